From an optimization exercise on the open Yosys and OpenROAD flow, aimed at small area, a short achievable clock period and few clock cycles per item; shortcuts taken in it are not production practice.
Where RTL was checked, it was by simulation tests only, not by an equivalence proof against the original.
The runs stand in the order in which they began. Some may have run side by side, so a run need not build on the results above it, and the first need not be the original design.
Some runs may be left out. An edit can pass the tests and still lose a function that they never use.
Only the layout flow was run in runs 3, 4, 6, 7, 13, 17 to 20 and 23; the RTL was not checked for function there.

===== flow/run.sh =====
#!/bin/bash
# synth_recipe.tcl (not shown) runs the flow's synth.tcl, then flattens the netlist and writes it again
# the make line also repeats each setting of config.mk as NAME=value (left out here)
make -C /OpenROAD-flow-scripts/flow DESIGN_CONFIG=/design/flow/config.mk WORK_HOME=/design/flow/orfs CLKGATE_MAP_FILE= SYNTH_SCRIPT=/design/flow/synth_recipe.tcl finish

===== flow/design.v =====
module Rsa256Core (
	input          i_clk,
	input          i_rst,
	input          i_start,
	input  [255:0] i_a,  
	input  [255:0] i_d,  
	input  [255:0] i_n,
	output [255:0] o_a_pow_d,  
	output         o_finished
);
localparam S_IDLE = 2'd0;
localparam S_PREP = 2'd1;
localparam S_MONT = 2'd2;
localparam S_CALC = 2'd3;
logic i_prep_flag;
logic i_mont_flag;
logic o_mont1_flag;
logic o_mont2_flag;
logic o_prep_flag;
logic [255:0] o_mont1;
logic [255:0] o_mont2;
logic [255:0] o_prep;
logic [1:0] state;
logic [1:0] state_nxt;
logic [7:0] counter;
logic [7:0] counter_nxt;
logic [255:0] t,t_nxt,m,m_nxt;
logic [255:0] s_a, s_a_nxt;
logic [255:0] c_d, c_d_nxt;
logic finish, finish_nxt;
RsaMont rsa_mont1(.i_clk(i_clk), .i_rst(i_rst), .i_start(i_mont_flag), .i_a(m), .i_b(t), .i_n(i_n), .o_ab(o_mont1), .o_finished(o_mont1_flag));
RsaMont rsa_mont2(.i_clk(i_clk), .i_rst(i_rst), .i_start(i_mont_flag), .i_a(t), .i_b(t), .i_n(i_n), .o_ab(o_mont2), .o_finished(o_mont2_flag));
PreMult pre_mult(.i_clk(i_clk), .i_rst(i_rst),  .i_start(i_prep_flag), .i_a(s_a), .i_n(i_n), .o_aMul256(o_prep), .o_finished(o_prep_flag));
assign o_a_pow_d = m;
assign o_finished = finish;
always_comb begin
	case(state)
	S_IDLE: begin
		if(i_start) begin
			state_nxt = S_PREP;
			s_a_nxt = i_a;
		end
		else begin
			state_nxt = state;
			s_a_nxt = s_a;
		end
		counter_nxt = 8'd0;
		i_prep_flag = 1'd0;
		i_mont_flag = 1'd0;
		t_nxt = 256'd0;
		m_nxt = 256'd1;
		finish_nxt = 1'd0;
		c_d_nxt = i_d;
	end
	S_PREP: begin
		if(o_prep_flag) begin
			state_nxt = S_MONT;
			i_prep_flag = 1'd0;
			t_nxt = o_prep;
		end
		else begin
			state_nxt = state;
			i_prep_flag = 1'd1;
			t_nxt = t;
		end
		counter_nxt = 8'd0;
		i_mont_flag = 1'd0;
		m_nxt = m;
		finish_nxt = 1'd0;
		s_a_nxt = s_a;
		c_d_nxt = i_d;
	end
	S_MONT: begin
		if(o_mont1_flag&o_mont2_flag) begin
			state_nxt = S_CALC;
			i_mont_flag = 1'd0;
			t_nxt = o_mont2;
			m_nxt = (c_d[0])? o_mont1 : m;
		end
		else begin
			state_nxt = state;
			i_mont_flag = 1'd1;
			t_nxt = t;
			m_nxt = m;
		end
		counter_nxt = counter;
		i_prep_flag = 1'd0;
		finish_nxt = 1'd0;
		s_a_nxt = s_a;
		c_d_nxt = c_d;
	end
	S_CALC: begin
		if(counter == 8'd255) begin
			state_nxt = S_IDLE;
			counter_nxt = 8'd0;
			finish_nxt = 1'd1;
		end
		else begin
			state_nxt = S_MONT;
			counter_nxt = counter + 8'd1;
			finish_nxt = 1'd0;
		end
		i_prep_flag = 1'd0;
		i_mont_flag = 1'd0;
		t_nxt = t;
		m_nxt = m;
		s_a_nxt = s_a;
		c_d_nxt = c_d >> 1;
	end
	endcase
end
always_ff @(posedge i_clk) begin
	if(i_rst) begin
		state <= S_IDLE;
		counter <= 8'd0;
		t <= 256'd0;
		m <= 256'd1;
		finish <= 1'd0;
		c_d <= i_d;
	end 
	else begin
		state <= state_nxt;
		counter <= counter_nxt;
		t <= t_nxt;
		m <= m_nxt;
		finish <= finish_nxt;
		c_d <= c_d_nxt;
	end
	s_a <= s_a_nxt;
end
endmodule
module RsaMont (
	input          i_clk,
	input          i_rst,
	input 		   reset_flag,
	input          i_start,
	input  [255:0] i_a, 
	input  [255:0] i_b, 
	input  [255:0] i_n,
	output [255:0] o_ab, 
	output         o_finished
);
localparam S_IDLE = 1'b0;
localparam S_PROC = 1'b1;
logic [257:0] m1,m2,m3;  
logic state;
logic state_nxt;
logic [7:0] counter;
logic [7:0] counter_nxt;
logic [257:0] data;  
logic [257:0] data_nxt;  
logic [255:0] c_a;
logic [255:0] c_a_next;
logic finish, finish_nxt;
assign o_finished = finish;
assign o_ab = data[255:0];
always_comb begin 
	if(c_a[0]) begin
		m1 = data + {2'b0,i_b};
	end
	else begin
		m1 = data;
	end
	if(m1[0]) begin
		m2 = m1 + {2'b0,i_n};
	end
	else begin
		m2 = m1;
	end
	m3 = m2 >> 1;
end
always_comb begin
	case(state)
	S_IDLE: begin
		if(i_start) begin
			state_nxt = S_PROC;
		end
		else begin
			state_nxt = state;
		end
		counter_nxt = 8'd0;
		data_nxt = 257'd0;
		c_a_next = i_a;
		finish_nxt =1'd0;
	end
	S_PROC: begin
		if(counter == 8'd255) begin
			state_nxt = S_IDLE;
			counter_nxt = 8'd0;
			data_nxt = (m3 >= {2'b0,i_n})? m3 - {2'b0,i_n} : m3;
			finish_nxt = 1'd1;
		end
		else begin
			state_nxt = state;
			counter_nxt = counter + 8'd1;
			data_nxt = m3;
			finish_nxt =1'd0;
		end
		c_a_next = c_a >> 1;
	end
	endcase
end
always_ff @(posedge i_clk) begin
	if(i_rst) begin
		state <= S_IDLE;
		counter <= 8'd0;
		data <= 257'd0;
		c_a <= i_a;
		finish <= 1'd0;
	end 
	else begin
		state <= state_nxt;
		counter <= counter_nxt;
		data <= data_nxt;
		c_a <= c_a_next;
		finish <= finish_nxt;
	end
end
endmodule
module PreMult (
	input          i_clk,
	input          i_rst,
	input 		   reset_flag,
	input          i_start,
	input  [255:0] i_a, 
	input  [255:0] i_n,
	output [255:0] o_aMul256,
	output         o_finished
);
localparam S_IDLE = 1'b0;
localparam S_PROC = 1'b1;
logic [256:0] tempt1,tempt2;
logic state;
logic state_nxt;
logic [7:0] counter;
logic [7:0] counter_nxt;
logic [256:0] data;
logic [256:0] data_nxt;
logic finish, finish_nxt;
assign o_finished = finish;
assign o_aMul256 = data[255:0];
always_comb begin 
	tempt1 = data << 1;
	tempt2 = (tempt1 > i_n)? tempt1 - i_n : tempt1; 
end
always_comb begin
	case(state)
	S_IDLE: begin
		if(i_start) begin
			state_nxt = S_PROC;
			data_nxt = {1'b0,i_a};
		end
		else begin
			state_nxt = state;
			data_nxt = 257'd0;
		end
		counter_nxt = 8'd0;
		finish_nxt =1'd0;
	end
	S_PROC: begin
		if(counter == 8'd255) begin
			state_nxt = S_IDLE;
			counter_nxt = 8'd0;
			finish_nxt =1'd1;
		end
		else begin
			state_nxt = state;
			counter_nxt = counter + 8'd1;
			finish_nxt =1'd0;
		end
		data_nxt = tempt2;
	end
	endcase
end
always_ff @(posedge i_clk) begin
	if(i_rst) begin
		state <= S_IDLE;
		counter <= 8'd0;
		data <= 257'd0;
		finish <= 1'd0;
	end 
	else begin
		state <= state_nxt;
		counter <= counter_nxt;
		data <= data_nxt;
		finish <= finish_nxt;
	end
end
endmodule

===== flow/config.mk =====
export PLATFORM = sky130hd
export DESIGN_NAME = Rsa256Core
export DESIGN_NICKNAME = Rsa256Core
export VERILOG_FILES = /design/flow/design.v
export SDC_FILE = /design/flow/constraint.sdc
export NUM_CORES = 4
export LEC_CHECK = 0
export CAP_MARGIN = 30
export CORE_MARGIN = 2
export CORE_UTILIZATION = 35
export SETUP_SLACK_MARGIN = 0.6
export SLEW_MARGIN = 20

===== flow/constraint.sdc =====
create_clock -name core_clock -period 14.0 [get_ports {i_clk}]
set_input_delay 2.8000 -clock core_clock [delete_from_list [all_inputs] [get_ports {i_clk}]]
set_output_delay 2.8000 -clock core_clock [all_outputs]
set_load 0.01 [all_outputs]

==> results of run 1 <==
[critical path, delay by kind of cell (launching register included)]
kind	cells	cell delay, ns
muxes	1	0.36
buffers and inverters	16	3.00
and+or+nand+nor	13	2.30
DFF	1	0.54
xor gates and xnor gates	2	0.67
adders and majority gates	3	1.09
AOI/OAI and AO/OA	24	5.22
[cells in the final DEF (no fill, tap or decap), types with 163 or more instances in the layout]
master / Yosys / final
xor2_1: 677 / 672
dfxtp_1: 1837 / 1827
nand3_1: 798 / 794
a22o_1: 294 / 294
nor2b_1: 169 / 163
a21oi_1: 4384 / 4343
edfxtp_1: 512 / 512
diode_2: 0 / 214
nor3_1: 480 / 461
nor2_1: 2617 / 2602
ha_1: 1798 / 1784
a31oi_1: 201 / 190
o21a_1: 280 / 279
buf_4: 20 / 5668
o21ai_0: 2294 / 2234
clkbuf_16: 0 / 301
o21ai_1: 129 / 170
nand4_1: 1029 / 1029
a21o_1: 767 / 766
inv_1: 998 / 995
xnor2_1: 1087 / 1080
nand2_1: 5209 / 5203
mux2_2: 731 / 731
clkdlybuf4s50_1: 0 / 1026
o21bai_1: 641 / 635
[state kept, by name (all words and copies together), names as in the netlist]
register           flops
state                  2
finish                 1
pre_mult.data        256
s_a                  256
pre_mult.state         1
rsa_mont1.counter      8
rsa_mont2.c_a        256
rsa_mont1.finish       1
counter                8
rsa_mont2.state        1
rsa_mont2.data       258
pre_mult.counter       8
rsa_mont1.data       258
c_d                  256
rsa_mont1.c_a        256
rsa_mont2.finish       1
rsa_mont1.state        1
rsa_mont2.counter      8
pre_mult.finish        1
t                    256
m                    256
[logic make-up after synthesis]
logic type / after synthesis
AND/OR/NAND/NOR: 11200
flip-flops: 2349
multiplexers: 855
buffers and inverters: 2898
AO/OA/AOI/OAI: 10300
XOR/XNOR: 1766
adder cells (fa/ha/maj): 1805
[repair_timing]
action / in CTS / in global routing
pin swaps: 7 / 41
gates cloned: 0 / 5
resized for setup: 47 / 231
setup buffers: 7 / 21
endpoints found under the setup margin: 506 / 515
[routing by layer]
metal | wire (µm) | global-route usage | vias up
li1 | - | - | 123000
met1 | 704000 | 0.671 | 137000
met2 | 514000 | 0.523 | 19900
met3 | 324000 | 0.333 | 2220
met4 | 66300 | 0.163 | 154
met5 | 4170 | 0.0377 | -
[stage by stage]
stage               cell area, µm²  setup WS, ns
floorplan                   222000          3.30
global placement            280000        -0.806
detailed placement          280000        -0.627
CTS                         290000         0.613
global route                292000         0.536
finish                      292000         0.474
[how the worst max path moves through the flow]
stage / depth (start not counted) / endpoint / startpoint / slack (ns)
4_1_cts: 62 / rsa_mont2.data[6]$_SDFF_PP0_ / t[0]$_SDFFE_PP0P_ / 0.61
6_report: 59 / rsa_mont2.data[23]$_SDFF_PP0_ / rsa_mont2.data[35]$_SDFF_PP0_ / 0.47
3_3_place_gp: 36 / rsa_mont1.data[253]$_SDFF_PP0_ / i_n[1] / -0.81
3_5_place_dp: 63 / rsa_mont2.data[68]$_SDFF_PP0_ / t[0]$_SDFFE_PP0P_ / -0.63
5_1_grt: 68 / rsa_mont1.data[56]$_SDFF_PP0_ / t[0]$_SDFFE_PP0P_ / 0.54
2_1_floorplan: 52 / rsa_mont1.data[253]$_SDFF_PP0_ / t[0]$_SDFFE_PP0P_ / 3.30
[layout make-up]
class,instances,area share
multi-input combinational,25900,0.547
timing repair buffer,6843,0.190
sequential,2349,0.178
tap,8379,0.0359
clock buffer,394,0.0279
inverter,1000,0.0129
clock inverter,128,0.00562
antenna,214,0.00183
==> impl_metrics.tcl, run 1 <==
set metrics [dict create \
    period_needed_ns 13.53 \
    grt_max_degree 154 \
    die_y_um 800 \
    synth_top_family_by_area "compound AO/OA/AOI/OAI gates" \
    run_status "finished clean" \
    crit_path_frequent_cell "buf_4" \
    cp_max_fo 18 \
    ant_nets 0 \
    min_path_type "register to register" \
    r2r_cells 59 \
    drt_iter0_markers 46000 \
    grt_pass1_vias 252000 \
    fmax_mhz 73.9 \
    portBuffers 1027 \
    synth_edf_count 512 \
    r2r_slack_ns 0.47 \
    synth_warnings 3 \
    cts_buffer_depth 4 \
    crit_path_top_delay_cell "dfxtp_1" \
    yosys-top-cells-count "5,209 x nand2_1, 4,384 x a21oi_1, 2,617 x nor2_1" \
    r2r-end "rsa_mont2.data[23]$_SDFF_PP0_" \
    rows 292 \
    h-tree-depth 5 \
    worstPathArrival_ns 14.41 \
    synth.mux.area_fraction 0.0427 \
    drt-vias-per-instance 6.23 \
    clock-skew-final_ns 0.106 \
    ff_latch_area_mm2 0.0522 \
    fp.coreArea_mm2 0.632 \
    syn_to_final_growth_pct 31.7 \
    synthesis.area_mm2 0.222 \
    final_hold_viol_count 0 \
    ys_ff_latch 2349 \
    grt_pass1_wl_um 2120000 \
    cts_tree "built" \
    dieArea_mm2 0.641 \
    clock_sinks 2349 \
    nFillCells 64500 \
    rsz0062_at_grt "true" \
    ctsHoldBuffers 0 \
    whs_endpoint "rsa_mont2.c_a[81]$_DFF_P_" \
    maxCapViolCount 0 \
    syn_avg_cell_area_um2 7.12 \
    finalCritPeriodShare 0.966 \
    crit_required_ns 14.88 \
    nets 39000 \
    wl_um 1610000 \
    seq_area_frac_synth 0.235 \
    tns_ns 0 \
    place_inst 44400 \
    end_kind "register" \
    start_kind "register" \
    synth_top_cell_area_share 0.166 \
    cts-buffers-inserted 286 \
    yosys.area_share.xor_xnor 0.0698 \
    synthSimpleGateAreaFrac 0.221 \
    yosysMostFrequentCell "nand2_1" \
    stdcell_count 45200 \
    drc_errors 0 \
    clock_latency_ns 1.09 \
    overflow 0 \
    synthAdderAreaFrac 0.102 \
    async_flop_share 0 \
    ys_types 118 \
    r2r-start "rsa_mont2.data[35]$_SDFF_PP0_" \
    multiInputGateArea_mm2 0.160 \
    cts.clk_slew.worst_paths_ns 0.06 \
    vias 282000 \
    yosys.area.top_type "dfxtp_1" \
    gp_congestion 1.21 \
    fin_hold_ws_ns 0.381 \
    grt_usage 0.472 \
    tightest_slew_ns 1.26 \
    setup_violations 0 \
    wire_per_inst_um 35.6 \
    synth_compound_area_frac 0.279 \
    min_from "rsa_mont2.c_a[82]$_DFF_P_" \
    synth_ff_type "dfxtp_1" \
    antenna_found_initial 343 \
    start_util 0.351 \
    critPathKind "register to register" \
    slew_violations 0 \
    relSlewSlack 0.157 \
    dp_hpwl_um 1390000 \
    final_core_util 0.463 \
    die_w_um 800 \
    root_buffer "clkbuf_16" \
    postSynthCellCount 31200 \
    drive_above_1_share 0.205 \
    synthTopCellsByArea "dfxtp_1 17%, ha_1 10%, a21oi_1 9.9%" \
    boundaryPins 1028 \
    min_path_cells 2 \
    max_stage_delay_ns 0.54 \
    dr.pass1.iters 8 \
]
Testbench counts, summed over its fixed seeds: cycles 1,597,512, items 24.
Power of run 1 is not shown: the default activity estimate is doubtful for this run.
==> run 2, diff against run 1 <==
==> flow/design.v (replaced) <==
module Rsa256Core (
	input          i_clk,
	input          i_rst,
	input          i_start,
	input  [255:0] i_a,  
	input  [255:0] i_d,  
	input  [255:0] i_n,
	output [255:0] o_a_pow_d,  
	output         o_finished
);
localparam int W  = 260;    
localparam int NI = 129;    
localparam int J  = 4;      
localparam int RT = W / 2;  
localparam logic [2:0] P_PRE  = 3'd0;
localparam logic [2:0] P_FIX  = 3'd1;
localparam logic [2:0] P_ONE  = 3'd2;
localparam logic [2:0] P_ZERO = 3'd3;
localparam logic [2:0] P_SQ   = 3'd4;
localparam logic [2:0] P_MUL  = 3'd5;
localparam logic [2:0] P_FIN  = 3'd6;
localparam logic [1:0] S_IDLE = 2'd0;
localparam logic [1:0] S_ACT  = 2'd1;  
localparam logic [1:0] S_CONV = 2'd2;  
localparam logic [1:0] S_WAIT = 2'd3;  
logic [255:0] Nr;        
logic [127:0] Dr;        
logic [256:0] A;         
logic [W-1:0] M;         
logic [W-1:0] S, C;      
logic [1:0] st;
logic [2:0] pk;          
logic [7:0] cnt;         
logic [7:0] rc;          
logic [8:0] k;           
logic [7:0] e;           
logic       found, dzero, dvalid;
logic       neg;         
logic       allq;
logic       finish;
logic       clr, mult, x1M, x1A, x2M, x2A, nNeg, one, q1f, q2f;
assign o_a_pow_d  = M[255:0];
assign o_finished = finish;
logic [W-1:0] Nw, Sg, Cg, y1, y2, n1, n2;
logic [W-1:0] aS, aCr, aC, bS, bCr, bC, rS, rC;
logic [W-1:0] cS, cCr, cC, dS, dCr, dC;
logic         q1, q2;
always_comb begin
	Nw = {{(W-256){1'b0}}, Nr};
	Sg = clr ? '0 : S;
	Cg = clr ? '0 : C;
	y1 = ({W{x1M}} & M) | ({W{x1A}} & {{(W-257){1'b0}}, A}) | ({W{nNeg}} & ~Nw)
	   | {{(W-1){1'b0}}, one};
	y2 = ({W{x2M}} & M) | ({W{x2A}} & {{(W-257){1'b0}}, A});
	q1  = (mult & (Sg[0] ^ Cg[0] ^ y1[0])) | q1f;
	n1  = {W{q1}} & Nw;
	aS  = Sg ^ Cg ^ y1;
	aCr = (Sg & Cg) | (Sg & y1) | (Cg & y1);
	aC  = {aCr[W-2:0], aCr[W-1]};
	bS  = aS ^ aC ^ n1;
	bCr = (aS & aC) | (aS & n1) | (aC & n1);
	bC  = {bCr[W-2:0], bCr[W-1]};
	rS  = {bS[0], bS[W-1:1]};
	rC  = {bC[0], bC[W-1:1]};
	q2  = (mult & ((Sg[1] ^ Cg[1] ^ y1[1]) ^ ((Sg[0] & Cg[0]) | (Sg[0] & y1[0]) | (Cg[0] & y1[0]))
	              ^ (q1 & Nr[1]) ^ q1 ^ y2[0])) | q2f;
	n2  = {W{q2}} & Nw;
	cS  = rS ^ rC ^ y2;
	cCr = (rS & rC) | (rS & y2) | (rC & y2);
	cC  = {cCr[W-2:0], cCr[W-1]};
	dS  = cS ^ cC ^ n2;
	dCr = (cS & cC) | (cS & n2) | (cC & n2);
	dC  = {dCr[W-2:0], dCr[W-1]};
end
always_ff @(posedge i_clk) begin
	S <= {dS[0], dS[W-1:1]};
	C <= {dC[0], dC[W-1:1]};
end
logic [W-1:0] Srot;
assign Srot = {S[W-1-2*J:0], S[W-1:W-2*J]};
logic Czero, cap;
assign Czero = ~|C;
assign cap   = (st == S_CONV) && (rc == J) && Czero;
logic Dbit;
assign Dbit = Dr[e[7:1]];
always_ff @(posedge i_clk) begin
	for (int j = 0; j < 128; j++) Dr[j] <= e[0] ? i_d[2*j+1] : i_d[2*j];
	Nr <= i_n;
end
always_ff @(posedge i_clk) begin
	if (cap) M <= Srot;
	if (st == S_IDLE) A <= {1'b0, i_a};
	else if (cap && (pk == P_PRE || pk == P_FIX)) A <= Srot[256:0];
end
logic [2:0] nxt_after_pre;
always_comb begin
	if (dzero)        nxt_after_pre = P_ONE;
	else if (e == 0)  nxt_after_pre = P_FIN;
	else              nxt_after_pre = P_SQ;
end
logic [7:0] ni;
logic [1:0] xnext;
assign ni = cnt + 8'd1;
always_comb begin
	if (st == S_ACT) xnext = {M[{ni, 1'b1}], M[{ni, 1'b0}]};
	else if (cap)    xnext = Srot[1:0];
	else             xnext = M[1:0];
end
logic       go;      
logic [2:0] gok;     
logic       gneg;    
always_comb begin
	go = 1'b0; gok = P_PRE; gneg = neg;
	if (st == S_IDLE) begin
		go = i_start; gok = P_PRE; gneg = 1'b0;
	end else if (st == S_WAIT) begin
		go = found; gok = nxt_after_pre;
	end else if (cap) begin
		gneg = Srot[W-1];
		go = 1'b1;
		case (pk)
		P_PRE: begin
			if (k != 9'd257)   gok = P_PRE;
			else if (Srot[W-1]) gok = P_FIX;
			else begin go = found; gok = nxt_after_pre; end
		end
		P_FIX: begin go = found; gok = nxt_after_pre; end
		P_SQ: begin
			if (Dbit)         gok = P_MUL;
			else if (e == 0)  gok = P_FIN;
			else              gok = P_SQ;
		end
		P_MUL: gok = (e == 0) ? P_FIN : P_SQ;
		P_FIN: begin go = allq; gok = P_ZERO; end
		default: go = 1'b0;  
		endcase
	end
end
always_ff @(posedge i_clk) begin
	clr <= 1'b0; mult <= 1'b0; x1M <= 1'b0; x1A <= 1'b0; x2M <= 1'b0; x2A <= 1'b0;
	nNeg <= 1'b0; one <= 1'b0; q1f <= 1'b0; q2f <= 1'b0;
	finish <= 1'b0;
	if (st != S_IDLE && !found) begin
		if (dvalid) begin
			if (Dbit) found <= 1'b1;
			else if (e == 0) begin found <= 1'b1; dzero <= 1'b1; end
			else begin e <= e - 8'd1; dvalid <= 1'b0; end
		end else dvalid <= 1'b1;
	end
	case (st)
	S_ACT: begin
		if (cnt == NI - 1) begin
			st <= S_CONV; rc <= 8'd0;
		end else begin
			cnt  <= cnt + 8'd1;
			mult <= 1'b1;
			if (pk != P_FIN) begin
				x1M <= xnext[0] & (pk != P_MUL);
				x1A <= xnext[0] & (pk == P_MUL);
				x2M <= xnext[1] & (pk != P_MUL);
				x2A <= xnext[1] & (pk == P_MUL);
			end
		end
		if (pk == P_FIN) allq <= allq & q1 & q2;
	end
	S_CONV: begin
		rc <= (rc == RT - 1) ? 8'd0 : rc + 8'd1;
		if (cap) begin
			neg <= Srot[W-1];
			if (pk == P_PRE) k <= k + 9'd1;
			if (!go) begin
				st <= (pk == P_PRE || pk == P_FIX) ? S_WAIT : S_IDLE;
				finish <= !(pk == P_PRE || pk == P_FIX);
			end
		end
	end
	default: ;
	endcase
	if (go) begin
		pk  <= gok;
		clr <= 1'b1;
		if (gok == P_SQ || gok == P_MUL || gok == P_FIN) begin
			st   <= S_ACT;
			cnt  <= 8'd0;
			mult <= 1'b1;
			allq <= 1'b1;
			if (gok == P_FIN) x1M <= 1'b1;
			else begin
				x1M <= xnext[0] & (gok == P_SQ);
				x1A <= xnext[0] & (gok == P_MUL);
				x2M <= xnext[1] & (gok == P_SQ);
				x2A <= xnext[1] & (gok == P_MUL);
			end
			if (gok == P_SQ) e <= e - 8'd1;
		end else begin
			st <= S_CONV;
			rc <= 8'd0;
			case (gok)
			P_PRE: begin
				if (st == S_IDLE) x2A <= 1'b1; else x2M <= 1'b1;
				if (gneg) q1f <= 1'b1; else nNeg <= 1'b1;
			end
			P_FIX: begin x1M <= 1'b1; q2f <= 1'b1; end
			P_ONE: one <= 1'b1;
			default: ;
			endcase
		end
	end
	if (st == S_IDLE && i_start) begin
		k <= 9'd0; e <= 8'd255; found <= 1'b0; dzero <= 1'b0; dvalid <= 1'b0; neg <= 1'b0;
	end
	if (i_rst) begin
		st <= S_IDLE;
		finish <= 1'b0;
		clr <= 1'b0; mult <= 1'b0; x1M <= 1'b0; x1A <= 1'b0; x2M <= 1'b0; x2A <= 1'b0;
		nNeg <= 1'b0; one <= 1'b0; q1f <= 1'b0; q2f <= 1'b0;
	end
end
endmodule
==> run 2 against run 1 <==
Final cell count is 76% lower. Clock-buffer cell count is 164 lower. Global-route usage is 21 points lower. Routed wire length is 80% lower. Clock skew is 0.047 ns lower. Highest routed layer unchanged. Sequential share of layout area is 16 points higher.
==> impl_metrics.tcl, run 2 <==
set metrics [dict create \
    top_regs "C x260, M x260, S x260" \
    multiInputGateArea_mm2 0.0419 \
    clock_sinks 1475 \
    ys_ff_latch 1475 \
    stdcell_count 11000 \
    final_hold_viol_count 0 \
    seq_area_frac_synth 0.414 \
    layout_common_cells "1,063 x inv_1, 1,032 x fa_1, 1,027 x clkdlybuf4s50_1" \
    postCtsSetupRepairBufs 0 \
    start_util 0.352 \
    synth_warnings 1 \
    grt_pass1_wl_um 455000 \
    synthesis.area_mm2 0.0839 \
    relSlewSlack 0.285 \
    start_kind "register" \
    tightest_slew_ns 1.07 \
    grt_usage 0.264 \
    rows 179 \
    ys_types 83 \
    clock_latency_ns 0.84 \
    place_inst 10600 \
    ff_latch_area_mm2 0.0348 \
    vias 56800 \
    yosys.area.top_type "fa_1" \
    postSynthCellCount 6949 \
    syn_avg_cell_area_um2 12.1 \
    yosysMostFrequentCell "inv_1" \
    crit_path_frequent_cell "fa_1" \
    drt_iter0_markers 5074 \
    ctsHoldBuffers 0 \
    crit_required_ns 14.69 \
    synth_top_cell_area_share 0.246 \
    ant_nets 0 \
    end_kind "register" \
    run_status "finished clean" \
    fp.coreArea_mm2 0.238 \
    root_buffer "clkbuf_16" \
    dr.pass1.iters 5 \
    grt_pass1_vias 60600 \
    syn_to_final_growth_pct 21.2 \
    layout_commonest_cell "inv_1" \
    fmax_mhz 160 \
    clock-skew-final_ns 0.0596 \
    synth_ff_type "dfxtp_1" \
    min_path_type "register to register" \
    cts_tree "built" \
    post_cts_resized 0 \
    die_y_um 494 \
    gp_congestion 0.941 \
    overflow 0 \
    nets 9444 \
    drive_above_1_share 0.113 \
    async_flop_share 0 \
    portBuffers 1027 \
    drt-vias-per-instance 5.17 \
    cts.clk_slew.worst_paths_ns 0.06 \
    finalCritPeriodShare 0.446 \
    die_w_um 494 \
    boundaryPins 1028 \
    max_stage_delay_ns 0.91 \
    synth_edf_count 519 \
    slew_violations 0 \
    placed_area_mm2 0.0955 \
    drc_errors 0 \
    wire_per_inst_um 29.7 \
    worstPathArrival_ns 6.94 \
    tns_ns 0 \
    grt_max_degree 153 \
    cp_max_fo 105 \
    fin_area_mm2 0.102 \
    dp_hpwl_um 248000 \
    wl_um 326000 \
    antenna_found_initial 109 \
    cts-buffers-inserted 175 \
    path_cells "inv_8, o21ai_0, a211oi_1, fa_1, inv_1, a21o_4, nand2_1, fa_1, xnor2_1, a21oi_4, buf_4, buf_4, nor2b_1, fa_1" \
    nFillCells 22000 \
    critPathKind "register to register" \
    rsz0062_at_grt "false" \
    h-tree-depth 4 \
    maxCapViolCount 0 \
    setup_violations 0 \
    synthTopCellsByArea "fa_1 25%, dfxtp_1 23%, edfxtp_1 19%" \
    dieArea_mm2 0.244 \
    period_needed_ns 6.25 \
    crit_path_top_delay_cell "buf_4" \
    yosys-top-cells-count "1,065 x inv_1, 1,032 x fa_1, 956 x dfxtp_1" \
    cts_buffer_depth 3 \
    final_core_util 0.427 \
]
-- run 2: critical path: cells and delay by family (launching register included) --
family	cells	cell delay [ns]
flops	1	0.39
buf+inv	4	2.17
xor+xnor	1	0.20
fa+ha+maj	3	1.53
simple gates	2	0.35
compound gates	4	1.24
-- run 2: cells by family (layout without fill, tap and decap cells) --
group / count (synthesis) / count (layout) / synth area share
fa+ha+maj: 1052 / 1052 / 0.249
mux: 531 / 531 / 0.0840
xor+xnor: 18 / 18 / 0.00197
flops: 1475 / 1475 / 0.414
other cells: 0 / 39 / 0
buf+inv: 1666 / 2491 / 0.0869
compound gates: 893 / 893 / 0.0759
simple gates: 1314 / 1314 / 0.0879
-- run 2: worst paths after layout --
kind / end / slack, ns / depth (start not counted) / startpoint
worst max-delay path: S[179]$_DFF_P_ / 7.75 / 14 / nNeg$_SDFF_PP0_
worst min-delay path: M[146]$_DFFE_PN_ / 0.44 / 0 / S[138]$_DFF_P_
worst min register to register: M[146]$_DFFE_PN_ / 0.44 / 0 / S[138]$_DFF_P_
worst max register to register: S[179]$_DFF_P_ / 7.75 / 14 / nNeg$_SDFF_PP0_
-- run 2: layout make-up --
type                    count  area share
multi-input cells        3808       0.413
flip-flops and latches   1475       0.342
repair buffers           1095       0.108
clock buffers             230      0.0474
inverters                1066      0.0395
well taps                3167      0.0390
clock inverters           100      0.0107
diodes                     39    0.000960
-- run 2: routing by layer --
metal / track usage / up-vias / share of wire / routed length, µm
li1: - / 23900 / - / -
met1: 0.323 / 29500 / 0.38 / 123000
met2: 0.431 / 2716 / 0.48 / 156000
met3: 0.0695 / 594 / 0.089 / 28900
met4: 0.134 / 84 / 0.053 / 17200
met5: 0 / - / 0.0016 / 516
-- run 2: stage by stage --
| step | hold slack (ns) | setup slack, ns |
|---|---|---|
| after floorplan | 0.401 | 5.52 |
| after global placement | 0.423 | 7.15 |
| after detailed placement | 0.427 | 7.51 |
| after CTS | 0.438 | 7.48 |
| after global routing | 0.453 | 7.42 |
| final | 0.436 | 7.75 |
Testbench counts for the RTL of run 2, summed over its fixed seeds: cycles 1,266,033, items 24.
Power of run 2 is not shown: the default activity estimate is doubtful for this run.
==> run 3, diff against run 2 <==
--- a/flow/design.v
+++ b/flow/design.v
@@ -14,2 +14,3 @@
 localparam int RT = W / 2;  
+localparam int CL = 132;    
 localparam logic [2:0] P_PRE  = 3'd0;
@@ -21,8 +22,9 @@
 localparam logic [2:0] P_FIN  = 3'd6;
-localparam logic [1:0] S_IDLE = 2'd0;
-localparam logic [1:0] S_ACT  = 2'd1;  
-localparam logic [1:0] S_CONV = 2'd2;  
-localparam logic [1:0] S_WAIT = 2'd3;  
+localparam logic [2:0] S_IDLE  = 3'd0;
+localparam logic [2:0] S_ACT   = 3'd1;  
+localparam logic [2:0] S_CONV  = 3'd2;  
+localparam logic [2:0] S_WAIT  = 3'd3;  
+localparam logic [2:0] S_CLEAN = 3'd4;  
 logic [255:0] Nr;        
-logic [127:0] Dr;        
+logic [15:0]  Dr;        
 logic [256:0] A;         
@@ -30,3 +32,3 @@
 logic [W-1:0] S, C;      
-logic [1:0] st;
+logic [2:0] st;
 logic [2:0] pk;          
@@ -36,2 +38,3 @@
 logic [7:0] e;           
+logic [7:0] cl;          
 logic       found, dzero, dvalid;
@@ -41,8 +44,9 @@
 logic       clr, mult, x1M, x1A, x2M, x2A, nNeg, one, q1f, q2f;
+logic       mq, y10, y11, y20;
 assign o_a_pow_d  = M[255:0];
 assign o_finished = finish;
-logic [W-1:0] Nw, Sg, Cg, y1, y2, n1, n2;
+logic [W-1:0] Nw, Sg, y1, y2, n1, n2;
 logic [W-1:0] aS, aCr, aC, bS, bCr, bC, rS, rC;
 logic [W-1:0] cS, cCr, cC, dS, dCr, dC;
-logic         q1, q2;
+logic         q1, q1m, q2;
 always_comb begin
@@ -50,3 +54,2 @@
 	Sg = clr ? '0 : S;
-	Cg = clr ? '0 : C;
 	y1 = ({W{x1M}} & M) | ({W{x1A}} & {{(W-257){1'b0}}, A}) | ({W{nNeg}} & ~Nw)
@@ -54,9 +57,9 @@
 	y2 = ({W{x2M}} & M) | ({W{x2A}} & {{(W-257){1'b0}}, A});
-	q1  = (mult & (Sg[0] ^ Cg[0] ^ y1[0])) | q1f;
+	q1m = (mq & (S[0] ^ C[0])) ^ y10;
+	q1  = q1m | q1f;
+	q2  = ((mq & (S[1] ^ C[1])) ^ y11 ^ ((mq & S[0] & C[0]) | (mq & (S[0] | C[0]) & y10))
+	      ^ (q1m & ~Nr[1]) ^ y20) | q2f;
 	n1  = {W{q1}} & Nw;
-	aS  = Sg ^ Cg ^ y1;
-	aCr = (Sg & Cg) | (Sg & y1) | (Cg & y1);
+	n2  = {W{q2}} & Nw;
 	aC  = {aCr[W-2:0], aCr[W-1]};
-	bS  = aS ^ aC ^ n1;
-	bCr = (aS & aC) | (aS & n1) | (aC & n1);
 	bC  = {bCr[W-2:0], bCr[W-1]};
@@ -64,11 +67,10 @@
 	rC  = {bC[0], bC[W-1:1]};
-	q2  = (mult & ((Sg[1] ^ Cg[1] ^ y1[1]) ^ ((Sg[0] & Cg[0]) | (Sg[0] & y1[0]) | (Cg[0] & y1[0]))
-	              ^ (q1 & Nr[1]) ^ q1 ^ y2[0])) | q2f;
-	n2  = {W{q2}} & Nw;
-	cS  = rS ^ rC ^ y2;
-	cCr = (rS & rC) | (rS & y2) | (rC & y2);
 	cC  = {cCr[W-2:0], cCr[W-1]};
-	dS  = cS ^ cC ^ n2;
-	dCr = (cS & cC) | (cS & n2) | (cC & n2);
 	dC  = {dCr[W-2:0], dCr[W-1]};
+end
+for (genvar i = 0; i < W; i++) begin : g_csa
+	RsaFa fa_a (.a(Sg[i]), .b(C[i]),  .c(y1[i]), .s(aS[i]), .co(aCr[i]));
+	RsaFa fa_b (.a(aS[i]), .b(aC[i]), .c(n1[i]), .s(bS[i]), .co(bCr[i]));
+	RsaFa fa_c (.a(rS[i]), .b(rC[i]), .c(y2[i]), .s(cS[i]), .co(cCr[i]));
+	RsaFa fa_d (.a(cS[i]), .b(cC[i]), .c(n2[i]), .s(dS[i]), .co(dCr[i]));
 end
@@ -84,7 +86,9 @@
 logic Dbit;
-assign Dbit = Dr[e[7:1]];
-always_ff @(posedge i_clk) begin
-	for (int j = 0; j < 128; j++) Dr[j] <= e[0] ? i_d[2*j+1] : i_d[2*j];
+assign Dbit = Dr[e[7:4]];
+always_ff @(posedge i_clk) begin
+	for (int j = 0; j < 16; j++) Dr[j] <= i_d[16*j + e[3:0]];
 	Nr <= i_n;
 end
+logic ldA;
+assign ldA = cap && (pk == P_PRE || pk == P_FIX);
 always_ff @(posedge i_clk) begin
@@ -92,3 +96,3 @@
 	if (st == S_IDLE) A <= {1'b0, i_a};
-	else if (cap && (pk == P_PRE || pk == P_FIX)) A <= Srot[256:0];
+	else if (ldA) A <= Srot[256:0];
 end
@@ -101,3 +105,3 @@
 logic [7:0] ni;
-logic [1:0] xnext;
+logic [1:0] xnext, mn, an;
 assign ni = cnt + 8'd1;
@@ -107,2 +111,4 @@
 	else             xnext = M[1:0];
+	mn = cap ? Srot[1:0] : M[1:0];
+	an = ldA ? Srot[1:0] : A[1:0];
 end
@@ -114,3 +120,5 @@
 	if (st == S_IDLE) begin
-		go = i_start; gok = P_PRE; gneg = 1'b0;
+		go = i_start && cl == CL; gok = P_PRE; gneg = 1'b0;
+	end else if (st == S_CLEAN) begin
+		go = cl == CL; gok = P_PRE; gneg = 1'b0;
 	end else if (st == S_WAIT) begin
@@ -138,6 +146,38 @@
 end
-always_ff @(posedge i_clk) begin
-	clr <= 1'b0; mult <= 1'b0; x1M <= 1'b0; x1A <= 1'b0; x2M <= 1'b0; x2A <= 1'b0;
-	nNeg <= 1'b0; one <= 1'b0; q1f <= 1'b0; q2f <= 1'b0;
+logic       n_mult, n_x1M, n_x1A, n_x2M, n_x2A;
+logic       n_yM;    
+always_comb begin
+	n_mult = 1'b0; n_x1M = 1'b0; n_x1A = 1'b0; n_x2M = 1'b0; n_x2A = 1'b0;
+	n_yM = 1'b1;
+	if (go && (gok == P_SQ || gok == P_MUL || gok == P_FIN)) begin
+		n_mult = 1'b1;
+		n_yM = gok != P_MUL;
+		if (gok == P_FIN) n_x1M = 1'b1;
+		else begin
+			n_x1M = xnext[0] & n_yM;
+			n_x1A = xnext[0] & !n_yM;
+			n_x2M = xnext[1] & n_yM;
+			n_x2A = xnext[1] & !n_yM;
+		end
+	end else if (st == S_ACT && cnt != NI - 1) begin
+		n_mult = 1'b1;
+		n_yM = pk != P_MUL;
+		if (pk != P_FIN) begin
+			n_x1M = xnext[0] & n_yM;
+			n_x1A = xnext[0] & !n_yM;
+			n_x2M = xnext[1] & n_yM;
+			n_x2A = xnext[1] & !n_yM;
+		end
+	end
+end
+always_ff @(posedge i_clk) begin
+	clr <= 1'b0; nNeg <= 1'b0; one <= 1'b0; q1f <= 1'b0; q2f <= 1'b0; x1M <= 1'b0; x2M <= 1'b0;
 	finish <= 1'b0;
+	mult <= n_mult; x1A <= n_x1A; x2A <= n_x2A;
+	if (n_mult) begin x1M <= n_x1M; x2M <= n_x2M; end
+	mq  <= n_mult & !go;
+	y10 <= (n_x1M & mn[0]) | (n_x1A & an[0]);
+	y11 <= (n_x1M & mn[1]) | (n_x1A & an[1]);
+	y20 <= (n_x2M & mn[0]) | (n_x2A & an[0]);
+	if (cl != CL) cl <= cl + 8'd1;
 	if (st != S_IDLE && !found) begin
@@ -154,10 +194,3 @@
 		end else begin
-			cnt  <= cnt + 8'd1;
-			mult <= 1'b1;
-			if (pk != P_FIN) begin
-				x1M <= xnext[0] & (pk != P_MUL);
-				x1A <= xnext[0] & (pk == P_MUL);
-				x2M <= xnext[1] & (pk != P_MUL);
-				x2A <= xnext[1] & (pk == P_MUL);
-			end
+			cnt <= cnt + 8'd1;
 		end
@@ -184,11 +217,3 @@
 			cnt  <= 8'd0;
-			mult <= 1'b1;
 			allq <= 1'b1;
-			if (gok == P_FIN) x1M <= 1'b1;
-			else begin
-				x1M <= xnext[0] & (gok == P_SQ);
-				x1A <= xnext[0] & (gok == P_MUL);
-				x2M <= xnext[1] & (gok == P_SQ);
-				x2A <= xnext[1] & (gok == P_MUL);
-			end
 			if (gok == P_SQ) e <= e - 8'd1;
@@ -199,3 +224,3 @@
 			P_PRE: begin
-				if (st == S_IDLE) x2A <= 1'b1; else x2M <= 1'b1;
+				if (st == S_IDLE || st == S_CLEAN) x2A <= 1'b1; else x2M <= 1'b1;
 				if (gneg) q1f <= 1'b1; else nNeg <= 1'b1;
@@ -210,2 +235,3 @@
 		k <= 9'd0; e <= 8'd255; found <= 1'b0; dzero <= 1'b0; dvalid <= 1'b0; neg <= 1'b0;
+		if (cl != CL) st <= S_CLEAN;
 	end
@@ -214,4 +240,6 @@
 		finish <= 1'b0;
+		cl <= 8'd0;
 		clr <= 1'b0; mult <= 1'b0; x1M <= 1'b0; x1A <= 1'b0; x2M <= 1'b0; x2A <= 1'b0;
 		nNeg <= 1'b0; one <= 1'b0; q1f <= 1'b0; q2f <= 1'b0;
+		mq <= 1'b0; y10 <= 1'b0; y11 <= 1'b0; y20 <= 1'b0;
 	end
@@ -219 +247,11 @@
 endmodule
+module RsaFa (
+	input  a,
+	input  b,
+	input  c,
+	output s,
+	output co
+);
+assign s  = a ^ b ^ c;
+assign co = (a & b) | (a & c) | (b & c);
+endmodule
==> flow/flow/run.sh (new file) <==
#!/bin/bash
# Standard synthesis, then the standard layout steps with timing repair aimed
# at a period of about 14 - SETUP_SLACK_MARGIN ns (the constraints stay those
# of the design) and smaller port buffers.
set -euo pipefail
MARGIN=${MARGIN:-9.8}
bash standard.sh synth > synth.log 2>&1
bash standard.sh SETUP_SLACK_MARGIN=$MARGIN "BUFFER_PORTS_ARGS=-buffer_cell sky130_fd_sc_hd__buf_2" finish > layout.log 2>&1
==> flow/standard.sh (new file) <==
#!/bin/bash
# synth_recipe.tcl (not shown) runs the flow's synth.tcl, then flattens the netlist and writes it again
# the make line also repeats each setting of config.mk as NAME=value (left out here)
make -C /OpenROAD-flow-scripts/flow DESIGN_CONFIG=/design/flow/config.mk WORK_HOME=/design/flow/orfs CLKGATE_MAP_FILE= SYNTH_SCRIPT=/design/flow/synth_recipe.tcl "${@:-finish}"
--- a/flow/config.mk
+++ b/flow/config.mk
@@ -7,2 +7,3 @@
 export LEC_CHECK = 0
+export ABC_CLOCK_PERIOD_IN_PS = 3500
 export CAP_MARGIN = 30
@@ -12 +13,2 @@
 export SLEW_MARGIN = 20
+export SYNTH_HIERARCHICAL = 1
removed: flow/run.sh
==> run 3 against run 2 <==
Register-to-register slack better by 2.0 ns. Sequential share of layout area increased by 0.93 points. Global-route usage increased by 1.9 points. Utilization is 0.15 points lower. Die area fell by 8.0%. Fmax rose by 43%. Highest routed layer unchanged.
==> impl_metrics.tcl, run 3 <==
set metrics [dict create \
    vias 55200 \
    drive_above_1_share 0.268 \
    drt-vias-per-instance 5.48 \
    min_path_type "register to register" \
    cp_max_fo 2 \
    top_regs "C x260, M x260, S x260" \
    end_kind "output pin" \
    fp.coreArea_mm2 0.219 \
    maxCapViolCount 0 \
    syn_avg_cell_area_um2 12.7 \
    die_w_um 473 \
    critPathKind "register to output pin" \
    rows 172 \
    yosysMostFrequentCell "fa_1" \
    portBuffers 1027 \
    min_from "S[250]$_DFF_P_" \
    r2r-start "cnt[0]$_DFF_P_" \
    wl_met3_um 32900 \
    period_needed_ns 4.38 \
    overflow 0 \
    met2WireLength_um 143000 \
    drt_iter0_markers 5655 \
    cts_buffer_depth 3 \
    clock_sinks 1375 \
    wl_met1_um 131000 \
    finalCritPeriodShare 0.313 \
    layout_common_cells "1,040 x fa_1, 880 x buf_2, 844 x dfxtp_1" \
    dr.pass1.iters 6 \
    die_y_um 473 \
    ant_nets 0 \
    relSlewSlack 0.111 \
    drc_errors 0 \
    setup_violations 0 \
    grt_pass1_wl_um 447000 \
    path_buf_inv 1 \
    seq_area_frac_synth 0.424 \
    grt_pass1_vias 58000 \
    ys_ff_latch 1375 \
    synth_top_cell_area_share 0.270 \
    cts_tree "built" \
    synthTopCellsByArea "fa_1 27%, dfxtp_1 22%, edfxtp_1 20%" \
    postSynthCellCount 6051 \
    nFillCells 20200 \
    crit_path_top_delay_cell "edfxtp_1" \
    path_cells "buf_2" \
    wl_um 322000 \
    synth_edf_count 519 \
    rsz0062_at_grt "true" \
    grt_usage 0.284 \
    boundaryPins 1028 \
    yosys-top-cells-count "1,040 x fa_1, 856 x dfxtp_1, 814 x nand2_1" \
    ctsHoldBuffers 0 \
    cts-buffers-inserted 162 \
    wire_per_inst_um 31.9 \
    tightest_slew_ns 1.33 \
    grt_max_degree 160 \
    tns_ns 0 \
    yosys.area.top_type "fa_1" \
    fmax_mhz 229 \
    highest_layer "met5" \
    dp_hpwl_um 230000 \
    synth_ff_type "dfxtp_1" \
    gp_congestion 0.954 \
    crit_family "flip-flops" \
    crit_required_ns 11.20 \
    root_buffer "clkbuf_16" \
    layout_commonest_cell "fa_1" \
    clock_latency_ns 0.85 \
    antenna_found_initial 42 \
    nets 8880 \
    dieArea_mm2 0.224 \
    ys_types 81 \
    start_util 0.352 \
    crit_start "M[31]$_DFFE_PN_" \
    start_kind "register" \
    syn_to_final_growth_pct 20.9 \
    async_flop_share 0 \
    synth_warnings 7 \
    synthesis.area_mm2 0.0771 \
    final_hold_viol_count 0 \
    cts.clk_slew.worst_paths_ns 0.06 \
    layout_setup_ws_ns 9.62 \
    multiInputGateArea_mm2 0.0413 \
    max_stage_delay_ns 0.53 \
    ff_latch_area_mm2 0.0328 \
    post-place-ws_ns 8.56 \
    h-tree-depth 4 \
    slew_violations 0 \
    worstPathArrival_ns 1.58 \
    clock-skew-final_ns 0.0504 \
    run_status "finished clean" \
]
## run 3: cell count changes after synthesis, moves of 12 or more
cell / before / now
nor2_1: 57 / 69
mux2_2: 409 / 4
inv_1: 1065 / 23
nand2_1: 293 / 814
nor4_1: 66 / 92
mux4_2: 89 / 155
dfxtp_1: 956 / 856
## run 3: through the flow
step,area (µm²),hold WS (ns),util,cells
after floorplan,77200,0.401,-,6058
after global placement,83300,0.431,0.380,9409
after detailed placement,83500,0.432,0.381,9417
after CTS,92400,0.437,0.421,9995
after global routing,93200,0.441,0.425,10100
final,93300,0.435,0.425,10100
## run 3: area by class of cell
type,instances,share of cell area
sequential,1375,0.351
multi-input combinational,4059,0.443
clock buffer,221,0.0489
antenna,18,0.000483
inverter,25,0.00129
timing repair inverter,3,0.000282
clock inverter,84,0.0113
timing repair buffer,1432,0.105
tap,2871,0.0385
## run 3: final timing paths
path                                          to  slack [ns]  depth (start not counted)
worst max register to register    x1M$_SDFF_PP0_        9.73                         12
worst min register to register  M[258]$_DFFE_PN_        0.43                          0
worst max-delay path               o_a_pow_d[31]        9.62                          1
worst min-delay path            M[258]$_DFFE_PN_        0.43                          0
## run 3: kinds of logic (layout without fill, tap and decap cells)
family / count (synthesis) / count (layout) / synth area share
AND/OR/NAND/NOR: 1893 / 1895 / 0.125
flip-flops: 1375 / 1375 / 0.424
adder cells (fa/ha/maj): 1051 / 1051 / 0.272
AO/OA/AOI/OAI: 886 / 886 / 0.0813
buffers and inverters: 626 / 1765 / 0.0437
multiplexers: 186 / 186 / 0.0495
XOR/XNOR: 33 / 33 / 0.00399
other: 1 / 26 / 0.0000486
## run 3: repair_timing
action / 4_1_cts / 5_1_grt
pin swaps: 4 / 1
setup endpoints to repair: 1127 / 499
gates cloned: 10 / 3
resized for setup: 304 / 34
buffers inserted: 263 / 70
## run 3: Yosys stat by module, one instance, submodules excluded
module / area [µm²] / cells inside
RsaFa: 20.0 / 1
Rsa256Core: 56300 / 5011
## run 3: layer usage
metal / GRT usage / up-vias
li1: - / 22700
met1: 0.384 / 28800
met2: 0.431 / 3215
met3: 0.0783 / 539
met4: 0.112 / 14
met5: 0 / -
Power of run 3 is not shown: the default activity estimate is doubtful for this run.
==> run 4, diff against run 3 <==
--- a/flow/design.v
+++ b/flow/design.v
@@ -45,3 +45,2 @@
 logic       mq, y10, y11, y20;
-assign o_a_pow_d  = M[255:0];
 assign o_finished = finish;
@@ -85,2 +84,5 @@
 assign cap   = (st == S_CONV) && (rc == J) && Czero;
+logic [W-1:0] Sout;
+assign Sout = {S[W-3-2*J:0], S[W-1:W-2-2*J]};
+assign o_a_pow_d = Sout[255:0];
 logic Dbit;
==> run 4 against run 3 <==
Synthesized area unchanged. Flip-flop and latch count unchanged. Synthesized cell count unchanged. Fmax increased by 2.9%. Register-to-register slack improved by 0.02 ns. Largest cell class unchanged. Highest routed layer unchanged. Global-route usage increased by 0.40 points.
==> impl_metrics.tcl, run 4 <==
set metrics [dict create \
    run_status "finished clean" \
    grt_pass1_wl_um 452000 \
    yosysMostFrequentCell "fa_1" \
    top_regs "C x260, M x260, S x260" \
    layout_setup_ws_ns 9.75 \
    die_w_um 473 \
    cts_buffer_depth 3 \
    async_flop_share 0 \
    use_met1 0.384 \
    tns_ns 0 \
    met2_usage 0.423 \
    syn_avg_cell_area_um2 12.7 \
    final_core_util 0.425 \
    wl_um 325000 \
    die_y_um 473 \
    layout_common_cells "1,040 x fa_1, 859 x buf_2, 811 x nand2_1" \
    root_buffer "clkbuf_16" \
    crit_family "buffers and inverters" \
    fin_hold_ws_ns 0.438 \
    drt-vias-per-instance 5.54 \
    slew_violations 0 \
    start_util 0.352 \
    clock-skew-final_ns 0.0542 \
    start_kind "register" \
    wire_per_inst_um 32.7 \
    synthTopCellsByArea "fa_1 27%, dfxtp_1 22%, edfxtp_1 20%" \
    ctsHoldBuffers 0 \
    antenna_found_initial 53 \
    crit_path_top_delay_cell "dfxtp_4" \
    seq_area_frac_synth 0.424 \
    final_hold_viol_count 0 \
    synth_warnings 7 \
    portBuffers 1027 \
    ys_types 81 \
    layout_commonest_cell "fa_1" \
    ant_nets 0 \
    end_kind "register" \
    clock_latency_ns 0.85 \
    dr.pass1.iters 8 \
    fp.coreArea_mm2 0.219 \
    gp_congestion 0.937 \
    grt_usage 0.288 \
    critPathKind "register to register" \
    nets 8756 \
    finalCritPeriodShare 0.304 \
    boundaryPins 1028 \
    tightest_slew_ns 1.11 \
    path_buf_inv 3 \
    syn_to_final_growth_pct 20.9 \
    synth_ff_type "dfxtp_1" \
    dp_hpwl_um 231000 \
    vias 55200 \
    yosys.area.top_type "fa_1" \
    cp_max_fo 63 \
    dieArea_mm2 0.224 \
    maxCapViolCount 0 \
    synth_edf_count 519 \
    min_path_type "register to register" \
    rows 172 \
    max_stage_delay_ns 1.00 \
    path_cells "buf_4, buf_16, buf_4, a22o_1, fa_1, fa_1" \
    top_usage_layer "met2" \
    cts.clk_slew.worst_paths_ns 0.06 \
    setup_violations 0 \
    use_met3 0.0935 \
    cts-buffers-inserted 163 \
    grt_pass1_vias 58200 \
    yosys-top-cells-count "1,040 x fa_1, 856 x dfxtp_1, 814 x nand2_1" \
    drive_above_1_share 0.291 \
    postSynthCellCount 6051 \
    post-place-ws_ns 7.74 \
    crit_required_ns 14.69 \
    drt_iter0_markers 6101 \
    worstPathArrival_ns 4.95 \
    grt_max_degree 140 \
    relSlewSlack 0.259 \
    cts_tree "built" \
    synthesis.area_mm2 0.0771 \
    ys_ff_latch 1375 \
    synth_top_cell_area_share 0.270 \
    fmax_mhz 235 \
    clock_sinks 1375 \
    h-tree-depth 4 \
    period_needed_ns 4.25 \
    overflow 0 \
    drc_errors 0 \
    rsz0062_at_grt "true" \
]
[run 4: cell counts after synthesis]
Identical to the previous run, type by type.
[run 4: per-stage QoR]
step,cell area [µm²],instances
5_1_grt,93200,9954
2_1_floorplan,77200,6058
4_1_cts,93100,9939
3_3_place_gp,83300,9411
3_5_place_dp,83500,9423
6_report,93300,9959
[run 4: what timing repair did]
item / in CTS / in global routing
resized for setup: 792 / 9
gates cloned: 9 / 1
buffers inserted: 203 / 3
pin swaps: 6 / 2
endpoints found under the setup margin: 1149 / 507
[run 4: worst register-to-register path, delay by kind of cell (launching register included)]
family / cells / cell delay, ns
AO/OA/AOI/OAI: 1 / 0.40
flip-flops: 1 / 1.00
buffers and inverters: 3 / 1.72
adder cells (fa/ha/maj): 2 / 0.99
[run 4: Yosys stat by module (local to each module, per instance)]
module	copies in the design	flops+latches	area (µm²)
Rsa256Core	1	1375	56300
RsaFa	1040	0	20.0
[run 4: cell families after synthesis]
family,count (synthesis),share of synthesized area
xor+xnor,33,0.00399
simple gates,1893,0.125
fa+ha+maj,1051,0.272
compound gates,886,0.0813
mux,186,0.0495
buf+inv,626,0.0437
flops,1375,0.424
other cells,1,0.0000486
[run 4: per-layer routing]
metal  part of all wire  vias up  wire length [µm]
li1                   -    22400                 -
met1               0.40    28800            129000
met5            0.00053        -               171
met3               0.12      640             37600
met2               0.43     3292            141000
met4              0.053       22             17200
[run 4: final cells by class]
type | count | area, µm²
repair inverters | 2 | 17.5
inverters | 25 | 120
repair buffers | 1307 | 8850
clock inverters | 84 | 1060
clock buffers | 220 | 4560
fillers | 20300 | 126000
multi-input cells | 4060 | 41300
diodes | 15 | 37.5
well taps | 2871 | 3590
flip-flops and latches | 1375 | 33700
[run 4: path summary, 6_finish.rpt]
path / from / endpoint / slack, ns / depth (start not counted)
setup / recovery: x2A$_SDFF_PP0_ / S[59]$_DFF_P_ / 9.75 / 6
setup reg to reg: x2A$_SDFF_PP0_ / S[59]$_DFF_P_ / 9.75 / 6
hold reg to reg: S[249]$_DFF_P_ / M[257]$_DFFE_PN_ / 0.44 / 0
hold / removal: S[249]$_DFF_P_ / M[257]$_DFFE_PN_ / 0.44 / 0
Power of run 4 is not shown: the default activity estimate is doubtful for this run.
==> run 5, diff against run 4 <==
--- a/flow/design.v
+++ b/flow/design.v
@@ -27,3 +27,3 @@
 localparam logic [2:0] S_CLEAN = 3'd4;  
-logic [255:0] Nr;        
+logic         Nr1;       
 logic [15:0]  Dr;        
@@ -35,2 +35,3 @@
 logic [7:0] cnt;         
+logic [7:0] cnt1;        
 logic [7:0] rc;          
@@ -51,6 +52,5 @@
 always_comb begin
-	Nw = {{(W-256){1'b0}}, Nr};
+	Nw = {{(W-256){1'b0}}, i_n};
 	Sg = clr ? '0 : S;
-	y1 = ({W{x1M}} & M) | ({W{x1A}} & {{(W-257){1'b0}}, A}) | ({W{nNeg}} & ~Nw)
-	   | {{(W-1){1'b0}}, one};
+	y1 = ({W{x1M}} & M) | ({W{x1A}} & {{(W-257){1'b0}}, A}) | {{(W-1){1'b0}}, one};
 	y2 = ({W{x2M}} & M) | ({W{x2A}} & {{(W-257){1'b0}}, A});
@@ -59,4 +59,4 @@
 	q2  = ((mq & (S[1] ^ C[1])) ^ y11 ^ ((mq & S[0] & C[0]) | (mq & (S[0] | C[0]) & y10))
-	      ^ (q1m & ~Nr[1]) ^ y20) | q2f;
-	n1  = {W{q1}} & Nw;
+	      ^ (q1m & ~Nr1) ^ y20) | q2f;
+	n1  = ({W{q1}} & Nw) | ({W{nNeg}} & ~Nw);
 	n2  = {W{q2}} & Nw;
@@ -91,3 +91,3 @@
 	for (int j = 0; j < 16; j++) Dr[j] <= i_d[16*j + e[3:0]];
-	Nr <= i_n;
+	Nr1 <= i_n[1];
 end
@@ -106,7 +106,5 @@
 end
-logic [7:0] ni;
 logic [1:0] xnext, mn, an;
-assign ni = cnt + 8'd1;
-always_comb begin
-	if (st == S_ACT) xnext = {M[{ni, 1'b1}], M[{ni, 1'b0}]};
+always_comb begin
+	if (st == S_ACT) xnext = {M[{cnt1, 1'b1}], M[{cnt1, 1'b0}]};
 	else if (cap)    xnext = Srot[1:0];
@@ -197,2 +195,3 @@
 			cnt <= cnt + 8'd1;
+			cnt1 <= cnt1 + 8'd1;
 		end
@@ -219,2 +218,3 @@
 			cnt  <= 8'd0;
+			cnt1 <= 8'd1;
 			allq <= 1'b1;
==> flow/flow/run.sh (replaced) <==
#!/bin/bash
set -euo pipefail
PRE=${PRE:-8.5}
POST=${POST:-9.8}
BUF="BUFFER_PORTS_ARGS=-buffer_cell sky130_fd_sc_hd__buf_2"
bash standard.sh synth > synth.log 2>&1
bash standard.sh SETUP_SLACK_MARGIN=$PRE "$BUF" place > place.log 2>&1
bash standard.sh SETUP_SLACK_MARGIN=$POST "$BUF" finish > finish.log 2>&1
--- a/flow/config.mk
+++ b/flow/config.mk
@@ -10,3 +10,3 @@
 export CORE_MARGIN = 2
-export CORE_UTILIZATION = 35
+export CORE_UTILIZATION = 50
 export SETUP_SLACK_MARGIN = 0.6
==> run 5 against run 4 <==
Synthesized area down 6.4%. Largest cell class unchanged. Critical path depth shrank 5. Clock skew down 0.021 ns. Global-route usage rose by 8.9 points. First-iteration DRC count decreased by 11%. Still clean on timing, DRC and antenna. Routed wire length is 15% lower. Utilization is 15 points higher. Register-to-register slack gained 0.08 ns. Via count shrank 5.3%.
==> impl_metrics.tcl, run 5 <==
set metrics [dict create \
    synthesis.area_mm2 0.0722 \
    layout_common_cells "1,040 x fa_1, 985 x buf_2, 817 x nand2_1" \
    r2r-end "S[113]$_DFF_P_" \
    finalCritPeriodShare 0.301 \
    antenna_found_initial 105 \
    drt_iter0_markers 5450 \
    seq_area_frac_synth 0.385 \
    crit_path_top_delay_cell "dfxtp_1" \
    r2r_cells 6 \
    use_met1 0.485 \
    end_kind "output pin" \
    gp_congestion 0.952 \
    critical_path.endpoint "o_finished" \
    async_flop_share 0 \
    grt_max_degree 160 \
    root_buffer "clkbuf_16" \
    yosys-top-cells-count "1,040 x fa_1, 819 x nand2_1, 609 x dfxtp_1" \
    cts_buffer_depth 3 \
    top_regs "C x260, M x260, S x260" \
    synth_top_cell_area_share 0.288 \
    crit_required_ns 11.20 \
    critPathKind "register to output pin" \
    cts-buffers-inserted 135 \
    drc_errors 0 \
    drt-vias-per-instance 6.06 \
    grt_pass1_vias 54700 \
    max_stage_delay_ns 0.45 \
    drive_above_1_share 0.265 \
    synthTopCellsByArea "fa_1 29%, edfxtp_1 22%, dfxtp_1 17%" \
    cts.clk_slew.worst_paths_ns 0.06 \
    die_y_um 384 \
    run_status "finished clean" \
    h-tree-depth 4 \
    yosys.area.top_type "fa_1" \
    fin_hold_ws_ns 0.464 \
    tns_ns 0 \
    period_needed_ns 4.21 \
    clock_sinks 1128 \
    slew_violations 0 \
    vias 52300 \
    clock-skew-final_ns 0.0335 \
    synth_warnings 7 \
    r2r_slack_ns 9.83 \
    fin_area_mm2 0.0832 \
    portBuffers 1027 \
    worstPathArrival_ns 1.41 \
    setup_violations 0 \
    wl_um 277000 \
    start_kind "register" \
    fp.coreArea_mm2 0.143 \
    wire_per_inst_um 32.1 \
    nets 8356 \
    top_usage_layer "met2" \
    min_path_type "register to register" \
    final_core_util 0.580 \
    rsz0062_at_grt "false" \
    ys_ff_latch 1128 \
    grt_usage 0.377 \
    r2r-start "clr$_SDFF_PP0_" \
    boundaryPins 1028 \
    syn_to_final_growth_pct 15.2 \
    maxCapViolCount 0 \
    synth_edf_count 519 \
    path_cells "buf_2" \
    use_met3 0.0720 \
    relSlewSlack 0.151 \
    cp.depth 1 \
    die_w_um 384 \
    placed_area_mm2 0.0772 \
    clock_latency_ns 0.80 \
    tightest_slew_ns 1.27 \
    cp_max_fo 1 \
    crit_start "finish$_SDFF_PP0_" \
    layout_commonest_cell "fa_1" \
    yosysMostFrequentCell "fa_1" \
    start_util 0.503 \
    ys_types 89 \
    final_hold_viol_count 0 \
    rows 139 \
    dieArea_mm2 0.147 \
    fmax_mhz 238 \
    cts_tree "built" \
    grt_pass1_wl_um 394000 \
    syn_avg_cell_area_um2 12.3 \
    postSynthCellCount 5874 \
    path_buf_inv 1 \
    dr.pass1.iters 5 \
    met2_usage 0.583 \
    synth_ff_type "dfxtp_1" \
    overflow 0 \
    crit_family "flip-flops" \
    min_from "k[8]$_SDFFE_PP0P_" \
    ant_nets 0 \
    dp_hpwl_um 201000 \
    ctsHoldBuffers 0 \
]
-- run 5: changes by cell type after synthesis, sizes merged, moves of 6 or more --
cell and change:
nor2 +270, a22o +264, nor2b -259, a22oi -256, o21ai -256, a21oi +250, dfxtp -247, nor4 +15
and3 +12, mux4 -12, nand2b -10, nand4b +8, nor3 +6
-- run 5: modules after synthesis (local to each module, per instance) --
module,copies in the design,flip-flops and latches
Rsa256Core,1,1128
RsaFa,1040,0
-- run 5: worst min-delay path by stage --
stage / cells past startpoint / end / slack (ns)
6_report: 1 / k[8]$_SDFFE_PP0P_ / 0.46
5_1_grt: 0 / M[143]$_DFFE_PN_ / 0.48
4_1_cts: 1 / allq$_DFF_P_ / 0.46
3_5_place_dp: 1 / allq$_DFF_P_ / 0.45
3_3_place_gp: 1 / allq$_DFF_P_ / 0.44
2_1_floorplan: 0 / M[257]$_DFFE_PN_ / 0.40
-- run 5: cell families after synthesis --
logic type,share of synthesized area
multiplexers,0.0498
other,0.0000519
XOR/XNOR,0.00412
buffers and inverters,0.0477
AO/OA/AOI/OAI,0.0930
AND/OR/NAND/NOR,0.130
flip-flops,0.385
adder cells (fa/ha/maj),0.290
-- run 5: timing repair --
item,4_1_cts,5_1_grt
setup buffers,19,9
setup endpoints to repair,1110,419
cloned,4,1
pin swaps,6,6
resized for setup,378,23
-- run 5: metal layers --
layer	wire length (µm)	up-vias
met5	44	-
met4	20900	8
met3	24400	674
met2	129000	3111
met1	103000	26900
li1	-	21600
-- run 5: area by class of cell --
type | instances | area (µm²)
clock buffer | 209 | 4100
antenna | 80 | 200
timing repair buffer | 1121 | 6460
fill | 12200 | 60300
inverter | 25 | 93.8
tap | 1903 | 2380
clock inverter | 41 | 364
sequential | 1128 | 28300
multi-input combinational | 4122 | 41300
-- run 5: per-stage QoR --
step | std cells | worst slack (ns)
after floorplan | 5877 | 7.54
after global placement | 8252 | 7.53
after detailed placement | 8264 | 7.73
after CTS | 8537 | 9.80
after global routing | 8623 | 9.80
final | 8629 | 9.79
Testbench counts for the RTL of run 5, summed over its fixed seeds: cycles 1,267,081, items 24.
Power of run 5 is not shown: the default activity estimate is doubtful for this run.
==> run 6, diff against run 5 <==
--- a/flow/design.v
+++ b/flow/design.v
@@ -15,2 +15,4 @@
 localparam int CL = 132;    
+localparam int NS = 4;      
+localparam int SW = W / NS;
 localparam logic [2:0] P_PRE  = 3'd0;
@@ -44,20 +46,29 @@
 logic       finish;
-logic       clr, mult, x1M, x1A, x2M, x2A, nNeg, one, q1f, q2f;
+logic       mult, one, q1f, q2f;
+logic [5:0] ctl [NS];    
+logic [5:0] ctl_n;
 logic       mq, y10, y11, y20;
 assign o_finished = finish;
-logic [W-1:0] Nw, Sg, y1, y2, n1, n2;
+logic [W-1:0] Nw, Aw, Sg, y1, y2, n1, n2;
 logic [W-1:0] aS, aCr, aC, bS, bCr, bC, rS, rC;
 logic [W-1:0] cS, cCr, cC, dS, dCr, dC;
-logic         q1, q1m, q2;
-always_comb begin
-	Nw = {{(W-256){1'b0}}, i_n};
-	Sg = clr ? '0 : S;
-	y1 = ({W{x1M}} & M) | ({W{x1A}} & {{(W-257){1'b0}}, A}) | {{(W-1){1'b0}}, one};
-	y2 = ({W{x2M}} & M) | ({W{x2A}} & {{(W-257){1'b0}}, A});
-	q1m = (mq & (S[0] ^ C[0])) ^ y10;
-	q1  = q1m | q1f;
-	q2  = ((mq & (S[1] ^ C[1])) ^ y11 ^ ((mq & S[0] & C[0]) | (mq & (S[0] | C[0]) & y10))
-	      ^ (q1m & ~Nr1) ^ y20) | q2f;
-	n1  = ({W{q1}} & Nw) | ({W{nNeg}} & ~Nw);
-	n2  = {W{q2}} & Nw;
+logic [NS-1:0] q1s, q2s;
+logic         q1, q2;
+for (genvar s = 0; s < NS; s++) begin : g_slice
+	RsaCtlReg u_ctl (.clk(i_clk), .d(ctl_n), .q(ctl[s]));
+	RsaQ u_q (.s0(S[0]), .s1(S[1]), .c0(C[0]), .c1(C[1]), .mq(mq), .y10(y10), .y11(y11),
+	          .y20(y20), .nn1(~Nr1), .q1f(q1f), .q2f(q2f), .q1(q1s[s]), .q2(q2s[s]));
+	for (genvar i = s * SW; i < (s + 1) * SW; i++) begin : g_bit
+		assign Sg[i] = S[i] & !ctl[s][5];
+		assign y1[i] = (ctl[s][4] & M[i]) | (ctl[s][3] & Aw[i]) | (i == 0 && one);
+		assign y2[i] = (ctl[s][2] & M[i]) | (ctl[s][1] & Aw[i]);
+		assign n1[i] = (q1s[s] & Nw[i]) | (ctl[s][0] & !Nw[i]);
+		assign n2[i] = q2s[s] & Nw[i];
+	end
+end
+assign q1 = q1s[0];
+assign q2 = q2s[0];
+always_comb begin
+	Nw  = {{(W-256){1'b0}}, i_n};
+	Aw  = {{(W-257){1'b0}}, A};
 	aC  = {aCr[W-2:0], aCr[W-1]};
@@ -172,7 +183,22 @@
 end
-always_ff @(posedge i_clk) begin
-	clr <= 1'b0; nNeg <= 1'b0; one <= 1'b0; q1f <= 1'b0; q2f <= 1'b0; x1M <= 1'b0; x2M <= 1'b0;
+logic n_pre, n_pre_a;
+always_comb begin
+	n_pre   = go && gok == P_PRE;
+	n_pre_a = n_pre && (st == S_IDLE || st == S_CLEAN);
+	ctl_n = '0;
+	if (!i_rst) begin
+		ctl_n[5] = go;                                               
+		ctl_n[4] = (n_mult & n_x1M) | (go && gok == P_FIX);          
+		ctl_n[3] = n_x1A;                                            
+		ctl_n[2] = (n_mult & n_x2M) | (n_pre & !n_pre_a);            
+		ctl_n[1] = n_x2A | n_pre_a;                                  
+		ctl_n[0] = n_pre & !gneg;                                    
+	end
+end
+always_ff @(posedge i_clk) begin
 	finish <= 1'b0;
-	mult <= n_mult; x1A <= n_x1A; x2A <= n_x2A;
-	if (n_mult) begin x1M <= n_x1M; x2M <= n_x2M; end
+	mult <= n_mult;
+	one  <= go && gok == P_ONE;
+	q1f  <= n_pre && gneg;
+	q2f  <= go && gok == P_FIX;
 	mq  <= n_mult & !go;
@@ -214,3 +240,2 @@
 		pk  <= gok;
-		clr <= 1'b1;
 		if (gok == P_SQ || gok == P_MUL || gok == P_FIN) begin
@@ -224,11 +249,2 @@
 			rc <= 8'd0;
-			case (gok)
-			P_PRE: begin
-				if (st == S_IDLE || st == S_CLEAN) x2A <= 1'b1; else x2M <= 1'b1;
-				if (gneg) q1f <= 1'b1; else nNeg <= 1'b1;
-			end
-			P_FIX: begin x1M <= 1'b1; q2f <= 1'b1; end
-			P_ONE: one <= 1'b1;
-			default: ;
-			endcase
 		end
@@ -243,4 +259,3 @@
 		cl <= 8'd0;
-		clr <= 1'b0; mult <= 1'b0; x1M <= 1'b0; x1A <= 1'b0; x2M <= 1'b0; x2A <= 1'b0;
-		nNeg <= 1'b0; one <= 1'b0; q1f <= 1'b0; q2f <= 1'b0;
+		mult <= 1'b0; one <= 1'b0; q1f <= 1'b0; q2f <= 1'b0;
 		mq <= 1'b0; y10 <= 1'b0; y11 <= 1'b0; y20 <= 1'b0;
@@ -248,2 +263,19 @@
 end
+endmodule
+module RsaCtlReg (
+	input              clk,
+	input        [5:0] d,
+	output logic [5:0] q
+);
+always_ff @(posedge clk) q <= d;
+endmodule
+module RsaQ (
+	input  s0, s1, c0, c1, mq, y10, y11, y20, nn1, q1f, q2f,
+	output q1, q2
+);
+logic q1m;
+assign q1m = (mq & (s0 ^ c0)) ^ y10;
+assign q1  = q1m | q1f;
+assign q2  = ((mq & (s1 ^ c1)) ^ y11 ^ ((mq & s0 & c0) | (mq & (s0 | c0) & y10))
+             ^ (q1m & nn1) ^ y20) | q2f;
 endmodule
==> run 6 against run 5 <==
Still clean on timing, DRC and antenna. Utilization down 0.16 points. Clock skew increased by 0.0065 ns. Sequential share of layout area increased by 0.10 points. Worst setup slack worse by 0.017 ns. Synthesized area is 1.4% higher. Clock-buffer cell count fell by 12. Register-to-register slack better by 0.10 ns. Die area rose by 1.4%. Global-route usage fell by 1.3 points. Flip-flop and latch count grew 18. Final cell count down 3.0%. Fmax fell by 0.40%.
==> impl_metrics.tcl, run 6 <==
set metrics [dict create \
    run_status "finished clean" \
    seq_area_frac_synth 0.384 \
    tns_ns 0 \
    grt_pass1_vias 53700 \
    clock_latency_ns 0.79 \
    synth_top_family_by_area "adder cells" \
    cts_buffer_depth 3 \
    grt_usage 0.364 \
    syn_avg_cell_area_um2 13.0 \
    grt_pass1_wl_um 390000 \
    postSynthCellCount 5638 \
    ys_ff_latch 1146 \
    rsz0062_at_grt "true" \
    top_regs "C x260, M x260, S x260" \
    synth_top_cell_area_share 0.284 \
    final_core_util 0.578 \
    finalCritPeriodShare 0.302 \
    setup_violations 0 \
    drc_errors 0 \
    synthesis.area_mm2 0.0733 \
    portBuffers 1027 \
    r2r_slack_ns 9.93 \
    synthSimpleGateAreaFrac 0.114 \
    ctsHoldBuffers 0 \
    tightest_slew_ns 1.08 \
    layout_commonest_cell "fa_1" \
    boundaryPins 1028 \
    ant_nets 0 \
    end_kind "register" \
    dp_hpwl_um 196000 \
    cts_tree "built" \
    fmax_mhz 237 \
    drt-vias-per-instance 6.08 \
    post-place-ws_ns 8.05 \
    layout_setup_ws_ns 9.77 \
    relSlewSlack 0.278 \
    synth_warnings 9 \
    period_needed_ns 4.23 \
    h-tree-depth 4 \
    synth.mux.area_fraction 0.0879 \
    rows 140 \
    critical_path.endpoint "S[54]$_DFF_P_" \
    yosys-top-cells-count "1,040 x fa_1, 809 x nand2_1, 627 x dfxtp_1" \
    crit_required_ns 14.65 \
    r2r_cells 11 \
    nFillCells 12000 \
    fp.coreArea_mm2 0.146 \
    crit_start "i_n[56]" \
    synth_edf_count 519 \
    synthTopCellsByArea "fa_1 28%, edfxtp_1 21%, dfxtp_1 17%" \
    r2r-start "rc[0]$_DFF_P_" \
    drive_above_1_share 0.321 \
    cp_max_fo 2 \
    grt_max_degree 83 \
    clock-skew-final_ns 0.0400 \
    wire_per_inst_um 32.4 \
    wl_um 271000 \
    min_path_type "register to register" \
    die_w_um 387 \
    vias 50900 \
    synth_compound_area_frac 0.0746 \
    antenna_found_initial 59 \
    syn_to_final_growth_pct 14.9 \
    gp_congestion 0.986 \
    synthAdderAreaFrac 0.287 \
    maxCapViolCount 0 \
    yosys.area.top_type "fa_1" \
    drt_iter0_markers 4896 \
    overflow 0 \
    yosys.area_share.xor_xnor 0.00579 \
    critPathKind "primary input to register" \
    ys_types 79 \
    layout_common_cells "1,040 x fa_1, 986 x buf_2, 808 x nand2_1" \
    async_flop_share 0 \
    dieArea_mm2 0.150 \
    synth_ff_type "dfxtp_1" \
    clock_sinks 1146 \
    slew_violations 0 \
    worstPathArrival_ns 4.88 \
    nets 8131 \
    start_util 0.503 \
    die_y_um 387 \
    dr.pass1.iters 5 \
    root_buffer "clkbuf_16" \
    yosysMostFrequentCell "fa_1" \
    r2r-end "A[38]$_DFFE_PP_" \
    cts.clk_slew.worst_paths_ns 0.06 \
    fin_hold_ws_ns 0.453 \
    final_hold_viol_count 0 \
    cts-buffers-inserted 138 \
    start_kind "primary input" \
]
-- run 6: cell types whose count changed in the layout (fill, tap and decap cells not counted), sizes merged, moves of 14 or more --
cell | previous run | this run
a21oi | 282 | 36
dfxtp | 609 | 627
diode | 80 | 34
a22oi | 2 | 17
mux2 | 7 | 264
nor2b | 525 | 266
and2 | 11 | 269
nor2 | 339 | 83
mux2i | 25 | 39
nor4 | 111 | 84
-- run 6: critical path: stages --
cell and delay (ns):
buf_2 0.17, mux2_2 0.36, fa_1 0.48, fa_1 0.56
fa_1 0.50
-- run 6: final cells by class --
type                    count  area (µm²)  area share
multi-input cells        3877       42100       0.501
flip-flops and latches   1146       28700       0.341
repair buffers           1112        6200      0.0737
clock buffers             197        3930      0.0467
well taps                1917        2400      0.0285
clock inverters            58         584     0.00694
inverters                  30         113     0.00134
diodes                     34        85.1     0.00101
-- run 6: per-stage QoR --
| step | area (µm²) | instances |
|---|---|---|
| 2_1_floorplan | 73300 | 5641 |
| 3_3_place_gp | 78200 | 8050 |
| 3_5_place_dp | 78300 | 8057 |
| 4_1_cts | 83900 | 8329 |
| 5_1_grt | 84100 | 8365 |
| 6_report | 84200 | 8371 |
-- run 6: worst min path at each step --
stage / start / end / slack (ns) / depth (start not counted)
floorplan: S[249]$_DFF_P_ / M[257]$_DFFE_PN_ / 0.40 / 0
global placement: S[246]$_DFF_P_ / M[254]$_DFFE_PN_ / 0.44 / 0
detailed placement: S[246]$_DFF_P_ / M[254]$_DFFE_PN_ / 0.44 / 0
CTS: S[246]$_DFF_P_ / M[254]$_DFFE_PN_ / 0.45 / 0
global route: S[66]$_DFF_P_ / M[74]$_DFFE_PN_ / 0.48 / 0
finish: S[246]$_DFF_P_ / M[254]$_DFFE_PN_ / 0.45 / 0
-- run 6: per-layer routing --
| metal | wire length (µm) | vias to the layer above | track usage |
|---|---|---|---|
| met3 | 26900 | 493 | 0.0934 |
| met4 | 12400 | 20 | 0.153 |
| met2 | 124000 | 2779 | 0.557 |
| li1 | - | 20800 | - |
| met1 | 108000 | 26800 | 0.495 |
| met5 | 115 | - | 0 |
-- run 6: Yosys stat by module, one instance, submodules excluded --
module	flip-flops and latches	times used	cells
RsaFa	0	1040	1
RsaQ	0	4	22
Rsa256Core	1122	1	4486
RsaCtlReg	6	4	6
-- run 6: kinds of logic (layout without fill, tap and decap cells) --
family                     after synthesis  count (layout)
AOI/OAI and AO/OA                      658             659
muxes                                  439             439
DFF                                   1146            1146
adders and majority gates             1055            1055
other                                    1              38
and+or+nand+nor                       1673            1675
buffers and inverters                  621            1397
xor gates and xnor gates                45              45
-- run 6: timing repair --
action / CTS / global route
gates resized for setup: 416 / 25
pin swaps: 5 / 6
buffers inserted: 14 / 5
cloned: 3 / 1
setup endpoints to repair: 747 / 393
Power of run 6 is not shown: the default activity estimate is doubtful for this run.
==> run 7, diff against run 6 <==
--- a/flow/design.v
+++ b/flow/design.v
@@ -15,4 +15,2 @@
 localparam int CL = 132;    
-localparam int NS = 4;      
-localparam int SW = W / NS;
 localparam logic [2:0] P_PRE  = 3'd0;
@@ -46,33 +44,27 @@
 logic       finish;
-logic       mult, one, q1f, q2f;
-logic [5:0] ctl [NS];    
-logic [5:0] ctl_n;
+logic       clr, mult, x1M, x1A, x2M, x2A, nNeg, one, q1f, q2f;
 logic       mq, y10, y11, y20;
+logic       cb;          
 assign o_finished = finish;
-logic [W-1:0] Nw, Aw, Sg, y1, y2, n1, n2;
-logic [W-1:0] aS, aCr, aC, bS, bCr, bC, rS, rC;
+logic [W-1:0] Nw, Sg, y1, y2, y2s, n1, n2, n2s;
+logic [W-1:0] aS, aCr, aC, bS, bCr, bC;
 logic [W-1:0] cS, cCr, cC, dS, dCr, dC;
-logic [NS-1:0] q1s, q2s;
-logic         q1, q2;
-for (genvar s = 0; s < NS; s++) begin : g_slice
-	RsaCtlReg u_ctl (.clk(i_clk), .d(ctl_n), .q(ctl[s]));
-	RsaQ u_q (.s0(S[0]), .s1(S[1]), .c0(C[0]), .c1(C[1]), .mq(mq), .y10(y10), .y11(y11),
-	          .y20(y20), .nn1(~Nr1), .q1f(q1f), .q2f(q2f), .q1(q1s[s]), .q2(q2s[s]));
-	for (genvar i = s * SW; i < (s + 1) * SW; i++) begin : g_bit
-		assign Sg[i] = S[i] & !ctl[s][5];
-		assign y1[i] = (ctl[s][4] & M[i]) | (ctl[s][3] & Aw[i]) | (i == 0 && one);
-		assign y2[i] = (ctl[s][2] & M[i]) | (ctl[s][1] & Aw[i]);
-		assign n1[i] = (q1s[s] & Nw[i]) | (ctl[s][0] & !Nw[i]);
-		assign n2[i] = q2s[s] & Nw[i];
-	end
-end
-assign q1 = q1s[0];
-assign q2 = q2s[0];
-always_comb begin
-	Nw  = {{(W-256){1'b0}}, i_n};
-	Aw  = {{(W-257){1'b0}}, A};
+logic         q1, q1m, q2, c0p;
+logic [2:0]   t0;
+always_comb begin
+	Nw = {{(W-256){1'b0}}, i_n};
+	Sg = clr ? '0 : S;
+	y1 = ({W{x1M}} & M) | ({W{x1A}} & {{(W-257){1'b0}}, A}) | {{(W-1){1'b0}}, one};
+	y2 = ({W{x2M}} & M) | ({W{x2A}} & {{(W-257){1'b0}}, A});
+	t0  = {2'b0, mq & S[0]} + {2'b0, mq & C[0]} + {2'b0, y10} + {2'b0, cb};
+	q1m = t0[0];
+	q1  = q1m | q1f;
+	c0p = (t0 == 3'd1) || (t0 == 3'd2);  
+	q2  = ((mq & (S[1] ^ C[1])) ^ y11 ^ y20 ^ (q1m & Nr1) ^ c0p) | q2f;
+	n1  = ({W{q1}} & Nw) | ({W{nNeg}} & ~Nw);
+	n2  = {W{q2}} & Nw;
+	y2s = {y2[W-2:0], y2[W-1] | cb};
+	n2s = {n2[W-2:0], n2[W-1]};
 	aC  = {aCr[W-2:0], aCr[W-1]};
 	bC  = {bCr[W-2:0], bCr[W-1]};
-	rS  = {bS[0], bS[W-1:1]};
-	rC  = {bC[0], bC[W-1:1]};
 	cC  = {cCr[W-2:0], cCr[W-1]};
@@ -81,10 +73,11 @@
 for (genvar i = 0; i < W; i++) begin : g_csa
-	RsaFa fa_a (.a(Sg[i]), .b(C[i]),  .c(y1[i]), .s(aS[i]), .co(aCr[i]));
-	RsaFa fa_b (.a(aS[i]), .b(aC[i]), .c(n1[i]), .s(bS[i]), .co(bCr[i]));
-	RsaFa fa_c (.a(rS[i]), .b(rC[i]), .c(y2[i]), .s(cS[i]), .co(cCr[i]));
-	RsaFa fa_d (.a(cS[i]), .b(cC[i]), .c(n2[i]), .s(dS[i]), .co(dCr[i]));
-end
-always_ff @(posedge i_clk) begin
-	S <= {dS[0], dS[W-1:1]};
-	C <= {dC[0], dC[W-1:1]};
+	RsaFa fa_a (.a(Sg[i]), .b(C[i]),  .c(y1[i]),  .s(aS[i]), .co(aCr[i]));
+	RsaFa fa_b (.a(aS[i]), .b(aC[i]), .c(y2s[i]), .s(bS[i]), .co(bCr[i]));
+	RsaFa fa_c (.a(bS[i]), .b(bC[i]), .c(n1[i]),  .s(cS[i]), .co(cCr[i]));
+	RsaFa fa_d (.a(cS[i]), .b(cC[i]), .c(n2s[i]), .s(dS[i]), .co(dCr[i]));
+end
+always_ff @(posedge i_clk) begin
+	S  <= {dS[1:0] & {2{!mult}}, dS[W-1:2]};
+	C  <= {dC[1:0] & {2{!mult}}, dC[W-1:2]};
+	cb <= mult & dS[1];
 end
@@ -183,22 +176,7 @@
 end
-logic n_pre, n_pre_a;
-always_comb begin
-	n_pre   = go && gok == P_PRE;
-	n_pre_a = n_pre && (st == S_IDLE || st == S_CLEAN);
-	ctl_n = '0;
-	if (!i_rst) begin
-		ctl_n[5] = go;                                               
-		ctl_n[4] = (n_mult & n_x1M) | (go && gok == P_FIX);          
-		ctl_n[3] = n_x1A;                                            
-		ctl_n[2] = (n_mult & n_x2M) | (n_pre & !n_pre_a);            
-		ctl_n[1] = n_x2A | n_pre_a;                                  
-		ctl_n[0] = n_pre & !gneg;                                    
-	end
-end
-always_ff @(posedge i_clk) begin
+always_ff @(posedge i_clk) begin
+	clr <= 1'b0; nNeg <= 1'b0; one <= 1'b0; q1f <= 1'b0; q2f <= 1'b0; x1M <= 1'b0; x2M <= 1'b0;
 	finish <= 1'b0;
-	mult <= n_mult;
-	one  <= go && gok == P_ONE;
-	q1f  <= n_pre && gneg;
-	q2f  <= go && gok == P_FIX;
+	mult <= n_mult; x1A <= n_x1A; x2A <= n_x2A;
+	if (n_mult) begin x1M <= n_x1M; x2M <= n_x2M; end
 	mq  <= n_mult & !go;
@@ -240,2 +218,3 @@
 		pk  <= gok;
+		clr <= 1'b1;
 		if (gok == P_SQ || gok == P_MUL || gok == P_FIN) begin
@@ -249,2 +228,11 @@
 			rc <= 8'd0;
+			case (gok)
+			P_PRE: begin
+				if (st == S_IDLE || st == S_CLEAN) x2A <= 1'b1; else x2M <= 1'b1;
+				if (gneg) q1f <= 1'b1; else nNeg <= 1'b1;
+			end
+			P_FIX: begin x1M <= 1'b1; q2f <= 1'b1; end
+			P_ONE: one <= 1'b1;
+			default: ;
+			endcase
 		end
@@ -259,3 +247,4 @@
 		cl <= 8'd0;
-		mult <= 1'b0; one <= 1'b0; q1f <= 1'b0; q2f <= 1'b0;
+		clr <= 1'b0; mult <= 1'b0; x1M <= 1'b0; x1A <= 1'b0; x2M <= 1'b0; x2A <= 1'b0;
+		nNeg <= 1'b0; one <= 1'b0; q1f <= 1'b0; q2f <= 1'b0;
 		mq <= 1'b0; y10 <= 1'b0; y11 <= 1'b0; y20 <= 1'b0;
@@ -263,19 +252,2 @@
 end
-endmodule
-module RsaCtlReg (
-	input              clk,
-	input        [5:0] d,
-	output logic [5:0] q
-);
-always_ff @(posedge clk) q <= d;
-endmodule
-module RsaQ (
-	input  s0, s1, c0, c1, mq, y10, y11, y20, nn1, q1f, q2f,
-	output q1, q2
-);
-logic q1m;
-assign q1m = (mq & (s0 ^ c0)) ^ y10;
-assign q1  = q1m | q1f;
-assign q2  = ((mq & (s1 ^ c1)) ^ y11 ^ ((mq & s0 & c0) | (mq & (s0 | c0) & y10))
-             ^ (q1m & nn1) ^ y20) | q2f;
 endmodule
==> run 7 against run 6 <==
The layout now fails its checks (max-slew violations). Flip-flop and latch count decreased by 16. Non-clock buffer count increased by 8. Register-to-register slack got worse by 0.06 ns. Critical endpoint is now o_a_pow_d[92].
==> impl_metrics.tcl, run 7 <==
set metrics [dict create \
    synth_warnings 7 \
    synthesis.area_mm2 0.0721 \
    min_from "S[249]$_DFF_P_" \
    yosys.area.top_type "fa_1" \
    fp.coreArea_mm2 0.143 \
    overflow 0 \
    relSlewSlack -0.0610 \
    yosysMostFrequentCell "fa_1" \
    nFillCells 11900 \
    die_y_um 384 \
    period_needed_ns 4.17 \
    cts-buffers-inserted 135 \
    grt_pass1_wl_um 372000 \
    syn_to_final_growth_pct 14.8 \
    rows 139 \
    grt_usage 0.358 \
    drt_iter0_markers 4351 \
    gp_congestion 0.940 \
    finalCritPeriodShare 0.298 \
    slew_violations 55 \
    dp_hpwl_um 193000 \
    grt_max_degree 167 \
    cp_max_fo 4 \
    crit_path_top_delay_cell "dfxtp_4" \
    start_util 0.503 \
    dr.pass1.iters 5 \
    setup_violations 0 \
    synthTopCellsByArea "fa_1 29%, edfxtp_1 22%, dfxtp_1 17%" \
    drive_above_1_share 0.312 \
    ff_latch_area_mm2 0.0283 \
    die_w_um 384 \
    r2r-start "x1M$_SDFF_PP0_" \
    postSynthCellCount 5448 \
    vias 49900 \
    synth_edf_count 519 \
    rsz0062_at_grt "false" \
    nets 7956 \
    ys_types 79 \
    cts_tree "built" \
    maxCapViolCount 0 \
    layout_commonest_cell "fa_1" \
    ant_nets 0 \
    end_kind "output pin" \
    tns_ns 0 \
    async_flop_share 0 \
    start_kind "register" \
    portBuffers 1027 \
    tightest_slew_ns 1.59 \
    synth_ff_type "dfxtp_1" \
    root_buffer "clkbuf_16" \
    path_cells "buf_2" \
    so_faults "max-slew violations" \
    antenna_found_initial 106 \
    final_hold_viol_count 0 \
    cts.clk_slew.worst_paths_ns 0.06 \
    run_status "complete, but fails checks" \
    ys_ff_latch 1130 \
    multiInputGateArea_mm2 0.0412 \
    top_regs "C x260, M x260, S x260" \
    path_buf_inv 1 \
    clock_sinks 1130 \
    yosys-top-cells-count "1,041 x fa_1, 611 x dfxtp_1, 528 x nor2b_1" \
    drc_errors 0 \
    crit_family "flip-flops" \
    wl_um 264000 \
    fmax_mhz 240 \
    cts_buffer_depth 3 \
    critPathKind "register to output pin" \
    seq_area_frac_synth 0.386 \
    clock_latency_ns 0.77 \
    crit_start "S[82]$_DFF_P_" \
    max_stage_delay_ns 0.44 \
    grt_pass1_vias 51700 \
    clock-skew-final_ns 0.0334 \
    worstPathArrival_ns 1.37 \
    drt-vias-per-instance 6.07 \
    ctsHoldBuffers 0 \
    dieArea_mm2 0.147 \
    boundaryPins 1028 \
    min_path_type "register to register" \
    syn_avg_cell_area_um2 13.2 \
    layout_common_cells "1,041 x fa_1, 1,018 x buf_2, 528 x nor2b_1" \
    wire_per_inst_um 32.1 \
    final_core_util 0.577 \
    crit_required_ns 11.20 \
    synth_top_cell_area_share 0.289 \
    h-tree-depth 4 \
]
==> run 7: changes by cell type after synthesis, moves of 12 or more <==
cell and delta:
nand2_1 -738, nor2_1 +277, a21oi_1 +265, nor2b_1 +262, and2_1 -254, mux2i_1 +78, mux4_2 -48, a221oi_1 +16
dfxtp_1 -16, o21ai_0 +15, xnor2_1 -14, nor4_1 +12
==> run 7: final cells by class <==
type / instances / area share
Multi-Input combinational cell: 3723 / 0.498
Sequential cell: 1130 / 0.341
Timing Repair Buffer: 1120 / 0.0761
Clock buffer: 204 / 0.0488
Tap cell: 1903 / 0.0288
Clock inverter: 43 / 0.00367
Antenna cell: 77 / 0.00233
Inverter: 21 / 0.000952
==> run 7: path summary, 6_finish.rpt <==
path                            to  slack, ns  depth (start not counted)
setup / recovery     o_a_pow_d[92]       9.83                          1
hold / removal    M[257]$_DFFE_PN_       0.44                          0
hold reg to reg   M[257]$_DFFE_PN_       0.44                          0
setup reg to reg     S[39]$_DFF_P_       9.87                          7
==> run 7: per-layer routing <==
layer	vias up	routed length, µm	track usage
met5	-	230	0
met2	2772	124000	0.555
met3	583	23700	0.0892
met1	25900	98000	0.447
met4	38	18000	0.233
li1	20700	-	-
==> run 7: through the flow <==
step	instance area (µm²)	hold WS (ns)	worst slack (ns)	cells
6_report	82800	0.442	9.83	8221
5_1_grt	82800	0.455	9.80	8207
4_1_cts	82400	0.449	9.79	8135
3_5_place_dp	77200	0.423	8.12	7862
3_3_place_gp	77100	0.408	8.16	7855
2_1_floorplan	72200	0.401	3.04	5451
==> run 7: per-module statistics from Yosys (local to each module, per instance) <==
module      cells inside  cell area, µm²  flops+latches
Rsa256Core          4408           51300           1130
RsaFa                  1            20.0              0
==> run 7: what timing repair did <==
action / in CTS / in global routing
cloned: 4 / 1
resized for setup: 322 / 17
setup buffers: 22 / 4
setup endpoints to repair: 1100 / 342
pin swaps: 5 / 1
==> run 7: kinds of logic after synthesis <==
kind of cell | after synthesis | synth area share
AO/OA/AOI/OAI | 963 | 0.0984
XOR/XNOR | 31 | 0.00376
adder cells (fa/ha/maj) | 1054 | 0.291
buffers and inverters | 601 | 0.0450
flip-flops | 1130 | 0.386
multiplexers | 469 | 0.0849
other | 1 | 0.0000520
AND/OR/NAND/NOR | 1199 | 0.0911
Power of run 7 is not shown: the default activity estimate is doubtful for this run.
==> run 8, diff against run 7 <==
--- a/flow/design.v
+++ b/flow/design.v
@@ -15,2 +15,4 @@
 localparam int CL = 132;    
+localparam int NS = 4;      
+localparam int SW = W / NS;
 localparam logic [2:0] P_PRE  = 3'd0;
@@ -44,3 +46,5 @@
 logic       finish;
-logic       clr, mult, x1M, x1A, x2M, x2A, nNeg, one, q1f, q2f;
+logic       mult, one, q1f, q2f;
+logic [5:0] ctl [NS];    
+logic [5:0] ctl_n;
 logic       mq, y10, y11, y20;
@@ -48,19 +52,24 @@
 assign o_finished = finish;
-logic [W-1:0] Nw, Sg, y1, y2, y2s, n1, n2, n2s;
+logic [W-1:0] Nw, Aw, Sg, y1, y2, y2s, n1, n2, n2s;
 logic [W-1:0] aS, aCr, aC, bS, bCr, bC;
 logic [W-1:0] cS, cCr, cC, dS, dCr, dC;
-logic         q1, q1m, q2, c0p;
-logic [2:0]   t0;
-always_comb begin
-	Nw = {{(W-256){1'b0}}, i_n};
-	Sg = clr ? '0 : S;
-	y1 = ({W{x1M}} & M) | ({W{x1A}} & {{(W-257){1'b0}}, A}) | {{(W-1){1'b0}}, one};
-	y2 = ({W{x2M}} & M) | ({W{x2A}} & {{(W-257){1'b0}}, A});
-	t0  = {2'b0, mq & S[0]} + {2'b0, mq & C[0]} + {2'b0, y10} + {2'b0, cb};
-	q1m = t0[0];
-	q1  = q1m | q1f;
-	c0p = (t0 == 3'd1) || (t0 == 3'd2);  
-	q2  = ((mq & (S[1] ^ C[1])) ^ y11 ^ y20 ^ (q1m & Nr1) ^ c0p) | q2f;
-	n1  = ({W{q1}} & Nw) | ({W{nNeg}} & ~Nw);
-	n2  = {W{q2}} & Nw;
+logic [NS-1:0] q1s, q2s;
+logic         q1, q2;
+for (genvar s = 0; s < NS; s++) begin : g_slice
+	RsaCtlReg u_ctl (.clk(i_clk), .d(ctl_n), .q(ctl[s]));
+	RsaQ u_q (.s0(S[0]), .s1(S[1]), .c0(C[0]), .c1(C[1]), .cb(cb), .mq(mq), .y10(y10),
+	          .y11(y11), .y20(y20), .n1(Nr1), .q1f(q1f), .q2f(q2f), .q1(q1s[s]), .q2(q2s[s]));
+	for (genvar i = s * SW; i < (s + 1) * SW; i++) begin : g_bit
+		assign Sg[i] = S[i] & !ctl[s][5];
+		assign y1[i] = (ctl[s][4] & M[i]) | (ctl[s][3] & Aw[i]) | (i == 0 && one);
+		assign y2[i] = (ctl[s][2] & M[i]) | (ctl[s][1] & Aw[i]);
+		assign n1[i] = (q1s[s] & Nw[i]) | (ctl[s][0] & !Nw[i]);
+		assign n2[i] = q2s[s] & Nw[i];
+	end
+end
+assign q1 = q1s[0];
+assign q2 = q2s[0];
+always_comb begin
+	Nw  = {{(W-256){1'b0}}, i_n};
+	Aw  = {{(W-257){1'b0}}, A};
 	y2s = {y2[W-2:0], y2[W-1] | cb};
@@ -176,7 +185,22 @@
 end
-always_ff @(posedge i_clk) begin
-	clr <= 1'b0; nNeg <= 1'b0; one <= 1'b0; q1f <= 1'b0; q2f <= 1'b0; x1M <= 1'b0; x2M <= 1'b0;
+logic n_pre, n_pre_a;
+always_comb begin
+	n_pre   = go && gok == P_PRE;
+	n_pre_a = n_pre && (st == S_IDLE || st == S_CLEAN);
+	ctl_n = '0;
+	if (!i_rst) begin
+		ctl_n[5] = go;                                               
+		ctl_n[4] = (n_mult & n_x1M) | (go && gok == P_FIX);          
+		ctl_n[3] = n_x1A;                                            
+		ctl_n[2] = (n_mult & n_x2M) | (n_pre & !n_pre_a);            
+		ctl_n[1] = n_x2A | n_pre_a;                                  
+		ctl_n[0] = n_pre & !gneg;                                    
+	end
+end
+always_ff @(posedge i_clk) begin
 	finish <= 1'b0;
-	mult <= n_mult; x1A <= n_x1A; x2A <= n_x2A;
-	if (n_mult) begin x1M <= n_x1M; x2M <= n_x2M; end
+	mult <= n_mult;
+	one  <= go && gok == P_ONE;
+	q1f  <= n_pre && gneg;
+	q2f  <= go && gok == P_FIX;
 	mq  <= n_mult & !go;
@@ -218,3 +242,2 @@
 		pk  <= gok;
-		clr <= 1'b1;
 		if (gok == P_SQ || gok == P_MUL || gok == P_FIN) begin
@@ -228,11 +251,2 @@
 			rc <= 8'd0;
-			case (gok)
-			P_PRE: begin
-				if (st == S_IDLE || st == S_CLEAN) x2A <= 1'b1; else x2M <= 1'b1;
-				if (gneg) q1f <= 1'b1; else nNeg <= 1'b1;
-			end
-			P_FIX: begin x1M <= 1'b1; q2f <= 1'b1; end
-			P_ONE: one <= 1'b1;
-			default: ;
-			endcase
 		end
@@ -247,4 +261,3 @@
 		cl <= 8'd0;
-		clr <= 1'b0; mult <= 1'b0; x1M <= 1'b0; x1A <= 1'b0; x2M <= 1'b0; x2A <= 1'b0;
-		nNeg <= 1'b0; one <= 1'b0; q1f <= 1'b0; q2f <= 1'b0;
+		mult <= 1'b0; one <= 1'b0; q1f <= 1'b0; q2f <= 1'b0;
 		mq <= 1'b0; y10 <= 1'b0; y11 <= 1'b0; y20 <= 1'b0;
@@ -252,2 +265,21 @@
 end
+endmodule
+module RsaCtlReg (
+	input              clk,
+	input        [5:0] d,
+	output logic [5:0] q
+);
+always_ff @(posedge clk) q <= d;
+endmodule
+module RsaQ (
+	input  s0, s1, c0, c1, cb, mq, y10, y11, y20, n1, q1f, q2f,
+	output q1, q2
+);
+logic [2:0] t0;   
+logic       q1m, c0p;
+assign t0  = {2'b0, mq & s0} + {2'b0, mq & c0} + {2'b0, y10} + {2'b0, cb};
+assign q1m = t0[0];
+assign q1  = q1m | q1f;
+assign c0p = (t0 == 3'd1) || (t0 == 3'd2);  
+assign q2  = ((mq & (s1 ^ c1)) ^ y11 ^ y20 ^ (q1m & n1) ^ c0p) | q2f;
 endmodule
--- a/flow/config.mk
+++ b/flow/config.mk
@@ -10,3 +10,3 @@
 export CORE_MARGIN = 2
-export CORE_UTILIZATION = 50
+export CORE_UTILIZATION = 55
 export SETUP_SLACK_MARGIN = 0.6
==> run 8 against run 7 <==
Now clean on timing, DRC and antenna. Die area fell by 7.3%. Clock-buffer cell count fell by 21. Flip-flop and latch count grew 18. Highest routed layer unchanged.
==> impl_metrics.tcl, run 8 <==
set metrics [dict create \
    r2r_slack_ns 9.92 \
    min_path_cells 0 \
    layout_commonest_cell "fa_1" \
    root_buffer "clkbuf_16" \
    yosys.area.top_type "fa_1" \
    cts_tree "built" \
    tns_ns 0 \
    clock_sinks 1148 \
    path_buf_inv 1 \
    drc_errors 0 \
    whs_endpoint "M[257]$_DFFE_PN_" \
    dieArea_mm2 0.137 \
    tightest_slew_ns 1.09 \
    critPathKind "register to output pin" \
    crit_path_top_delay_cell "dfxtp_4" \
    period_needed_ns 4.18 \
    path_cells "buf_6" \
    portBuffers 1027 \
    nets 8136 \
    ant_nets 0 \
    grt_pass1_vias 52800 \
    max_stage_delay_ns 0.45 \
    start_util 0.553 \
    cts.clk_slew.worst_paths_ns 0.06 \
    crit_required_ns 11.20 \
    syn_to_final_growth_pct 13.9 \
    dr.pass1.iters 6 \
    slew_violations 0 \
    wire_per_inst_um 31.7 \
    synth_edf_count 519 \
    finalCritPeriodShare 0.299 \
    vias 50500 \
    synth_warnings 9 \
    maxCapViolCount 0 \
    rsz0062_at_grt "true" \
    die_w_um 370 \
    die_y_um 370 \
    top_regs "C x260, M x260, S x260" \
    r2r-start "C[163]$_DFF_P_" \
    wl_um 260000 \
    run_status "finished clean" \
    end_kind "output pin" \
    seq_area_frac_synth 0.383 \
    synthTopCellsByArea "fa_1 28%, edfxtp_1 21%, dfxtp_1 17%" \
    synthesis.area_mm2 0.0735 \
    dp_hpwl_um 189000 \
    cts_buffer_depth 3 \
    clock_latency_ns 0.79 \
    synth_ff_type "dfxtp_1" \
    fp.coreArea_mm2 0.133 \
    drt-vias-per-instance 6.16 \
    syn_avg_cell_area_um2 13.0 \
    grt_usage 0.386 \
    min_path_type "register to register" \
    antenna_found_initial 42 \
    drive_above_1_share 0.320 \
    synth_top_cell_area_share 0.284 \
    fmax_mhz 239 \
    async_flop_share 0 \
    clock-skew-final_ns 0.0297 \
    drt_iter0_markers 4558 \
    min_from "S[249]$_DFF_P_" \
    postSynthCellCount 5649 \
    layout_common_cells "1,044 x fa_1, 985 x buf_2, 822 x nand2_1" \
    grt_pass1_wl_um 375000 \
    yosysMostFrequentCell "fa_1" \
    start_kind "register" \
    ctsHoldBuffers 0 \
    h-tree-depth 4 \
    relSlewSlack 0.273 \
    grt_max_degree 152 \
    yosys-top-cells-count "1,044 x fa_1, 824 x nand2_1, 629 x dfxtp_1" \
    ys_types 86 \
    worstPathArrival_ns 1.38 \
    rows 134 \
    gp_congestion 0.933 \
    r2r_cells 7 \
    final_hold_viol_count 0 \
    cp_max_fo 4 \
    r2r-end "M[153]$_DFFE_PN_" \
    setup_violations 0 \
    crit_family "flip-flops" \
    overflow 0 \
    cts-buffers-inserted 135 \
    boundaryPins 1028 \
    ys_ff_latch 1148 \
]
## run 8: changes by cell type after synthesis, sizes merged, moves of 18 or more
cell,delta
mux2i,-88
nor2,-270
nand2,+754
a21oi,-278
buf,+19
mux4,+54
nor2b,-258
a22oi,-20
and2,+258
dfxtp,+18
## run 8: final cells by class
class	instances	area, µm²
Multi-Input combinational cell	3878	42100
Antenna cell	15	37.5
Clock buffer	183	3870
Tap cell	1768	2210
Timing Repair Buffer	1101	5990
Sequential cell	1148	28700
Inverter	38	143
Clock inverter	66	649
Fill cell	10500	49200
## run 8: stage by stage
step	setup WS (ns)	std cells	hold slack, ns	utilization	area, µm²
2_1_floorplan	5.15	5652	0.401	-	73500
3_3_place_gp	7.88	7910	0.415	0.588	78100
3_5_place_dp	8.49	7911	0.414	0.588	78200
4_1_cts	9.79	8178	0.422	0.628	83600
5_1_grt	9.79	8190	0.448	0.629	83700
6_report	9.82	8197	0.420	0.630	83700
## run 8: worst max path at each step
stage | depth (start not counted) | slack (ns) | endpoint | startpoint
2_1_floorplan | 8 | 5.15 | st[1]$_SDFF_PP0_ | C[103]$_DFF_P_
3_3_place_gp | 9 | 7.88 | A[110]$_DFFE_PP_ | C[30]$_DFF_P_
3_5_place_dp | 11 | 8.49 | A[109]$_DFFE_PP_ | rc[0]$_DFF_P_
4_1_cts | 1 | 9.79 | o_a_pow_d[199] | S[189]$_DFF_P_
5_1_grt | 1 | 9.79 | o_a_pow_d[199] | S[189]$_DFF_P_
6_report | 1 | 9.82 | o_a_pow_d[199] | S[189]$_DFF_P_
## run 8: repair_timing
action | CTS | global route
pin swaps | 1 | 1
resized for setup | 373 | 16
setup buffers | 15 | 2
endpoints found under the setup margin | 566 | 355
cloned | 3 | 1
## run 8: per-module statistics from Yosys (local to each module, per instance)
| module | flip-flops and latches | area [µm²] | cells |
|---|---|---|---|
| RsaCtlReg | 6 | 120 | 6 |
| RsaQ | 0 | 178 | 21 |
| Rsa256Core | 1124 | 51500 | 4501 |
| RsaFa | 0 | 20.0 | 1 |
## run 8: cells by family (layout without fill, tap and decap cells)
group | Yosys count | count (layout) | share of synthesized area
simple gates | 1678 | 1681 | 0.114
flops | 1148 | 1148 | 0.383
compound gates | 658 | 658 | 0.0757
buf+inv | 629 | 1388 | 0.0467
xor+xnor | 43 | 43 | 0.00587
mux | 429 | 429 | 0.0870
fa+ha+maj | 1063 | 1063 | 0.288
other cells | 1 | 19 | 0.0000510
## run 8: layer usage
| layer | track usage | wire (µm) | vias to the layer above |
|---|---|---|---|
| li1 | - | - | 20800 |
| met1 | 0.522 | 102000 | 26500 |
| met2 | 0.593 | 118000 | 2661 |
| met3 | 0.0963 | 24700 | 519 |
| met4 | 0.171 | 13900 | 34 |
| met5 | 0 | 241 | - |
Testbench counts for the RTL of run 8, summed over its fixed seeds: cycles 1,267,081, items 24.
Power of run 8 is not shown: the default activity estimate is doubtful for this run.
==> run 9, diff against run 8 <==
--- a/flow/flow/run.sh
+++ b/flow/flow/run.sh
@@ -3,3 +3,3 @@
 PRE=${PRE:-8.5}
-POST=${POST:-9.8}
+POST=${POST:-10.3}
 BUF="BUFFER_PORTS_ARGS=-buffer_cell sky130_fd_sc_hd__buf_2"
==> run 9 against run 8 <==
Still clean on timing, DRC and antenna. Fmax about the same. Clock-buffer cell count did not move. Register-to-register slack improved by 0.36 ns. Worst setup slack got worse by 0.0012 ns. Via count grew 3.2%. Global-route usage grew 1.8 points. Worst hold slack better by 0.0019 ns. Clock skew decreased by 0.0013 ns. Final cell count up 2.9%. Synthesized area is the same. Final area increased by 5.0%. Critical endpoint unchanged.
==> impl_metrics.tcl, run 9 <==
set metrics [dict create \
    die_w_um 370 \
    layout_common_cells "1,043 x fa_1, 822 x nand2_1, 768 x buf_2" \
    grt_max_degree 152 \
    portBuffers 1027 \
    fp.coreArea_mm2 0.133 \
    setup_violations 0 \
    whs_endpoint "M[257]$_DFFE_PN_" \
    top_regs "C x260, M x260, S x260" \
    worstPathArrival_ns 1.38 \
    cp_max_fo 4 \
    r2r_cells 10 \
    seq_area_frac_synth 0.383 \
    ys_ff_latch 1148 \
    tns_ns 0 \
    relSlewSlack 0.273 \
    r2r-end "g_slice[1].u_ctl.q[4]$_DFF_P_" \
    path_cells "buf_6" \
    ff_latch_area_mm2 0.0292 \
    ant_nets 0 \
    stdcell_count 8433 \
    min_path_type "register to register" \
    synth_edf_count 519 \
    nets 8371 \
    finalCritPeriodShare 0.299 \
    wire_per_inst_um 32.4 \
    grt_pass1_vias 54900 \
    cts.clk_slew.worst_paths_ns 0.06 \
    cts-buffers-inserted 135 \
    min_from "S[249]$_DFF_P_" \
    clock_latency_ns 0.79 \
    ys_types 86 \
    syn_to_final_growth_pct 19.6 \
    synth_ff_type "dfxtp_1" \
    drc_errors 0 \
    min_path_cells 0 \
    r2r-start "cnt1[1]$_DFF_P_" \
    cts_tree "built" \
    dp_hpwl_um 189000 \
    overflow 0 \
    fmax_mhz 239 \
    synth_warnings 9 \
    tightest_slew_ns 1.09 \
    start_util 0.553 \
    dr.pass1.iters 6 \
    synth_top_cell_area_share 0.284 \
    nFillCells 10000 \
    root_buffer "clkbuf_16" \
    maxCapViolCount 0 \
    run_status "finished clean" \
    clock_sinks 1148 \
    boundaryPins 1028 \
    yosysMostFrequentCell "fa_1" \
    vias 52100 \
    max_stage_delay_ns 0.45 \
    crit_required_ns 11.20 \
    start_kind "register" \
    final_hold_viol_count 0 \
    rows 134 \
    cts_buffer_depth 3 \
    drt_iter0_markers 4946 \
    layout_commonest_cell "fa_1" \
    place_inst 7911 \
    h-tree-depth 4 \
    yosys-top-cells-count "1,044 x fa_1, 824 x nand2_1, 629 x dfxtp_1" \
    grt_usage 0.403 \
    synthesis.area_mm2 0.0735 \
    syn_avg_cell_area_um2 13.0 \
    async_flop_share 0 \
    dieArea_mm2 0.137 \
    r2r_slack_ns 10.28 \
    gp_congestion 0.933 \
    yosys.area.top_type "fa_1" \
    end_kind "output pin" \
    crit_family "flip-flops" \
    slew_violations 0 \
    period_needed_ns 4.18 \
    crit_path_top_delay_cell "dfxtp_4" \
    die_y_um 370 \
    synthTopCellsByArea "fa_1 28%, edfxtp_1 21%, dfxtp_1 17%" \
    postSynthCellCount 5649 \
    critPathKind "register to output pin" \
    wl_um 273000 \
    clock-skew-final_ns 0.0284 \
    drt-vias-per-instance 6.18 \
    drive_above_1_share 0.350 \
    multiInputGateArea_mm2 0.0423 \
    path_buf_inv 1 \
    antenna_found_initial 45 \
    rsz0062_at_grt "true" \
    grt_pass1_wl_um 390000 \
]
## run 9: per-module statistics from Yosys (local to each module, per instance)
module | cells | copies in the design | cell area, µm² | flip-flops and latches
RsaCtlReg | 6 | 4 | 120 | 6
RsaFa | 1 | 1040 | 20.0 | 0
RsaQ | 21 | 4 | 178 | 0
Rsa256Core | 4501 | 1 | 51500 | 1124
## run 9: worst max path at each step
stage,endpoint,slack (ns),start,depth (start not counted)
after global routing,o_a_pow_d[199],9.80,S[189]$_DFF_P_,1
after global placement,A[110]$_DFFE_PP_,7.88,C[30]$_DFF_P_,9
after detailed placement,A[109]$_DFFE_PP_,8.49,rc[0]$_DFF_P_,11
after floorplan,st[1]$_SDFF_PP0_,5.15,C[103]$_DFF_P_,8
final,o_a_pow_d[199],9.82,S[189]$_DFF_P_,1
after CTS,o_a_pow_d[199],9.79,S[189]$_DFF_P_,1
## run 9: cells by family (layout without fill, tap and decap cells)
logic type                 Yosys count  after routing  synth area share
AOI/OAI and AO/OA                  658            658            0.0757
muxes                              429            429            0.0870
buffers and inverters              629           1620            0.0467
and+or+nand+nor                   1678           1684             0.114
DFF                               1148           1148             0.383
xor gates and xnor gates            43             43           0.00587
other                                1             20         0.0000510
adders and majority gates         1063           1063             0.288
## run 9: layout make-up
type	instances	area share
flip-flops and latches	1148	0.332
multi-input cells	3881	0.482
well taps	1768	0.0252
clock inverters	66	0.00739
diodes	16	0.000456
inverters	38	0.00162
repair buffers	1333	0.107
clock buffers	183	0.0440
## run 9: layer usage
metal	part of all wire	routed length, µm	GRT usage
met5	0.00075	206	0
met2	0.46	125000	0.620
met4	0.059	16100	0.201
met1	0.38	104000	0.531
met3	0.10	28200	0.107
## run 9: per-stage QoR
| stage | utilization | setup slack [ns] | hold WS [ns] | cell area (µm²) |
|---|---|---|---|---|
| 6_report | 0.661 | 9.82 | 0.422 | 87900 |
| 5_1_grt | 0.661 | 9.80 | 0.448 | 87800 |
| 4_1_cts | 0.658 | 9.79 | 0.422 | 87500 |
| 3_5_place_dp | 0.588 | 8.49 | 0.414 | 78200 |
| 3_3_place_gp | 0.588 | 7.88 | 0.415 | 78100 |
| 2_1_floorplan | - | 5.15 | 0.401 | 73500 |
## run 9: repair_timing
action | in CTS | in global routing
hold buffers | 0 | 0
pin swaps | 2 | 10
cloned | 10 | 2
gates resized for setup | 877 | 42
setup buffers | 237 | 7
endpoints found under the setup margin | 1280 | 731
Power of run 9 is not shown: the default activity estimate is doubtful for this run.
==> run 10, diff against run 9 <==
--- a/flow/config.mk
+++ b/flow/config.mk
@@ -11,2 +11,4 @@
 export CORE_UTILIZATION = 55
+export CTS_CLUSTER_DIAMETER = 100
+export CTS_CLUSTER_SIZE = 20
 export SETUP_SLACK_MARGIN = 0.6
==> run 10 against run 9 <==
Still clean on timing, DRC and antenna. Clock-buffer cell count shrank 70. Highest routed layer unchanged. First-iteration DRC count grew 4.1%. Worst setup slack gained 0.089 ns. Synthesized area is the same. Synthesized cell count is the same. Worst hold slack gained 0.017 ns.
==> impl_metrics.tcl, run 10 <==
set metrics [dict create \
    run_status "finished clean" \
    maxCapViolCount 0 \
    crit_path_top_delay_cell "dfxtp_2" \
    dieArea_mm2 0.137 \
    clock_latency_ns 0.68 \
    synth.mux.area_fraction 0.0870 \
    ctsHoldBuffers 0 \
    min_path_type "register to register" \
    synthesis.area_mm2 0.0735 \
    ys_ff_latch 1148 \
    yosys.area_share.xor_xnor 0.00587 \
    slew_violations 0 \
    h-tree-depth 3 \
    synth_top_family_by_area "adder cells" \
    die_w_um 370 \
    syn_to_final_growth_pct 16.7 \
    synth_top_cell_area_share 0.284 \
    yosysMostFrequentCell "fa_1" \
    clock-skew-final_ns 0.0366 \
    grt_max_degree 152 \
    ys_types 86 \
    fmax_mhz 244 \
    root_buffer "clkbuf_16" \
    rsz0062_at_grt "true" \
    post-place-ws_ns 8.49 \
    stdcell_count 8306 \
    drive_above_1_share 0.338 \
    tightest_slew_ns 1.07 \
    critPathKind "register to output pin" \
    wl_um 270000 \
    synth_warnings 9 \
    cp_max_fo 2 \
    start_kind "register" \
    use_met1 0.531 \
    synthAdderAreaFrac 0.288 \
    seq_area_frac_synth 0.383 \
    crit_required_ns 11.20 \
    period_needed_ns 4.09 \
    rows 134 \
    yosys.area.top_type "fa_1" \
    grt_pass1_wl_um 386000 \
    final_hold_viol_count 0 \
    dp_hpwl_um 189000 \
    overflow 0 \
    wire_per_inst_um 32.5 \
    clock_sinks 1148 \
    layout_commonest_cell "fa_1" \
    path_cells "buf_6, buf_6" \
    postSynthCellCount 5649 \
    synth_ff_type "dfxtp_1" \
    cts_tree "built" \
    cts-buffers-inserted 67 \
    top_regs "C x260, M x260, S x260" \
    setup_violations 0 \
    drt-vias-per-instance 6.19 \
    drc_errors 0 \
    crit_path_frequent_cell "buf_6" \
    ff_latch_area_mm2 0.0292 \
    max_stage_delay_ns 0.33 \
    dr.pass1.iters 6 \
    yosys-top-cells-count "1,044 x fa_1, 824 x nand2_1, 629 x dfxtp_1" \
    fp.coreArea_mm2 0.133 \
    finalCritPeriodShare 0.292 \
    relSlewSlack 0.285 \
    async_flop_share 0 \
    top_usage_layer "met2" \
    nets 8305 \
    antenna_found_initial 47 \
    layout_common_cells "1,030 x fa_1, 822 x nand2_1, 712 x buf_2" \
    tns_ns 0 \
    r2r_slack_ns 10.28 \
    synthTopCellsByArea "fa_1 28%, edfxtp_1 21%, dfxtp_1 17%" \
    boundaryPins 1028 \
    grt_usage 0.398 \
    layout_setup_ws_ns 9.91 \
    cts.clk_slew.worst_paths_ns 0.08 \
    vias 51400 \
    drt_iter0_markers 5148 \
    grt_pass1_vias 53900 \
    portBuffers 1027 \
    gp_congestion 0.933 \
    place_inst 7911 \
    synth_edf_count 519 \
    worstPathArrival_ns 1.29 \
    met2_usage 0.612 \
    synth_compound_area_frac 0.0757 \
    start_util 0.553 \
    synthSimpleGateAreaFrac 0.114 \
    use_met3 0.0981 \
    syn_avg_cell_area_um2 13.0 \
    die_y_um 370 \
    multiInputGateArea_mm2 0.0426 \
    cts_buffer_depth 3 \
    ant_nets 0 \
    end_kind "output pin" \
    nFillCells 10300 \
]
-- run 10: modules after synthesis, one instance, submodules excluded --
module | flops+latches | area (µm²) | times used
Rsa256Core | 1124 | 51500 | 1
RsaCtlReg | 6 | 120 | 4
RsaFa | 0 | 20.0 | 1040
RsaQ | 0 | 178 | 4
-- run 10: final timing paths --
kind                                      from          endpoint  cells past startpoint
worst min register to register  S[249]$_DFF_P_  M[257]$_DFFE_PN_                      0
worst min-delay path            S[249]$_DFF_P_  M[257]$_DFFE_PN_                      0
worst max register to register   C[67]$_DFF_P_   A[37]$_DFFE_PP_                     10
worst max-delay path            S[252]$_DFF_P_      o_a_pow_d[2]                      2
-- run 10: timing repair --
action	CTS	global route
setup endpoints to repair	1315	800
gates resized for setup	895	172
setup buffers	242	7
pin swaps	11	125
cloned	9	0
-- run 10: final cells by class --
| cell class | count | share of cell area |
|---|---|---|
| multi-input cells | 3881 | 0.497 |
| diodes | 18 | 0.000525 |
| clock inverters | 5 | 0.000963 |
| well taps | 1768 | 0.0258 |
| clock buffers | 113 | 0.0221 |
| flip-flops and latches | 1148 | 0.341 |
| repair buffers | 1335 | 0.112 |
| inverters | 38 | 0.00166 |
-- run 10: per-stage QoR --
| stage | util | hold WS (ns) | area (µm²) |
|---|---|---|---|
| 6_report | 0.645 | 0.439 | 85700 |
| 5_1_grt | 0.645 | 0.456 | 85700 |
| 4_1_cts | 0.640 | 0.437 | 85100 |
| 3_5_place_dp | 0.588 | 0.414 | 78200 |
| 3_3_place_gp | 0.588 | 0.415 | 78100 |
| 2_1_floorplan | - | 0.401 | 73500 |
-- run 10: cells by family after synthesis --
logic type | after synthesis
AOI/OAI and AO/OA | 658
buffers and inverters | 629
muxes | 429
other | 1
adders and majority gates | 1063
xor gates and xnor gates | 43
and+or+nand+nor | 1678
DFF | 1148
-- run 10: per-layer routing --
layer	share of wire	up-vias
met1	0.39	26900
met2	0.46	2914
met5	0.00087	-
met4	0.057	34
li1	-	21100
met3	0.099	527
-- run 10: worst max-delay path, delay by kind of cell, from the launching register on --
kind	cells	cell delay, ns
flip-flops	1	0.33
buffers and inverters	2	0.29
Power of run 10 is not shown: the default activity estimate is doubtful for this run.
==> run 11, diff against run 10 <==
--- a/flow/flow/run.sh
+++ b/flow/flow/run.sh
@@ -3,4 +3,4 @@
 PRE=${PRE:-8.5}
-POST=${POST:-10.3}
-BUF="BUFFER_PORTS_ARGS=-buffer_cell sky130_fd_sc_hd__buf_2"
+POST=${POST:-9.8}
+BUF="BUFFER_PORTS_ARGS=-buffer_cell sky130_fd_sc_hd__buf_1"
 bash standard.sh synth > synth.log 2>&1
--- a/flow/config.mk
+++ b/flow/config.mk
@@ -8,5 +8,5 @@
 export ABC_CLOCK_PERIOD_IN_PS = 3500
-export CAP_MARGIN = 30
+export CAP_MARGIN = 15
 export CORE_MARGIN = 2
-export CORE_UTILIZATION = 55
+export CORE_UTILIZATION = 65
 export CTS_CLUSTER_DIAMETER = 100
==> run 11 against run 10 <==
Still clean on timing, DRC and antenna. Final area shrank 7.9%. Utilization increased by 5.8 points. Synthesized cell count unchanged. Global-route usage increased by 4.6 points. First-iteration DRC count grew 9.2%. Critical path depth is 1 lower. Sequential share of layout area up 1.9 points. Non-clock buffer count shrank 259. Clock-buffer cell count grew 3. Die area fell by 15%. Fmax down 2.6%. Critical path type unchanged. Critical endpoint is now o_a_pow_d[202]. Highest routed layer unchanged.
==> impl_metrics.tcl, run 11 <==
set metrics [dict create \
    clock_latency_ns 0.69 \
    async_flop_share 0 \
    start_util 0.654 \
    synthesis.area_mm2 0.0735 \
    ys_ff_latch 1148 \
    clock_sinks 1148 \
    worstPathArrival_ns 1.40 \
    setup_violations 0 \
    path_cells "buf_2" \
    maxCapViolCount 0 \
    cts_buffer_depth 3 \
    nets 8042 \
    grt_usage 0.444 \
    drive_above_1_share 0.122 \
    cp_max_fo 4 \
    crit_path_top_delay_cell "dfxtp_1" \
    start_kind "register" \
    synthSimpleGateAreaFrac 0.114 \
    dr.pass1.iters 7 \
    min_path_type "register to register" \
    synth_edf_count 519 \
    cts_tree "built" \
    die_w_um 340 \
    layout_setup_ws_ns 9.80 \
    layout_common_cells "1,044 x fa_1, 961 x buf_1, 822 x nand2_1" \
    top_regs "C x260, M x260, S x260" \
    boundaryPins 1028 \
    overflow 0 \
    synth_top_family_by_area "adder cells" \
    yosys.area_share.xor_xnor 0.00587 \
    nFillCells 8086 \
    root_buffer "clkbuf_16" \
    dp_hpwl_um 188000 \
    slew_violations 0 \
    portBuffers 1027 \
    drt_iter0_markers 5620 \
    rows 123 \
    yosysMostFrequentCell "fa_1" \
    syn_to_final_growth_pct 7.41 \
    synth_compound_area_frac 0.0757 \
    yosys.area.top_type "fa_1" \
    fp.coreArea_mm2 0.112 \
    die_y_um 340 \
    synth_ff_type "dfxtp_1" \
    wl_um 254000 \
    tns_ns 0 \
    final_hold_viol_count 0 \
    gp_congestion 0.977 \
    synthTopCellsByArea "fa_1 28%, edfxtp_1 21%, dfxtp_1 17%" \
    seq_area_frac_synth 0.383 \
    tightest_slew_ns 1.09 \
    vias 51000 \
    synth.mux.area_fraction 0.0870 \
    cts-buffers-inserted 67 \
    wire_per_inst_um 32.6 \
    layout_commonest_cell "fa_1" \
    synthAdderAreaFrac 0.288 \
    grt_pass1_vias 52900 \
    grt_max_degree 82 \
    finalCritPeriodShare 0.300 \
    end_kind "output pin" \
    post-place-ws_ns 8.23 \
    fmax_mhz 238 \
    max_stage_delay_ns 0.49 \
    critPathKind "register to output pin" \
    crit_required_ns 11.20 \
    ys_types 86 \
    yosys-top-cells-count "1,044 x fa_1, 824 x nand2_1, 629 x dfxtp_1" \
    antenna_found_initial 50 \
    final_core_util 0.703 \
    ant_nets 0 \
    synth_warnings 9 \
    fin_hold_ws_ns 0.449 \
    run_status "finished clean" \
    cts.clk_slew.worst_paths_ns 0.09 \
    clock-skew-final_ns 0.0342 \
    dieArea_mm2 0.116 \
    crit_family "flip-flops" \
    postSynthCellCount 5649 \
    rsz0062_at_grt "false" \
    period_needed_ns 4.20 \
    grt_pass1_wl_um 367000 \
    synth_top_cell_area_share 0.284 \
    relSlewSlack 0.269 \
    drc_errors 0 \
    h-tree-depth 3 \
    drt-vias-per-instance 6.54 \
    syn_avg_cell_area_um2 13.0 \
    path_buf_inv 1 \
]
## run 11: cell counts after synthesis
Identical to the previous run, type by type.
## run 11: layer usage
metal | track usage | wire, µm | up-vias
met4 | 0.281 | 19600 | 28
met5 | 0 | 166 | -
met3 | 0.123 | 30400 | 692
met1 | 0.583 | 89900 | 26100
li1 | - | - | 20500
met2 | 0.660 | 114000 | 3572
## run 11: final timing paths
path | startpoint | end | slack (ns) | cells past startpoint
worst max-delay path | S[192]$_DFF_P_ | o_a_pow_d[202] | 9.80 | 1
worst min-delay path | S[249]$_DFF_P_ | M[257]$_DFFE_PN_ | 0.45 | 0
worst max register to register | C[87]$_DFF_P_ | A[155]$_DFFE_PP_ | 9.81 | 9
worst min register to register | S[249]$_DFF_P_ | M[257]$_DFFE_PN_ | 0.45 | 0
## run 11: metrics by stage
step                cell area, µm²  cells
floorplan                    73500   5652
global placement             76400   7633
detailed placement           76400   7633
CTS                          78700   7756
global route                 78900   7785
finish                       78900   7790
## run 11: Yosys stat by module (local to each module, per instance)
| module | cells | cell area (µm²) | flops+latches | times used |
|---|---|---|---|---|
| RsaCtlReg | 6 | 120 | 6 | 4 |
| Rsa256Core | 4501 | 51500 | 1124 | 1 |
| RsaQ | 21 | 178 | 0 | 4 |
| RsaFa | 1 | 20.0 | 0 | 1040 |
## run 11: layout make-up
type | instances | area (µm²) | share of cell area
diodes | 31 | 77.6 | 0.000983
inverters | 38 | 143 | 0.00181
flip-flops and latches | 1148 | 28400 | 0.360
clock buffers | 116 | 1900 | 0.0241
clock inverters | 4 | 33.8 | 0.000428
well taps | 1500 | 1880 | 0.0238
repair buffers | 1076 | 4450 | 0.0563
multi-input cells | 3877 | 42100 | 0.533
## run 11: repair_timing
item	4_1_cts	5_1_grt
endpoints found under the setup margin	430	293
setup buffers	0	3
gates cloned	3	0
pin swaps	1	0
hold buffers	0	0
gates resized for setup	167	40
## run 11: cells by family (layout without fill, tap and decap cells)
logic type / Yosys count / in the layout
xor+xnor: 43 / 43
buf+inv: 629 / 1234
flops: 1148 / 1148
other cells: 1 / 35
simple gates: 1678 / 1680
fa+ha+maj: 1063 / 1063
compound gates: 658 / 658
mux: 429 / 429
Power of run 11 is not shown: the default activity estimate is doubtful for this run.
==> run 12, diff against run 11 <==
--- a/flow/flow/run.sh
+++ b/flow/flow/run.sh
@@ -4,3 +4,3 @@
 POST=${POST:-9.8}
-BUF="BUFFER_PORTS_ARGS=-buffer_cell sky130_fd_sc_hd__buf_1"
+BUF="BUFFER_PORTS_ARGS=-buffer_cell sky130_fd_sc_hd__buf_2"
 bash standard.sh synth > synth.log 2>&1
--- a/flow/config.mk
+++ b/flow/config.mk
@@ -8,3 +8,3 @@
 export ABC_CLOCK_PERIOD_IN_PS = 3500
-export CAP_MARGIN = 15
+export CAP_MARGIN = 30
 export CORE_MARGIN = 2
==> run 12 against run 11 <==
Still clean. Critical endpoint is now o_a_pow_d[250]. Critical path depth did not move. Synthesized area did not move. Worst hold slack got worse by 0.0014 ns. Clock skew rose by 0.0043 ns. Sequential share of layout area fell by 0.64 points. Final cell count barely moved.
==> impl_metrics.tcl, run 12 <==
set metrics [dict create \
    run_status "finished clean" \
    dr.pass1.iters 6 \
    synthSimpleGateAreaFrac 0.114 \
    grt_max_degree 185 \
    critPathKind "register to output pin" \
    relSlewSlack 0.258 \
    root_buffer "clkbuf_16" \
    wl_um 253000 \
    synth_top_cell_area_share 0.284 \
    synthAdderAreaFrac 0.288 \
    drc_errors 0 \
    post-place-ws_ns 9.02 \
    layout_commonest_cell "fa_1" \
    gp_congestion 0.974 \
    fin_area_mm2 0.0803 \
    syn_to_final_growth_pct 9.34 \
    async_flop_share 0 \
    path_buf_inv 1 \
    final_hold_viol_count 0 \
    path_cells "buf_2" \
    start_kind "register" \
    h-tree-depth 3 \
    layout_common_cells "1,044 x fa_1, 1,009 x buf_2, 822 x nand2_1" \
    slew_violations 0 \
    synthesis.area_mm2 0.0735 \
    portBuffers 1027 \
    synth_ff_type "dfxtp_1" \
    vias 50700 \
    layout_setup_ws_ns 9.79 \
    rsz0062_at_grt "false" \
    cts_buffer_depth 3 \
    placed_area_mm2 0.0778 \
    synthTopCellsByArea "fa_1 28%, edfxtp_1 21%, dfxtp_1 17%" \
    fp.coreArea_mm2 0.112 \
    ant_nets 0 \
    cp_max_fo 4 \
    r2r_slack_ns 9.80 \
    postSynthCellCount 5649 \
    final_core_util 0.715 \
    finalCritPeriodShare 0.301 \
    top_regs "C x260, M x260, S x260" \
    yosysMostFrequentCell "fa_1" \
    period_needed_ns 4.21 \
    synth_top_family_by_area "adder cells" \
    grt_pass1_vias 52500 \
    dieArea_mm2 0.116 \
    clock_sinks 1148 \
    ctsHoldBuffers 0 \
    boundaryPins 1028 \
    overflow 0 \
    drive_above_1_share 0.277 \
    yosys.area_share.xor_xnor 0.00587 \
    ys_ff_latch 1148 \
    maxCapViolCount 0 \
    wire_per_inst_um 32.4 \
    ys_types 86 \
    cts-buffers-inserted 67 \
    synth.mux.area_fraction 0.0870 \
    cts_tree "built" \
    yosys-top-cells-count "1,044 x fa_1, 824 x nand2_1, 629 x dfxtp_1" \
    min_path_type "register to register" \
    crit_path_top_delay_cell "dfxtp_1" \
    tightest_slew_ns 1.11 \
    rows 123 \
    start_util 0.654 \
    synth_compound_area_frac 0.0757 \
    synth_edf_count 519 \
    clock-skew-final_ns 0.0385 \
    crit_family "flip-flops" \
    dp_hpwl_um 186000 \
    yosys.area.top_type "fa_1" \
    worstPathArrival_ns 1.41 \
    drt-vias-per-instance 6.51 \
    setup_violations 0 \
    seq_area_frac_synth 0.383 \
    fmax_mhz 238 \
    drt_iter0_markers 5483 \
    cts.clk_slew.worst_paths_ns 0.09 \
    die_w_um 340 \
    max_stage_delay_ns 0.49 \
    grt_pass1_wl_um 364000 \
    syn_avg_cell_area_um2 13.0 \
    tns_ns 0 \
    crit_required_ns 11.20 \
    antenna_found_initial 40 \
    end_kind "output pin" \
    nFillCells 7952 \
    nets 8047 \
    grt_usage 0.441 \
    clock_latency_ns 0.69 \
    synth_warnings 9 \
    die_y_um 340 \
]
[run 12: cell type report]
type | count | area, µm² | share of cell area
tap | 1500 | 1880 | 0.0234
multi-input combinational | 3876 | 42100 | 0.524
antenna | 26 | 65.1 | 0.000810
sequential | 1148 | 28400 | 0.353
timing repair buffer | 1082 | 5820 | 0.0724
clock buffer | 119 | 1970 | 0.0245
inverter | 38 | 143 | 0.00178
clock inverter | 3 | 22.5 | 0.000280
[run 12: path summary, 6_finish.rpt]
check | startpoint | end | cells after the start
hold / removal | S[249]$_DFF_P_ | M[257]$_DFFE_PN_ | 0
setup reg to reg | rc[2]$_DFF_P_ | y11$_SDFF_PP0_ | 10
setup / recovery | S[240]$_DFF_P_ | o_a_pow_d[250] | 1
hold reg to reg | S[249]$_DFF_P_ | M[257]$_DFFE_PN_ | 0
[run 12: modules after synthesis, one instance, submodules excluded]
module,area [µm²],times used,flip-flops and latches
RsaFa,20.0,1040,0
RsaQ,178,4,0
Rsa256Core,51500,1,1124
RsaCtlReg,120,4,6
[run 12: what timing repair did]
action	in CTS	in global routing
setup endpoints to repair	394	453
setup buffers	1	1
resized for setup	121	21
gates cloned	2	1
[run 12: metal layers]
metal	global-route usage	wire [µm]
met3	0.122	30300
met5	0	82
met1	0.578	89200
met2	0.651	112000
met4	0.294	20700
[run 12: stage by stage]
step / std cells / hold slack [ns]
6_report: 7792 / 0.448
5_1_grt: 7784 / 0.473
4_1_cts: 7761 / 0.445
3_5_place_dp: 7636 / 0.430
3_3_place_gp: 7633 / 0.426
2_1_floorplan: 5652 / 0.401
[run 12: cell families after synthesis]
| kind of cell | count (synthesis) |
|---|---|
| flops | 1148 |
| xor+xnor | 43 |
| mux | 429 |
| buf+inv | 629 |
| fa+ha+maj | 1063 |
| other cells | 1 |
| compound gates | 658 |
| simple gates | 1678 |
Power of run 12 is not shown: the default activity estimate is doubtful for this run.
==> run 13, diff against run 12 <==
--- a/flow/design.v
+++ b/flow/design.v
@@ -10,8 +10,8 @@
 );
-localparam int W  = 260;    
-localparam int NI = 129;    
-localparam int J  = 4;      
-localparam int RT = W / 2;  
-localparam int CL = 132;    
-localparam int NS = 4;      
+localparam int W  = 261;    
+localparam int NI = 86;     
+localparam int J  = 3;      
+localparam int RT = W / 3;  
+localparam int CL = 90;     
+localparam int NS = 3;      
 localparam int SW = W / NS;
@@ -29,3 +29,3 @@
 localparam logic [2:0] S_CLEAN = 3'd4;  
-logic         Nr1;       
+logic [2:1]   Nr;        
 logic [15:0]  Dr;        
@@ -47,22 +47,24 @@
 logic       mult, one, q1f, q2f;
-logic [5:0] ctl [NS];    
-logic [5:0] ctl_n;
-logic       mq, y10, y11, y20;
+logic [7:0] ctl [NS];    
+logic [7:0] ctl_n;
+logic       mq, y10, y11, y12, y20, y21, y30;
 logic       cb;          
 assign o_finished = finish;
-logic [W-1:0] Nw, Aw, Sg, y1, y2, y2s, n1, n2, n2s;
-logic [W-1:0] aS, aCr, aC, bS, bCr, bC;
-logic [W-1:0] cS, cCr, cC, dS, dCr, dC;
-logic [NS-1:0] q1s, q2s;
-logic         q1, q2;
+logic [W-1:0] Nw, Aw, Sg, y1, y2, y2s, y3, y3s, n1, n2, n2s, n3, n3s;
+logic [W-1:0] aS, aCr, aC, bS, bCr, bC, cS, cCr, cC;
+logic [W-1:0] dS, dCr, dC, eS, eCr, eC, fS, fCr, fC;
+logic [NS-1:0] q1s, q2s, q3s;
+logic         q1, q2, q3;
 for (genvar s = 0; s < NS; s++) begin : g_slice
 	RsaCtlReg u_ctl (.clk(i_clk), .d(ctl_n), .q(ctl[s]));
-	RsaQ u_q (.s0(S[0]), .s1(S[1]), .c0(C[0]), .c1(C[1]), .cb(cb), .mq(mq), .y10(y10),
-	          .y11(y11), .y20(y20), .n1(Nr1), .q1f(q1f), .q2f(q2f), .q1(q1s[s]), .q2(q2s[s]));
+	RsaQ u_q (.s(S[2:0]), .c(C[2:0]), .cb(cb), .mq(mq), .y1({y12, y11, y10}), .y2({y21, y20}),
+	          .y3(y30), .n(Nr), .q1f(q1f), .q2f(q2f), .q1(q1s[s]), .q2(q2s[s]), .q3(q3s[s]));
 	for (genvar i = s * SW; i < (s + 1) * SW; i++) begin : g_bit
-		assign Sg[i] = S[i] & !ctl[s][5];
-		assign y1[i] = (ctl[s][4] & M[i]) | (ctl[s][3] & Aw[i]) | (i == 0 && one);
-		assign y2[i] = (ctl[s][2] & M[i]) | (ctl[s][1] & Aw[i]);
+		assign Sg[i] = S[i] & !ctl[s][7];
+		assign y1[i] = (ctl[s][6] & M[i]) | (ctl[s][5] & Aw[i]) | (i == 0 && one);
+		assign y2[i] = (ctl[s][4] & M[i]) | (ctl[s][3] & Aw[i]);
+		assign y3[i] = (ctl[s][2] & M[i]) | (ctl[s][1] & Aw[i]);
 		assign n1[i] = (q1s[s] & Nw[i]) | (ctl[s][0] & !Nw[i]);
 		assign n2[i] = q2s[s] & Nw[i];
+		assign n3[i] = q3s[s] & Nw[i];
 	end
@@ -71,2 +73,3 @@
 assign q2 = q2s[0];
+assign q3 = q3s[0];
 always_comb begin
@@ -75,3 +78,5 @@
 	y2s = {y2[W-2:0], y2[W-1] | cb};
+	y3s = {y3[W-3:0], y3[W-1:W-2]};
 	n2s = {n2[W-2:0], n2[W-1]};
+	n3s = {n3[W-3:0], n3[W-1:W-2]};
 	aC  = {aCr[W-2:0], aCr[W-1]};
@@ -80,2 +85,4 @@
 	dC  = {dCr[W-2:0], dCr[W-1]};
+	eC  = {eCr[W-2:0], eCr[W-1]};
+	fC  = {fCr[W-2:0], fCr[W-1]};
 end
@@ -84,12 +91,16 @@
 	RsaFa fa_b (.a(aS[i]), .b(aC[i]), .c(y2s[i]), .s(bS[i]), .co(bCr[i]));
-	RsaFa fa_c (.a(bS[i]), .b(bC[i]), .c(n1[i]),  .s(cS[i]), .co(cCr[i]));
-	RsaFa fa_d (.a(cS[i]), .b(cC[i]), .c(n2s[i]), .s(dS[i]), .co(dCr[i]));
+	RsaFa fa_c (.a(bS[i]), .b(bC[i]), .c(y3s[i]), .s(cS[i]), .co(cCr[i]));
+	RsaFa fa_d (.a(cS[i]), .b(cC[i]), .c(n1[i]),  .s(dS[i]), .co(dCr[i]));
+	RsaFa fa_e (.a(dS[i]), .b(dC[i]), .c(n2s[i]), .s(eS[i]), .co(eCr[i]));
+	RsaFa fa_f (.a(eS[i]), .b(eC[i]), .c(n3s[i]), .s(fS[i]), .co(fCr[i]));
 end
+logic [3:0] low;
+assign low = {1'b0, fS[2:0]} + {1'b0, fC[2:0]};
 always_ff @(posedge i_clk) begin
-	S  <= {dS[1:0] & {2{!mult}}, dS[W-1:2]};
-	C  <= {dC[1:0] & {2{!mult}}, dC[W-1:2]};
-	cb <= mult & dS[1];
+	S  <= {fS[2:0] & {3{!mult}}, fS[W-1:3]};
+	C  <= {fC[2:0] & {3{!mult}}, fC[W-1:3]};
+	cb <= mult & low[3];
 end
 logic [W-1:0] Srot;
-assign Srot = {S[W-1-2*J:0], S[W-1:W-2*J]};
+assign Srot = {S[W-1-3*J:0], S[W-1:W-3*J]};
 logic Czero, cap;
@@ -98,3 +109,3 @@
 logic [W-1:0] Sout;
-assign Sout = {S[W-3-2*J:0], S[W-1:W-2-2*J]};
+assign Sout = {S[W-4-3*J:0], S[W-1:W-3-3*J]};
 assign o_a_pow_d = Sout[255:0];
@@ -104,3 +115,3 @@
 	for (int j = 0; j < 16; j++) Dr[j] <= i_d[16*j + e[3:0]];
-	Nr1 <= i_n[1];
+	Nr <= i_n[2:1];
 end
@@ -119,9 +130,11 @@
 end
-logic [1:0] xnext, mn, an;
+logic [2:0] xnext, mn, an;
+logic [8:0] xb;
+assign xb = {cnt1, 1'b0} + {1'b0, cnt1};    
 always_comb begin
-	if (st == S_ACT) xnext = {M[{cnt1, 1'b1}], M[{cnt1, 1'b0}]};
-	else if (cap)    xnext = Srot[1:0];
-	else             xnext = M[1:0];
-	mn = cap ? Srot[1:0] : M[1:0];
-	an = ldA ? Srot[1:0] : A[1:0];
+	if (st == S_ACT) xnext = M[xb +: 3];
+	else if (cap)    xnext = Srot[2:0];
+	else             xnext = M[2:0];
+	mn = cap ? Srot[2:0] : M[2:0];
+	an = ldA ? Srot[2:0] : A[2:0];
 end
@@ -159,3 +172,3 @@
 end
-logic       n_mult, n_x1M, n_x1A, n_x2M, n_x2A;
+logic       n_mult, n_x1M, n_x1A, n_x2M, n_x2A, n_x3M, n_x3A;
 logic       n_yM;    
@@ -163,2 +176,3 @@
 	n_mult = 1'b0; n_x1M = 1'b0; n_x1A = 1'b0; n_x2M = 1'b0; n_x2A = 1'b0;
+	n_x3M = 1'b0; n_x3A = 1'b0;
 	n_yM = 1'b1;
@@ -173,2 +187,4 @@
 			n_x2A = xnext[1] & !n_yM;
+			n_x3M = xnext[2] & n_yM;
+			n_x3A = xnext[2] & !n_yM;
 		end
@@ -182,2 +198,4 @@
 			n_x2A = xnext[1] & !n_yM;
+			n_x3M = xnext[2] & n_yM;
+			n_x3A = xnext[2] & !n_yM;
 		end
@@ -191,7 +209,9 @@
 	if (!i_rst) begin
-		ctl_n[5] = go;                                               
-		ctl_n[4] = (n_mult & n_x1M) | (go && gok == P_FIX);          
-		ctl_n[3] = n_x1A;                                            
-		ctl_n[2] = (n_mult & n_x2M) | (n_pre & !n_pre_a);            
-		ctl_n[1] = n_x2A | n_pre_a;                                  
+		ctl_n[7] = go;                                               
+		ctl_n[6] = (n_mult & n_x1M) | (go && gok == P_FIX);          
+		ctl_n[5] = n_x1A;                                            
+		ctl_n[4] = (n_mult & n_x2M) | (n_pre & !n_pre_a);            
+		ctl_n[3] = n_x2A | n_pre_a;                                  
+		ctl_n[2] = n_x3M;                                            
+		ctl_n[1] = n_x3A;                                            
 		ctl_n[0] = n_pre & !gneg;                                    
@@ -208,3 +228,6 @@
 	y11 <= (n_x1M & mn[1]) | (n_x1A & an[1]);
+	y12 <= (n_x1M & mn[2]) | (n_x1A & an[2]);
 	y20 <= (n_x2M & mn[0]) | (n_x2A & an[0]);
+	y21 <= (n_x2M & mn[1]) | (n_x2A & an[1]);
+	y30 <= (n_x3M & mn[0]) | (n_x3A & an[0]);
 	if (cl != CL) cl <= cl + 8'd1;
@@ -225,3 +248,3 @@
 		end
-		if (pk == P_FIN) allq <= allq & q1 & q2;
+		if (pk == P_FIN) allq <= allq & q1 & q2 & q3;
 	end
@@ -262,3 +285,3 @@
 		mult <= 1'b0; one <= 1'b0; q1f <= 1'b0; q2f <= 1'b0;
-		mq <= 1'b0; y10 <= 1'b0; y11 <= 1'b0; y20 <= 1'b0;
+		mq <= 1'b0; y10 <= 1'b0; y11 <= 1'b0; y12 <= 1'b0; y20 <= 1'b0; y21 <= 1'b0; y30 <= 1'b0;
 	end
@@ -268,4 +291,4 @@
 	input              clk,
-	input        [5:0] d,
-	output logic [5:0] q
+	input        [7:0] d,
+	output logic [7:0] q
 );
@@ -274,12 +297,16 @@
 module RsaQ (
-	input  s0, s1, c0, c1, cb, mq, y10, y11, y20, n1, q1f, q2f,
-	output q1, q2
+	input  [2:0] s, c, y1,
+	input  [1:0] y2,
+	input        y3, cb, mq,
+	input  [2:1] n,
+	input        q1f, q2f,
+	output       q1, q2, q3
 );
-logic [2:0] t0;   
-logic       q1m, c0p;
-assign t0  = {2'b0, mq & s0} + {2'b0, mq & c0} + {2'b0, y10} + {2'b0, cb};
-assign q1m = t0[0];
-assign q1  = q1m | q1f;
-assign c0p = (t0 == 3'd1) || (t0 == 3'd2);  
-assign q2  = ((mq & (s1 ^ c1)) ^ y11 ^ y20 ^ (q1m & n1) ^ c0p) | q2f;
+logic [2:0] t1, t2, t3;
+assign t1 = (s & {3{mq}}) + (c & {3{mq}}) + {2'b0, cb} + y1 + {y2, 1'b0} + {y3, 2'b0};
+assign t2 = t1 + ({n, 1'b1} & {3{t1[0]}});
+assign t3 = t2 + ({n[1], 2'b10} & {3{t2[1]}});
+assign q1 = t1[0] | q1f;
+assign q2 = t2[1] | q2f;
+assign q3 = t3[2];
 endmodule
--- a/flow/config.mk
+++ b/flow/config.mk
@@ -10,3 +10,3 @@
 export CORE_MARGIN = 2
-export CORE_UTILIZATION = 65
+export CORE_UTILIZATION = 55
 export CTS_CLUSTER_DIAMETER = 100
==> run 13 against run 12 <==
Still clean. Via count up 34%. Clock skew down 0.0015 ns. Fmax shrank 11%. Critical path depth is 8 higher. Global-route usage grew 0.37 points. Synthesized area rose by 27%. Register-to-register slack worse by 0.44 ns. First-iteration DRC count increased by 32%. Worst hold slack improved by 0.032 ns. Final cell count up 31%. Final area up 35%. Critical path type is now primary input to register. Largest cell class unchanged.
==> impl_metrics.tcl, run 13 <==
set metrics [dict create \
    h-tree-depth 3 \
    crit_path_top_delay_cell "fa_1" \
    clock_sinks 1155 \
    ctsHoldBuffers 0 \
    tightest_slew_ns 1.03 \
    ys_ff_latch 1155 \
    relSlewSlack 0.315 \
    path_cells "buf_6, mux2_4, fa_1, fa_1, fa_1, ha_1, a31o_2, a21oi_2, nor2b_1" \
    end_kind "register" \
    rsz0062_at_grt "true" \
    final_hold_viol_count 0 \
    maxCapViolCount 0 \
    max_stage_delay_ns 0.55 \
    synthesis.area_mm2 0.0931 \
    cts_tree "built" \
    overflow 0 \
    drc_errors 0 \
    crit_family "adder cells" \
    period_needed_ns 4.72 \
    clock-skew-final_ns 0.0371 \
    ys_types 90 \
    min_path_type "register to register" \
    fmax_mhz 212 \
    r2r_slack_ns 9.36 \
    syn_avg_cell_area_um2 13.1 \
    r2r_cells 11 \
    run_status "finished clean" \
    top_regs "C x261, M x261, S x261" \
    seq_area_frac_synth 0.304 \
    grt_max_degree 205 \
    drt_iter0_markers 7222 \
    dr.pass1.iters 5 \
    start_util 0.555 \
    finalCritPeriodShare 0.337 \
    layout_commonest_cell "fa_1" \
    grt_usage 0.445 \
    path_buf_inv 1 \
    crit_required_ns 14.60 \
    place_inst 9707 \
    fin_area_mm2 0.109 \
    min_from "allq$_DFF_P_" \
    cp_max_fo 4 \
    dieArea_mm2 0.172 \
    synth_top_cell_area_share 0.340 \
    boundaryPins 1028 \
    whs_endpoint "allq$_DFF_P_" \
    grt_pass1_vias 71100 \
    cts.clk_slew.worst_paths_ns 0.10 \
    fp.coreArea_mm2 0.168 \
    tns_ns 0 \
    portBuffers 1027 \
    rows 150 \
    wl_um 382000 \
    synth_ff_type "dfxtp_1" \
    postSynthCellCount 7119 \
    antenna_found_initial 79 \
    critPathKind "primary input to register" \
    vias 68200 \
    r2r-end "cb$_DFF_P_" \
    worstPathArrival_ns 5.33 \
    wire_per_inst_um 37.5 \
    root_buffer "clkbuf_16" \
    async_flop_share 0 \
    ant_nets 0 \
    yosys.area.top_type "fa_1" \
    dp_hpwl_um 249000 \
    die_y_um 415 \
    nets 10200 \
    min_path_cells 1 \
    die_w_um 415 \
    r2r-start "A[0]$_DFFE_PP_" \
    crit_path_frequent_cell "fa_1" \
    synth_warnings 9 \
    syn_to_final_growth_pct 16.8 \
    yosys-top-cells-count "1,579 x fa_1, 847 x nand2_1, 772 x a22o_1" \
    cts_buffer_depth 3 \
    layout_common_cells "1,261 x fa_1, 1,013 x buf_2, 846 x nand2_1" \
    cts-buffers-inserted 69 \
    placed_area_mm2 0.0980 \
    synthTopCellsByArea "fa_1 34%, edfxtp_1 17%, dfxtp_1 14%" \
    gp_congestion 0.985 \
    grt_pass1_wl_um 537000 \
    synth_edf_count 520 \
    setup_violations 0 \
    drive_above_1_share 0.389 \
    yosysMostFrequentCell "fa_1" \
    start_kind "primary input" \
    drt-vias-per-instance 6.69 \
    slew_violations 0 \
    stdcell_count 10200 \
    clock_latency_ns 0.72 \
]
==> run 13: how the worst max path moves through the flow <==
| stage | slack (ns) | start | cells after the start | to |
|---|---|---|---|---|
| global placement | 7.27 | C[128]$_DFF_P_ | 9 | A[105]$_DFFE_PP_ |
| floorplan | 8.34 | C[27]$_DFF_P_ | 6 | M[0]$_DFFE_PN_ |
| finish | 9.28 | i_n[1] | 9 | cb$_DFF_P_ |
| CTS | 9.30 | i_n[1] | 9 | cb$_DFF_P_ |
| global route | 9.21 | i_n[1] | 9 | cb$_DFF_P_ |
| detailed placement | 7.75 | C[87]$_DFF_P_ | 10 | A[104]$_DFFE_PP_ |
==> run 13: metal layers <==
metal,part of all wire,GRT usage
met2,0.45,0.669
met1,0.34,0.544
met3,0.10,0.100
met4,0.11,0.389
met5,0.00042,0
==> run 13: cell families after synthesis <==
group                      synth area share
other                             0.0000403
muxes                                 0.110
and+or+nand+nor                       0.109
adders and majority gates             0.343
buffers and inverters                0.0438
DFF                                   0.304
xor gates and xnor gates            0.00660
AOI/OAI and AO/OA                    0.0836
==> run 13: what timing repair did <==
action                     4_1_cts  5_1_grt
pin swaps                      376      279
buffers inserted               144       21
cloned                         108        5
resized for setup             1173      129
setup endpoints to repair     1274      700
==> run 13: stage by stage <==
| stage | hold WS, ns | setup slack [ns] | util |
|---|---|---|---|
| 2_1_floorplan | 0.401 | 8.34 | - |
| 3_3_place_gp | 0.446 | 7.27 | 0.584 |
| 3_5_place_dp | 0.450 | 7.75 | 0.585 |
| 4_1_cts | 0.471 | 9.30 | 0.642 |
| 5_1_grt | 0.499 | 9.21 | 0.648 |
| 6_report | 0.480 | 9.28 | 0.648 |
==> run 13: layout make-up <==
cell class / instances / area, µm²
sequential: 1155 / 28700
clock inverter: 13 / 125
fill: 12700 / 58900
inverter: 40 / 153
clock buffer: 113 / 1980
antenna: 70 / 175
timing repair buffer: 1383 / 11700
multi-input combinational: 5207 / 63000
tap: 2204 / 2760
==> run 13: per-module statistics from Yosys (local to each module, per instance) <==
module,area (µm²),flip-flops and latches
RsaFa,20.0,0
Rsa256Core,60400,1131
RsaQ,262,0
RsaCtlReg,160,8
Power of run 13 is not shown: the default activity estimate is doubtful for this run.
==> run 14, diff against run 13 <==
==> flow/design.v: back to that of run 8 <==
==> run 14 against run 13 <==
Utilization is 4.2 points lower. Clock-buffer cell count stayed put. Final area is 26% lower. Still clean. Final cell count is 21% lower. Critical path type is now register to output pin. Critical path depth is 8 lower. Clock skew is 0.0021 ns higher. Fmax is 12% higher. Sequential share of layout area is 8.7 points higher. Worst hold slack worse by 0.038 ns. Global-route usage is 6.5 points lower.
==> impl_metrics.tcl, run 14 <==
set metrics [dict create \
    run_status "finished clean" \
    cts-buffers-inserted 67 \
    synthTopCellsByArea "fa_1 28%, edfxtp_1 21%, dfxtp_1 17%" \
    ys_types 86 \
    drc_errors 0 \
    top_regs "C x260, M x260, S x260" \
    met2_usage 0.588 \
    grt_usage 0.379 \
    start_util 0.553 \
    use_met3 0.0858 \
    period_needed_ns 4.21 \
    clock_latency_ns 0.68 \
    r2r-end "A[105]$_DFFE_PP_" \
    portBuffers 1027 \
    die_w_um 370 \
    finalCritPeriodShare 0.300 \
    gp_congestion 0.933 \
    min_path_type "register to register" \
    cts_tree "built" \
    dieArea_mm2 0.137 \
    synth_ff_type "dfxtp_1" \
    ys_ff_latch 1148 \
    r2r_slack_ns 9.90 \
    dp_hpwl_um 189000 \
    rows 134 \
    critical_path.endpoint "o_a_pow_d[160]" \
    crit_family "flip-flops" \
    maxCapViolCount 0 \
    cts.clk_slew.worst_paths_ns 0.09 \
    synthesis.area_mm2 0.0735 \
    synth_top_cell_area_share 0.284 \
    layout_common_cells "1,044 x fa_1, 1,017 x buf_2, 822 x nand2_1" \
    grt_pass1_wl_um 370000 \
    cp_max_fo 4 \
    ctsHoldBuffers 0 \
    seq_area_frac_synth 0.383 \
    wire_per_inst_um 31.8 \
    fmax_mhz 238 \
    final_hold_viol_count 0 \
    postSynthCellCount 5649 \
    die_y_um 370 \
    tightest_slew_ns 1.05 \
    syn_to_final_growth_pct 9.69 \
    syn_avg_cell_area_um2 13.0 \
    nFillCells 10800 \
    worstPathArrival_ns 1.41 \
    drive_above_1_share 0.275 \
    r2r-start "C[67]$_DFF_P_" \
    top_usage_layer "met2" \
    critPathKind "register to output pin" \
    tns_ns 0 \
    synth_edf_count 519 \
    h-tree-depth 3 \
    rsz0062_at_grt "false" \
    path_buf_inv 1 \
    drt-vias-per-instance 6.13 \
    cp.depth 1 \
    async_flop_share 0 \
    crit_required_ns 11.20 \
    yosys-top-cells-count "1,044 x fa_1, 824 x nand2_1, 629 x dfxtp_1" \
    cts_buffer_depth 3 \
    clock_sinks 1148 \
    max_stage_delay_ns 0.53 \
    path_cells "buf_2" \
    fp.coreArea_mm2 0.133 \
    grt_pass1_vias 52000 \
    relSlewSlack 0.296 \
    ant_nets 0 \
    use_met1 0.518 \
    overflow 0 \
    start_kind "register" \
    boundaryPins 1028 \
    nets 8054 \
    slew_violations 0 \
    vias 49400 \
    dr.pass1.iters 6 \
    setup_violations 0 \
    drt_iter0_markers 4565 \
    antenna_found_initial 48 \
    wl_um 256000 \
    r2r_cells 10 \
    crit_start "S[150]$_DFF_P_" \
    clock-skew-final_ns 0.0392 \
    end_kind "output pin" \
    grt_max_degree 152 \
    root_buffer "clkbuf_16" \
    synth_warnings 9 \
    layout_commonest_cell "fa_1" \
    yosys.area.top_type "fa_1" \
    yosysMostFrequentCell "fa_1" \
    crit_path_top_delay_cell "dfxtp_1" \
]
[run 14: worst min-delay path by stage]
stage          cells after the start                to  slack [ns]           start
3_5_place_dp                       0  M[257]$_DFFE_PN_        0.41  S[249]$_DFF_P_
6_report                           0  M[257]$_DFFE_PN_        0.44  S[249]$_DFF_P_
4_1_cts                            0  M[257]$_DFFE_PN_        0.44  S[249]$_DFF_P_
2_1_floorplan                      0  M[257]$_DFFE_PN_        0.40  S[249]$_DFF_P_
5_1_grt                            0  M[257]$_DFFE_PN_        0.46  S[249]$_DFF_P_
3_3_place_gp                       0  M[257]$_DFFE_PN_        0.41  S[249]$_DFF_P_
[run 14: per-stage QoR]
| stage | util | cells | instance area, µm² | setup slack [ns] | hold WS [ns] |
|---|---|---|---|---|---|
| global placement | 0.588 | 7910 | 78100 | 7.88 | 0.415 |
| detailed placement | 0.588 | 7911 | 78200 | 8.49 | 0.414 |
| global route | 0.606 | 8048 | 80600 | 9.80 | 0.459 |
| finish | 0.606 | 8059 | 80600 | 9.79 | 0.441 |
| CTS | 0.605 | 8034 | 80500 | 9.80 | 0.437 |
| floorplan | - | 5652 | 73500 | 5.15 | 0.401 |
[run 14: routing by layer]
| metal | part of all wire | vias to the layer above | wire length [µm] |
|---|---|---|---|
| li1 | - | 20500 | - |
| met1 | 0.40 | 26000 | 101000 |
| met2 | 0.46 | 2426 | 117000 |
| met3 | 0.092 | 454 | 23500 |
| met4 | 0.052 | 40 | 13300 |
| met5 | 0.00099 | - | 253 |
[run 14: layout make-up]
| cell class | instances | area, µm² | area share |
|---|---|---|---|
| tap | 1768 | 2210 | 0.0274 |
| inverter | 38 | 143 | 0.00177 |
| clock inverter | 5 | 82.6 | 0.00102 |
| sequential | 1148 | 28400 | 0.352 |
| antenna | 22 | 55.1 | 0.000683 |
| timing repair buffer | 1087 | 5760 | 0.0715 |
| clock buffer | 113 | 1890 | 0.0235 |
| multi-input combinational | 3878 | 42100 | 0.522 |
[run 14: Yosys stat by module (local to each module, per instance)]
| module | copies in the design | flops+latches | area (µm²) | cells inside |
|---|---|---|---|---|
| RsaQ | 4 | 0 | 178 | 21 |
| Rsa256Core | 1 | 1124 | 51500 | 4501 |
| RsaCtlReg | 4 | 6 | 120 | 6 |
| RsaFa | 1040 | 0 | 20.0 | 1 |
[run 14: repair_timing]
item                       in CTS  in global routing
setup endpoints to repair     394                360
hold endpoints to repair        0                  0
buffers inserted                1                  2
gates resized for setup       108                 16
pin swaps                       1                  0
cloned                          4                  0
[run 14: cell families (layout without fill, tap and decap cells)]
logic type | count (synthesis) | after routing | share of synthesized area
fa+ha+maj | 1063 | 1063 | 0.288
compound gates | 658 | 658 | 0.0757
xor+xnor | 43 | 43 | 0.00587
other cells | 1 | 26 | 0.0000510
simple gates | 1678 | 1681 | 0.114
mux | 429 | 429 | 0.0870
buf+inv | 629 | 1243 | 0.0467
flops | 1148 | 1148 | 0.383
Testbench counts for the RTL of run 14, summed over its fixed seeds: cycles 1,267,081, items 24.
Power of run 14 is not shown: the default activity estimate is doubtful for this run.
==> run 15, diff against run 14 <==
--- a/flow/flow/run.sh
+++ b/flow/flow/run.sh
@@ -3,3 +3,3 @@
 PRE=${PRE:-8.5}
-POST=${POST:-9.8}
+POST=${POST:-10.0}
 BUF="BUFFER_PORTS_ARGS=-buffer_cell sky130_fd_sc_hd__buf_2"
==> run 15 against run 14 <==
Sequential share of layout area decreased by 0.48 points. Routed wire length up 4.1%. Clock-buffer cell count unchanged. Die area is the same. Synthesized area stayed put.
==> impl_metrics.tcl, run 15 <==
set metrics [dict create \
    rows 134 \
    r2r-end "st[1]$_SDFF_PP0_" \
    crit_required_ns 11.20 \
    min_from "S[249]$_DFF_P_" \
    run_status "finished clean" \
    placed_area_mm2 0.0782 \
    clock_latency_ns 0.68 \
    rsz0062_at_grt "true" \
    fin_area_mm2 0.0841 \
    wl_um 266000 \
    path_cells "buf_6" \
    maxCapViolCount 0 \
    syn_to_final_growth_pct 14.4 \
    die_w_um 370 \
    yosysMostFrequentCell "fa_1" \
    syn_avg_cell_area_um2 13.0 \
    tns_ns 0 \
    drt_iter0_markers 4709 \
    drt-vias-per-instance 6.16 \
    final_core_util 0.632 \
    min_path_cells 0 \
    dr.pass1.iters 6 \
    r2r_slack_ns 9.99 \
    crit_family "flip-flops" \
    layout_commonest_cell "fa_1" \
    fmax_mhz 244 \
    place_inst 7911 \
    critPathKind "register to output pin" \
    ys_ff_latch 1148 \
    dp_hpwl_um 189000 \
    start_kind "register" \
    slew_violations 0 \
    h-tree-depth 3 \
    ys_types 86 \
    cp_max_fo 4 \
    end_kind "output pin" \
    ant_nets 0 \
    fp.coreArea_mm2 0.133 \
    synthesis.area_mm2 0.0735 \
    die_y_um 370 \
    yosys.area.top_type "fa_1" \
    drc_errors 0 \
    final_hold_viol_count 0 \
    ctsHoldBuffers 0 \
    synthTopCellsByArea "fa_1 28%, edfxtp_1 21%, dfxtp_1 17%" \
    clock-skew-final_ns 0.0392 \
    vias 51000 \
    overflow 0 \
    drive_above_1_share 0.330 \
    top_regs "C x260, M x260, S x260" \
    min_path_type "register to register" \
    stdcell_count 8284 \
    postSynthCellCount 5649 \
    yosys-top-cells-count "1,044 x fa_1, 824 x nand2_1, 629 x dfxtp_1" \
    cts.clk_slew.worst_paths_ns 0.09 \
    path_buf_inv 1 \
    grt_pass1_vias 53400 \
    grt_max_degree 152 \
    setup_violations 0 \
    async_flop_share 0 \
    whs_endpoint "M[257]$_DFFE_PN_" \
    gp_congestion 0.933 \
    layout_common_cells "1,044 x fa_1, 886 x buf_2, 822 x nand2_1" \
    wire_per_inst_um 32.2 \
    grt_pass1_wl_um 381000 \
    crit_path_top_delay_cell "dfxtp_4" \
    seq_area_frac_synth 0.383 \
    max_stage_delay_ns 0.47 \
    root_buffer "clkbuf_16" \
    portBuffers 1027 \
    period_needed_ns 4.09 \
    clock_sinks 1148 \
    tightest_slew_ns 1.07 \
    synth_warnings 9 \
    synth_ff_type "dfxtp_1" \
    nets 8283 \
    cts-buffers-inserted 67 \
    dieArea_mm2 0.137 \
    worstPathArrival_ns 1.29 \
    cts_buffer_depth 3 \
    grt_usage 0.393 \
    antenna_found_initial 46 \
    cts_tree "built" \
    finalCritPeriodShare 0.292 \
    r2r-start "C[123]$_DFF_P_" \
    r2r_cells 10 \
    start_util 0.553 \
    synth_edf_count 519 \
    boundaryPins 1028 \
    synth_top_cell_area_share 0.284 \
    relSlewSlack 0.287 \
]
-- run 15: cell count changes in the layout (fill, tap and decap cells not counted), sizes merged --
cell | previous run | this run
bufbuf | 1 | 2
diode | 22 | 18
clkbuf | 115 | 113
buf | 1084 | 1313
nand2b | 14 | 15
-- run 15: cells by family (layout without fill, tap and decap cells) --
logic type,after synthesis,in the layout,synth area share
and+or+nand+nor,1678,1682,0.114
DFF,1148,1148,0.383
adders and majority gates,1063,1063,0.288
AOI/OAI and AO/OA,658,658,0.0757
buffers and inverters,629,1471,0.0467
muxes,429,429,0.0870
xor gates and xnor gates,43,43,0.00587
other,1,22,0.0000510
-- run 15: repair_timing --
item / CTS / global route
endpoints found under the setup margin: 880 / 240
cloned: 5 / 1
endpoints found under the hold margin: 0 / 0
buffers inserted: 228 / 2
pin swaps: 1 / 0
gates resized for setup: 726 / 21
-- run 15: Yosys stat by module (local to each module, per instance) --
module	cell area (µm²)	times used	cells
Rsa256Core	51500	1	4501
RsaQ	178	4	21
RsaFa	20.0	1040	1
RsaCtlReg	120	4	6
-- run 15: cell type report --
| cell class | instances | area, µm² |
|---|---|---|
| tap | 1768 | 2210 |
| sequential | 1148 | 29200 |
| antenna | 18 | 45.0 |
| fill | 10500 | 48900 |
| timing repair buffer | 1315 | 8380 |
| multi-input combinational | 3879 | 42200 |
| clock inverter | 5 | 82.6 |
| clock buffer | 113 | 1890 |
| inverter | 38 | 143 |
-- run 15: worst max path at each step --
stage                         from               end  slack [ns]  cells after the start
detailed placement   rc[0]$_DFF_P_  A[109]$_DFFE_PP_        8.49                     11
finish              S[189]$_DFF_P_    o_a_pow_d[199]        9.91                      1
global placement     C[30]$_DFF_P_  A[110]$_DFFE_PP_        7.88                      9
floorplan           C[103]$_DFF_P_  st[1]$_SDFF_PP0_        5.15                      8
global route        S[252]$_DFF_P_      o_a_pow_d[2]        9.89                      2
CTS                 S[252]$_DFF_P_      o_a_pow_d[2]        9.89                      2
-- run 15: metal layers --
layer / global-route usage / wire length, µm
met5: 0 / 242
met4: 0.181 / 14700
met1: 0.527 / 103000
met2: 0.609 / 122000
met3: 0.0923 / 25700
-- run 15: through the flow --
stage | hold WS (ns) | worst slack, ns
2_1_floorplan | 0.401 | 5.15
3_3_place_gp | 0.415 | 7.88
3_5_place_dp | 0.414 | 8.49
4_1_cts | 0.437 | 9.89
5_1_grt | 0.457 | 9.89
6_report | 0.438 | 9.91
Power of run 15 is not shown: the default activity estimate is doubtful for this run.
==> run 16, diff against run 15 <==
--- a/flow/flow/run.sh
+++ b/flow/flow/run.sh
@@ -3,3 +3,3 @@
 PRE=${PRE:-8.5}
-POST=${POST:-10.0}
+POST=${POST:-10.1}
 BUF="BUFFER_PORTS_ARGS=-buffer_cell sky130_fd_sc_hd__buf_2"
==> run 16 against run 15 <==
Utilization increased by 0.66 points. Register-to-register slack improved by 0.09 ns. Fmax about the same. Final area increased by 1.0%. Non-clock buffer count increased by 9. Synthesized area unchanged. Die area unchanged. First-iteration DRC count increased by 1.5%. Clock skew decreased by 0.0014 ns. Largest cell class unchanged. Still clean. Critical path depth increased by 1.
==> impl_metrics.tcl, run 16 <==
set metrics [dict create \
    dp_hpwl_um 189000 \
    crit_path_top_delay_cell "dfxtp_2" \
    cts.clk_slew.worst_paths_ns 0.08 \
    fp.coreArea_mm2 0.133 \
    synth_ff_type "dfxtp_1" \
    die_w_um 370 \
    end_kind "output pin" \
    wire_per_inst_um 32.3 \
    cts_buffer_depth 3 \
    yosysMostFrequentCell "fa_1" \
    grt_usage 0.394 \
    finalCritPeriodShare 0.292 \
    yosys.area.top_type "fa_1" \
    drt_iter0_markers 4779 \
    rsz0062_at_grt "true" \
    worstPathArrival_ns 1.29 \
    critPathKind "register to output pin" \
    synthAdderAreaFrac 0.288 \
    synth.mux.area_fraction 0.0870 \
    synth_compound_area_frac 0.0757 \
    yosys-top-cells-count "1,044 x fa_1, 824 x nand2_1, 629 x dfxtp_1" \
    path_buf_inv 2 \
    start_util 0.553 \
    run_status "finished clean" \
    cts-buffers-inserted 67 \
    start_kind "register" \
    syn_to_final_growth_pct 15.6 \
    root_buffer "clkbuf_16" \
    synth_top_family_by_area "adder cells" \
    maxCapViolCount 0 \
    fin_area_mm2 0.0850 \
    layout_common_cells "1,044 x fa_1, 822 x nand2_1, 770 x buf_2" \
    seq_area_frac_synth 0.383 \
    crit_family "flip-flops" \
    vias 51200 \
    drt-vias-per-instance 6.17 \
    rows 134 \
    async_flop_share 0 \
    synthesis.area_mm2 0.0735 \
    nFillCells 10300 \
    slew_violations 0 \
    top_regs "C x260, M x260, S x260" \
    die_y_um 370 \
    gp_congestion 0.933 \
    postSynthCellCount 5649 \
    grt_pass1_wl_um 383000 \
    clock_latency_ns 0.68 \
    tns_ns 0 \
    relSlewSlack 0.241 \
    overflow 0 \
    cts_tree "built" \
    clock_sinks 1148 \
    synth_warnings 9 \
    clock-skew-final_ns 0.0379 \
    path_cells "buf_6, buf_6" \
    nets 8293 \
    dieArea_mm2 0.137 \
    max_stage_delay_ns 0.33 \
    min_path_type "register to register" \
    tightest_slew_ns 1.14 \
    h-tree-depth 3 \
    wl_um 268000 \
    drive_above_1_share 0.332 \
    setup_violations 0 \
    syn_avg_cell_area_um2 13.0 \
    ys_types 86 \
    layout_commonest_cell "fa_1" \
    portBuffers 1027 \
    placed_area_mm2 0.0782 \
    antenna_found_initial 46 \
    final_hold_viol_count 0 \
    cp_max_fo 2 \
    synthTopCellsByArea "fa_1 28%, edfxtp_1 21%, dfxtp_1 17%" \
    crit_required_ns 11.20 \
    period_needed_ns 4.09 \
    dr.pass1.iters 5 \
    synth_top_cell_area_share 0.284 \
    ant_nets 0 \
    ys_ff_latch 1148 \
    drc_errors 0 \
    synthSimpleGateAreaFrac 0.114 \
    grt_max_degree 152 \
    grt_pass1_vias 53700 \
    boundaryPins 1028 \
    synth_edf_count 519 \
    crit_path_frequent_cell "buf_6" \
    fmax_mhz 244 \
    yosys.area_share.xor_xnor 0.00587 \
]
[run 16: path summary, 6_finish.rpt]
path,from,endpoint,slack (ns),cells past startpoint
min,S[249]$_DFF_P_,M[257]$_DFFE_PN_,0.44,0
min reg2reg,S[249]$_DFF_P_,M[257]$_DFFE_PN_,0.44,0
max reg2reg,mq$_SDFF_PP0_,S[168]$_DFF_P_,10.08,11
max,S[252]$_DFF_P_,o_a_pow_d[2],9.91,2
[run 16: area by class of cell]
class,instances,area [µm²],share of cell area
clock buffer,113,1890,0.0223
tap,1768,2210,0.0260
multi-input combinational,3880,42200,0.496
timing repair buffer,1324,9220,0.109
inverter,38,143,0.00168
sequential,1148,29200,0.343
clock inverter,5,82.6,0.000972
antenna,20,50.0,0.000589
[run 16: cells by family (layout without fill, tap and decap cells)]
family | after synthesis | in the layout
flops | 1148 | 1148
fa+ha+maj | 1063 | 1063
other cells | 1 | 24
mux | 429 | 429
compound gates | 658 | 658
xor+xnor | 43 | 43
simple gates | 1678 | 1683
buf+inv | 629 | 1480
[run 16: routing by layer]
metal	part of all wire	vias up	GRT usage
li1	-	21000	-
met1	0.39	26800	0.528
met2	0.46	2790	0.612
met3	0.096	514	0.0914
met4	0.055	36	0.182
met5	0.00089	-	0
[run 16: stage by stage]
step	worst slack [ns]	std cells	util	hold slack, ns
2_1_floorplan	5.15	5652	-	0.401
3_3_place_gp	7.88	7910	0.588	0.415
3_5_place_dp	8.49	7911	0.588	0.414
4_1_cts	9.89	8266	0.637	0.437
5_1_grt	9.89	8285	0.639	0.458
6_report	9.91	8296	0.639	0.441
[run 16: what timing repair did]
action                                  CTS  global route
hold buffers                              0             0
cloned                                    5             3
pin swaps                                 1             0
gates resized for setup                 858            22
endpoints found under the setup margin  893           617
buffers inserted                        232             6
[run 16: Yosys stat by module (local to each module, per instance)]
| module | copies in the design | cells | area, µm² |
|---|---|---|---|
| Rsa256Core | 1 | 4501 | 51500 |
| RsaFa | 1040 | 1 | 20.0 |
| RsaQ | 4 | 21 | 178 |
| RsaCtlReg | 4 | 6 | 120 |
Power of run 16 is not shown: the default activity estimate is doubtful for this run.
==> run 17, diff against run 16 <==
--- a/flow/design.v
+++ b/flow/design.v
@@ -10,8 +10,8 @@
 );
-localparam int W  = 260;    
-localparam int NI = 129;    
-localparam int J  = 4;      
-localparam int RT = W / 2;  
-localparam int CL = 132;    
-localparam int NS = 4;      
+localparam int W  = 261;    
+localparam int NI = 86;     
+localparam int J  = 3;      
+localparam int RT = W / 3;  
+localparam int CL = 90;     
+localparam int NS = 3;      
 localparam int SW = W / NS;
@@ -29,3 +29,3 @@
 localparam logic [2:0] S_CLEAN = 3'd4;  
-logic         Nr1;       
+logic [255:0] Nr;        
 logic [15:0]  Dr;        
@@ -47,22 +47,24 @@
 logic       mult, one, q1f, q2f;
-logic [5:0] ctl [NS];    
-logic [5:0] ctl_n;
-logic       mq, y10, y11, y20;
+logic [7:0] ctl [NS];    
+logic [7:0] ctl_n;
+logic       mq, y10, y11, y12, y20, y21, y30;
 logic       cb;          
 assign o_finished = finish;
-logic [W-1:0] Nw, Aw, Sg, y1, y2, y2s, n1, n2, n2s;
-logic [W-1:0] aS, aCr, aC, bS, bCr, bC;
-logic [W-1:0] cS, cCr, cC, dS, dCr, dC;
-logic [NS-1:0] q1s, q2s;
-logic         q1, q2;
+logic [W-1:0] Nw, Aw, Sg, y1, y2, y2s, y3, y3s, n1, n2, n2s, n3, n3s;
+logic [W-1:0] aS, aCr, aC, bS, bCr, bC, cS, cCr, cC;
+logic [W-1:0] dS, dCr, dC, eS, eCr, eC, fS, fCr, fC;
+logic [NS-1:0] q1s, q2s, q3s;
+logic         q1, q2, q3;
 for (genvar s = 0; s < NS; s++) begin : g_slice
 	RsaCtlReg u_ctl (.clk(i_clk), .d(ctl_n), .q(ctl[s]));
-	RsaQ u_q (.s0(S[0]), .s1(S[1]), .c0(C[0]), .c1(C[1]), .cb(cb), .mq(mq), .y10(y10),
-	          .y11(y11), .y20(y20), .n1(Nr1), .q1f(q1f), .q2f(q2f), .q1(q1s[s]), .q2(q2s[s]));
+	RsaQ u_q (.s(S[2:0]), .c(C[2:0]), .cb(cb), .mq(mq), .y1({y12, y11, y10}), .y2({y21, y20}),
+	          .y3(y30), .n(Nr[2:1]), .q1f(q1f), .q2f(q2f), .q1(q1s[s]), .q2(q2s[s]), .q3(q3s[s]));
 	for (genvar i = s * SW; i < (s + 1) * SW; i++) begin : g_bit
-		assign Sg[i] = S[i] & !ctl[s][5];
-		assign y1[i] = (ctl[s][4] & M[i]) | (ctl[s][3] & Aw[i]) | (i == 0 && one);
-		assign y2[i] = (ctl[s][2] & M[i]) | (ctl[s][1] & Aw[i]);
+		assign Sg[i] = S[i] & !ctl[s][7];
+		assign y1[i] = (ctl[s][6] & M[i]) | (ctl[s][5] & Aw[i]) | (i == 0 && one);
+		assign y2[i] = (ctl[s][4] & M[i]) | (ctl[s][3] & Aw[i]);
+		assign y3[i] = (ctl[s][2] & M[i]) | (ctl[s][1] & Aw[i]);
 		assign n1[i] = (q1s[s] & Nw[i]) | (ctl[s][0] & !Nw[i]);
 		assign n2[i] = q2s[s] & Nw[i];
+		assign n3[i] = q3s[s] & Nw[i];
 	end
@@ -71,7 +73,10 @@
 assign q2 = q2s[0];
+assign q3 = q3s[0];
 always_comb begin
-	Nw  = {{(W-256){1'b0}}, i_n};
+	Nw  = {{(W-256){1'b0}}, Nr};
 	Aw  = {{(W-257){1'b0}}, A};
 	y2s = {y2[W-2:0], y2[W-1] | cb};
+	y3s = {y3[W-3:0], y3[W-1:W-2]};
 	n2s = {n2[W-2:0], n2[W-1]};
+	n3s = {n3[W-3:0], n3[W-1:W-2]};
 	aC  = {aCr[W-2:0], aCr[W-1]};
@@ -80,2 +85,4 @@
 	dC  = {dCr[W-2:0], dCr[W-1]};
+	eC  = {eCr[W-2:0], eCr[W-1]};
+	fC  = {fCr[W-2:0], fCr[W-1]};
 end
@@ -84,12 +91,14 @@
 	RsaFa fa_b (.a(aS[i]), .b(aC[i]), .c(y2s[i]), .s(bS[i]), .co(bCr[i]));
-	RsaFa fa_c (.a(bS[i]), .b(bC[i]), .c(n1[i]),  .s(cS[i]), .co(cCr[i]));
-	RsaFa fa_d (.a(cS[i]), .b(cC[i]), .c(n2s[i]), .s(dS[i]), .co(dCr[i]));
+	RsaFa fa_c (.a(bS[i]), .b(bC[i]), .c(y3s[i]), .s(cS[i]), .co(cCr[i]));
+	RsaFa fa_d (.a(cS[i]), .b(cC[i]), .c(n1[i]),  .s(dS[i]), .co(dCr[i]));
+	RsaFa fa_e (.a(dS[i]), .b(dC[i]), .c(n2s[i]), .s(eS[i]), .co(eCr[i]));
+	RsaFa fa_f (.a(eS[i]), .b(eC[i]), .c(n3s[i]), .s(fS[i]), .co(fCr[i]));
 end
 always_ff @(posedge i_clk) begin
-	S  <= {dS[1:0] & {2{!mult}}, dS[W-1:2]};
-	C  <= {dC[1:0] & {2{!mult}}, dC[W-1:2]};
-	cb <= mult & dS[1];
+	S  <= {fS[2:0] & {3{!mult}}, fS[W-1:3]};
+	C  <= {fC[2:0] & {3{!mult}}, fC[W-1:3]};
+	cb <= mult & (fS[2] | fS[1] | fC[2] | fC[1]);
 end
 logic [W-1:0] Srot;
-assign Srot = {S[W-1-2*J:0], S[W-1:W-2*J]};
+assign Srot = {S[W-1-3*J:0], S[W-1:W-3*J]};
 logic Czero, cap;
@@ -98,3 +107,3 @@
 logic [W-1:0] Sout;
-assign Sout = {S[W-3-2*J:0], S[W-1:W-2-2*J]};
+assign Sout = {S[W-4-3*J:0], S[W-1:W-3-3*J]};
 assign o_a_pow_d = Sout[255:0];
@@ -104,3 +113,3 @@
 	for (int j = 0; j < 16; j++) Dr[j] <= i_d[16*j + e[3:0]];
-	Nr1 <= i_n[1];
+	Nr <= i_n;
 end
@@ -119,9 +128,11 @@
 end
-logic [1:0] xnext, mn, an;
+logic [2:0] xnext, mn, an;
+logic [8:0] xb;
+assign xb = {cnt1, 1'b0} + {1'b0, cnt1};    
 always_comb begin
-	if (st == S_ACT) xnext = {M[{cnt1, 1'b1}], M[{cnt1, 1'b0}]};
-	else if (cap)    xnext = Srot[1:0];
-	else             xnext = M[1:0];
-	mn = cap ? Srot[1:0] : M[1:0];
-	an = ldA ? Srot[1:0] : A[1:0];
+	if (st == S_ACT) xnext = M[xb +: 3];
+	else if (cap)    xnext = Srot[2:0];
+	else             xnext = M[2:0];
+	mn = cap ? Srot[2:0] : M[2:0];
+	an = ldA ? Srot[2:0] : A[2:0];
 end
@@ -159,3 +170,3 @@
 end
-logic       n_mult, n_x1M, n_x1A, n_x2M, n_x2A;
+logic       n_mult, n_x1M, n_x1A, n_x2M, n_x2A, n_x3M, n_x3A;
 logic       n_yM;    
@@ -163,2 +174,3 @@
 	n_mult = 1'b0; n_x1M = 1'b0; n_x1A = 1'b0; n_x2M = 1'b0; n_x2A = 1'b0;
+	n_x3M = 1'b0; n_x3A = 1'b0;
 	n_yM = 1'b1;
@@ -173,2 +185,4 @@
 			n_x2A = xnext[1] & !n_yM;
+			n_x3M = xnext[2] & n_yM;
+			n_x3A = xnext[2] & !n_yM;
 		end
@@ -182,2 +196,4 @@
 			n_x2A = xnext[1] & !n_yM;
+			n_x3M = xnext[2] & n_yM;
+			n_x3A = xnext[2] & !n_yM;
 		end
@@ -191,7 +207,9 @@
 	if (!i_rst) begin
-		ctl_n[5] = go;                                               
-		ctl_n[4] = (n_mult & n_x1M) | (go && gok == P_FIX);          
-		ctl_n[3] = n_x1A;                                            
-		ctl_n[2] = (n_mult & n_x2M) | (n_pre & !n_pre_a);            
-		ctl_n[1] = n_x2A | n_pre_a;                                  
+		ctl_n[7] = go;                                               
+		ctl_n[6] = (n_mult & n_x1M) | (go && gok == P_FIX);          
+		ctl_n[5] = n_x1A;                                            
+		ctl_n[4] = (n_mult & n_x2M) | (n_pre & !n_pre_a);            
+		ctl_n[3] = n_x2A | n_pre_a;                                  
+		ctl_n[2] = n_x3M;                                            
+		ctl_n[1] = n_x3A;                                            
 		ctl_n[0] = n_pre & !gneg;                                    
@@ -208,3 +226,6 @@
 	y11 <= (n_x1M & mn[1]) | (n_x1A & an[1]);
+	y12 <= (n_x1M & mn[2]) | (n_x1A & an[2]);
 	y20 <= (n_x2M & mn[0]) | (n_x2A & an[0]);
+	y21 <= (n_x2M & mn[1]) | (n_x2A & an[1]);
+	y30 <= (n_x3M & mn[0]) | (n_x3A & an[0]);
 	if (cl != CL) cl <= cl + 8'd1;
@@ -225,3 +246,3 @@
 		end
-		if (pk == P_FIN) allq <= allq & q1 & q2;
+		if (pk == P_FIN) allq <= allq & q1 & q2 & q3;
 	end
@@ -262,3 +283,3 @@
 		mult <= 1'b0; one <= 1'b0; q1f <= 1'b0; q2f <= 1'b0;
-		mq <= 1'b0; y10 <= 1'b0; y11 <= 1'b0; y20 <= 1'b0;
+		mq <= 1'b0; y10 <= 1'b0; y11 <= 1'b0; y12 <= 1'b0; y20 <= 1'b0; y21 <= 1'b0; y30 <= 1'b0;
 	end
@@ -268,4 +289,4 @@
 	input              clk,
-	input        [5:0] d,
-	output logic [5:0] q
+	input        [7:0] d,
+	output logic [7:0] q
 );
@@ -274,12 +295,16 @@
 module RsaQ (
-	input  s0, s1, c0, c1, cb, mq, y10, y11, y20, n1, q1f, q2f,
-	output q1, q2
+	input  [2:0] s, c, y1,
+	input  [1:0] y2,
+	input        y3, cb, mq,
+	input  [2:1] n,
+	input        q1f, q2f,
+	output       q1, q2, q3
 );
-logic [2:0] t0;   
-logic       q1m, c0p;
-assign t0  = {2'b0, mq & s0} + {2'b0, mq & c0} + {2'b0, y10} + {2'b0, cb};
-assign q1m = t0[0];
-assign q1  = q1m | q1f;
-assign c0p = (t0 == 3'd1) || (t0 == 3'd2);  
-assign q2  = ((mq & (s1 ^ c1)) ^ y11 ^ y20 ^ (q1m & n1) ^ c0p) | q2f;
+logic [2:0] t1, t2, t3;
+assign t1 = (s & {3{mq}}) + (c & {3{mq}}) + {2'b0, cb} + y1 + {y2, 1'b0} + {y3, 2'b0};
+assign t2 = t1 + ({n, 1'b1} & {3{t1[0]}});
+assign t3 = t2 + ({n[1], 2'b10} & {3{t2[1]}});
+assign q1 = t1[0] | q1f;
+assign q2 = t2[1] | q2f;
+assign q3 = t3[2];
 endmodule
--- a/flow/flow/run.sh
+++ b/flow/flow/run.sh
@@ -2,4 +2,4 @@
 set -euo pipefail
-PRE=${PRE:-8.5}
-POST=${POST:-10.1}
+PRE=${PRE:-8.3}
+POST=${POST:-9.6}
 BUF="BUFFER_PORTS_ARGS=-buffer_cell sky130_fd_sc_hd__buf_2"
==> run 17 against run 16 <==
Fmax decreased by 7.5%. Critical path depth increased by 13. Sequential share of layout area decreased by 3.5 points. First-iteration DRC count increased by 51%. Critical endpoint is now S[151]$_DFF_P_. Worst hold slack improved by 0.013 ns. Global-route usage decreased by 0.34 points. Die area increased by 33%. Non-clock buffer count decreased by 68. Largest cell class unchanged.
==> impl_metrics.tcl, run 17 <==
set metrics [dict create \
    run_status "finished clean" \
    synthAdderAreaFrac 0.326 \
    r2r-start "S[1]$_DFF_P_" \
    synthSimpleGateAreaFrac 0.0775 \
    tightest_slew_ns 1.16 \
    critPathKind "register to register" \
    grt_usage 0.390 \
    antenna_found_initial 46 \
    fp.coreArea_mm2 0.176 \
    layout_common_cells "1,568 x fa_1, 1,030 x buf_2, 830 x dfxtp_1" \
    fin_hold_ws_ns 0.453 \
    h-tree-depth 3 \
    rsz0062_at_grt "true" \
    yosys-top-cells-count "1,579 x fa_1, 889 x dfxtp_1, 773 x a22o_1" \
    r2r_slack_ns 9.58 \
    relSlewSlack 0.219 \
    layout_commonest_cell "fa_1" \
    async_flop_share 0 \
    cts_tree "built" \
    synthTopCellsByArea "fa_1 32%, dfxtp_1 18%, edfxtp_1 16%" \
    nets 9898 \
    min_path_type "register to register" \
    dr.pass1.iters 6 \
    cts.clk_slew.worst_paths_ns 0.09 \
    tns_ns 0 \
    ant_nets 0 \
    rows 154 \
    drt-vias-per-instance 6.55 \
    start_kind "register" \
    top_regs "C x261, M x261, S x261" \
    final_core_util 0.617 \
    synth_top_family_by_area "adder cells" \
    end_kind "register" \
    drt_iter0_markers 7227 \
    overflow 0 \
    grt_pass1_vias 67400 \
    crit_required_ns 14.73 \
    clock_sinks 1409 \
    fmax_mhz 226 \
    synth_warnings 9 \
    die_y_um 426 \
    vias 65100 \
    dp_hpwl_um 253000 \
    slew_violations 0 \
    place_inst 9633 \
    dieArea_mm2 0.181 \
    wire_per_inst_um 36.1 \
    yosys.area.top_type "fa_1" \
    die_w_um 426 \
    gp_congestion 0.963 \
    ctsHoldBuffers 0 \
    maxCapViolCount 0 \
    min_from "S[248]$_DFF_P_" \
    grt_max_degree 161 \
    setup_violations 0 \
    synth.mux.area_fraction 0.127 \
    final_hold_viol_count 0 \
    crit_start "S[1]$_DFF_P_" \
    worstPathArrival_ns 5.15 \
    synth_top_cell_area_share 0.323 \
    finalCritPeriodShare 0.316 \
    postSynthCellCount 6876 \
    synth_compound_area_frac 0.0813 \
    syn_to_final_growth_pct 11.2 \
    period_needed_ns 4.42 \
    boundaryPins 1028 \
    yosysMostFrequentCell "fa_1" \
    wl_um 359000 \
    seq_area_frac_synth 0.342 \
    yosys.area_share.xor_xnor 0.00589 \
    syn_avg_cell_area_um2 14.2 \
    cts_buffer_depth 3 \
    grt_pass1_wl_um 501000 \
    ys_ff_latch 1409 \
    synth_ff_type "dfxtp_1" \
    portBuffers 1027 \
    synthesis.area_mm2 0.0978 \
    clock_latency_ns 0.78 \
    root_buffer "clkbuf_16" \
    cts-buffers-inserted 81 \
    synth_edf_count 520 \
    cp_max_fo 9 \
    ys_types 89 \
    clock-skew-final_ns 0.0630 \
    drive_above_1_share 0.309 \
    stdcell_count 9942 \
    drc_errors 0 \
    start_util 0.555 \
]
[run 17: final cells by class]
| cell class | count | area (µm²) |
|---|---|---|
| fillers | 13700 | 67500 |
| multi-input cells | 4738 | 61100 |
| flip-flops and latches | 1409 | 33500 |
| repair buffers | 1256 | 8630 |
| well taps | 2340 | 2930 |
| clock buffers | 140 | 2340 |
| inverters | 40 | 150 |
| clock inverters | 6 | 56.3 |
| diodes | 13 | 32.5 |
[run 17: worst max-delay path, cell delays in order (launching register included)]
cell and delay (ns):
dfxtp_4 0.37, and2_4 0.14, fa_1 0.49, inv_1 0.05
fa_1 0.50, inv_2 0.05, ha_4 0.25, inv_2 0.03
fa_2 0.55, buf_6 0.12, nand2b_4 0.19, buf_12 0.21
buf_12 0.15, and2_1 0.15, fa_1 0.50, fa_2 0.58
[run 17: worst paths after layout]
kind / endpoint / depth (start not counted)
min reg2reg: M[257]$_DFFE_PN_ / 0
max: S[151]$_DFF_P_ / 15
min: M[257]$_DFFE_PN_ / 0
max reg2reg: S[151]$_DFF_P_ / 15
[run 17: logic make-up after synthesis]
family          Yosys count
compound gates          939
xor+xnor                 64
fa+ha+maj              1601
buf+inv                 742
flops                  1409
mux                     836
other cells               1
simple gates           1284
[run 17: routing by layer]
metal	track usage	share of wire	vias up
met1	0.523	0.38	34600
met4	0.199	0.065	16
met2	0.601	0.46	4077
li1	-	-	25600
met5	0	0.00026	-
met3	0.0879	0.098	804
[run 17: timing repair]
action | 4_1_cts | 5_1_grt
setup endpoints to repair | 870 | 778
pin swaps | 33 | 76
gates cloned | 22 | 28
buffers inserted | 53 | 41
resized for setup | 164 | 106
[run 17: per-module statistics from Yosys (local to each module, per instance)]
module      cell area, µm²  flip-flops and latches  times used  cells inside
Rsa256Core           65200                    1385           1          5193
RsaQ                   262                       0           3            31
RsaCtlReg              160                       8           3             8
RsaFa                 20.0                       0        1566             1
[run 17: stage by stage]
| step | cell area [µm²] | setup slack, ns |
|---|---|---|
| after floorplan | 97800 | 8.34 |
| after global placement | 103000 | 8.34 |
| after detailed placement | 103000 | 8.34 |
| after CTS | 107000 | 9.60 |
| after global routing | 109000 | 9.51 |
| final | 109000 | 9.58 |
Power of run 17 is not shown: the default activity estimate is doubtful for this run.
==> run 18, diff against run 17 <==
--- a/flow/flow/run.sh
+++ b/flow/flow/run.sh
@@ -2,4 +2,4 @@
 set -euo pipefail
-PRE=${PRE:-8.3}
-POST=${POST:-9.6}
+PRE=${PRE:-8.5}
+POST=${POST:-9.8}
 BUF="BUFFER_PORTS_ARGS=-buffer_cell sky130_fd_sc_hd__buf_2"
==> run 18 against run 17 <==
Synthesized cell count stayed put. Critical path type unchanged. Clock-buffer cell count is 3 higher. Worst hold slack better by 0.034 ns. Register-to-register slack better by 0.05 ns. Die area stayed put. Highest routed layer unchanged. Via count is 2.6% higher. Sequential share of layout area is 0.53 points lower. First-iteration DRC count is 5.5% lower.
==> impl_metrics.tcl, run 18 <==
set metrics [dict create \
    run_status "finished clean" \
    r2r-start "cnt1[0]$_DFF_P_" \
    wire_per_inst_um 37.1 \
    r2r_slack_ns 9.62 \
    crit_family "multiplexers" \
    syn_to_final_growth_pct 15.0 \
    min_path_cells 1 \
    dr.pass1.iters 6 \
    seq_area_frac_synth 0.342 \
    layout_commonest_cell "fa_1" \
    synth_edf_count 520 \
    crit_path_top_delay_cell "fa_4" \
    fmax_mhz 228 \
    synth_warnings 9 \
    boundaryPins 1028 \
    r2r-end "g_slice[1].u_ctl.q[6]$_DFF_P_" \
    layout_common_cells "1,428 x fa_1, 998 x buf_2, 773 x a22o_1" \
    cp.depth 13 \
    relSlewSlack 0.298 \
    highest_layer "met5" \
    cts-buffers-inserted 82 \
    die_w_um 426 \
    end_kind "register" \
    overflow 0 \
    grt_max_degree 122 \
    yosys-top-cells-count "1,579 x fa_1, 889 x dfxtp_1, 773 x a22o_1" \
    drt_iter0_markers 6830 \
    top_regs "C x261, M x261, S x261" \
    dieArea_mm2 0.181 \
    grt_usage 0.401 \
    rows 154 \
    nets 9998 \
    yosysMostFrequentCell "fa_1" \
    drt-vias-per-instance 6.64 \
    wl_met3_um 43700 \
    cts.clk_slew.worst_paths_ns 0.10 \
    clock_latency_ns 0.78 \
    async_flop_share 0 \
    root_buffer "clkbuf_16" \
    min_path_type "register to register" \
    portBuffers 1027 \
    worstPathArrival_ns 5.03 \
    max_stage_delay_ns 0.88 \
    ant_nets 0 \
    ys_ff_latch 1409 \
    clock-skew-final_ns 0.0490 \
    synthTopCellsByArea "fa_1 32%, dfxtp_1 18%, edfxtp_1 16%" \
    ys_types 89 \
    syn_avg_cell_area_um2 14.2 \
    fp.coreArea_mm2 0.176 \
    synth_top_cell_area_share 0.323 \
    start_kind "register" \
    rsz0062_at_grt "true" \
    antenna_found_initial 50 \
    postSynthCellCount 6876 \
    final_hold_viol_count 0 \
    slew_violations 0 \
    wl_met1_um 136000 \
    path_buf_inv 3 \
    maxCapViolCount 0 \
    ctsHoldBuffers 0 \
    grt_pass1_vias 69100 \
    grt_pass1_wl_um 513000 \
    cts_tree "built" \
    cp_max_fo 6 \
    met2WireLength_um 168000 \
    synthesis.area_mm2 0.0978 \
    min_from "allq$_DFF_P_" \
    cts_buffer_depth 3 \
    gp_congestion 0.972 \
    tns_ns 0 \
    critPathKind "register to register" \
    r2r_cells 13 \
    tightest_slew_ns 1.05 \
    synth_ff_type "dfxtp_1" \
    die_y_um 426 \
    drc_errors 0 \
    drive_above_1_share 0.394 \
    wl_um 373000 \
    dp_hpwl_um 251000 \
    path_cells "ha_4, fa_4, buf_6, buf_12, mux4_2, mux4_2, nand2_2, nand4_1, o2111a_2, a311oi_4, buf_6, o31ai_4, or2_1" \
    finalCritPeriodShare 0.313 \
    start_util 0.555 \
    vias 66800 \
    fin_hold_ws_ns 0.488 \
    h-tree-depth 3 \
    yosys.area.top_type "fa_1" \
    setup_violations 0 \
    crit_required_ns 14.65 \
    period_needed_ns 4.38 \
    clock_sinks 1409 \
    whs_endpoint "allq$_DFF_P_" \
]
-- run 18: per-stage QoR --
| step | instance area, µm² | cells | setup slack, ns | utilization |
|---|---|---|---|---|
| finish | 112000 | 10100 | 9.62 | 0.638 |
| global placement | 103000 | 9628 | 7.17 | 0.584 |
| detailed placement | 103000 | 9637 | 8.20 | 0.585 |
| CTS | 110000 | 9950 | 9.67 | 0.623 |
| floorplan | 97800 | 6885 | 8.34 | - |
| global route | 112000 | 10000 | 9.55 | 0.637 |
-- run 18: kinds of logic (layout without fill, tap and decap cells) --
logic type / count (synthesis) / count (layout) / share of synthesized area
and+or+nand+nor: 1284 / 1290 / 0.0775
adders and majority gates: 1601 / 1601 / 0.326
DFF: 1409 / 1409 / 0.342
buffers and inverters: 742 / 1544 / 0.0399
xor gates and xnor gates: 64 / 65 / 0.00589
muxes: 836 / 836 / 0.127
other: 1 / 31 / 0.0000384
AOI/OAI and AO/OA: 939 / 939 / 0.0813
-- run 18: cell type report --
class	instances	area, µm²
Fill cell	13400	63900
Multi-Input combinational cell	4741	62300
Sequential cell	1409	34100
Timing Repair Buffer	1352	10400
Tap cell	2340	2930
Clock buffer	143	2400
Inverter	40	153
Clock inverter	9	98.8
Antenna cell	21	52.6
-- run 18: worst max-delay path by stage --
stage                     from                            end  slack (ns)
2_1_floorplan   C[221]$_DFF_P_                 M[0]$_DFFE_PN_        8.34
5_1_grt          mq$_SDFF_PP0_                 S[142]$_DFF_P_        9.55
3_5_place_dp   cnt1[0]$_DFF_P_  g_slice[0].u_ctl.q[6]$_DFF_P_        8.20
4_1_cts          mq$_SDFF_PP0_                  S[54]$_DFF_P_        9.67
6_report       cnt1[0]$_DFF_P_  g_slice[1].u_ctl.q[6]$_DFF_P_        9.62
3_3_place_gp     C[37]$_DFF_P_                A[64]$_DFFE_PP_        7.17
-- run 18: routing by layer --
layer / vias to the layer above / track usage
met2: 4601 / 0.607
met4: 12 / 0.207
met5: - / 0
met3: 903 / 0.103
met1: 35400 / 0.538
li1: 25800 / -
-- run 18: modules after synthesis (local to each module, per instance) --
module / cells inside / flip-flops and latches / times used / cell area [µm²]
Rsa256Core: 5193 / 1385 / 1 / 65200
RsaCtlReg: 8 / 8 / 3 / 160
RsaFa: 1 / 0 / 1566 / 20.0
RsaQ: 31 / 0 / 3 / 262
-- run 18: repair_timing --
action / 4_1_cts / 5_1_grt
gates cloned: 43 / 43
setup endpoints to repair: 1259 / 620
resized for setup: 717 / 372
setup buffers: 118 / 39
pin swaps: 115 / 217
Power of run 18 is not shown: the default activity estimate is doubtful for this run.
==> run 19, diff against run 18 <==
--- a/flow/design.v
+++ b/flow/design.v
@@ -302,9 +302,18 @@
 );
-logic [2:0] t1, t2, t3;
-assign t1 = (s & {3{mq}}) + (c & {3{mq}}) + {2'b0, cb} + y1 + {y2, 1'b0} + {y3, 2'b0};
-assign t2 = t1 + ({n, 1'b1} & {3{t1[0]}});
-assign t3 = t2 + ({n[1], 2'b10} & {3{t2[1]}});
-assign q1 = t1[0] | q1f;
-assign q2 = t2[1] | q2f;
-assign q3 = t3[2];
+logic [2:0] sg, cg, z, zh;
+logic       q1m, q2m, q3m, b1, k0lo, k0hi, k1b;
+assign sg   = s & {3{mq}};
+assign cg   = c & {3{mq}};
+assign q1m  = sg[0] ^ cg[0] ^ cb ^ y1[0];
+assign k0hi = (sg[0] & cg[0] & (cb | y1[0])) | (cb & y1[0] & (sg[0] | cg[0]));
+assign k0lo = (sg[0] | cg[0] | cb | y1[0]) & !k0hi;
+assign b1   = q1m & n[1];
+assign q2m  = sg[1] ^ cg[1] ^ y1[1] ^ y2[0] ^ b1 ^ k0lo;
+assign z    = {2'b0, sg[1]} + {2'b0, cg[1]} + {2'b0, y1[1]} + {2'b0, y2[0]} + {2'b0, b1} + {2'b0, k0lo};
+assign zh   = (z + {2'b0, z[0]}) >> 1;
+assign k1b  = zh[0] ^ k0hi;
+assign q3m  = sg[2] ^ cg[2] ^ y1[2] ^ y2[1] ^ y3 ^ (q1m & n[2]) ^ (q2m & n[1]) ^ k1b;
+assign q1   = q1m | q1f;
+assign q2   = q2m | q2f;
+assign q3   = q3m;
 endmodule
--- a/flow/flow/run.sh
+++ b/flow/flow/run.sh
@@ -2,4 +2,4 @@
 set -euo pipefail
-PRE=${PRE:-8.5}
-POST=${POST:-9.8}
+PRE=${PRE:-8.3}
+POST=${POST:-9.6}
 BUF="BUFFER_PORTS_ARGS=-buffer_cell sky130_fd_sc_hd__buf_2"
==> run 19 against run 18 <==
Highest routed layer unchanged. Clock-buffer cell count is 2 lower. Clock skew down 0.0045 ns. Global-route usage shrank 0.85 points. Fmax fell by 0.67%. Worst setup slack worse by 0.029 ns. Synthesized cell count up 10%. Sequential share of layout area is 0.64 points higher. Non-clock buffer count is 124 lower. Final cell count increased by 5.4%.
==> impl_metrics.tcl, run 19 <==
set metrics [dict create \
    run_status "finished clean" \
    drt-vias-per-instance 6.43 \
    cp_max_fo 4 \
    synthesis.area_mm2 0.0985 \
    crit_start "S[98]$_DFF_P_" \
    layout_commonest_cell "fa_1" \
    dieArea_mm2 0.182 \
    postSynthCellCount 7585 \
    synth_ff_type "dfxtp_1" \
    synth_top_cell_area_share 0.320 \
    worstPathArrival_ns 1.61 \
    nets 10500 \
    top_regs "C x261, M x261, S x261" \
    slew_violations 0 \
    overflow 0 \
    seq_area_frac_synth 0.339 \
    r2r-start "g_slice[2].u_ctl.q[4]$_DFF_P_" \
    ys_types 90 \
    clock-skew-final_ns 0.0445 \
    crit_required_ns 11.20 \
    yosys.area.top_type "fa_1" \
    gp_congestion 0.957 \
    start_kind "register" \
    wl_um 360000 \
    antenna_found_initial 35 \
    ant_nets 0 \
    yosysMostFrequentCell "fa_1" \
    cts.clk_slew.worst_paths_ns 0.10 \
    path_buf_inv 1 \
    relSlewSlack 0.244 \
    wl_met3_um 35100 \
    synth_edf_count 520 \
    grt_pass1_wl_um 509000 \
    ys_ff_latch 1409 \
    wl_met1_um 140000 \
    synthTopCellsByArea "fa_1 32%, dfxtp_1 18%, edfxtp_1 16%" \
    tightest_slew_ns 1.13 \
    syn_to_final_growth_pct 10.1 \
    start_util 0.552 \
    end_kind "output pin" \
    h-tree-depth 3 \
    boundaryPins 1028 \
    crit_path_top_delay_cell "dfxtp_1" \
    max_stage_delay_ns 0.61 \
    grt_pass1_vias 70000 \
    path_cells "buf_2" \
    synth_warnings 9 \
    wire_per_inst_um 34.0 \
    fp.coreArea_mm2 0.178 \
    crit_family "flip-flops" \
    min_path_type "register to register" \
    final_hold_viol_count 0 \
    async_flop_share 0 \
    root_buffer "clkbuf_16" \
    syn_avg_cell_area_um2 13.0 \
    nFillCells 14200 \
    finalCritPeriodShare 0.315 \
    cts-buffers-inserted 81 \
    vias 68200 \
    grt_max_degree 173 \
    rows 155 \
    die_y_um 427 \
    fmax_mhz 227 \
    clock_latency_ns 0.78 \
    die_w_um 427 \
    rsz0062_at_grt "true" \
    highest_layer "met5" \
    met2WireLength_um 162000 \
    tns_ns 0 \
    layout_common_cells "1,567 x fa_1, 1,031 x buf_2, 921 x nand2_1" \
    period_needed_ns 4.41 \
    maxCapViolCount 0 \
    setup_violations 0 \
    cts_buffer_depth 3 \
    portBuffers 1027 \
    dp_hpwl_um 256000 \
    drive_above_1_share 0.242 \
    cts_tree "built" \
    min_from "S[248]$_DFF_P_" \
    dr.pass1.iters 6 \
    drc_errors 0 \
    yosys-top-cells-count "1,573 x fa_1, 926 x nand2_1, 889 x dfxtp_1" \
    clock_sinks 1409 \
    critPathKind "register to output pin" \
    grt_usage 0.393 \
    drt_iter0_markers 7209 \
]
==> run 19: cell count changes in the layout (fill, tap and decap cells not counted), sizes merged, moves of 15 or more <==
| cell | previous run | this run |
|---|---|---|
| a221oi | 0 | 18 |
| buf | 1316 | 1215 |
| clkbuf | 175 | 150 |
| mux2 | 526 | 261 |
| mux2i | 36 | 100 |
| mux4 | 274 | 237 |
| nand2 | 98 | 932 |
| nand2b | 20 | 5 |
| nand3 | 33 | 61 |
| nor2 | 107 | 89 |
| o21ai | 30 | 48 |
==> run 19: repair_timing <==
item | in CTS | in global routing
gates resized for setup | 136 | 61
gates cloned | 13 | 13
setup endpoints to repair | 975 | 451
pin swaps | 25 | 21
hold buffers | 0 | 0
setup buffers | 43 | 42
==> run 19: path summary, 6_finish.rpt <==
check                     endpoint  slack [ns]  depth (start not counted)
setup / recovery    o_a_pow_d[110]        9.59                          1
hold / removal    M[257]$_DFFE_PN_        0.46                          0
setup reg to reg        cb$_DFF_P_        9.60                          8
hold reg to reg   M[257]$_DFFE_PN_        0.46                          0
==> run 19: logic make-up (layout without fill, tap and decap cells) <==
family,count (synthesis),after routing,synth area share
simple gates,2117,2120,0.108
flops,1409,1409,0.339
fa+ha+maj,1598,1598,0.323
compound gates,997,997,0.0845
mux,598,598,0.0943
buf+inv,786,1416,0.0423
xor+xnor,79,79,0.00802
other cells,1,27,0.0000381
==> run 19: cell type report <==
| cell class | count | area [µm²] | share of cell area |
|---|---|---|---|
| clock buffers | 141 | 2360 | 0.0217 |
| diodes | 17 | 42.5 | 0.000392 |
| repair buffers | 1228 | 7910 | 0.0729 |
| inverters | 41 | 156 | 0.00144 |
| well taps | 2355 | 2950 | 0.0272 |
| flip-flops and latches | 1409 | 33600 | 0.310 |
| clock inverters | 6 | 68.8 | 0.000635 |
| multi-input cells | 5402 | 61400 | 0.566 |
==> run 19: modules after synthesis (local to each module, per instance) <==
module | flops+latches | copies in the design | cells inside
RsaCtlReg | 8 | 3 | 8
Rsa256Core | 1385 | 1 | 5869
RsaFa | 0 | 1566 | 1
RsaQ | 0 | 3 | 42
==> run 19: through the flow <==
| stage | instances | hold WS [ns] | cell area (µm²) | utilization | worst slack, ns |
|---|---|---|---|---|---|
| after CTS | 10500 | 0.448 | 108000 | 0.603 | 9.60 |
| after global placement | 10300 | 0.409 | 103000 | 0.580 | 7.53 |
| after detailed placement | 10300 | 0.426 | 104000 | 0.582 | 7.89 |
| final | 10600 | 0.456 | 108000 | 0.608 | 9.59 |
| after floorplan | 7594 | 0.401 | 98500 | - | 5.40 |
| after global routing | 10600 | 0.466 | 108000 | 0.608 | 9.50 |
==> run 19: per-layer routing <==
| metal | track usage | vias up |
|---|---|---|
| met3 | 0.0896 | 773 |
| met1 | 0.536 | 35900 |
| li1 | - | 27300 |
| met5 | 0 | - |
| met4 | 0.204 | 16 |
| met2 | 0.591 | 4086 |
Power of run 19 is not shown: the default activity estimate is doubtful for this run.
==> run 20, diff against run 19 <==
--- a/flow/flow/run.sh
+++ b/flow/flow/run.sh
@@ -2,4 +2,4 @@
 set -euo pipefail
-PRE=${PRE:-8.3}
-POST=${POST:-9.6}
+PRE=${PRE:-8.5}
+POST=${POST:-9.8}
 BUF="BUFFER_PORTS_ARGS=-buffer_cell sky130_fd_sc_hd__buf_2"
==> run 20 against run 19 <==
Synthesized cell count is the same. First-iteration DRC count grew 1.4%. Largest cell class unchanged. Sequential share of layout area shrank 0.40 points. Critical path type is now register to register.
==> impl_metrics.tcl, run 20 <==
set metrics [dict create \
    final_core_util 0.627 \
    rsz0062_at_grt "true" \
    seq_area_frac_synth 0.339 \
    ys_ff_latch 1409 \
    layout_commonest_cell "fa_1" \
    synth_edf_count 520 \
    antenna_found_initial 33 \
    rows 155 \
    dp_hpwl_um 256000 \
    cts.clk_slew.worst_paths_ns 0.09 \
    gp_congestion 0.957 \
    r2r-end "cb$_DFF_P_" \
    start_kind "register" \
    die_w_um 427 \
    boundaryPins 1028 \
    end_kind "register" \
    whs_endpoint "M[257]$_DFFE_PN_" \
    finalCritPeriodShare 0.313 \
    h-tree-depth 3 \
    r2r_slack_ns 9.62 \
    fmax_mhz 228 \
    die_y_um 427 \
    nFillCells 13900 \
    drc_errors 0 \
    async_flop_share 0 \
    final_hold_viol_count 0 \
    yosys-top-cells-count "1,573 x fa_1, 926 x nand2_1, 889 x dfxtp_1" \
    dr.pass1.iters 5 \
    cts-buffers-inserted 81 \
    synth_warnings 9 \
    synth_ff_type "dfxtp_1" \
    ant_nets 0 \
    drt-vias-per-instance 6.48 \
    start_util 0.552 \
    overflow 0 \
    clock_sinks 1409 \
    period_needed_ns 4.38 \
    wl_um 374000 \
    fp.coreArea_mm2 0.178 \
    cts_buffer_depth 3 \
    crit_required_ns 14.64 \
    tightest_slew_ns 1.13 \
    min_path_type "register to register" \
    maxCapViolCount 0 \
    ys_types 90 \
    clock_latency_ns 0.79 \
    grt_usage 0.401 \
    stdcell_count 10700 \
    layout_common_cells "1,430 x fa_1, 998 x buf_2, 917 x nand2_1" \
    synth_top_cell_area_share 0.320 \
    syn_avg_cell_area_um2 13.0 \
    slew_violations 0 \
    grt_max_degree 173 \
    run_status "finished clean" \
    min_path_cells 0 \
    drive_above_1_share 0.316 \
    worstPathArrival_ns 5.02 \
    critPathKind "register to register" \
    top_regs "C x261, M x261, S x261" \
    cts_tree "built" \
    place_inst 10300 \
    tns_ns 0 \
    synthTopCellsByArea "fa_1 32%, dfxtp_1 18%, edfxtp_1 16%" \
    portBuffers 1027 \
    yosysMostFrequentCell "fa_1" \
    vias 69200 \
    wire_per_inst_um 35.0 \
    setup_violations 0 \
    yosys.area.top_type "fa_1" \
    drt_iter0_markers 7311 \
    r2r-start "A[1]$_DFFE_PP_" \
    dieArea_mm2 0.182 \
    grt_pass1_wl_um 518000 \
    nets 10600 \
    cp_max_fo 2 \
    synthesis.area_mm2 0.0985 \
    min_from "S[248]$_DFF_P_" \
    clock-skew-final_ns 0.0496 \
    syn_to_final_growth_pct 13.6 \
    grt_pass1_vias 70600 \
    root_buffer "clkbuf_16" \
    r2r_cells 8 \
    postSynthCellCount 7585 \
    relSlewSlack 0.240 \
]
-- run 20: changes by cell type in the layout (fill, tap and decap cells not counted), moves of 49 or more --
cell	before	now
dfxtp_1	817	604
and2_1	536	371
and2_4	6	171
fa_1	1567	1430
fa_2	5	142
dfxtp_4	28	162
dfxtp_2	44	123
buf_4	103	152
-- run 20: worst max-delay path, stage by stage, from the launching register on --
cell	delay [ns]
edfxtp_1	0.55
a22o_1	0.27
fa_1	0.49
fa_2	0.62
fa_1	0.44
fa_1	0.48
fa_1	0.58
fa_1	0.43
o41a_1	0.38
-- run 20: Yosys stat by module (local to each module, per instance) --
module	cell area, µm²	cells
Rsa256Core	65600	5869
RsaCtlReg	160	8
RsaFa	20.0	1
RsaQ	350	42
-- run 20: layout make-up --
cell class | instances | area [µm²] | share of cell area
Sequential cell | 1409 | 34200 | 0.306
Multi-Input combinational cell | 5402 | 62300 | 0.557
Clock buffer | 141 | 2360 | 0.0211
Timing Repair Buffer | 1324 | 9790 | 0.0875
Tap cell | 2355 | 2950 | 0.0263
Inverter | 41 | 161 | 0.00144
Clock inverter | 6 | 68.8 | 0.000615
Antenna cell | 14 | 35.0 | 0.000313
-- run 20: logic make-up (layout without fill, tap and decap cells) --
kind of cell / count (synthesis) / after routing / share of synthesized area
DFF: 1409 / 1409 / 0.339
muxes: 598 / 598 / 0.0943
adders and majority gates: 1598 / 1598 / 0.323
xor gates and xnor gates: 79 / 79 / 0.00802
buffers and inverters: 786 / 1512 / 0.0423
and+or+nand+nor: 2117 / 2120 / 0.108
other: 1 / 24 / 0.0000381
AOI/OAI and AO/OA: 997 / 997 / 0.0845
-- run 20: worst max-delay path by stage --
| stage | slack, ns | endpoint | depth (start not counted) | start |
|---|---|---|---|---|
| 2_1_floorplan | 5.40 | st[1]$_SDFF_PP0_ | 8 | C[48]$_DFF_P_ |
| 3_3_place_gp | 7.53 | A[128]$_DFFE_PP_ | 10 | C[79]$_DFF_P_ |
| 3_5_place_dp | 7.89 | A[128]$_DFFE_PP_ | 10 | C[82]$_DFF_P_ |
| 4_1_cts | 9.65 | cb$_DFF_P_ | 8 | A[1]$_DFFE_PP_ |
| 5_1_grt | 9.42 | S[230]$_DFF_P_ | 21 | mq$_SDFF_PP0_ |
| 6_report | 9.62 | cb$_DFF_P_ | 8 | A[1]$_DFFE_PP_ |
-- run 20: layer usage --
layer,track usage,up-vias,wire length [µm]
met5,0,-,101
met4,0.215,16,24800
met3,0.0866,839,38400
met2,0.601,4494,168000
met1,0.550,36300,142000
li1,-,27500,-
-- run 20: timing repair --
item                                     CTS  global route
cloned                                    26            37
endpoints found under the setup margin  1194           613
resized for setup                        561           417
pin swaps                                143           221
setup buffers                             98            47
hold buffers                               0             0
-- run 20: per-stage QoR --
step                worst slack, ns  hold WS, ns  area [µm²]
floorplan                      5.40        0.401       98500
global placement               7.53        0.409      103000
detailed placement             7.89        0.426      104000
CTS                            9.65        0.448      109000
global route                   9.42        0.466      112000
finish                         9.62        0.451      112000
Power of run 20 is not shown: the default activity estimate is doubtful for this run.
==> run 21, diff against run 20 <==
--- a/flow/design.v
+++ b/flow/design.v
@@ -17,2 +17,4 @@
 localparam int SW = W / NS;
+localparam int NC = 9;      
+localparam int CW = W / NC;
 localparam logic [2:0] P_PRE  = 3'd0;
@@ -47,3 +49,3 @@
 logic       mult, one, q1f, q2f;
-logic [7:0] ctl [NS];    
+logic [7:0] ctl [NC];    
 logic [7:0] ctl_n;
@@ -57,4 +59,6 @@
 logic         q1, q2, q3;
+for (genvar t = 0; t < NC; t++) begin : g_cslice
+	RsaCtlReg u_ctl (.clk(i_clk), .d(ctl_n), .q(ctl[t]));
+end
 for (genvar s = 0; s < NS; s++) begin : g_slice
-	RsaCtlReg u_ctl (.clk(i_clk), .d(ctl_n), .q(ctl[s]));
 	RsaQ u_q (.s(S[2:0]), .c(C[2:0]), .cb(cb), .mq(mq), .y1({y12, y11, y10}), .y2({y21, y20}),
@@ -62,7 +66,7 @@
 	for (genvar i = s * SW; i < (s + 1) * SW; i++) begin : g_bit
-		assign Sg[i] = S[i] & !ctl[s][7];
-		assign y1[i] = (ctl[s][6] & M[i]) | (ctl[s][5] & Aw[i]) | (i == 0 && one);
-		assign y2[i] = (ctl[s][4] & M[i]) | (ctl[s][3] & Aw[i]);
-		assign y3[i] = (ctl[s][2] & M[i]) | (ctl[s][1] & Aw[i]);
-		assign n1[i] = (q1s[s] & Nw[i]) | (ctl[s][0] & !Nw[i]);
+		assign Sg[i] = S[i] & !ctl[i / CW][7];
+		assign y1[i] = (ctl[i / CW][6] & M[i]) | (ctl[i / CW][5] & Aw[i]) | (i == 0 && one);
+		assign y2[i] = (ctl[i / CW][4] & M[i]) | (ctl[i / CW][3] & Aw[i]);
+		assign y3[i] = (ctl[i / CW][2] & M[i]) | (ctl[i / CW][1] & Aw[i]);
+		assign n1[i] = (q1s[s] & Nw[i]) | (ctl[i / CW][0] & !Nw[i]);
 		assign n2[i] = q2s[s] & Nw[i];
--- a/flow/flow/run.sh
+++ b/flow/flow/run.sh
@@ -2,4 +2,4 @@
 set -euo pipefail
-PRE=${PRE:-8.5}
-POST=${POST:-9.8}
+PRE=${PRE:-8.1}
+POST=${POST:-9.4}
 BUF="BUFFER_PORTS_ARGS=-buffer_cell sky130_fd_sc_hd__buf_2"
==> run 21 against run 20 <==
Final cell count is 7.1% lower. Worst hold slack got worse by 0.0041 ns. Non-clock buffer count decreased by 145. Largest cell class unchanged. Via count fell by 6.3%. Final area down 3.6%. Global-route usage shrank 1.4 points. First-iteration DRC count grew 5.1%. Utilization fell by 2.3 points. Critical path depth is 7 lower. Die area increased by 0.22%. Still clean on timing, DRC and antenna.
==> impl_metrics.tcl, run 21 <==
set metrics [dict create \
    r2r-end "A[200]$_DFFE_PP_" \
    drt_iter0_markers 7684 \
    min_from "S[248]$_DFF_P_" \
    r2r-start "C[92]$_DFF_P_" \
    cts_buffer_depth 3 \
    top_regs "C x261, M x261, S x261" \
    run_status "finished clean" \
    gp_congestion 1.03 \
    synth_edf_count 520 \
    drc_errors 0 \
    dp_hpwl_um 266000 \
    drive_above_1_share 0.291 \
    start_util 0.553 \
    slew_violations 0 \
    clock-skew-final_ns 0.0485 \
    maxCapViolCount 0 \
    whs_endpoint "M[257]$_DFFE_PN_" \
    path_cells "buf_2" \
    yosysMostFrequentCell "fa_1" \
    cts_tree "built" \
    drt-vias-per-instance 6.53 \
    period_needed_ns 4.54 \
    boundaryPins 1028 \
    grt_max_degree 130 \
    portBuffers 1027 \
    layout_commonest_cell "fa_1" \
    tns_ns 0 \
    syn_avg_cell_area_um2 14.3 \
    end_kind "output pin" \
    dr.pass1.iters 6 \
    root_buffer "clkbuf_16" \
    synth_ff_type "dfxtp_1" \
    synth_warnings 9 \
    clock_latency_ns 0.77 \
    cp_max_fo 4 \
    rows 155 \
    postSynthCellCount 6891 \
    seq_area_frac_synth 0.348 \
    fmax_mhz 220 \
    syn_to_final_growth_pct 9.25 \
    min_path_type "register to register" \
    min_path_cells 0 \
    fp.coreArea_mm2 0.178 \
    synthTopCellsByArea "fa_1 32%, dfxtp_1 19%, edfxtp_1 16%" \
    finalCritPeriodShare 0.324 \
    worstPathArrival_ns 1.74 \
    yosys.area.top_type "fa_1" \
    crit_required_ns 11.20 \
    synthesis.area_mm2 0.0987 \
    dieArea_mm2 0.183 \
    cts-buffers-inserted 83 \
    grt_pass1_wl_um 502000 \
    cp.depth 1 \
    ant_nets 0 \
    overflow 0 \
    crit_path_top_delay_cell "dfxtp_1" \
    start_kind "register" \
    clock_sinks 1457 \
    r2r_slack_ns 9.47 \
    rsz0062_at_grt "true" \
    wl_um 351000 \
    async_flop_share 0 \
    yosys-top-cells-count "1,573 x fa_1, 937 x dfxtp_1, 770 x a22o_1" \
    antenna_found_initial 66 \
    ys_types 87 \
    cts.clk_slew.worst_paths_ns 0.09 \
    final_hold_viol_count 0 \
    critPathKind "register to output pin" \
    ys_ff_latch 1457 \
    grt_usage 0.387 \
    synth_top_cell_area_share 0.319 \
    r2r_cells 9 \
    path_buf_inv 1 \
    grt_pass1_vias 68400 \
    h-tree-depth 3 \
    vias 64900 \
    setup_violations 0 \
    die_y_um 428 \
    max_stage_delay_ns 0.64 \
    layout_common_cells "1,572 x fa_1, 1,031 x buf_2, 909 x dfxtp_1" \
    tightest_slew_ns 1.06 \
    nets 9850 \
    wire_per_inst_um 35.3 \
    crit_family "flip-flops" \
    relSlewSlack 0.284 \
    die_w_um 428 \
]
## run 21: cell type report
cell class,count,area [µm²]
flip-flops and latches,1457,34400
well taps,2355,2950
diodes,27,67.6
clock inverters,8,82.6
repair buffers,1179,6780
inverters,35,131
clock buffers,145,2370
multi-input cells,4725,61000
fillers,13800,70600
## run 21: worst max-delay path by stage
stage | startpoint | end | slack (ns)
after detailed placement | C[92]$_DFF_P_ | A[121]$_DFFE_PP_ | 7.60
after CTS | i_start | y21$_SDFF_PP0_ | 9.40
final | S[167]$_DFF_P_ | o_a_pow_d[179] | 9.46
after global placement | C[92]$_DFF_P_ | y30$_SDFF_PP0_ | 7.73
after floorplan | C[35]$_DFF_P_ | e[4]$_SDFF_PP1_ | 7.10
after global routing | i_start | y11$_SDFF_PP0_ | 9.35
## run 21: routing by layer
metal	wire [µm]	vias up	track usage
li1	-	25500	-
met1	137000	34500	0.537
met2	158000	4123	0.578
met3	37500	747	0.105
met4	18400	12	0.165
met5	79	-	0
## run 21: stage by stage
step                hold slack [ns]  area (µm²)  instances  utilization  setup slack (ns)
floorplan                     0.401       98800       6900            -              7.10
global placement              0.408      104000       9694        0.584              7.73
detailed placement            0.414      104000       9703        0.585              7.60
CTS                           0.440      107000       9881        0.601              9.40
global route                  0.453      108000       9916        0.604              9.35
finish                        0.447      108000       9931        0.604              9.46
## run 21: logic make-up (layout without fill, tap and decap cells)
| logic type | after synthesis | after routing | synth area share |
|---|---|---|---|
| buf+inv | 721 | 1367 | 0.0383 |
| simple gates | 1279 | 1282 | 0.0763 |
| mux | 832 | 832 | 0.127 |
| xor+xnor | 79 | 79 | 0.00792 |
| compound gates | 924 | 924 | 0.0794 |
| fa+ha+maj | 1598 | 1598 | 0.322 |
| flops | 1457 | 1457 | 0.348 |
| other cells | 1 | 37 | 0.0000380 |
## run 21: what timing repair did
action	4_1_cts	5_1_grt
cloned	4	3
hold buffers	0	0
setup endpoints to repair	850	509
gates resized for setup	57	41
setup buffers	21	15
pin swaps	8	12
## run 21: per-module statistics from Yosys, one instance, submodules excluded
| module | times used | flops+latches | cells |
|---|---|---|---|
| Rsa256Core | 1 | 1385 | 5127 |
| RsaCtlReg | 9 | 8 | 8 |
| RsaFa | 1566 | 0 | 1 |
| RsaQ | 3 | 0 | 42 |
Testbench counts for the RTL of run 21, summed over its fixed seeds: cycles 852,482, items 24.
Power of run 21 is not shown: the default activity estimate is doubtful for this run.
==> run 22, diff against run 21 <==
--- a/flow/flow/run.sh
+++ b/flow/flow/run.sh
@@ -2,4 +2,4 @@
 set -euo pipefail
-PRE=${PRE:-8.1}
-POST=${POST:-9.4}
+PRE=${PRE:-8.3}
+POST=${POST:-9.6}
 BUF="BUFFER_PORTS_ARGS=-buffer_cell sky130_fd_sc_hd__buf_2"
==> run 22 against run 21 <==
Final area increased by 0.92%. Via count increased by 0.89%. Synthesized cell count unchanged. Die area unchanged.
==> impl_metrics.tcl, run 22 <==
set metrics [dict create \
    yosysMostFrequentCell "fa_1" \
    cts_tree "built" \
    drc_errors 0 \
    tns_ns 0 \
    top_regs "C x261, M x261, S x261" \
    clock_latency_ns 0.77 \
    gp_congestion 1.04 \
    nFillCells 13900 \
    start_util 0.553 \
    setup_violations 0 \
    crit_path_frequent_cell "fa_1" \
    finalCritPeriodShare 0.315 \
    clock_sinks 1457 \
    relSlewSlack 0.211 \
    layout_commonest_cell "fa_1" \
    synthTopCellsByArea "fa_1 32%, dfxtp_1 19%, edfxtp_1 16%" \
    yosys-top-cells-count "1,573 x fa_1, 937 x dfxtp_1, 770 x a22o_1" \
    start_kind "register" \
    ant_nets 0 \
    drt-vias-per-instance 6.56 \
    max_stage_delay_ns 0.57 \
    h-tree-depth 3 \
    synth_warnings 9 \
    grt_pass1_wl_um 505000 \
    die_y_um 428 \
    synth_ff_type "dfxtp_1" \
    synth_top_cell_area_share 0.319 \
    rows 155 \
    syn_avg_cell_area_um2 14.3 \
    syn_to_final_growth_pct 10.3 \
    grt_pass1_vias 68700 \
    seq_area_frac_synth 0.348 \
    min_path_type "register to register" \
    crit_family "adder cells" \
    cts.clk_slew.worst_paths_ns 0.09 \
    postSynthCellCount 6891 \
    cts-buffers-inserted 84 \
    run_status "finished clean" \
    wire_per_inst_um 36.0 \
    final_hold_viol_count 0 \
    die_w_um 428 \
    cp_max_fo 16 \
    ys_ff_latch 1457 \
    drt_iter0_markers 7923 \
    portBuffers 1027 \
    synth_edf_count 520 \
    tightest_slew_ns 1.17 \
    yosys.area.top_type "fa_1" \
    slew_violations 0 \
    synthesis.area_mm2 0.0987 \
    dieArea_mm2 0.183 \
    grt_usage 0.390 \
    nets 9901 \
    clock-skew-final_ns 0.0509 \
    path_cells "a22o_1, fa_1, fa_1, fa_1, fa_1, fa_1, fa_1, o41a_1" \
    fmax_mhz 227 \
    overflow 0 \
    layout_common_cells "1,572 x fa_1, 1,032 x buf_2, 877 x dfxtp_1" \
    period_needed_ns 4.40 \
    fp.coreArea_mm2 0.178 \
    dr.pass1.iters 6 \
    rsz0062_at_grt "true" \
    maxCapViolCount 0 \
    crit_required_ns 14.62 \
    async_flop_share 0 \
    dp_hpwl_um 266000 \
    worstPathArrival_ns 5.02 \
    ys_types 87 \
    end_kind "register" \
    critPathKind "register to register" \
    root_buffer "clkbuf_16" \
    boundaryPins 1028 \
    drive_above_1_share 0.301 \
    path_buf_inv 0 \
    wl_um 359000 \
    cts_buffer_depth 3 \
    grt_max_degree 88 \
    antenna_found_initial 53 \
    crit_path_top_delay_cell "dfxtp_4" \
    vias 65400 \
]
[run 22: cell types whose count changed in the layout (fill, tap and decap cells not counted), sizes merged]
| cell | change |
|---|---|
| a21o | +1 |
| buf | +41 |
| bufbuf | +1 |
| clkbuf | +10 |
| clkinvlp | +1 |
| diode | -3 |
| inv | -1 |
| nand2 | -1 |
[run 22: worst register-to-register path, cell delays in order, from the launching register on]
cell,delay (ns)
dfxtp_4,0.57
a22o_1,0.23
fa_1,0.44
fa_1,0.57
fa_1,0.53
fa_1,0.53
fa_1,0.52
fa_1,0.54
o41a_1,0.34
[run 22: modules after synthesis (local to each module, per instance)]
module,flops+latches,area [µm²],cells,copies in the design
RsaCtlReg,8,160,8,9
RsaQ,0,350,42,3
Rsa256Core,1385,64800,5127,1
RsaFa,0,20.0,1,1566
[run 22: timing repair]
item	CTS	global route
pin swaps	18	18
resized for setup	108	67
hold buffers	0	0
endpoints found under the setup margin	1096	518
cloned	6	14
setup buffers	32	33
[run 22: layer usage]
layer	track usage	part of all wire
met5	0	0.00027
met4	0.180	0.055
met3	0.105	0.11
met2	0.578	0.45
met1	0.542	0.39
[run 22: through the flow]
stage | utilization | hold slack, ns | setup slack (ns) | cell area (µm²) | std cells
final | 0.610 | 0.445 | 9.60 | 109000 | 9980
after global routing | 0.610 | 0.449 | 9.49 | 109000 | 9963
after CTS | 0.604 | 0.442 | 9.59 | 108000 | 9902
after detailed placement | 0.585 | 0.413 | 7.60 | 104000 | 9709
after global placement | 0.584 | 0.408 | 7.67 | 104000 | 9699
after floorplan | - | 0.401 | 7.10 | 98800 | 6900
[run 22: cell type report]
type / instances / area [µm²] / share of cell area
multi-input cells: 4725 / 61100 / 0.562
inverters: 35 / 131 / 0.00121
well taps: 2355 / 2950 / 0.0271
clock inverters: 8 / 92.6 / 0.000851
repair buffers: 1229 / 7490 / 0.0689
flip-flops and latches: 1457 / 34500 / 0.317
diodes: 24 / 60.1 / 0.000552
clock buffers: 147 / 2450 / 0.0226
[run 22: cell families (layout without fill, tap and decap cells)]
kind of cell	after synthesis	in the layout	share of synthesized area
and+or+nand+nor	1279	1281	0.0763
adders and majority gates	1598	1598	0.322
muxes	832	832	0.127
AOI/OAI and AO/OA	924	925	0.0794
other	1	34	0.0000380
DFF	1457	1457	0.348
xor gates and xnor gates	79	79	0.00792
buffers and inverters	721	1419	0.0383
[run 22: path summary, 6_finish.rpt]
check	start	depth (start not counted)	to	slack (ns)
worst max-delay path	g_cslice[0].u_ctl.q[5]$_DFF_P_	8	cb$_DFF_P_	9.60
worst min-delay path	S[248]$_DFF_P_	0	M[257]$_DFFE_PN_	0.44
worst max register to register	g_cslice[0].u_ctl.q[5]$_DFF_P_	8	cb$_DFF_P_	9.60
worst min register to register	S[248]$_DFF_P_	0	M[257]$_DFFE_PN_	0.44
Power of run 22 is not shown: the default activity estimate is doubtful for this run.
==> run 23, diff against run 22 <==
--- a/flow/design.v
+++ b/flow/design.v
@@ -53,2 +53,3 @@
 logic       cb;          
+logic [3:0] cbr;         
 assign o_finished = finish;
@@ -101,6 +102,7 @@
 always_ff @(posedge i_clk) begin
-	S  <= {fS[2:0] & {3{!mult}}, fS[W-1:3]};
-	C  <= {fC[2:0] & {3{!mult}}, fC[W-1:3]};
-	cb <= mult & (fS[2] | fS[1] | fC[2] | fC[1]);
+	S   <= {fS[2:0] & {3{!mult}}, fS[W-1:3]};
+	C   <= {fC[2:0] & {3{!mult}}, fC[W-1:3]};
+	cbr <= {fS[2:1], fC[2:1]} & {4{mult}};
 end
+assign cb = |cbr;
 logic [W-1:0] Srot;
==> run 23 against run 22 <==
Still clean. Die area increased by 0.42%. Global-route usage up 0.12 points. Fmax is 3.7% lower. Clock-buffer cell count up 5. First-iteration DRC count fell by 10%. Non-clock buffer count increased by 21. Final area is 2.1% higher. Via count up 4.4%. Sequential share of layout area fell by 0.52 points. Worst setup slack got worse by 0.17 ns. Final cell count grew 5.9%. Critical path type unchanged. Critical endpoint is now S[140]$_DFF_P_.
==> impl_metrics.tcl, run 23 <==
set metrics [dict create \
    dr.pass1.iters 6 \
    yosysMostFrequentCell "fa_1" \
    worstPathArrival_ns 5.28 \
    cp_max_fo 6 \
    synth_top_cell_area_share 0.318 \
    die_y_um 428 \
    nFillCells 14000 \
    synth_warnings 9 \
    boundaryPins 1028 \
    fin_hold_ws_ns 0.446 \
    start_kind "register" \
    postSynthCellCount 7499 \
    setup_violations 0 \
    tns_ns 0 \
    drive_above_1_share 0.307 \
    portBuffers 1027 \
    dieArea_mm2 0.184 \
    clock-skew-final_ns 0.0552 \
    slew_violations 0 \
    overflow 0 \
    finalCritPeriodShare 0.327 \
    die_w_um 428 \
    vias 68300 \
    clock_sinks 1460 \
    r2r_slack_ns 9.42 \
    syn_to_final_growth_pct 12.0 \
    antenna_found_initial 25 \
    period_needed_ns 4.58 \
    dp_hpwl_um 257000 \
    yosys.area.top_type "fa_1" \
    grt_pass1_vias 71300 \
    fmax_mhz 219 \
    wire_per_inst_um 34.1 \
    fp.coreArea_mm2 0.179 \
    end_kind "register" \
    gp_congestion 0.943 \
    synthesis.area_mm2 0.0991 \
    layout_commonest_cell "fa_1" \
    rsz0062_at_grt "true" \
    min_path_type "register to register" \
    drc_errors 0 \
    cts-buffers-inserted 84 \
    nets 10500 \
    cts_buffer_depth 3 \
    cts.clk_slew.worst_paths_ns 0.08 \
    critPathKind "register to register" \
    cts_tree "built" \
    run_status "finished clean" \
    grt_usage 0.392 \
    final_hold_viol_count 0 \
    clock_latency_ns 0.79 \
    root_buffer "clkbuf_16" \
    final_core_util 0.621 \
    tightest_slew_ns 1.21 \
    synth_ff_type "dfxtp_1" \
    top_regs "C x261, M x261, S x261" \
    relSlewSlack 0.194 \
    drt_iter0_markers 7119 \
    async_flop_share 0 \
    synth_edf_count 520 \
    seq_area_frac_synth 0.347 \
    maxCapViolCount 0 \
    h-tree-depth 3 \
    syn_avg_cell_area_um2 13.2 \
    rows 155 \
    crit_required_ns 14.70 \
    yosys-top-cells-count "1,573 x fa_1, 940 x dfxtp_1, 871 x nand2_1" \
    grt_pass1_wl_um 517000 \
    ctsHoldBuffers 0 \
    layout_common_cells "1,367 x fa_1, 1,027 x buf_2, 864 x nand2_1" \
    place_inst 10300 \
    drt-vias-per-instance 6.47 \
    ys_types 90 \
    wl_um 360000 \
    ant_nets 0 \
    start_util 0.554 \
    grt_max_degree 140 \
    synthTopCellsByArea "fa_1 32%, dfxtp_1 19%, edfxtp_1 16%" \
    ys_ff_latch 1460 \
    stdcell_count 10600 \
]
-- run 23: cells by family after synthesis --
family | after synthesis | share of synthesized area
buffers and inverters | 753 | 0.0393
XOR/XNOR | 79 | 0.00789
flip-flops | 1460 | 0.347
other | 1 | 0.0000378
AO/OA/AOI/OAI | 978 | 0.0826
multiplexers | 579 | 0.0969
AND/OR/NAND/NOR | 2051 | 0.105
adder cells (fa/ha/maj) | 1598 | 0.321
-- run 23: area by class of cell --
type | count | area (µm²) | share of cell area
multi-input combinational | 5298 | 62500 | 0.563
sequential | 1460 | 34600 | 0.312
timing repair buffer | 1250 | 8280 | 0.0746
tap | 2355 | 2950 | 0.0265
clock buffer | 152 | 2540 | 0.0229
inverter | 38 | 143 | 0.00128
clock inverter | 4 | 33.8 | 0.000304
antenna | 11 | 27.5 | 0.000248
-- run 23: final timing paths --
check / from / end / cells after the start
hold / removal: S[248]$_DFF_P_ / M[257]$_DFFE_PN_ / 0
setup reg to reg: cbr[2]$_DFF_P_ / S[140]$_DFF_P_ / 21
setup / recovery: cbr[2]$_DFF_P_ / S[140]$_DFF_P_ / 21
hold reg to reg: S[248]$_DFF_P_ / M[257]$_DFFE_PN_ / 0
-- run 23: metal layers --
metal | share of wire | global-route usage | vias up | routed length (µm)
li1 | - | - | 27200 | -
met3 | 0.097 | 0.0787 | 703 | 34800
met4 | 0.061 | 0.191 | 8 | 21900
met1 | 0.39 | 0.544 | 36200 | 140000
met2 | 0.45 | 0.594 | 4202 | 163000
met5 | 0.00015 | 0 | - | 55
-- run 23: modules after synthesis, one instance, submodules excluded --
module,cells inside,copies in the design
RsaCtlReg,8,9
RsaFa,1,1566
RsaQ,42,3
Rsa256Core,5735,1
-- run 23: critical path, cell delays in order (launching register included) --
cell      delay (ns)
dfxtp_2         0.33
buf_6           0.11
or4_4           0.57
buf_6           0.15
nand3b_1        0.09
nand2_2         0.08
a21o_1          0.18
fa_1            0.48
inv_1           0.05
ha_2            0.17
xor2_1          0.15
xnor2_1         0.20
xnor2_1         0.17
xnor2_1         0.12
xnor2_1         0.28
xnor2_2         0.15
buf_4           0.17
buf_6           0.11
buf_8           0.14
buf_16          0.16
and2_4          0.16
fa_2            0.50
-- run 23: per-stage QoR --
stage | worst slack, ns | instance area, µm²
global route | 9.34 | 111000
finish | 9.42 | 111000
global placement | 8.22 | 104000
floorplan | 3.35 | 99200
detailed placement | 8.00 | 105000
CTS | 9.42 | 110000
-- run 23: what timing repair did --
item / 4_1_cts / 5_1_grt
resized for setup: 331 / 371
endpoints found under the setup margin: 1034 / 630
pin swaps: 42 / 61
cloned: 32 / 9
setup buffers: 74 / 17
Power of run 23 is not shown: the default activity estimate is doubtful for this run.
==> run 24, diff against run 23 <==
--- a/flow/design.v
+++ b/flow/design.v
@@ -53,3 +53,2 @@
 logic       cb;          
-logic [3:0] cbr;         
 assign o_finished = finish;
@@ -102,7 +101,6 @@
 always_ff @(posedge i_clk) begin
-	S   <= {fS[2:0] & {3{!mult}}, fS[W-1:3]};
-	C   <= {fC[2:0] & {3{!mult}}, fC[W-1:3]};
-	cbr <= {fS[2:1], fC[2:1]} & {4{mult}};
+	S  <= {fS[2:0] & {3{!mult}}, fS[W-1:3]};
+	C  <= {fC[2:0] & {3{!mult}}, fC[W-1:3]};
+	cb <= mult & (fS[2] | fS[1] | fC[2] | fC[1]);
 end
-assign cb = |cbr;
 logic [W-1:0] Srot;
--- a/flow/config.mk
+++ b/flow/config.mk
@@ -10,3 +10,3 @@
 export CORE_MARGIN = 2
-export CORE_UTILIZATION = 55
+export CORE_UTILIZATION = 65
 export CTS_CLUSTER_DIAMETER = 100
==> run 24 against run 23 <==
Clock-buffer cell count fell by 6. Clock skew fell by 0.012 ns. First-iteration DRC count rose by 20%. Routed wire length fell by 4.5%. Final cell count fell by 8.8%. Via count fell by 2.6%. Synthesized cell count fell by 8.1%. Non-clock buffer count fell by 42. Die area fell by 16%. Register-to-register slack improved by 0.23 ns. Final area fell by 2.7%.
==> impl_metrics.tcl, run 24 <==
set metrics [dict create \
    die_y_um 394 \
    crit_required_ns 11.20 \
    synth_edf_count 520 \
    cts_buffer_depth 3 \
    boundaryPins 1028 \
    placed_area_mm2 0.104 \
    dp_hpwl_um 254000 \
    period_needed_ns 4.42 \
    synth_top_cell_area_share 0.319 \
    min_from "S[248]$_DFF_P_" \
    rows 142 \
    synth_ff_type "dfxtp_1" \
    drt_iter0_markers 8542 \
    dieArea_mm2 0.155 \
    syn_avg_cell_area_um2 14.3 \
    wl_met3_um 47300 \
    drt-vias-per-instance 6.91 \
    wire_per_inst_um 35.7 \
    final_hold_viol_count 0 \
    path_cells "buf_2" \
    min_path_type "register to register" \
    ys_types 87 \
    grt_max_degree 136 \
    fin_area_mm2 0.108 \
    syn_to_final_growth_pct 9.46 \
    relSlewSlack 0.274 \
    cp_max_fo 4 \
    root_buffer "clkbuf_16" \
    yosys-top-cells-count "1,573 x fa_1, 937 x dfxtp_1, 770 x a22o_1" \
    cts-buffers-inserted 84 \
    finalCritPeriodShare 0.315 \
    yosysMostFrequentCell "fa_1" \
    ctsHoldBuffers 0 \
    fp.coreArea_mm2 0.150 \
    rsz0062_at_grt "true" \
    synthesis.area_mm2 0.0987 \
    highest_layer "met5" \
    postSynthCellCount 6891 \
    cts.clk_slew.worst_paths_ns 0.09 \
    critPathKind "register to output pin" \
    post-place-ws_ns 7.91 \
    clock_latency_ns 0.76 \
    end_kind "output pin" \
    grt_pass1_vias 69900 \
    overflow 0 \
    clock_sinks 1457 \
    async_flop_share 0 \
    max_stage_delay_ns 0.51 \
    dr.pass1.iters 8 \
    drc_errors 0 \
    seq_area_frac_synth 0.348 \
    gp_congestion 1.02 \
    tightest_slew_ns 1.09 \
    path_buf_inv 1 \
    antenna_found_initial 49 \
    start_util 0.657 \
    yosys.area.top_type "fa_1" \
    drive_above_1_share 0.298 \
    fmax_mhz 226 \
    fin_hold_ws_ns 0.451 \
    ant_nets 0 \
    grt_usage 0.445 \
    top_regs "C x261, M x261, S x261" \
    ys_ff_latch 1457 \
    tns_ns 0 \
    wl_met1_um 121000 \
    worstPathArrival_ns 1.62 \
    layout_setup_ws_ns 9.58 \
    nets 9881 \
    synthTopCellsByArea "fa_1 32%, dfxtp_1 19%, edfxtp_1 16%" \
    run_status "finished clean" \
    die_w_um 394 \
    layout_common_cells "1,567 x fa_1, 1,026 x buf_2, 890 x dfxtp_1" \
    h-tree-depth 3 \
    clock-skew-final_ns 0.0429 \
    nFillCells 10100 \
    portBuffers 1027 \
    vias 66500 \
    r2r-start "mq$_SDFF_PP0_" \
    wl_um 344000 \
    setup_violations 0 \
    crit_start "S[217]$_DFF_P_" \
    grt_pass1_wl_um 496000 \
    cts_tree "built" \
    slew_violations 0 \
    maxCapViolCount 0 \
    crit_family "flip-flops" \
    layout_commonest_cell "fa_1" \
    met2WireLength_um 152000 \
    synth_warnings 9 \
    crit_path_top_delay_cell "dfxtp_1" \
    start_kind "register" \
]
run 24: worst paths after layout:
kind	end	slack, ns	cells after the start
worst max-delay path	o_a_pow_d[229]	9.58	1
worst min-delay path	M[257]$_DFFE_PN_	0.45	0
worst max register to register	S[239]$_DFF_P_	9.65	18
worst min register to register	M[257]$_DFFE_PN_	0.45	0
run 24: final cells by class:
class	count	area (µm²)	area share
diodes	37	92.6	0.000857
clock buffers	146	2410	0.0223
clock inverters	10	98.8	0.000915
inverters	35	131	0.00122
multi-input cells	4726	61100	0.566
flip-flops and latches	1457	34500	0.319
well taps	2016	2520	0.0234
repair buffers	1208	7200	0.0666
run 24: metrics by stage:
step | util | std cells
after floorplan | - | 6900
after global placement | 0.690 | 9356
after detailed placement | 0.691 | 9365
after CTS | 0.713 | 9560
after global routing | 0.718 | 9617
final | 0.719 | 9635
run 24: per-module statistics from Yosys (local to each module, per instance):
| module | flip-flops and latches | cells | cell area [µm²] |
|---|---|---|---|
| Rsa256Core | 1385 | 5127 | 64800 |
| RsaCtlReg | 8 | 8 | 160 |
| RsaFa | 0 | 1 | 20.0 |
| RsaQ | 0 | 42 | 350 |
run 24: what timing repair did:
action	4_1_cts	5_1_grt
cloned	8	10
pin swaps	22	37
resized for setup	95	74
setup endpoints to repair	997	652
setup buffers	31	26
run 24: layer usage:
metal / track usage / up-vias
met2: 0.656 / 5352
li1: - / 25600
met5: 0 / -
met4: 0.240 / 26
met3: 0.143 / 1015
met1: 0.593 / 34500
run 24: logic make-up (layout without fill, tap and decap cells):
logic type / count (synthesis) / in the layout / share of synthesized area
DFF: 1457 / 1457 / 0.348
buffers and inverters: 721 / 1399 / 0.0383
muxes: 832 / 832 / 0.127
AOI/OAI and AO/OA: 924 / 927 / 0.0794
adders and majority gates: 1598 / 1598 / 0.322
and+or+nand+nor: 1279 / 1280 / 0.0763
other: 1 / 47 / 0.0000380
xor gates and xnor gates: 79 / 79 / 0.00792
Testbench counts for the RTL of run 24, summed over its fixed seeds: cycles 852,482, items 24.
Power of run 24 is not shown: the default activity estimate is doubtful for this run.
==> run 25, diff against run 24 <==
--- a/flow/flow/run.sh
+++ b/flow/flow/run.sh
@@ -4,3 +4,3 @@
 POST=${POST:-9.6}
-BUF="BUFFER_PORTS_ARGS=-buffer_cell sky130_fd_sc_hd__buf_2"
+BUF="BUFFER_PORTS_ARGS=-buffer_cell sky130_fd_sc_hd__buf_1"
 bash standard.sh synth > synth.log 2>&1
--- a/flow/config.mk
+++ b/flow/config.mk
@@ -10,3 +10,3 @@
 export CORE_MARGIN = 2
-export CORE_UTILIZATION = 65
+export CORE_UTILIZATION = 55
 export CTS_CLUSTER_DIAMETER = 100
==> run 25 against run 24 <==
Still clean on timing, DRC and antenna. Die area increased by 18%. Via count decreased by 2.4%. Flip-flop and latch count unchanged. Final cell count increased by 3.2%. Critical path depth increased by 9. Synthesized cell count unchanged. Clock skew increased by 0.016 ns. Final area decreased by 0.72%. Critical endpoint is now A[116]$_DFFE_PP_.
==> impl_metrics.tcl, run 25 <==
set metrics [dict create \
    run_status "finished clean" \
    critPathKind "register to register" \
    path_cells "nor4_1, nand4_1, or4_4, nand3b_4, nor2_1, nand2_4, nand2b_4, buf_6, buf_16, buf_12" \
    nFillCells 14200 \
    cts.clk_slew.worst_paths_ns 0.09 \
    start_kind "register" \
    worstPathArrival_ns 4.80 \
    portBuffers 1027 \
    synth_warnings 9 \
    clock_sinks 1457 \
    die_w_um 428 \
    postSynthCellCount 6891 \
    rows 155 \
    syn_to_final_growth_pct 8.67 \
    drive_above_1_share 0.168 \
    period_needed_ns 4.39 \
    min_from "S[245]$_DFF_P_" \
    whs_endpoint "M[254]$_DFFE_PN_" \
    ant_nets 0 \
    end_kind "register" \
    relSlewSlack 0.302 \
    wl_um 354000 \
    drt-vias-per-instance 6.53 \
    min_path_cells 0 \
    drt_iter0_markers 7520 \
    grt_pass1_wl_um 501000 \
    place_inst 9702 \
    tightest_slew_ns 1.05 \
    dr.pass1.iters 6 \
    gp_congestion 1.02 \
    tns_ns 0 \
    finalCritPeriodShare 0.313 \
    yosysMostFrequentCell "fa_1" \
    layout_common_cells "1,571 x fa_1, 1,000 x buf_1, 870 x dfxtp_1" \
    grt_max_degree 138 \
    final_hold_viol_count 0 \
    h-tree-depth 3 \
    yosys.area.top_type "fa_1" \
    maxCapViolCount 0 \
    clock-skew-final_ns 0.0584 \
    synth_ff_type "dfxtp_1" \
    fin_hold_ws_ns 0.460 \
    rsz0062_at_grt "true" \
    r2r_slack_ns 9.61 \
    synth_top_cell_area_share 0.319 \
    yosys-top-cells-count "1,573 x fa_1, 937 x dfxtp_1, 770 x a22o_1" \
    max_stage_delay_ns 0.71 \
    drc_errors 0 \
    seq_area_frac_synth 0.348 \
    boundaryPins 1028 \
    syn_avg_cell_area_um2 14.3 \
    layout_commonest_cell "fa_1" \
    crit_path_top_delay_cell "or4_4" \
    synthesis.area_mm2 0.0987 \
    fmax_mhz 228 \
    stdcell_count 9945 \
    crit_required_ns 14.42 \
    slew_violations 0 \
    antenna_found_initial 51 \
    vias 64900 \
    clock_latency_ns 0.77 \
    r2r-start "C[67]$_DFF_P_" \
    ys_ff_latch 1457 \
    fp.coreArea_mm2 0.178 \
    ys_types 87 \
    overflow 0 \
    synth_edf_count 520 \
    start_util 0.553 \
    top_regs "C x261, M x261, S x261" \
    dieArea_mm2 0.183 \
    nets 9878 \
    die_y_um 428 \
    ctsHoldBuffers 0 \
    setup_violations 0 \
    async_flop_share 0 \
    grt_pass1_vias 67500 \
    root_buffer "clkbuf_16" \
    r2r-end "A[116]$_DFFE_PP_" \
    synthTopCellsByArea "fa_1 32%, dfxtp_1 19%, edfxtp_1 16%" \
    cts_tree "built" \
    dp_hpwl_um 265000 \
    cts_buffer_depth 3 \
    cp_max_fo 54 \
    grt_usage 0.387 \
    wire_per_inst_um 35.6 \
    r2r_cells 10 \
    min_path_type "register to register" \
    cts-buffers-inserted 83 \
]
## run 25: stage by stage
| step | area [µm²] | utilization | setup WS (ns) |
|---|---|---|---|
| floorplan | 98800 | - | 7.10 |
| global placement | 103000 | 0.576 | 7.58 |
| detailed placement | 103000 | 0.578 | 8.16 |
| CTS | 107000 | 0.597 | 9.59 |
| global route | 107000 | 0.601 | 9.57 |
| finish | 107000 | 0.601 | 9.61 |
## run 25: critical path: cells and delay by family (launching register included)
kind,cells,cell delay [ns]
flops,1,0.45
simple gates,7,2.52
buf+inv,3,0.91
## run 25: final cells by class
cell class | instances | area [µm²] | area share
Clock buffer | 145 | 2370 | 0.0221
Inverter | 35 | 131 | 0.00123
Antenna cell | 13 | 32.5 | 0.000303
Tap cell | 2355 | 2950 | 0.0275
Multi-Input combinational cell | 4726 | 61200 | 0.571
Timing Repair Buffer | 1206 | 5970 | 0.0557
Clock inverter | 8 | 106 | 0.000992
Sequential cell | 1457 | 34500 | 0.322
## run 25: timing repair
action / in CTS / in global routing
setup buffers: 35 / 24
cloned: 10 / 6
gates resized for setup: 132 / 71
pin swaps: 21 / 28
setup endpoints to repair: 1052 / 714
## run 25: metal layers
metal,up-vias,track usage,part of all wire
li1,25600,-,-
met1,34600,0.535,0.38
met2,4067,0.588,0.45
met3,709,0.100,0.11
met4,20,0.159,0.052
met5,-,0,0.00038
## run 25: how the worst max path moves through the flow
stage	depth (start not counted)	slack (ns)	endpoint	from
detailed placement	10	8.16	g_cslice[4].u_ctl.q[2]$_DFF_P_	i_start
global route	14	9.57	g_cslice[7].u_ctl.q[3]$_DFF_P_	cnt1[2]$_DFF_P_
finish	10	9.61	A[116]$_DFFE_PP_	C[67]$_DFF_P_
CTS	11	9.59	g_cslice[7].u_ctl.q[3]$_DFF_P_	i_start
global placement	9	7.58	A[200]$_DFFE_PP_	C[92]$_DFF_P_
floorplan	11	7.10	e[4]$_SDFF_PP1_	C[35]$_DFF_P_
## run 25: cell families (layout without fill, tap and decap cells)
logic type | Yosys count | in the layout | share of synthesized area
mux | 832 | 832 | 0.127
flops | 1457 | 1457 | 0.348
fa+ha+maj | 1598 | 1598 | 0.322
compound gates | 924 | 925 | 0.0794
buf+inv | 721 | 1394 | 0.0383
xor+xnor | 79 | 79 | 0.00792
other cells | 1 | 23 | 0.0000380
simple gates | 1279 | 1282 | 0.0763
## run 25: Yosys stat by module, one instance, submodules excluded
| module | cells | cell area [µm²] | copies in the design | flip-flops and latches |
|---|---|---|---|---|
| RsaFa | 1 | 20.0 | 1566 | 0 |
| RsaCtlReg | 8 | 160 | 9 | 8 |
| Rsa256Core | 5127 | 64800 | 1 | 1385 |
| RsaQ | 42 | 350 | 3 | 0 |
Power of run 25 is not shown: the default activity estimate is doubtful for this run.
==> run 26, diff against run 25 <==
--- a/flow/design.v
+++ b/flow/design.v
@@ -31,3 +31,3 @@
 localparam logic [2:0] S_CLEAN = 3'd4;  
-logic [255:0] Nr;        
+logic [2:1]   Nr;        
 logic [15:0]  Dr;        
@@ -64,3 +64,3 @@
 	RsaQ u_q (.s(S[2:0]), .c(C[2:0]), .cb(cb), .mq(mq), .y1({y12, y11, y10}), .y2({y21, y20}),
-	          .y3(y30), .n(Nr[2:1]), .q1f(q1f), .q2f(q2f), .q1(q1s[s]), .q2(q2s[s]), .q3(q3s[s]));
+	          .y3(y30), .n(Nr), .q1f(q1f), .q2f(q2f), .q1(q1s[s]), .q2(q2s[s]), .q3(q3s[s]));
 	for (genvar i = s * SW; i < (s + 1) * SW; i++) begin : g_bit
@@ -79,3 +79,3 @@
 always_comb begin
-	Nw  = {{(W-256){1'b0}}, Nr};
+	Nw  = {{(W-256){1'b0}}, i_n};
 	Aw  = {{(W-257){1'b0}}, A};
@@ -117,3 +117,3 @@
 	for (int j = 0; j < 16; j++) Dr[j] <= i_d[16*j + e[3:0]];
-	Nr <= i_n;
+	Nr <= i_n[2:1];
 end
--- a/flow/flow/run.sh
+++ b/flow/flow/run.sh
@@ -4,3 +4,3 @@
 POST=${POST:-9.6}
-BUF="BUFFER_PORTS_ARGS=-buffer_cell sky130_fd_sc_hd__buf_1"
+BUF="BUFFER_PORTS_ARGS=-buffer_cell sky130_fd_sc_hd__buf_2"
 bash standard.sh synth > synth.log 2>&1
==> run 26 against run 25 <==
Still clean on timing, DRC and antenna. Die area is 4.3% lower. Synthesized cell count is 4.2% higher. Clock-buffer cell count is 22 lower. Clock skew is 0.016 ns lower. Flip-flop and latch count is 254 lower. Routed wire length is 2.1% higher. Final area is 3.3% lower. Utilization is 0.49 points higher. Worst setup slack worse by 0.093 ns. First-iteration DRC count is 2.1% lower. Fmax is 2.1% lower.
==> impl_metrics.tcl, run 26 <==
set metrics [dict create \
    syn_to_final_growth_pct 9.83 \
    maxCapViolCount 0 \
    postSynthCellCount 7179 \
    grt_pass1_vias 68600 \
    nets 10200 \
    drt-vias-per-instance 6.58 \
    fin_area_mm2 0.104 \
    antenna_found_initial 91 \
    setup_violations 0 \
    min_path_cells 0 \
    nFillCells 13700 \
    root_buffer "clkbuf_16" \
    end_kind "register" \
    dp_hpwl_um 267000 \
    die_w_um 418 \
    worstPathArrival_ns 5.11 \
    place_inst 9865 \
    syn_avg_cell_area_um2 13.2 \
    clock_latency_ns 0.73 \
    layout_commonest_cell "fa_1" \
    synth_ff_type "dfxtp_1" \
    start_kind "register" \
    die_y_um 418 \
    ys_ff_latch 1203 \
    boundaryPins 1028 \
    tightest_slew_ns 1.31 \
    vias 66600 \
    clock-skew-final_ns 0.0425 \
    grt_usage 0.413 \
    clock_sinks 1203 \
    wl_um 361000 \
    portBuffers 1027 \
    slew_violations 0 \
    r2r_cells 14 \
    ys_types 88 \
    yosys-top-cells-count "1,573 x fa_1, 883 x nand2_1, 772 x a22o_1" \
    wire_per_inst_um 35.7 \
    grt_pass1_wl_um 510000 \
    synth_top_cell_area_share 0.334 \
    final_hold_viol_count 0 \
    drc_errors 0 \
    critPathKind "register to register" \
    stdcell_count 10100 \
    overflow 0 \
    fmax_mhz 223 \
    rsz0062_at_grt "true" \
    fp.coreArea_mm2 0.171 \
    crit_required_ns 14.63 \
    synth_edf_count 520 \
    cts_buffer_depth 3 \
    drt_iter0_markers 7359 \
    cts_tree "built" \
    finalCritPeriodShare 0.320 \
    rows 152 \
    layout_common_cells "1,569 x fa_1, 1,034 x buf_2, 880 x nand2_1" \
    seq_area_frac_synth 0.310 \
    h-tree-depth 3 \
    synthesis.area_mm2 0.0944 \
    ant_nets 0 \
    synth_warnings 9 \
    path_cells "ha_4, fa_2, buf_6, mux4_2, nand2_1, and3_1, a311oi_1, a311oi_1, a31oi_1, mux4_2, a31oi_1, or2_1, o22ai_4, buf_12" \
    cts.clk_slew.worst_paths_ns 0.09 \
    ctsHoldBuffers 0 \
    yosys.area.top_type "fa_1" \
    run_status "finished clean" \
    gp_congestion 0.977 \
    period_needed_ns 4.48 \
    max_stage_delay_ns 0.57 \
    start_util 0.552 \
    min_path_type "register to register" \
    relSlewSlack 0.126 \
    yosysMostFrequentCell "fa_1" \
    cp_max_fo 31 \
    async_flop_share 0 \
    drive_above_1_share 0.253 \
    placed_area_mm2 0.0998 \
    cts-buffers-inserted 72 \
    crit_path_top_delay_cell "fa_2" \
    top_regs "C x261, M x261, S x261" \
    tns_ns 0 \
    synthTopCellsByArea "fa_1 33%, edfxtp_1 17%, dfxtp_1 14%" \
    grt_max_degree 178 \
    dieArea_mm2 0.175 \
    dr.pass1.iters 8 \
]
-- run 26: modules after synthesis, one instance, submodules excluded --
| module | cells | times used | area, µm² | flops+latches |
|---|---|---|---|---|
| RsaCtlReg | 8 | 9 | 160 | 8 |
| Rsa256Core | 5415 | 1 | 60600 | 1131 |
| RsaFa | 1 | 1566 | 20.0 | 0 |
| RsaQ | 42 | 3 | 350 | 0 |
-- run 26: worst paths after layout --
| path | from | endpoint | slack [ns] |
|---|---|---|---|
| worst min register to register | S[248]$_DFF_P_ | M[257]$_DFFE_PN_ | 0.48 |
| worst max-delay path | cnt1[1]$_DFF_P_ | g_cslice[6].u_ctl.q[4]$_DFF_P_ | 9.52 |
| worst min-delay path | S[248]$_DFF_P_ | M[257]$_DFFE_PN_ | 0.48 |
| worst max register to register | cnt1[1]$_DFF_P_ | g_cslice[6].u_ctl.q[4]$_DFF_P_ | 9.52 |
-- run 26: what timing repair did --
action	4_1_cts	5_1_grt
buffers inserted	34	25
gates cloned	8	12
endpoints found under the setup margin	1042	685
gates resized for setup	88	40
endpoints found under the hold margin	0	0
pin swaps	28	15
-- run 26: critical path: cells and delay by family, from the launching register on --
kind / cells / cell delay [ns]
compound gates: 5 / 1.29
fa+ha+maj: 2 / 0.80
buf+inv: 2 / 0.65
flops: 1 / 0.42
mux: 2 / 0.65
simple gates: 3 / 0.54
-- run 26: cells by family after synthesis --
logic type	synth area share
AOI/OAI and AO/OA	0.0813
xor gates and xnor gates	0.00909
adders and majority gates	0.337
buffers and inverters	0.0436
DFF	0.310
muxes	0.109
other	0.0000397
and+or+nand+nor	0.110
-- run 26: metrics by stage --
step	hold WS, ns	worst slack [ns]	utilization
2_1_floorplan	0.401	5.20	-
3_3_place_gp	0.451	7.36	0.582
3_5_place_dp	0.461	7.70	0.583
4_1_cts	0.483	9.60	0.601
5_1_grt	0.486	9.53	0.606
6_report	0.475	9.52	0.606
-- run 26: layout make-up --
type	instances	area, µm²	area share
multi-input combinational	5241	61500	0.593
sequential	1203	29400	0.283
timing repair buffer	1235	7600	0.0733
tap	2233	2790	0.0269
clock buffer	123	2110	0.0203
inverter	35	138	0.00133
antenna	39	97.6	0.000941
clock inverter	10	83.8	0.000808
-- run 26: per-layer routing --
layer | wire (µm) | GRT usage | vias up
met1 | 136000 | 0.558 | 35200
met5 | 290 | 0 | -
li1 | - | - | 26200
met3 | 38100 | 0.100 | 892
met2 | 163000 | 0.624 | 4214
met4 | 23800 | 0.213 | 44
Testbench counts for the RTL of run 26, summed over its fixed seeds: cycles 852,482, items 24.
Power of run 26 is not shown: the default activity estimate is doubtful for this run.
==> run 27, diff against run 26 <==
--- a/flow/flow/run.sh
+++ b/flow/flow/run.sh
@@ -4,3 +4,3 @@
 POST=${POST:-9.6}
-BUF="BUFFER_PORTS_ARGS=-buffer_cell sky130_fd_sc_hd__buf_2"
+BUF="BUFFER_PORTS_ARGS=-buffer_cell sky130_fd_sc_hd__buf_1"
 bash standard.sh synth > synth.log 2>&1
==> run 27 against run 26 <==
Synthesized area stayed put. First-iteration DRC count is 1.3% higher. Utilization is 0.64 points lower. Clock skew is 0.0055 ns higher. Largest cell class unchanged.
==> impl_metrics.tcl, run 27 <==
set metrics [dict create \
    path_buf_inv 1 \
    ctsHoldBuffers 0 \
    finalCritPeriodShare 0.318 \
    dr.pass1.iters 6 \
    syn_to_final_growth_pct 8.67 \
    grt_max_degree 156 \
    dieArea_mm2 0.175 \
    yosysMostFrequentCell "fa_1" \
    grt_pass1_vias 68400 \
    period_needed_ns 4.45 \
    drt_iter0_markers 7452 \
    async_flop_share 0 \
    max_stage_delay_ns 0.53 \
    synth_ff_type "dfxtp_1" \
    synthTopCellsByArea "fa_1 33%, edfxtp_1 17%, dfxtp_1 14%" \
    synth_edf_count 520 \
    cts_tree "built" \
    min_path_type "register to register" \
    rsz0062_at_grt "true" \
    path_cells "buf_6, mux2_4, fa_1, fa_1, fa_1, o41a_1" \
    die_w_um 418 \
    boundaryPins 1028 \
    cts.clk_slew.worst_paths_ns 0.09 \
    dp_hpwl_um 270000 \
    ant_nets 0 \
    fp.coreArea_mm2 0.171 \
    portBuffers 1027 \
    maxCapViolCount 0 \
    die_y_um 418 \
    relSlewSlack 0.267 \
    yosys.area.top_type "fa_1" \
    min_path_cells 0 \
    crit_family "adder cells" \
    start_kind "primary input" \
    synth_top_cell_area_share 0.334 \
    ys_ff_latch 1203 \
    critPathKind "primary input to register" \
    wl_um 361000 \
    drt-vias-per-instance 6.57 \
    postSynthCellCount 7179 \
    layout_common_cells "1,561 x fa_1, 1,001 x buf_1, 879 x nand2_1" \
    crit_required_ns 14.59 \
    clock-skew-final_ns 0.0480 \
    start_util 0.552 \
    synth_warnings 9 \
    ys_types 88 \
    r2r_cells 9 \
    fmax_mhz 224 \
    antenna_found_initial 80 \
    nets 10200 \
    crit_path_frequent_cell "fa_1" \
    whs_endpoint "M[257]$_DFFE_PN_" \
    grt_usage 0.412 \
    cts-buffers-inserted 71 \
    vias 66500 \
    run_status "finished clean" \
    h-tree-depth 3 \
    drive_above_1_share 0.134 \
    yosys-top-cells-count "1,573 x fa_1, 883 x nand2_1, 772 x a22o_1" \
    grt_pass1_wl_um 509000 \
    top_regs "C x261, M x261, S x261" \
    crit_path_top_delay_cell "fa_1" \
    drc_errors 0 \
    gp_congestion 1.00 \
    min_from "S[248]$_DFF_P_" \
    rows 152 \
    syn_avg_cell_area_um2 13.2 \
    r2r_slack_ns 9.60 \
    r2r-start "A[0]$_DFFE_PP_" \
    clock_sinks 1203 \
    root_buffer "clkbuf_16" \
    end_kind "register" \
    clock_latency_ns 0.74 \
    r2r-end "cb$_DFF_P_" \
    seq_area_frac_synth 0.310 \
    worstPathArrival_ns 5.05 \
    wire_per_inst_um 35.7 \
    synthesis.area_mm2 0.0944 \
    setup_violations 0 \
    layout_commonest_cell "fa_1" \
    slew_violations 0 \
    tns_ns 0 \
    cp_max_fo 4 \
    cts_buffer_depth 3 \
    overflow 0 \
    tightest_slew_ns 1.09 \
    final_hold_viol_count 0 \
]
-- run 27: cell counts after synthesis --
Identical to the previous run, type by type.
-- run 27: cells by family after synthesis --
logic type | Yosys count | synth area share
multiplexers | 592 | 0.109
AO/OA/AOI/OAI | 908 | 0.0813
other | 1 | 0.0000397
flip-flops | 1203 | 0.310
adder cells (fa/ha/maj) | 1598 | 0.337
buffers and inverters | 747 | 0.0436
AND/OR/NAND/NOR | 2044 | 0.110
XOR/XNOR | 86 | 0.00909
-- run 27: worst reg2reg max path: cells and delay by family, from the launching register on --
family | cells | cell delay (ns)
adder cells (fa/ha/maj) | 6 | 2.95
flip-flops | 1 | 0.36
buffers and inverters | 1 | 0.18
AO/OA/AOI/OAI | 2 | 0.79
-- run 27: worst max-delay path by stage --
stage,startpoint,endpoint,slack (ns),cells past startpoint
global route,mq$_SDFF_PP0_,S[89]$_DFF_P_,9.47,19
global placement,C[97]$_DFF_P_,A[0]$_DFFE_PP_,7.15,10
CTS,S[72]$_DFF_P_,o_a_pow_d[84],9.60,1
floorplan,C[218]$_DFF_P_,y12$_SDFF_PP0_,5.20,10
finish,i_n[2],cb$_DFF_P_,9.55,6
detailed placement,C[45]$_DFF_P_,A[0]$_DFFE_PP_,7.58,11
-- run 27: Yosys stat by module (local to each module, per instance) --
| module | flip-flops and latches | times used | cells inside |
|---|---|---|---|
| Rsa256Core | 1131 | 1 | 5415 |
| RsaQ | 0 | 3 | 42 |
| RsaCtlReg | 8 | 9 | 8 |
| RsaFa | 0 | 1566 | 1 |
-- run 27: layer usage --
| metal | up-vias | routed length (µm) | track usage | share of wire |
|---|---|---|---|---|
| li1 | 26200 | - | - | - |
| met3 | 871 | 36500 | 0.0918 | 0.10 |
| met2 | 4107 | 164000 | 0.624 | 0.45 |
| met5 | - | 434 | 0 | 0.0012 |
| met4 | 46 | 23800 | 0.218 | 0.066 |
| met1 | 35300 | 137000 | 0.560 | 0.38 |
-- run 27: stage by stage --
| step | hold slack, ns | std cells | area, µm² | util | worst slack, ns |
|---|---|---|---|---|---|
| 2_1_floorplan | 0.401 | 7188 | 94500 | - | 5.20 |
| 3_3_place_gp | 0.450 | 9861 | 98300 | 0.575 | 7.15 |
| 3_5_place_dp | 0.448 | 9877 | 98600 | 0.576 | 7.58 |
| 6_report | 0.455 | 10100 | 103000 | 0.599 | 9.55 |
| 4_1_cts | 0.463 | 10000 | 102000 | 0.593 | 9.60 |
| 5_1_grt | 0.474 | 10100 | 103000 | 0.599 | 9.47 |
-- run 27: area by class of cell --
cell class                 count  area (µm²)
multi-input combinational   5242       61700
sequential                  1203       29400
tap                         2233        2790
clock inverter                 9         104
clock buffer                 118        2050
timing repair buffer        1239        6320
fill                       13900       68600
antenna                       50         125
inverter                      35         131
-- run 27: repair_timing --
action / CTS / global route
setup buffers: 26 / 21
gates cloned: 7 / 17
gates resized for setup: 125 / 113
pin swaps: 25 / 23
setup endpoints to repair: 1085 / 603
Power of run 27 is not shown: the default activity estimate is doubtful for this run.
==> run 28, diff against run 27 <==
--- a/flow/flow/run.sh
+++ b/flow/flow/run.sh
@@ -3,3 +3,3 @@
 PRE=${PRE:-8.3}
-POST=${POST:-9.6}
+POST=${POST:-9.7}
 BUF="BUFFER_PORTS_ARGS=-buffer_cell sky130_fd_sc_hd__buf_1"
==> run 28 against run 27 <==
Still clean on timing, DRC and antenna. Worst setup slack better by 0.054 ns. Clock skew is 0.0010 ns lower. Sequential share of layout area is 0.23 points lower. Die area stayed put. Routed wire length is 1.2% higher. Flip-flop and latch count stayed put. Critical path depth stayed put. Final cell count is 0.27% higher. Worst hold slack better by 0.0042 ns. Synthesized cell count stayed put. Non-clock buffer count is 36 higher. Critical endpoint unchanged. Highest routed layer unchanged.
==> impl_metrics.tcl, run 28 <==
set metrics [dict create \
    run_status "finished clean" \
    whs_endpoint "M[257]$_DFFE_PN_" \
    wl_um 366000 \
    syn_avg_cell_area_um2 13.2 \
    r2r-start "A[0]$_DFFE_PP_" \
    grt_pass1_wl_um 513000 \
    nFillCells 13800 \
    gp_congestion 1.00 \
    synth_ff_type "dfxtp_1" \
    maxCapViolCount 0 \
    r2r-end "cb$_DFF_P_" \
    yosys.area.top_type "fa_1" \
    ys_types 88 \
    synthesis.area_mm2 0.0944 \
    stdcell_count 10200 \
    rsz0062_at_grt "true" \
    r2r_slack_ns 9.64 \
    setup_violations 0 \
    critPathKind "primary input to register" \
    ant_nets 0 \
    drt_iter0_markers 7354 \
    cts_tree "built" \
    fp.coreArea_mm2 0.171 \
    final_hold_viol_count 0 \
    seq_area_frac_synth 0.310 \
    finalCritPeriodShare 0.314 \
    top_regs "C x261, M x261, S x261" \
    dp_hpwl_um 270000 \
    place_inst 9877 \
    cts-buffers-inserted 71 \
    fmax_mhz 227 \
    min_path_type "register to register" \
    die_y_um 418 \
    start_util 0.552 \
    ys_ff_latch 1203 \
    dieArea_mm2 0.175 \
    grt_usage 0.416 \
    async_flop_share 0 \
    root_buffer "clkbuf_16" \
    period_needed_ns 4.40 \
    layout_common_cells "1,506 x fa_1, 959 x buf_1, 876 x nand2_1" \
    cp_max_fo 2 \
    crit_required_ns 14.60 \
    end_kind "register" \
    relSlewSlack 0.241 \
    overflow 0 \
    min_from "S[248]$_DFF_P_" \
    worstPathArrival_ns 5.00 \
    syn_to_final_growth_pct 9.88 \
    tns_ns 0 \
    drc_errors 0 \
    nets 10200 \
    min_path_cells 0 \
    tightest_slew_ns 1.13 \
    clock-skew-final_ns 0.0469 \
    post-place-ws_ns 7.58 \
    antenna_found_initial 81 \
    rows 152 \
    die_w_um 418 \
    clock_latency_ns 0.74 \
    postSynthCellCount 7179 \
    synth_edf_count 520 \
    cts_buffer_depth 3 \
    layout_setup_ws_ns 9.60 \
    grt_pass1_vias 68700 \
    dr.pass1.iters 6 \
    clock_sinks 1203 \
    layout_commonest_cell "fa_1" \
    synth_top_cell_area_share 0.334 \
    yosys-top-cells-count "1,573 x fa_1, 883 x nand2_1, 772 x a22o_1" \
    synthTopCellsByArea "fa_1 33%, edfxtp_1 17%, dfxtp_1 14%" \
    yosysMostFrequentCell "fa_1" \
    boundaryPins 1028 \
    grt_max_degree 156 \
    cts.clk_slew.worst_paths_ns 0.09 \
    h-tree-depth 3 \
    drive_above_1_share 0.166 \
    synth_warnings 9 \
    r2r_cells 9 \
    start_kind "primary input" \
    drt-vias-per-instance 6.60 \
    portBuffers 1027 \
    slew_violations 0 \
    vias 67000 \
    wire_per_inst_um 36.0 \
]
==> run 28: changes by cell type in the layout (fill, tap and decap cells not counted), moves of 42 or more <==
cell | previous run | this run
fa_2 | 12 | 67
fa_1 | 1561 | 1506
and2_4 | 50 | 108
dfxtp_1 | 634 | 582
dfxtp_2 | 42 | 87
and2_1 | 490 | 432
buf_1 | 1001 | 959
==> run 28: final cells by class <==
| cell class | count | area [µm²] | area share |
|---|---|---|---|
| clock buffer | 118 | 2050 | 0.0197 |
| inverter | 35 | 131 | 0.00127 |
| multi-input combinational | 5242 | 62100 | 0.598 |
| sequential | 1203 | 29400 | 0.284 |
| antenna | 41 | 103 | 0.000989 |
| tap | 2233 | 2790 | 0.0269 |
| clock inverter | 9 | 104 | 0.00100 |
| timing repair buffer | 1275 | 7030 | 0.0678 |
==> run 28: Yosys stat by module, one instance, submodules excluded <==
| module | flip-flops and latches | times used | cells inside |
|---|---|---|---|
| Rsa256Core | 1131 | 1 | 5415 |
| RsaFa | 0 | 1566 | 1 |
| RsaCtlReg | 8 | 9 | 8 |
| RsaQ | 0 | 3 | 42 |
==> run 28: cells by family (layout without fill, tap and decap cells) <==
family | after synthesis | count (layout) | synth area share
xor+xnor | 86 | 86 | 0.00909
flops | 1203 | 1203 | 0.310
other cells | 1 | 51 | 0.0000397
mux | 592 | 592 | 0.109
compound gates | 908 | 908 | 0.0813
buf+inv | 747 | 1437 | 0.0436
simple gates | 2044 | 2048 | 0.110
fa+ha+maj | 1598 | 1598 | 0.337
==> run 28: per-stage QoR <==
stage | utilization | area, µm² | hold WS, ns
finish | 0.606 | 104000 | 0.459
global route | 0.606 | 104000 | 0.474
CTS | 0.596 | 102000 | 0.463
detailed placement | 0.576 | 98600 | 0.448
global placement | 0.575 | 98300 | 0.450
floorplan | - | 94500 | 0.401
==> run 28: worst max-delay path by stage <==
stage	start	to	slack, ns	cells after the start
global placement	C[97]$_DFF_P_	A[0]$_DFFE_PP_	7.15	10
global route	mq$_SDFF_PP0_	S[161]$_DFF_P_	9.52	20
CTS	i_n[2]	cb$_DFF_P_	9.61	6
floorplan	C[218]$_DFF_P_	y12$_SDFF_PP0_	5.20	10
finish	i_n[1]	cb$_DFF_P_	9.60	6
detailed placement	C[45]$_DFF_P_	A[0]$_DFFE_PP_	7.58	11
==> run 28: worst max-delay path, stage by stage <==
cell and delay (ns):
buf_8 0.10, mux2_4 0.29, fa_1 0.47, fa_1 0.51, fa_1 0.42, o41a_1 0.41
==> run 28: repair_timing <==
item,in CTS,in global routing
setup buffers,36,35
hold buffers,0,0
resized for setup,219,295
gates cloned,12,24
endpoints found under the setup margin,1155,789
pin swaps,29,41
==> run 28: layer usage <==
layer,global-route usage,routed length [µm],vias to the layer above
met2,0.627,165000,4332
met1,0.557,136000,35400
met5,0,301,-
li1,-,-,26300
met3,0.102,39100,941
met4,0.227,24400,44
Power of run 28 is not shown: the default activity estimate is doubtful for this run.
==> run 29, diff against run 28 <==
--- a/flow/flow/run.sh
+++ b/flow/flow/run.sh
@@ -3,3 +3,3 @@
 PRE=${PRE:-8.3}
-POST=${POST:-9.7}
+POST=${POST:-9.6}
 BUF="BUFFER_PORTS_ARGS=-buffer_cell sky130_fd_sc_hd__buf_1"
--- a/flow/config.mk
+++ b/flow/config.mk
@@ -11,4 +11,4 @@
 export CORE_UTILIZATION = 55
-export CTS_CLUSTER_DIAMETER = 100
-export CTS_CLUSTER_SIZE = 20
+export CTS_CLUSTER_DIAMETER = 110
+export CTS_CLUSTER_SIZE = 24
 export SETUP_SLACK_MARGIN = 0.6
==> run 29 against run 28 <==
Flip-flop and latch count did not move. Critical path depth did not move. Die area did not move. First-iteration DRC count rose by 2.9%. Final area is 1.4% lower. Via count down 0.71%. Utilization fell by 0.87 points. Still clean. Highest routed layer unchanged. Sequential share of layout area up 0.34 points. Worst hold slack improved by 0.0047 ns. Final cell count fell by 0.55%.
==> impl_metrics.tcl, run 29 <==
set metrics [dict create \
    run_status "finished clean" \
    drc_errors 0 \
    wl_um 363000 \
    die_y_um 418 \
    tightest_slew_ns 1.15 \
    layout_common_cells "1,559 x fa_1, 1,000 x buf_1, 879 x nand2_1" \
    fp.coreArea_mm2 0.171 \
    drt-vias-per-instance 6.59 \
    relSlewSlack 0.227 \
    cp_max_fo 4 \
    yosys-top-cells-count "1,573 x fa_1, 883 x nand2_1, 772 x a22o_1" \
    end_kind "register" \
    dr.pass1.iters 5 \
    synthesis.area_mm2 0.0944 \
    maxCapViolCount 0 \
    grt_pass1_wl_um 508000 \
    root_buffer "clkbuf_16" \
    drive_above_1_share 0.134 \
    tns_ns 0 \
    antenna_found_initial 81 \
    slew_violations 0 \
    critPathKind "primary input to register" \
    synth_warnings 9 \
    nets 10100 \
    layout_commonest_cell "fa_1" \
    top_regs "C x261, M x261, S x261" \
    layout_setup_ws_ns 9.58 \
    nFillCells 14000 \
    drt_iter0_markers 7567 \
    synth_edf_count 520 \
    yosys.area.top_type "fa_1" \
    dieArea_mm2 0.175 \
    crit_required_ns 14.64 \
    wire_per_inst_um 35.9 \
    crit_path_frequent_cell "fa_1" \
    finalCritPeriodShare 0.316 \
    placed_area_mm2 0.0986 \
    overflow 0 \
    gp_congestion 1.00 \
    synthTopCellsByArea "fa_1 33%, edfxtp_1 17%, dfxtp_1 14%" \
    max_stage_delay_ns 0.50 \
    seq_area_frac_synth 0.310 \
    synth_ff_type "dfxtp_1" \
    final_hold_viol_count 0 \
    fmax_mhz 226 \
    postSynthCellCount 7179 \
    rows 152 \
    h-tree-depth 2 \
    post-place-ws_ns 7.58 \
    dp_hpwl_um 270000 \
    yosysMostFrequentCell "fa_1" \
    grt_pass1_vias 68000 \
    cts_buffer_depth 3 \
    period_needed_ns 4.42 \
    syn_to_final_growth_pct 8.30 \
    die_w_um 418 \
    clock_sinks 1203 \
    setup_violations 0 \
    rsz0062_at_grt "true" \
    min_path_type "register to register" \
    start_util 0.552 \
    crit_path_top_delay_cell "fa_1" \
    async_flop_share 0 \
    ant_nets 0 \
    path_cells "buf_2, mux2_2, fa_1, fa_1, fa_1, o41a_1" \
    vias 66600 \
    cts.clk_slew.worst_paths_ns 0.11 \
    fin_area_mm2 0.102 \
    worstPathArrival_ns 5.06 \
    grt_usage 0.410 \
    ctsHoldBuffers 0 \
    clock_latency_ns 0.78 \
    cts-buffers-inserted 58 \
    start_kind "primary input" \
    grt_max_degree 156 \
    syn_avg_cell_area_um2 13.2 \
    ys_ff_latch 1203 \
    portBuffers 1027 \
    cts_tree "built" \
    boundaryPins 1028 \
    clock-skew-final_ns 0.0723 \
    fin_hold_ws_ns 0.464 \
    ys_types 88 \
    synth_top_cell_area_share 0.334 \
]
-- run 29: cell counts after synthesis --
No cell type changed its count.
-- run 29: worst paths after layout --
kind                  startpoint                              to  slack [ns]  cells after the start
setup reg to reg   C[97]$_DFF_P_  g_cslice[2].u_ctl.q[3]$_DFF_P_        9.61                     12
hold / removal    S[248]$_DFF_P_                M[257]$_DFFE_PN_        0.46                      0
hold reg to reg   S[248]$_DFF_P_                M[257]$_DFFE_PN_        0.46                      0
setup / recovery          i_n[1]                      cb$_DFF_P_        9.58                      6
-- run 29: metal layers --
| layer | global-route usage | routed length, µm | up-vias |
|---|---|---|---|
| met5 | 0 | 254 | - |
| met4 | 0.216 | 23600 | 38 |
| met3 | 0.0885 | 37600 | 852 |
| met2 | 0.622 | 164000 | 4275 |
| met1 | 0.560 | 137000 | 35200 |
| li1 | - | - | 26200 |
-- run 29: worst max-delay path, delay by kind of cell --
family | cells | cell delay, ns
muxes | 1 | 0.35
buffers and inverters | 1 | 0.12
adders and majority gates | 3 | 1.37
AOI/OAI and AO/OA | 1 | 0.41
-- run 29: cells by family (layout without fill, tap and decap cells) --
group | count (synthesis) | count (layout) | share of synthesized area
other | 1 | 50 | 0.0000397
AND/OR/NAND/NOR | 2044 | 2049 | 0.110
adder cells (fa/ha/maj) | 1598 | 1598 | 0.337
buffers and inverters | 747 | 1381 | 0.0436
XOR/XNOR | 86 | 86 | 0.00909
AO/OA/AOI/OAI | 908 | 908 | 0.0813
flip-flops | 1203 | 1203 | 0.310
multiplexers | 592 | 592 | 0.109
-- run 29: metrics by stage --
stage          cells   util
6_report       10100  0.597
5_1_grt        10100  0.597
4_1_cts        10000  0.591
3_5_place_dp    9877  0.576
3_3_place_gp    9861  0.575
2_1_floorplan   7188      -
-- run 29: per-module statistics from Yosys (local to each module, per instance) --
module	flip-flops and latches	cells	area [µm²]	times used
Rsa256Core	1131	5415	60600	1
RsaFa	0	1	20.0	1566
RsaCtlReg	8	8	160	9
RsaQ	0	42	350	3
-- run 29: repair_timing --
action | 4_1_cts | 5_1_grt
endpoints found under the setup margin | 1089 | 625
gates cloned | 7 | 21
pin swaps | 21 | 29
endpoints found under the hold margin | 0 | 0
buffers inserted | 26 | 18
resized for setup | 129 | 119
-- run 29: cell type report --
type                            count  area, µm²  share of cell area
Clock buffer                       97       1670              0.0164
Multi-Input combinational cell   5243      61800               0.604
Clock inverter                     11       87.6            0.000856
Antenna cell                       40        100            0.000979
Inverter                           35        131             0.00128
Sequential cell                  1203      29400               0.287
Tap cell                         2233       2790              0.0273
Timing Repair Buffer             1238       6340              0.0620
Power of run 29 is not shown: the default activity estimate is doubtful for this run.

## afterwards: timing with drivers on the ports
The results above use ideal ports. As a check the final layouts listed here were re-extracted and re-timed, cells and wires unchanged. Step 1, drivers: a clkbuf_16 drives i_clk and a buf_2 each remaining input, both assumed. Step 2 also shifts input and output timing later by t, the mid clock arrival at the registers, as if the neighbouring blocks saw the same clock. a / b / c = ideal ports / drivers / drivers and shift; a / b = the first two.
| run | t, ns | setup slack, ns | worst data-port slew with drivers (ns) |
|---|---|---|---|
| run 1 | 1.191 | 0.474 / 0.474 / 0.264 | 0.48 |
| run 2 | 0.903 | 7.751 / 7.751 / 7.751 | 0.27 |
| run 3 | 0.922 | 9.624 / 9.528 / 8.907 | 0.21 |
| run 4 | 0.917 | 9.746 / 9.689 / 9.145 | 0.24 |
| run 5 | 0.859 | 9.790 / 9.711 / 9.013 | 0.34 |
| run 6 | 0.864 | 9.773 / 9.731 / 8.891 | 0.27 |
| run 7 | 0.834 | 9.832 / 9.753 / 8.932 | 0.29 |
| run 8 | 0.863 | 9.817 / 9.726 / 9.284 | 0.30 |
| run 9 | 0.869 | 9.816 / 9.724 / 9.378 | 0.30 |
| run 10 | 0.752 | 9.905 / 9.813 / 9.368 | 0.31 |
| run 11 | 0.753 | 9.796 / 9.713 / 9.303 | 0.33 |
| run 12 | 0.746 | 9.791 / 9.712 / 9.169 | 0.34 |
| run 13 | 0.795 | 9.277 / 9.226 / 8.430 | 0.35 |
| run 14 | 0.748 | 9.794 / 9.707 / 9.304 | 0.32 |
| run 15 | 0.750 | 9.910 / 9.821 / 9.326 | 0.32 |
| run 16 | 0.750 | 9.907 / 9.818 / 9.286 | 0.30 |
| run 17 | 0.849 | 9.578 / 9.497 / 8.776 | 0.21 |
| run 18 | 0.859 | 9.623 / 9.623 / 8.816 | 0.28 |
| run 19 | 0.860 | 9.594 / 9.494 / 9.004 | 0.19 |
| run 20 | 0.866 | 9.623 / 9.623 / 9.052 | 0.19 |
| run 21 | 0.847 | 9.459 / 9.362 / 8.594 | 0.17 |
| run 22 | 0.845 | 9.595 / 9.509 / 8.683 | 0.26 |
| run 23 | 0.867 | 9.423 / 9.423 / 9.149 | 0.21 |
| run 24 | 0.821 | 9.584 / 9.500 / 8.757 | 0.30 |
| run 25 | 0.842 | 9.611 / 9.524 / 8.789 | 0.19 |
| run 26 | 0.807 | 9.518 / 9.468 / 8.661 | 0.26 |
| run 27 | 0.811 | 9.546 / 9.462 / 8.651 | 0.24 |
| run 28 | 0.802 | 9.599 / 9.521 / 8.719 | 0.26 |
| run 29 | 0.838 | 9.581 / 9.485 / 8.663 | 0.23 |
The setup slack of run 29, which loses most, moves by -0.096 ns with the drivers and by -0.918 ns with both steps.
